Source: an optimization exercise on an open RTL-to-GDS flow (aim: small area, a short achievable clock period and few clock cycles). Production flows keep margins and buffers that such runs may drop.
Function was checked by simulation only, so behaviour that the tests miss may differ from the original.
Runs are listed by start time; runs that overlapped did not see each other's results, and the first one shown may already differ from the original design.
Not every run is shown, and edits may drop behaviour that the tests do not exercise.

### design/flow/design.v
module CoeffTokenDecode (
  input  logic [15:0] Bits,
  input  logic  [4:0] nC,
  output logic  [4:0] TotalCoeff,
  output logic  [1:0] TrailingOnes,
  output logic  [4:0] Len
);
function automatic [11:0] ct0(input [15:0] b);
  casez (b)
    16'b1???????????????: ct0 = 12'd1;
    16'b01??????????????: ct0 = 12'd162;
    16'b001?????????????: ct0 = 12'd323;
    16'b00011???????????: ct0 = 12'd485;
    16'b000101??????????: ct0 = 12'd134;
    16'b000100??????????: ct0 = 12'd294;
    16'b000011??????????: ct0 = 12'd614;
    16'b0000101?????????: ct0 = 12'd455;
    16'b0000100?????????: ct0 = 12'd743;
    16'b00000111????????: ct0 = 12'd264;
    16'b00000110????????: ct0 = 12'd424;
    16'b00000101????????: ct0 = 12'd584;
    16'b00000100????????: ct0 = 12'd872;
    16'b000000111???????: ct0 = 12'd393;
    16'b000000110???????: ct0 = 12'd553;
    16'b000000101???????: ct0 = 12'd713;
    16'b000000100???????: ct0 = 12'd1001;
    16'b0000000111??????: ct0 = 12'd522;
    16'b0000000110??????: ct0 = 12'd682;
    16'b0000000101??????: ct0 = 12'd842;
    16'b0000000100??????: ct0 = 12'd1130;
    16'b00000000111?????: ct0 = 12'd651;
    16'b00000000110?????: ct0 = 12'd811;
    16'b00000000101?????: ct0 = 12'd971;
    16'b00000000100?????: ct0 = 12'd1259;
    16'b0000000001111???: ct0 = 12'd781;
    16'b0000000001011???: ct0 = 12'd909;
    16'b0000000001110???: ct0 = 12'd941;
    16'b0000000001000???: ct0 = 12'd1037;
    16'b0000000001010???: ct0 = 12'd1069;
    16'b0000000001101???: ct0 = 12'd1101;
    16'b0000000001001???: ct0 = 12'd1229;
    16'b0000000001100???: ct0 = 12'd1389;
    16'b00000000001111??: ct0 = 12'd1166;
    16'b00000000001110??: ct0 = 12'd1198;
    16'b00000000001011??: ct0 = 12'd1294;
    16'b00000000001010??: ct0 = 12'd1326;
    16'b00000000001101??: ct0 = 12'd1358;
    16'b00000000001001??: ct0 = 12'd1486;
    16'b00000000001100??: ct0 = 12'd1518;
    16'b00000000001000??: ct0 = 12'd1646;
    16'b000000000001111?: ct0 = 12'd1423;
    16'b000000000001110?: ct0 = 12'd1455;
    16'b000000000001011?: ct0 = 12'd1551;
    16'b000000000001010?: ct0 = 12'd1583;
    16'b000000000001101?: ct0 = 12'd1615;
    16'b000000000000001?: ct0 = 12'd1711;
    16'b000000000001001?: ct0 = 12'd1743;
    16'b000000000001100?: ct0 = 12'd1775;
    16'b000000000001000?: ct0 = 12'd1903;
    16'b0000000000001111: ct0 = 12'd1680;
    16'b0000000000001011: ct0 = 12'd1808;
    16'b0000000000001110: ct0 = 12'd1840;
    16'b0000000000001101: ct0 = 12'd1872;
    16'b0000000000000111: ct0 = 12'd1936;
    16'b0000000000001010: ct0 = 12'd1968;
    16'b0000000000001001: ct0 = 12'd2000;
    16'b0000000000001100: ct0 = 12'd2032;
    16'b0000000000000100: ct0 = 12'd2064;
    16'b0000000000000110: ct0 = 12'd2096;
    16'b0000000000000101: ct0 = 12'd2128;
    16'b0000000000001000: ct0 = 12'd2160;
    default: ct0 = {12{1'bx}};
  endcase
endfunction
function automatic [11:0] ct1(input [15:0] b);
  casez (b)
    16'b11??????????????: ct1 = 12'd2;
    16'b10??????????????: ct1 = 12'd162;
    16'b011?????????????: ct1 = 12'd323;
    16'b0101????????????: ct1 = 12'd484;
    16'b0100????????????: ct1 = 12'd612;
    16'b00111???????????: ct1 = 12'd293;
    16'b00110???????????: ct1 = 12'd741;
    16'b001011??????????: ct1 = 12'd134;
    16'b000111??????????: ct1 = 12'd262;
    16'b001010??????????: ct1 = 12'd422;
    16'b001001??????????: ct1 = 12'd454;
    16'b000110??????????: ct1 = 12'd550;
    16'b000101??????????: ct1 = 12'd582;
    16'b001000??????????: ct1 = 12'd870;
    16'b000100??????????: ct1 = 12'd998;
    16'b0000111?????????: ct1 = 12'd391;
    16'b0000110?????????: ct1 = 12'd679;
    16'b0000101?????????: ct1 = 12'd711;
    16'b0000100?????????: ct1 = 12'd1127;
    16'b00000111????????: ct1 = 12'd520;
    16'b00000100????????: ct1 = 12'd648;
    16'b00000110????????: ct1 = 12'd808;
    16'b00000101????????: ct1 = 12'd840;
    16'b000000111???????: ct1 = 12'd777;
    16'b000000110???????: ct1 = 12'd937;
    16'b000000101???????: ct1 = 12'd969;
    16'b000000100???????: ct1 = 12'd1257;
    16'b00000001111?????: ct1 = 12'd907;
    16'b00000001011?????: ct1 = 12'd1035;
    16'b00000001110?????: ct1 = 12'd1067;
    16'b00000001101?????: ct1 = 12'd1099;
    16'b00000001010?????: ct1 = 12'd1195;
    16'b00000001001?????: ct1 = 12'd1227;
    16'b00000001100?????: ct1 = 12'd1387;
    16'b00000001000?????: ct1 = 12'd1515;
    16'b000000001111????: ct1 = 12'd1164;
    16'b000000001011????: ct1 = 12'd1292;
    16'b000000001110????: ct1 = 12'd1324;
    16'b000000001101????: ct1 = 12'd1356;
    16'b000000001000????: ct1 = 12'd1420;
    16'b000000001010????: ct1 = 12'd1452;
    16'b000000001001????: ct1 = 12'd1484;
    16'b000000001100????: ct1 = 12'd1644;
    16'b0000000001111???: ct1 = 12'd1549;
    16'b0000000001110???: ct1 = 12'd1581;
    16'b0000000001101???: ct1 = 12'd1613;
    16'b0000000001011???: ct1 = 12'd1677;
    16'b0000000001010???: ct1 = 12'd1709;
    16'b0000000001001???: ct1 = 12'd1741;
    16'b0000000001100???: ct1 = 12'd1773;
    16'b0000000000111???: ct1 = 12'd1805;
    16'b0000000000110???: ct1 = 12'd1869;
    16'b0000000001000???: ct1 = 12'd1901;
    16'b0000000000001???: ct1 = 12'd2029;
    16'b00000000001011??: ct1 = 12'd1838;
    16'b00000000001001??: ct1 = 12'd1934;
    16'b00000000001000??: ct1 = 12'd1966;
    16'b00000000001010??: ct1 = 12'd1998;
    16'b00000000000111??: ct1 = 12'd2062;
    16'b00000000000110??: ct1 = 12'd2094;
    16'b00000000000101??: ct1 = 12'd2126;
    16'b00000000000100??: ct1 = 12'd2158;
    default: ct1 = {12{1'bx}};
  endcase
endfunction
function automatic [11:0] ct2(input [15:0] b);
  casez (b)
    16'b1111????????????: ct2 = 12'd4;
    16'b1110????????????: ct2 = 12'd164;
    16'b1101????????????: ct2 = 12'd324;
    16'b1100????????????: ct2 = 12'd484;
    16'b1011????????????: ct2 = 12'd612;
    16'b1010????????????: ct2 = 12'd740;
    16'b1001????????????: ct2 = 12'd868;
    16'b1000????????????: ct2 = 12'd996;
    16'b01111???????????: ct2 = 12'd293;
    16'b01100???????????: ct2 = 12'd421;
    16'b01110???????????: ct2 = 12'd453;
    16'b01010???????????: ct2 = 12'd549;
    16'b01011???????????: ct2 = 12'd581;
    16'b01000???????????: ct2 = 12'd677;
    16'b01001???????????: ct2 = 12'd709;
    16'b01101???????????: ct2 = 12'd1125;
    16'b001111??????????: ct2 = 12'd134;
    16'b001011??????????: ct2 = 12'd262;
    16'b001000??????????: ct2 = 12'd390;
    16'b001110??????????: ct2 = 12'd806;
    16'b001101??????????: ct2 = 12'd838;
    16'b001010??????????: ct2 = 12'd934;
    16'b001001??????????: ct2 = 12'd966;
    16'b001100??????????: ct2 = 12'd1254;
    16'b0001111?????????: ct2 = 12'd519;
    16'b0001011?????????: ct2 = 12'd647;
    16'b0001001?????????: ct2 = 12'd775;
    16'b0001000?????????: ct2 = 12'd903;
    16'b0001110?????????: ct2 = 12'd1063;
    16'b0001101?????????: ct2 = 12'd1095;
    16'b0001010?????????: ct2 = 12'd1223;
    16'b0001100?????????: ct2 = 12'd1383;
    16'b00001111????????: ct2 = 12'd1032;
    16'b00001011????????: ct2 = 12'd1160;
    16'b00001110????????: ct2 = 12'd1192;
    16'b00001010????????: ct2 = 12'd1320;
    16'b00001101????????: ct2 = 12'd1352;
    16'b00001001????????: ct2 = 12'd1480;
    16'b00001100????????: ct2 = 12'd1512;
    16'b00001000????????: ct2 = 12'd1640;
    16'b000001111???????: ct2 = 12'd1289;
    16'b000001011???????: ct2 = 12'd1417;
    16'b000001110???????: ct2 = 12'd1449;
    16'b000001000???????: ct2 = 12'd1545;
    16'b000001010???????: ct2 = 12'd1577;
    16'b000001101???????: ct2 = 12'd1609;
    16'b000000111???????: ct2 = 12'd1705;
    16'b000001001???????: ct2 = 12'd1737;
    16'b000001100???????: ct2 = 12'd1769;
    16'b0000001101??????: ct2 = 12'd1674;
    16'b0000001001??????: ct2 = 12'd1802;
    16'b0000001100??????: ct2 = 12'd1834;
    16'b0000001011??????: ct2 = 12'd1866;
    16'b0000001010??????: ct2 = 12'd1898;
    16'b0000000101??????: ct2 = 12'd1930;
    16'b0000001000??????: ct2 = 12'd1962;
    16'b0000000111??????: ct2 = 12'd1994;
    16'b0000000110??????: ct2 = 12'd2026;
    16'b0000000001??????: ct2 = 12'd2058;
    16'b0000000100??????: ct2 = 12'd2090;
    16'b0000000011??????: ct2 = 12'd2122;
    16'b0000000010??????: ct2 = 12'd2154;
    default: ct2 = {12{1'bx}};
  endcase
endfunction
function automatic [11:0] ct3(input [15:0] b);
  casez (b)
    16'b000011??????????: ct3 = 12'd6;
    16'b000000??????????: ct3 = 12'd134;
    16'b000001??????????: ct3 = 12'd166;
    16'b000100??????????: ct3 = 12'd262;
    16'b000101??????????: ct3 = 12'd294;
    16'b000110??????????: ct3 = 12'd326;
    16'b001000??????????: ct3 = 12'd390;
    16'b001001??????????: ct3 = 12'd422;
    16'b001010??????????: ct3 = 12'd454;
    16'b001011??????????: ct3 = 12'd486;
    16'b001100??????????: ct3 = 12'd518;
    16'b001101??????????: ct3 = 12'd550;
    16'b001110??????????: ct3 = 12'd582;
    16'b001111??????????: ct3 = 12'd614;
    16'b010000??????????: ct3 = 12'd646;
    16'b010001??????????: ct3 = 12'd678;
    16'b010010??????????: ct3 = 12'd710;
    16'b010011??????????: ct3 = 12'd742;
    16'b010100??????????: ct3 = 12'd774;
    16'b010101??????????: ct3 = 12'd806;
    16'b010110??????????: ct3 = 12'd838;
    16'b010111??????????: ct3 = 12'd870;
    16'b011000??????????: ct3 = 12'd902;
    16'b011001??????????: ct3 = 12'd934;
    16'b011010??????????: ct3 = 12'd966;
    16'b011011??????????: ct3 = 12'd998;
    16'b011100??????????: ct3 = 12'd1030;
    16'b011101??????????: ct3 = 12'd1062;
    16'b011110??????????: ct3 = 12'd1094;
    16'b011111??????????: ct3 = 12'd1126;
    16'b100000??????????: ct3 = 12'd1158;
    16'b100001??????????: ct3 = 12'd1190;
    16'b100010??????????: ct3 = 12'd1222;
    16'b100011??????????: ct3 = 12'd1254;
    16'b100100??????????: ct3 = 12'd1286;
    16'b100101??????????: ct3 = 12'd1318;
    16'b100110??????????: ct3 = 12'd1350;
    16'b100111??????????: ct3 = 12'd1382;
    16'b101000??????????: ct3 = 12'd1414;
    16'b101001??????????: ct3 = 12'd1446;
    16'b101010??????????: ct3 = 12'd1478;
    16'b101011??????????: ct3 = 12'd1510;
    16'b101100??????????: ct3 = 12'd1542;
    16'b101101??????????: ct3 = 12'd1574;
    16'b101110??????????: ct3 = 12'd1606;
    16'b101111??????????: ct3 = 12'd1638;
    16'b110000??????????: ct3 = 12'd1670;
    16'b110001??????????: ct3 = 12'd1702;
    16'b110010??????????: ct3 = 12'd1734;
    16'b110011??????????: ct3 = 12'd1766;
    16'b110100??????????: ct3 = 12'd1798;
    16'b110101??????????: ct3 = 12'd1830;
    16'b110110??????????: ct3 = 12'd1862;
    16'b110111??????????: ct3 = 12'd1894;
    16'b111000??????????: ct3 = 12'd1926;
    16'b111001??????????: ct3 = 12'd1958;
    16'b111010??????????: ct3 = 12'd1990;
    16'b111011??????????: ct3 = 12'd2022;
    16'b111100??????????: ct3 = 12'd2054;
    16'b111101??????????: ct3 = 12'd2086;
    16'b111110??????????: ct3 = 12'd2118;
    16'b111111??????????: ct3 = 12'd2150;
    default: ct3 = {12{1'bx}};
  endcase
endfunction
function automatic [11:0] ct4(input [15:0] b);
  casez (b)
    16'b1???????????????: ct4 = 12'd161;
    16'b01??????????????: ct4 = 12'd2;
    16'b001?????????????: ct4 = 12'd323;
    16'b000111??????????: ct4 = 12'd134;
    16'b000100??????????: ct4 = 12'd262;
    16'b000110??????????: ct4 = 12'd294;
    16'b000011??????????: ct4 = 12'd390;
    16'b000101??????????: ct4 = 12'd486;
    16'b000010??????????: ct4 = 12'd518;
    16'b0000011?????????: ct4 = 12'd423;
    16'b0000010?????????: ct4 = 12'd455;
    16'b0000000?????????: ct4 = 12'd615;
    16'b00000011????????: ct4 = 12'd552;
    16'b00000010????????: ct4 = 12'd584;
    default: ct4 = {12{1'bx}};
  endcase
endfunction
function automatic [11:0] ct5(input [15:0] b);
  casez (b)
    16'b1???????????????: ct5 = 12'd1;
    16'b01??????????????: ct5 = 12'd162;
    16'b001?????????????: ct5 = 12'd323;
    16'b00001???????????: ct5 = 12'd485;
    16'b000001??????????: ct5 = 12'd614;
    16'b0001111?????????: ct5 = 12'd135;
    16'b0001110?????????: ct5 = 12'd263;
    16'b0001101?????????: ct5 = 12'd295;
    16'b0001100?????????: ct5 = 12'd423;
    16'b0001011?????????: ct5 = 12'd455;
    16'b0001010?????????: ct5 = 12'd583;
    16'b0001001?????????: ct5 = 12'd743;
    16'b0001000?????????: ct5 = 12'd871;
    16'b000000111???????: ct5 = 12'd393;
    16'b000000110???????: ct5 = 12'd521;
    16'b000000101???????: ct5 = 12'd553;
    16'b000000100???????: ct5 = 12'd713;
    16'b0000000111??????: ct5 = 12'd650;
    16'b0000000110??????: ct5 = 12'd682;
    16'b0000000101??????: ct5 = 12'd842;
    16'b0000000100??????: ct5 = 12'd1002;
    16'b00000000111?????: ct5 = 12'd779;
    16'b00000000110?????: ct5 = 12'd811;
    16'b00000000101?????: ct5 = 12'd971;
    16'b00000000100?????: ct5 = 12'd1131;
    16'b000000000111????: ct5 = 12'd908;
    16'b000000000110????: ct5 = 12'd940;
    16'b000000000101????: ct5 = 12'd1068;
    16'b000000000100????: ct5 = 12'd1100;
    16'b0000000000111???: ct5 = 12'd1037;
    default: ct5 = {12{1'bx}};
  endcase
endfunction
always_comb begin
  if      (nC == 5'd30) {TotalCoeff, TrailingOnes, Len} = ct4(Bits);
  else if (nC == 5'd31) {TotalCoeff, TrailingOnes, Len} = ct5(Bits);
  else if (nC >= 5'd8)  {TotalCoeff, TrailingOnes, Len} = ct3(Bits);
  else if (nC >= 5'd4)  {TotalCoeff, TrailingOnes, Len} = ct2(Bits);
  else if (nC >= 5'd2)  {TotalCoeff, TrailingOnes, Len} = ct1(Bits);
  else                   {TotalCoeff, TrailingOnes, Len} = ct0(Bits);
end
endmodule
module TotalZeroTable_1 (
  input  logic [8:0] Bits,
  input  logic [3:0] TotalCoeff,
  input  logic       ChromaDC,
  output logic [3:0] TotalZeros,
  output logic [3:0] Len
);
function automatic [7:0] tz1(input [8:0] b);
  casez (b)
    9'b1????????: tz1 = 8'd1;
    9'b011??????: tz1 = 8'd19;
    9'b010??????: tz1 = 8'd35;
    9'b0011?????: tz1 = 8'd52;
    9'b0010?????: tz1 = 8'd68;
    9'b00011????: tz1 = 8'd85;
    9'b00010????: tz1 = 8'd101;
    9'b000011???: tz1 = 8'd118;
    9'b000010???: tz1 = 8'd134;
    9'b0000011??: tz1 = 8'd151;
    9'b0000010??: tz1 = 8'd167;
    9'b00000011?: tz1 = 8'd184;
    9'b00000010?: tz1 = 8'd200;
    9'b000000011: tz1 = 8'd217;
    9'b000000010: tz1 = 8'd233;
    9'b000000001: tz1 = 8'd249;
    default: tz1 = {8{1'bx}};
  endcase
endfunction
function automatic [7:0] tz2(input [8:0] b);
  casez (b)
    9'b111??????: tz2 = 8'd3;
    9'b110??????: tz2 = 8'd19;
    9'b101??????: tz2 = 8'd35;
    9'b100??????: tz2 = 8'd51;
    9'b011??????: tz2 = 8'd67;
    9'b0101?????: tz2 = 8'd84;
    9'b0100?????: tz2 = 8'd100;
    9'b0011?????: tz2 = 8'd116;
    9'b0010?????: tz2 = 8'd132;
    9'b00011????: tz2 = 8'd149;
    9'b00010????: tz2 = 8'd165;
    9'b000011???: tz2 = 8'd182;
    9'b000010???: tz2 = 8'd198;
    9'b000001???: tz2 = 8'd214;
    9'b000000???: tz2 = 8'd230;
    default: tz2 = {8{1'bx}};
  endcase
endfunction
function automatic [7:0] tz3(input [8:0] b);
  casez (b)
    9'b111??????: tz3 = 8'd19;
    9'b110??????: tz3 = 8'd35;
    9'b101??????: tz3 = 8'd51;
    9'b100??????: tz3 = 8'd99;
    9'b011??????: tz3 = 8'd115;
    9'b0101?????: tz3 = 8'd4;
    9'b0100?????: tz3 = 8'd68;
    9'b0011?????: tz3 = 8'd84;
    9'b0010?????: tz3 = 8'd132;
    9'b00011????: tz3 = 8'd149;
    9'b00010????: tz3 = 8'd165;
    9'b00001????: tz3 = 8'd197;
    9'b000001???: tz3 = 8'd182;
    9'b000000???: tz3 = 8'd214;
    default: tz3 = {8{1'bx}};
  endcase
endfunction
function automatic [7:0] tz4(input [8:0] b);
  casez (b)
    9'b111??????: tz4 = 8'd19;
    9'b110??????: tz4 = 8'd67;
    9'b101??????: tz4 = 8'd83;
    9'b100??????: tz4 = 8'd99;
    9'b011??????: tz4 = 8'd131;
    9'b0101?????: tz4 = 8'd36;
    9'b0100?????: tz4 = 8'd52;
    9'b0011?????: tz4 = 8'd116;
    9'b0010?????: tz4 = 8'd148;
    9'b00011????: tz4 = 8'd5;
    9'b00010????: tz4 = 8'd165;
    9'b00001????: tz4 = 8'd181;
    9'b00000????: tz4 = 8'd197;
    default: tz4 = {8{1'bx}};
  endcase
endfunction
function automatic [7:0] tz5(input [8:0] b);
  casez (b)
    9'b111??????: tz5 = 8'd51;
    9'b110??????: tz5 = 8'd67;
    9'b101??????: tz5 = 8'd83;
    9'b100??????: tz5 = 8'd99;
    9'b011??????: tz5 = 8'd115;
    9'b0101?????: tz5 = 8'd4;
    9'b0100?????: tz5 = 8'd20;
    9'b0011?????: tz5 = 8'd36;
    9'b0010?????: tz5 = 8'd132;
    9'b0001?????: tz5 = 8'd164;
    9'b00001????: tz5 = 8'd149;
    9'b00000????: tz5 = 8'd181;
    default: tz5 = {8{1'bx}};
  endcase
endfunction
function automatic [7:0] tz6(input [8:0] b);
  casez (b)
    9'b111??????: tz6 = 8'd35;
    9'b110??????: tz6 = 8'd51;
    9'b101??????: tz6 = 8'd67;
    9'b100??????: tz6 = 8'd83;
    9'b011??????: tz6 = 8'd99;
    9'b010??????: tz6 = 8'd115;
    9'b001??????: tz6 = 8'd147;
    9'b0001?????: tz6 = 8'd132;
    9'b00001????: tz6 = 8'd21;
    9'b000001???: tz6 = 8'd6;
    9'b000000???: tz6 = 8'd166;
    default: tz6 = {8{1'bx}};
  endcase
endfunction
function automatic [7:0] tz7(input [8:0] b);
  casez (b)
    9'b11???????: tz7 = 8'd82;
    9'b101??????: tz7 = 8'd35;
    9'b100??????: tz7 = 8'd51;
    9'b011??????: tz7 = 8'd67;
    9'b010??????: tz7 = 8'd99;
    9'b001??????: tz7 = 8'd131;
    9'b0001?????: tz7 = 8'd116;
    9'b00001????: tz7 = 8'd21;
    9'b000001???: tz7 = 8'd6;
    9'b000000???: tz7 = 8'd150;
    default: tz7 = {8{1'bx}};
  endcase
endfunction
function automatic [7:0] tz8(input [8:0] b);
  casez (b)
    9'b11???????: tz8 = 8'd66;
    9'b10???????: tz8 = 8'd82;
    9'b011??????: tz8 = 8'd51;
    9'b010??????: tz8 = 8'd99;
    9'b001??????: tz8 = 8'd115;
    9'b0001?????: tz8 = 8'd20;
    9'b00001????: tz8 = 8'd37;
    9'b000001???: tz8 = 8'd6;
    9'b000000???: tz8 = 8'd134;
    default: tz8 = {8{1'bx}};
  endcase
endfunction
function automatic [7:0] tz9(input [8:0] b);
  casez (b)
    9'b11???????: tz9 = 8'd50;
    9'b10???????: tz9 = 8'd66;
    9'b01???????: tz9 = 8'd98;
    9'b001??????: tz9 = 8'd83;
    9'b0001?????: tz9 = 8'd36;
    9'b00001????: tz9 = 8'd117;
    9'b000001???: tz9 = 8'd6;
    9'b000000???: tz9 = 8'd22;
    default: tz9 = {8{1'bx}};
  endcase
endfunction
function automatic [7:0] tz10(input [8:0] b);
  casez (b)
    9'b11???????: tz10 = 8'd50;
    9'b10???????: tz10 = 8'd66;
    9'b01???????: tz10 = 8'd82;
    9'b001??????: tz10 = 8'd35;
    9'b0001?????: tz10 = 8'd100;
    9'b00001????: tz10 = 8'd5;
    9'b00000????: tz10 = 8'd21;
    default: tz10 = {8{1'bx}};
  endcase
endfunction
function automatic [7:0] tz11(input [8:0] b);
  casez (b)
    9'b1????????: tz11 = 8'd65;
    9'b001??????: tz11 = 8'd35;
    9'b010??????: tz11 = 8'd51;
    9'b011??????: tz11 = 8'd83;
    9'b0000?????: tz11 = 8'd4;
    9'b0001?????: tz11 = 8'd20;
    default: tz11 = {8{1'bx}};
  endcase
endfunction
function automatic [7:0] tz12(input [8:0] b);
  casez (b)
    9'b1????????: tz12 = 8'd49;
    9'b01???????: tz12 = 8'd34;
    9'b001??????: tz12 = 8'd67;
    9'b0000?????: tz12 = 8'd4;
    9'b0001?????: tz12 = 8'd20;
    default: tz12 = {8{1'bx}};
  endcase
endfunction
function automatic [7:0] tz13(input [8:0] b);
  casez (b)
    9'b1????????: tz13 = 8'd33;
    9'b01???????: tz13 = 8'd50;
    9'b000??????: tz13 = 8'd3;
    9'b001??????: tz13 = 8'd19;
    default: tz13 = {8{1'bx}};
  endcase
endfunction
function automatic [7:0] tz14(input [8:0] b);
  casez (b)
    9'b1????????: tz14 = 8'd33;
    9'b00???????: tz14 = 8'd2;
    9'b01???????: tz14 = 8'd18;
    default: tz14 = {8{1'bx}};
  endcase
endfunction
function automatic [7:0] tz15(input [8:0] b);
  casez (b)
    9'b0????????: tz15 = 8'd1;
    9'b1????????: tz15 = 8'd17;
    default: tz15 = {8{1'bx}};
  endcase
endfunction
function automatic [7:0] tzdc1(input [2:0] b);
  casez (b)
    3'b1??: tzdc1 = 8'd1;
    3'b01?: tzdc1 = 8'd18;
    3'b001: tzdc1 = 8'd35;
    3'b000: tzdc1 = 8'd51;
    default: tzdc1 = {8{1'bx}};
  endcase
endfunction
function automatic [7:0] tzdc2(input [2:0] b);
  casez (b)
    3'b1??: tzdc2 = 8'd1;
    3'b01?: tzdc2 = 8'd18;
    3'b00?: tzdc2 = 8'd34;
    default: tzdc2 = {8{1'bx}};
  endcase
endfunction
function automatic [7:0] tzdc3(input [2:0] b);
  casez (b)
    3'b1??: tzdc3 = 8'd1;
    3'b0??: tzdc3 = 8'd17;
    default: tzdc3 = {8{1'bx}};
  endcase
endfunction
always_comb begin
  if (ChromaDC)
    case (TotalCoeff[1:0])
      2'd1: {TotalZeros, Len} = tzdc1(Bits[8:6]);
      2'd2: {TotalZeros, Len} = tzdc2(Bits[8:6]);
      2'd3: {TotalZeros, Len} = tzdc3(Bits[8:6]);
      default: {TotalZeros, Len} = 8'bx;
    endcase
  else
    case (TotalCoeff)
      4'd1: {TotalZeros, Len} = tz1(Bits);
      4'd2: {TotalZeros, Len} = tz2(Bits);
      4'd3: {TotalZeros, Len} = tz3(Bits);
      4'd4: {TotalZeros, Len} = tz4(Bits);
      4'd5: {TotalZeros, Len} = tz5(Bits);
      4'd6: {TotalZeros, Len} = tz6(Bits);
      4'd7: {TotalZeros, Len} = tz7(Bits);
      4'd8: {TotalZeros, Len} = tz8(Bits);
      4'd9: {TotalZeros, Len} = tz9(Bits);
      4'd10: {TotalZeros, Len} = tz10(Bits);
      4'd11: {TotalZeros, Len} = tz11(Bits);
      4'd12: {TotalZeros, Len} = tz12(Bits);
      4'd13: {TotalZeros, Len} = tz13(Bits);
      4'd14: {TotalZeros, Len} = tz14(Bits);
      4'd15: {TotalZeros, Len} = tz15(Bits);
      default: {TotalZeros, Len} = 8'bx;
    endcase
end
endmodule
module RunBeforeTable (
  input  logic [10:0] Bits,
  input  logic  [3:0] ZerosLeft,
  output logic  [3:0] RunBefore,
  output logic  [3:0] Len
);
function automatic [7:0] rb1(input [10:0] b);
  casez (b)
    11'b1??????????: rb1 = 8'd1;
    11'b0??????????: rb1 = 8'd17;
    default: rb1 = {8{1'bx}};
  endcase
endfunction
function automatic [7:0] rb2(input [10:0] b);
  casez (b)
    11'b1??????????: rb2 = 8'd1;
    11'b01?????????: rb2 = 8'd18;
    11'b00?????????: rb2 = 8'd34;
    default: rb2 = {8{1'bx}};
  endcase
endfunction
function automatic [7:0] rb3(input [10:0] b);
  casez (b)
    11'b11?????????: rb3 = 8'd2;
    11'b10?????????: rb3 = 8'd18;
    11'b01?????????: rb3 = 8'd34;
    11'b00?????????: rb3 = 8'd50;
    default: rb3 = {8{1'bx}};
  endcase
endfunction
function automatic [7:0] rb4(input [10:0] b);
  casez (b)
    11'b11?????????: rb4 = 8'd2;
    11'b10?????????: rb4 = 8'd18;
    11'b01?????????: rb4 = 8'd34;
    11'b001????????: rb4 = 8'd51;
    11'b000????????: rb4 = 8'd67;
    default: rb4 = {8{1'bx}};
  endcase
endfunction
function automatic [7:0] rb5(input [10:0] b);
  casez (b)
    11'b11?????????: rb5 = 8'd2;
    11'b10?????????: rb5 = 8'd18;
    11'b011????????: rb5 = 8'd35;
    11'b010????????: rb5 = 8'd51;
    11'b001????????: rb5 = 8'd67;
    11'b000????????: rb5 = 8'd83;
    default: rb5 = {8{1'bx}};
  endcase
endfunction
function automatic [7:0] rb6(input [10:0] b);
  casez (b)
    11'b11?????????: rb6 = 8'd2;
    11'b000????????: rb6 = 8'd19;
    11'b001????????: rb6 = 8'd35;
    11'b011????????: rb6 = 8'd51;
    11'b010????????: rb6 = 8'd67;
    11'b101????????: rb6 = 8'd83;
    11'b100????????: rb6 = 8'd99;
    default: rb6 = {8{1'bx}};
  endcase
endfunction
function automatic [7:0] rb7(input [10:0] b);
  casez (b)
    11'b111????????: rb7 = 8'd3;
    11'b110????????: rb7 = 8'd19;
    11'b101????????: rb7 = 8'd35;
    11'b100????????: rb7 = 8'd51;
    11'b011????????: rb7 = 8'd67;
    11'b010????????: rb7 = 8'd83;
    11'b001????????: rb7 = 8'd99;
    11'b0001???????: rb7 = 8'd116;
    11'b00001??????: rb7 = 8'd133;
    11'b000001?????: rb7 = 8'd150;
    11'b0000001????: rb7 = 8'd167;
    11'b00000001???: rb7 = 8'd184;
    11'b000000001??: rb7 = 8'd201;
    11'b0000000001?: rb7 = 8'd218;
    11'b00000000001: rb7 = 8'd235;
    default: rb7 = {8{1'bx}};
  endcase
endfunction
always_comb begin
  case (ZerosLeft)
    4'd1: {RunBefore, Len} = rb1(Bits);
    4'd2: {RunBefore, Len} = rb2(Bits);
    4'd3: {RunBefore, Len} = rb3(Bits);
    4'd4: {RunBefore, Len} = rb4(Bits);
    4'd5: {RunBefore, Len} = rb5(Bits);
    4'd6: {RunBefore, Len} = rb6(Bits);
    4'd0: {RunBefore, Len} = 8'bx;
    default: {RunBefore, Len} = rb7(Bits);
  endcase
end
endmodule
module CAVLC (
  input  logic        Clk,           
  input  logic        nReset,        
  input  logic        Enable,        
  input  logic  [4:0] nC,            
  input  logic [15:0] Bitstream,     
  output logic        RdReq,         
  output logic [12:0] LevelOut,      
  output logic        WrReq,         
  output logic        BlockDone,     
  output logic  [4:0] TotalCoeffOut  
);
localparam logic [2:0] S_F0 = 3'd0,   
                       S_F1 = 3'd1,   
                       S_CT = 3'd2,   
                       S_T1 = 3'd3,   
                       S_LV = 3'd4,   
                       S_TZ = 3'd5,   
                       S_RB = 3'd6,   
                       S_FW = 3'd7;   
logic  [2:0] State, NextState;
logic [15:0] W0, W1, W2;
logic        V2;
logic  [3:0] Ptr;
logic [31:0] Cat;
logic [15:0] Win;
logic  [4:0] NumShift;
logic  [4:0] PtrSum;
logic        Adv;
logic  [4:0] TotalCoeff;
logic  [1:0] TrailingOnes;
logic        ChromaDC;
logic  [4:0] LevelsLeft;
logic        First;
logic  [2:0] SuffixLength;
logic  [3:0] ZerosLeft;
logic  [3:0] RunsLeft;
logic  [1:0] T1Cnt;
logic  [1:0] T1Signs;
logic  [7:0] Level;
logic  [4:0] CtTotalCoeff;
logic  [1:0] CtTrailingOnes;
logic  [4:0] CtLen;
logic  [3:0] TzTotalZeros, TzLen;
logic  [3:0] RbRun, RbLen;
logic  [3:0] Prefix;
logic  [3:0] Suffix4;
logic  [7:0] LevelCode;
logic        Adjust;
logic  [6:0] Half;
logic  [7:0] LevelVal;
logic  [4:0] LvLen;
logic  [2:0] NextSuffixLength;
logic        MaxCoeff;
logic        BlockEnd;
logic        LvDecode;
logic  [1:0] T1CntNext;
assign LevelOut      = {{5{Level[7]}}, Level};
assign TotalCoeffOut = TotalCoeff;
assign Cat    = {W0, W1} << Ptr;
assign Win    = Cat[31:16];
assign PtrSum = {1'b0, Ptr} + NumShift;
assign Adv    = PtrSum[4];
CoeffTokenDecode uCoeffTokenDecode (
  .Bits        (Win),
  .nC          (nC),
  .TotalCoeff  (CtTotalCoeff),
  .TrailingOnes(CtTrailingOnes),
  .Len         (CtLen)
);
TotalZeroTable_1 uTotalZeroTable (
  .Bits        (Win[15:7]),
  .TotalCoeff  (TotalCoeff[3:0]),
  .ChromaDC    (ChromaDC),
  .TotalZeros  (TzTotalZeros),
  .Len         (TzLen)
);
RunBeforeTable uRunBeforeTable (
  .Bits        (Win[15:5]),
  .ZerosLeft   (ZerosLeft),
  .RunBefore   (RbRun),
  .Len         (RbLen)
);
always_comb begin
  casez (Win)
    16'b1???????????????: Prefix = 4'd0;
    16'b01??????????????: Prefix = 4'd1;
    16'b001?????????????: Prefix = 4'd2;
    16'b0001????????????: Prefix = 4'd3;
    16'b00001???????????: Prefix = 4'd4;
    16'b000001??????????: Prefix = 4'd5;
    16'b0000001?????????: Prefix = 4'd6;
    16'b00000001????????: Prefix = 4'd7;
    16'b000000001???????: Prefix = 4'd8;
    16'b0000000001??????: Prefix = 4'd9;
    16'b00000000001?????: Prefix = 4'd10;
    16'b000000000001????: Prefix = 4'd11;
    16'b0000000000001???: Prefix = 4'd12;
    16'b00000000000001??: Prefix = 4'd13;
    16'b000000000000001?: Prefix = 4'd14;
    default:              Prefix = 4'd15;
  endcase
end
logic [19:0] WinX;
assign WinX    = {Win, 4'b0} << Prefix;
assign Suffix4 = WinX[18:15];
always_comb begin
  case (SuffixLength)
    3'd0:    LevelCode = {4'd0, Prefix};
    3'd1:    LevelCode = {3'd0, Prefix, Suffix4[3]};
    3'd2:    LevelCode = {2'd0, Prefix, Suffix4[3:2]};
    3'd3:    LevelCode = {1'd0, Prefix, Suffix4[3:1]};
    default: LevelCode = {Prefix, Suffix4};
  endcase
end
assign Adjust   = First && (TrailingOnes != 2'd3);
assign Half     = LevelCode[7:1] + {6'd0, Adjust};
assign LevelVal = LevelCode[0] ? ~{1'b0, Half} : {1'b0, Half} + 8'd1;
assign LvLen    = {1'b0, Prefix} + {2'b0, SuffixLength} + 5'd1;
always_comb begin
  if (SuffixLength == 3'd0)
    NextSuffixLength = (Prefix >= (Adjust ? 4'd4 : 4'd6)) ? 3'd2 : 3'd1;
  else if (SuffixLength == 3'd1 && Adjust)
    NextSuffixLength = (Prefix >= 4'd2) ? 3'd2 : 3'd1;
  else if (Prefix >= 4'd3 && SuffixLength != 3'd4)
    NextSuffixLength = SuffixLength + 3'd1;
  else
    NextSuffixLength = SuffixLength;
end
assign MaxCoeff = ChromaDC ? (TotalCoeff == 5'd4) : (TotalCoeff == 5'd16);
assign LvDecode = (State == S_LV) && (T1Cnt == 2'd0);
always_comb begin
  NextState = State;
  NumShift  = 5'd0;
  BlockEnd  = 1'b0;
  case (State)
    S_CT: begin
      NumShift = CtLen;
      if (CtTotalCoeff == 5'd0)        BlockEnd  = 1'b1;
      else if (CtTrailingOnes != 2'd0) NextState = S_T1;
      else                             NextState = S_LV;
    end
    S_T1: begin
      NumShift = {3'd0, TrailingOnes};
      if (LevelsLeft == 5'd0) NextState = S_TZ;
      else                         NextState = S_LV;
    end
    S_LV: begin
      if (LvDecode) begin
        NumShift = LvLen;
        if (LevelsLeft == 5'd1) begin
          if (MaxCoeff) BlockEnd  = 1'b1;
          else          NextState = S_TZ;
        end
      end
    end
    S_TZ: begin
      NumShift = {1'b0, TzLen};
      if (TzTotalZeros == 4'd0 || TotalCoeff == 5'd1) BlockEnd  = 1'b1;
      else                                            NextState = S_RB;
    end
    S_RB: begin
      NumShift = {1'b0, RbLen};
      if (ZerosLeft == RbRun || RunsLeft == 4'd1) BlockEnd = 1'b1;
    end
    S_FW: BlockEnd = 1'b1;
    default: ;
  endcase
end
assign T1CntNext = (State == S_T1) ? TrailingOnes - 2'd1 :
                   (T1Cnt != 2'd0) ? T1Cnt - 2'd1 : 2'd0;
always_ff @(posedge Clk or negedge nReset)
  if (!nReset) begin
    State        <= S_F0;
    RdReq        <= 1'b0;
    WrReq        <= 1'b0;
    BlockDone    <= 1'b0;
    Ptr          <= '0;
    V2           <= 1'b0;
    T1Cnt        <= '0;
    TotalCoeff   <= '0;
    TrailingOnes <= '0;
    ChromaDC     <= 1'b0;
    LevelsLeft   <= '0;
    First        <= 1'b0;
    SuffixLength <= '0;
    ZerosLeft    <= '0;
    RunsLeft     <= '0;
    T1Signs      <= '0;
  end
  else if (!Enable) begin
    State     <= S_F0;
    RdReq     <= 1'b0;
    WrReq     <= 1'b0;
    BlockDone <= 1'b0;
    Ptr       <= '0;
    V2        <= 1'b0;
    T1Cnt     <= '0;
  end
  else begin
    WrReq     <= 1'b0;
    BlockDone <= 1'b0;
    case (State)
      S_F0: begin
        RdReq <= 1'b1;
        if (RdReq) State <= S_F1;
      end
      S_F1: begin
        State <= S_CT;
        V2    <= 1'b0;
      end
      default: begin
        Ptr   <= PtrSum[3:0];
        V2    <= !Adv;
        RdReq <= Adv;
        T1Cnt <= T1CntNext;
        if (BlockEnd) begin
          if (T1CntNext == 2'd0) begin
            State     <= S_CT;
            BlockDone <= 1'b1;
          end
          else State <= S_FW;
        end
        else State <= NextState;
        if (State == S_T1) WrReq <= 1'b1;
        else if (T1Cnt != 2'd0) WrReq <= 1'b1;
        else if (LvDecode) WrReq <= 1'b1;
        if (State == S_T1) T1Signs <= Win[14:13];
        else if (T1Cnt != 2'd0) T1Signs <= {T1Signs[0], 1'b0};
        if (State == S_CT) begin
          TotalCoeff   <= CtTotalCoeff;
          TrailingOnes <= CtTrailingOnes;
          ChromaDC     <= (nC == 5'd30);
          LevelsLeft   <= CtTotalCoeff - {3'd0, CtTrailingOnes};
          First        <= 1'b1;
          SuffixLength <= (CtTotalCoeff > 5'd10 && CtTrailingOnes != 2'd3) ? 3'd1 : 3'd0;
        end
        if (LvDecode) begin
          LevelsLeft   <= LevelsLeft - 5'd1;
          First        <= 1'b0;
          SuffixLength <= NextSuffixLength;
        end
        if (State == S_TZ) begin
          ZerosLeft <= TzTotalZeros;
          RunsLeft  <= TotalCoeff[3:0] - 4'd1;
        end
        if (State == S_RB) begin
          ZerosLeft <= ZerosLeft - RbRun;
          RunsLeft  <= RunsLeft - 4'd1;
        end
      end
    endcase
  end
always_ff @(posedge Clk) begin
  if (Enable) begin
    if (State == S_F0) W0 <= Bitstream;
    else if (State == S_F1) W1 <= Bitstream;
    else if (Adv) begin
      W0 <= W1;
      W1 <= V2 ? W2 : Bitstream;
    end
    if (!V2) W2 <= Bitstream;
  end
  if (State == S_T1)
    Level <= Win[15] ? 8'hFF : 8'h01;
  else if (T1Cnt != 2'd0)
    Level <= T1Signs[1] ? 8'hFF : 8'h01;
  else
    Level <= LevelVal;
end
endmodule
### design/flow/run.sh
#!/bin/bash
# synth_recipe.tcl (not shown) runs the flow's synth.tcl, then flattens the netlist and writes it again
# the make line also repeats each setting of config.mk as NAME=value (left out here)
make -C /OpenROAD-flow-scripts/flow DESIGN_CONFIG=/design/flow/config.mk WORK_HOME=/design/flow/orfs CLKGATE_MAP_FILE= SYNTH_SCRIPT=/design/flow/synth_recipe.tcl finish
### design/flow/config.mk
export PLATFORM = sky130hd
export DESIGN_NAME = CAVLC
export DESIGN_NICKNAME = CAVLC
export VERILOG_FILES = /design/flow/design.v
export SDC_FILE = /design/flow/constraint.sdc
export NUM_CORES = 4
export LEC_CHECK = 0
export CAP_MARGIN = 20
export CORE_MARGIN = 2
export CORE_UTILIZATION = 40
export SLEW_MARGIN = 20
### design/flow/constraint.sdc
create_clock -name core_clock -period 11.0 [get_ports {Clk}]
set_input_delay 2.2000 -clock core_clock [delete_from_list [all_inputs] [get_ports {Clk}]]
set_output_delay 2.2000 -clock core_clock [all_outputs]
set_load 0.01 [all_outputs]
==> run_summary.xml, run 1 <==
<?xml version="1.0" encoding="UTF-8"?>
<metrics>
  <group name="drt">
    <metric name="drt_iter0_drc" unit="">2500</metric>
    <metric name="detail_route.vias_per_cell" unit="">7.45</metric>
    <metric name="firstDrtPassIters" unit="">7</metric>
    <metric name="finalWirelength" unit="mm">75.5</metric>
    <metric name="routedWlPerCell" unit="µm">33.3</metric>
    <metric name="via_count" unit="">16900</metric>
    <metric name="final_antenna_net_count" unit="">0</metric>
    <metric name="remaining_drc_errors" unit="">0</metric>
  </group>
  <group name="yosys">
    <metric name="synth_seq_cells" unit="">96</metric>
    <metric name="post_synth_instance_area" unit="µm²">14100</metric>
    <metric name="syn-mean-instance-area" unit="µm²">7.65</metric>
    <metric name="synth-warning-count" unit="">4</metric>
    <metric name="synth_cells" unit="">1839</metric>
    <metric name="synthFlopType" unit="">sky130_fd_sc_hd__edfxtp_1</metric>
    <metric name="postSynth.asyncResetShare" unit="">0.417</metric>
    <metric name="yosys.cell_types.count" unit="">126</metric>
    <metric name="synth_enable_flop_cells" unit="">48</metric>
    <metric name="sequential_element_share_of_the_synthesized_area" unit="">0.185</metric>
    <metric name="syn_nets" unit="">1901</metric>
  </group>
  <group name="critical_path">
    <metric name="crit_path_end_kind" unit="">flip-flop</metric>
    <metric name="critPathSlowestCell" unit="">sky130_fd_sc_hd__dfrtp_2</metric>
    <metric name="critical_path.max_fanout" unit="">27</metric>
    <metric name="timing.critical_path.buf_inv" unit="">4</metric>
    <metric name="critical_path.most_common_cell" unit="">sky130_fd_sc_hd__inv_1</metric>
    <metric name="start_kind" unit="">flip-flop</metric>
    <metric name="cpLargestDelayFamily" unit="">compound AO/OA/AOI/OAI gates</metric>
    <metric name="critPathMaxStageDelay" unit="ns">0.63</metric>
    <metric name="cp.required" unit="ns">10.98</metric>
    <metric name="worst_path_class_setup" unit="">flip-flop to flip-flop</metric>
    <metric name="cp_data_arrival_time" unit="ns">8.52</metric>
  </group>
  <group name="cts">
    <metric name="hold_buf_count_cts" unit="">0</metric>
    <metric name="clk-insertion-delay-late" unit="ns">0.35</metric>
    <metric name="numCtsBuffers" unit="">9</metric>
    <metric name="post_cts_resize_count" unit="">0</metric>
    <metric name="clock_sink_count" unit="">96</metric>
    <metric name="cts.repair_timing.setup_buffer_count" unit="">0</metric>
    <metric name="max-clock-path-buffers" unit="">2</metric>
    <metric name="clk_pin_slew" unit="ns">0.07</metric>
    <metric name="cts.root.buffer_cell" unit="">sky130_fd_sc_hd__clkbuf_16</metric>
    <metric name="tritoncts" unit="">yes</metric>
    <metric name="htreeDepth" unit="">3</metric>
  </group>
  <group name="timing">
    <metric name="fmax" unit="MHz">117</metric>
    <metric name="maxSlewHeadroom" unit="">0.182</metric>
    <metric name="rsz_0062_raised_after_global_routing" unit="">false</metric>
    <metric name="timing.clock.skew" unit="ns">0.00851</metric>
    <metric name="setup_viol" unit="">0</metric>
    <metric name="worstMarginPinSlew" unit="ns">1.20</metric>
    <metric name="setup_tns" unit="ns">0</metric>
    <metric name="final_critical_period" unit="ns">8.53</metric>
    <metric name="maxSlewViolCount" unit="">0</metric>
    <metric name="fin_crit_sh" unit="">0.776</metric>
    <metric name="finalHoldViolCount" unit="">0</metric>
  </group>
  <group name="finish">
    <metric name="num-fill-cells" unit="">3634</metric>
    <metric name="layout.core_utilization" unit="">0.439</metric>
    <metric name="area_delta_synth_final" unit="%">7.86</metric>
    <metric name="layout-drive-gt1-share" unit="">0.140</metric>
    <metric name="insertedDiodeCount" unit="">0</metric>
    <metric name="design.final.nets" unit="">1869</metric>
  </group>
  <group name="run_status">
    <metric name="outcome" unit="">no timing/DRC/antenna violations</metric>
  </group>
  <group name="floorplanning">
    <metric name="die-height" unit="µm">192</metric>
    <metric name="dieArea" unit="µm²">36700</metric>
    <metric name="io-pin-count" unit="">45</metric>
    <metric name="site_row_count" unit="">68</metric>
    <metric name="chipWidth" unit="µm">192</metric>
    <metric name="placeableCoreArea" unit="µm²">34500</metric>
    <metric name="initial_core_utilization" unit="">0.407</metric>
  </group>
  <group name="grt">
    <metric name="grt_max_degree" unit="">47</metric>
    <metric name="first_global_vias" unit="">15900</metric>
    <metric name="global_route.overflow_total" unit="">0</metric>
    <metric name="initial_antenna_violation_count" unit="">1</metric>
    <metric name="gr-usage-all-layers" unit="">0.409</metric>
    <metric name="grt_first_pass_wirelength" unit="mm">110</metric>
  </group>
  <group name="placement">
    <metric name="dp_hpwl" unit="mm">55.2</metric>
    <metric name="globalplace.congestion" unit="">1.06</metric>
    <metric name="place.port_buffers" unit="">44</metric>
  </group>
  <group name="min_path">
    <metric name="timing.hold.worst.class" unit="">flip-flop to flip-flop</metric>
  </group>
  <group name="run">
    <metric name="cap_viol_max_count" unit="">0</metric>
  </group>
</metrics>
## tightest hold or removal path, delay by kind of cell, from the launching register on
kind	cells	cell delay, ns
AO/OA/AOI/OAI	2	0.15
flip-flops	1	0.34
## sequential cells by signal (all words and copies together) (netlist names), 5 cells and up
register and flops:
W0 16, W1 16, W2 16, Level 8, LevelsLeft 5, TotalCoeff 5
## Yosys cell counts (24+ instances only)
library cell	n	share of area
sky130_fd_sc_hd__a21oi_1	144	0.051
sky130_fd_sc_hd__a31oi_1	37	0.016
sky130_fd_sc_hd__clkbuf_1	95	0.025
sky130_fd_sc_hd__dfrtp_1	40	0.071
sky130_fd_sc_hd__edfxtp_1	48	0.10
sky130_fd_sc_hd__ha_1	34	0.030
sky130_fd_sc_hd__inv_1	32	0.0085
sky130_fd_sc_hd__mux2_2	69	0.055
sky130_fd_sc_hd__mux2i_1	42	0.030
sky130_fd_sc_hd__mux4_2	24	0.038
sky130_fd_sc_hd__nand2_1	195	0.052
sky130_fd_sc_hd__nand3_1	82	0.029
sky130_fd_sc_hd__nand4_1	29	0.013
sky130_fd_sc_hd__nor2_1	184	0.049
sky130_fd_sc_hd__nor3_1	76	0.027
sky130_fd_sc_hd__o21ai_0	132	0.047
sky130_fd_sc_hd__o22ai_1	26	0.012
## final cells by class
class / instances / area [µm²] / area share
multi-input combinational: 1558 / 10700 / 0.704
sequential: 96 / 2610 / 0.172
timing repair buffer: 103 / 878 / 0.0579
tap: 455 / 569 / 0.0375
clock buffer: 9 / 225 / 0.0148
inverter: 39 / 151 / 0.00998
clock inverter: 7 / 61.3 / 0.00404
## final timing paths
kind	slack [ns]	depth (start not counted)	start	end
worst max-delay path	2.47	27	Ptr[0]	W0[13]
worst min-delay path	0.52	2	T1Signs[0]	T1Signs[0]
worst max register to register	2.47	27	Ptr[0]	W0[13]
worst min register to register	0.52	2	T1Signs[0]	T1Signs[0]
max in group asynchronous	8.30	1	nReset	Ptr[2]
min in group asynchronous	2.01	1	nReset	LevelsLeft[2]
## cells by family after synthesis
family / synth area share
muxes: 0.139
xor gates and xnor gates: 0.0131
AOI/OAI and AO/OA: 0.325
adders and majority gates: 0.0359
buffers and inverters: 0.0607
DFF: 0.185
and+or+nand+nor: 0.242
## metal layers
metal	wire [µm]	vias to the layer above	track usage
li1	-	7112	-
met1	29200	8053	0.530
met2	31200	1357	0.603
met3	9200	369	0.106
met4	5950	2	0.261
met5	11	-	0
## stage by stage
stage | area, µm² | hold slack [ns] | setup WS [ns] | instances
floorplan | 14100 | 0.473 | 3.25 | 1839
finish | 15200 | 0.522 | 2.47 | 2267
global placement | 14900 | 0.500 | 2.98 | 2250
detailed placement | 14900 | 0.505 | 2.74 | 2250
global route | 15200 | 0.567 | 1.89 | 2267
CTS | 15100 | 0.523 | 2.71 | 2266
## cells in the final DEF, fill, tap and decap left out, types with 18 or more instances in the layout
cell	count
sky130_fd_sc_hd__nor3_1	74
sky130_fd_sc_hd__a2111oi_0	21
sky130_fd_sc_hd__dfrtp_1	37
sky130_fd_sc_hd__a221oi_1	18
sky130_fd_sc_hd__o31ai_1	20
sky130_fd_sc_hd__mux2_2	69
sky130_fd_sc_hd__inv_1	32
sky130_fd_sc_hd__nand4_1	29
sky130_fd_sc_hd__o211ai_1	23
sky130_fd_sc_hd__mux2i_1	38
sky130_fd_sc_hd__a211oi_1	23
sky130_fd_sc_hd__a21oi_1	144
sky130_fd_sc_hd__nand2_1	195
sky130_fd_sc_hd__o22ai_1	26
sky130_fd_sc_hd__nand3_1	82
sky130_fd_sc_hd__ha_1	34
sky130_fd_sc_hd__buf_4	58
sky130_fd_sc_hd__edfxtp_1	48
sky130_fd_sc_hd__nor4_1	19
sky130_fd_sc_hd__o21ai_0	130
sky130_fd_sc_hd__clkdlybuf4s50_1	43
sky130_fd_sc_hd__nor2_1	183
sky130_fd_sc_hd__mux4_2	24
sky130_fd_sc_hd__a31oi_1	37
Testbench counts, summed over its fixed seeds: cycles 27,245.
Power of run 1 is not shown: default switching activity piles up to over one toggle a cycle in this logic, so the estimate is an artifact.
--- run 2: outline of the changes from run 1 ---
design/flow/design.v: 975 -> 4142 lines; modules unchanged: 0
  CoeffTokenDecode: edited, 338 -> 579 lines, not shown
  TotalZeroTable_1: edited, 270 -> 2375 lines, shown in part
  RunBeforeTable: edited, 96 -> 911 lines, not shown
  CAVLC: edited, 271 -> 277 lines
==> module TotalZeroTable_1, changes in run 2, first 59 of 2566 lines <==
@@ -1,3 +1,4 @@
 module TotalZeroTable_1 (
-  input  logic [8:0] Bits,
+  input  logic [3:0] Lz,
+  input  logic [2:0] S,
   input  logic [3:0] TotalCoeff,
@@ -7,20 +8,76 @@
 );
-function automatic [7:0] tz1(input [8:0] b);
-  casez (b)
-    9'b1????????: tz1 = 8'd1;
-    9'b011??????: tz1 = 8'd19;
-    9'b010??????: tz1 = 8'd35;
-    9'b0011?????: tz1 = 8'd52;
-    9'b0010?????: tz1 = 8'd68;
-    9'b00011????: tz1 = 8'd85;
-    9'b00010????: tz1 = 8'd101;
-    9'b000011???: tz1 = 8'd118;
-    9'b000010???: tz1 = 8'd134;
-    9'b0000011??: tz1 = 8'd151;
-    9'b0000010??: tz1 = 8'd167;
-    9'b00000011?: tz1 = 8'd184;
-    9'b00000010?: tz1 = 8'd200;
-    9'b000000011: tz1 = 8'd217;
-    9'b000000010: tz1 = 8'd233;
-    9'b000000001: tz1 = 8'd249;
+function automatic [7:0] tz1(input [6:0] i);
+  case (i)
+    7'd0: tz1 = {4'd0, 4'd1};
+    7'd1: tz1 = {4'd0, 4'd1};
+    7'd2: tz1 = {4'd0, 4'd1};
+    7'd3: tz1 = {4'd0, 4'd1};
+    7'd4: tz1 = {4'd0, 4'd1};
+    7'd5: tz1 = {4'd0, 4'd1};
+    7'd6: tz1 = {4'd0, 4'd1};
+    7'd7: tz1 = {4'd0, 4'd1};
+    7'd8: tz1 = {4'd2, 4'd3};
+    7'd9: tz1 = {4'd2, 4'd3};
+    7'd10: tz1 = {4'd2, 4'd3};
+    7'd11: tz1 = {4'd2, 4'd3};
+    7'd12: tz1 = {4'd1, 4'd3};
+    7'd13: tz1 = {4'd1, 4'd3};
+    7'd14: tz1 = {4'd1, 4'd3};
+    7'd15: tz1 = {4'd1, 4'd3};
+    7'd16: tz1 = {4'd4, 4'd4};
+    7'd17: tz1 = {4'd4, 4'd4};
+    7'd18: tz1 = {4'd4, 4'd4};
+    7'd19: tz1 = {4'd4, 4'd4};
+    7'd20: tz1 = {4'd3, 4'd4};
+    7'd21: tz1 = {4'd3, 4'd4};
+    7'd22: tz1 = {4'd3, 4'd4};
+    7'd23: tz1 = {4'd3, 4'd4};
+    7'd24: tz1 = {4'd6, 4'd5};
+    7'd25: tz1 = {4'd6, 4'd5};
+    7'd26: tz1 = {4'd6, 4'd5};
+    7'd27: tz1 = {4'd6, 4'd5};
+    7'd28: tz1 = {4'd5, 4'd5};
+    7'd29: tz1 = {4'd5, 4'd5};
+    7'd30: tz1 = {4'd5, 4'd5};
==> module CAVLC, changes in run 2 <==
@@ -22,5 +22,5 @@
 logic [15:0] W0, W1, W2;
-logic        V2;
-logic  [3:0] Ptr;
-logic [31:0] Cat;
+logic  [4:0] Ptr;
+logic  [4:0] PtrBase;
+logic [47:0] Cat;
 logic [15:0] Win;
@@ -28,3 +28,2 @@
 logic  [4:0] PtrSum;
-logic        Adv;
 logic  [4:0] TotalCoeff;
@@ -47,2 +46,7 @@
 logic  [3:0] Suffix4;
+logic  [5:0] Suffix6;
+logic        CtFit;
+logic  [4:0] CtShift;
+logic  [2:0] CtSigns;
+logic        CtT1Write;
 logic  [7:0] LevelCode;
@@ -59,8 +63,11 @@
 assign TotalCoeffOut = TotalCoeff;
-assign Cat    = {W0, W1} << Ptr;
-assign Win    = Cat[31:16];
-assign PtrSum = {1'b0, Ptr} + NumShift;
-assign Adv    = PtrSum[4];
+assign Cat    = {W0, W1, W2} << Ptr;
+assign Win    = Cat[47:32];
+assign PtrBase = LvDecode ? {1'b0, Ptr[3:0]} + {2'b0, SuffixLength} + 5'd1 : {1'b0, Ptr[3:0]};
+assign PtrSum  = PtrBase + NumShift;
+assign RdReq   = Ptr[4];
 CoeffTokenDecode uCoeffTokenDecode (
-  .Bits        (Win),
+  .Lz          (Prefix),
+  .S6          (Suffix6),
+  .Win         (Win),
   .nC          (nC),
@@ -68,6 +75,10 @@
   .TrailingOnes(CtTrailingOnes),
-  .Len         (CtLen)
+  .Len         (CtLen),
+  .Fit         (CtFit),
+  .Shift       (CtShift),
+  .Signs       (CtSigns)
 );
 TotalZeroTable_1 uTotalZeroTable (
-  .Bits        (Win[15:7]),
+  .Lz          (Prefix),
+  .S           (Suffix6[5:3]),
   .TotalCoeff  (TotalCoeff[3:0]),
@@ -78,3 +89,4 @@
 RunBeforeTable uRunBeforeTable (
-  .Bits        (Win[15:5]),
+  .Lz          (Prefix),
+  .S           (Suffix6[5:3]),
   .ZerosLeft   (ZerosLeft),
@@ -103,5 +115,6 @@
 end
-logic [19:0] WinX;
-assign WinX    = {Win, 4'b0} << Prefix;
-assign Suffix4 = WinX[18:15];
+logic [21:0] WinX;
+assign WinX    = {Win, 6'b0} << Prefix;
+assign Suffix6 = WinX[20:15];
+assign Suffix4 = Suffix6[5:2];
 always_comb begin
@@ -137,6 +150,7 @@
     S_CT: begin
-      NumShift = CtLen;
-      if (CtTotalCoeff == 5'd0)        BlockEnd  = 1'b1;
-      else if (CtTrailingOnes != 2'd0) NextState = S_T1;
-      else                             NextState = S_LV;
+      NumShift = CtShift;
+      if (CtTotalCoeff == 5'd0)                 BlockEnd  = 1'b1;
+      else if (CtTrailingOnes != 2'd0 && !CtFit) NextState = S_T1;
+      else if (CtTotalCoeff == {3'd0, CtTrailingOnes}) NextState = S_TZ;
+      else                                      NextState = S_LV;
     end
@@ -149,3 +163,3 @@
       if (LvDecode) begin
-        NumShift = LvLen;
+        NumShift = {1'b0, Prefix};
         if (LevelsLeft == 5'd1) begin
@@ -169,3 +183,5 @@
 end
+assign CtT1Write = (State == S_CT) && (CtTrailingOnes != 2'd0) && CtFit;
 assign T1CntNext = (State == S_T1) ? TrailingOnes - 2'd1 :
+                   CtT1Write       ? CtTrailingOnes - 2'd1 :
                    (T1Cnt != 2'd0) ? T1Cnt - 2'd1 : 2'd0;
@@ -174,3 +190,2 @@
     State        <= S_F0;
-    RdReq        <= 1'b0;
     WrReq        <= 1'b0;
@@ -178,3 +193,2 @@
     Ptr          <= '0;
-    V2           <= 1'b0;
     T1Cnt        <= '0;
@@ -192,3 +206,2 @@
     State     <= S_F0;
-    RdReq     <= 1'b0;
     WrReq     <= 1'b0;
@@ -196,3 +209,2 @@
     Ptr       <= '0;
-    V2        <= 1'b0;
     T1Cnt     <= '0;
@@ -204,13 +216,8 @@
       S_F0: begin
-        RdReq <= 1'b1;
-        if (RdReq) State <= S_F1;
+        Ptr <= 5'd16;
+        if (Ptr[4]) State <= S_F1;
       end
-      S_F1: begin
-        State <= S_CT;
-        V2    <= 1'b0;
-      end
+      S_F1: State <= S_CT;
       default: begin
-        Ptr   <= PtrSum[3:0];
-        V2    <= !Adv;
-        RdReq <= Adv;
+        Ptr   <= PtrSum;
         T1Cnt <= T1CntNext;
@@ -224,3 +231,3 @@
         else State <= NextState;
-        if (State == S_T1) WrReq <= 1'b1;
+        if (State == S_T1 || CtT1Write) WrReq <= 1'b1;
         else if (T1Cnt != 2'd0) WrReq <= 1'b1;
@@ -228,2 +235,3 @@
         if (State == S_T1) T1Signs <= Win[14:13];
+        else if (State == S_CT) T1Signs <= CtSigns[1:0];
         else if (T1Cnt != 2'd0) T1Signs <= {T1Signs[0], 1'b0};
@@ -254,10 +262,6 @@
 always_ff @(posedge Clk) begin
-  if (Enable) begin
-    if (State == S_F0) W0 <= Bitstream;
-    else if (State == S_F1) W1 <= Bitstream;
-    else if (Adv) begin
-      W0 <= W1;
-      W1 <= V2 ? W2 : Bitstream;
-    end
-    if (!V2) W2 <= Bitstream;
+  if (Enable && Ptr[4]) begin
+    W0 <= W1;
+    W1 <= W2;
+    W2 <= Bitstream;
   end
@@ -265,2 +269,4 @@
     Level <= Win[15] ? 8'hFF : 8'h01;
+  else if (State == S_CT)
+    Level <= CtSigns[2] ? 8'hFF : 8'h01;
   else if (T1Cnt != 2'd0)
--- a/design/flow/config.mk
+++ b/design/flow/config.mk
@@ -7,2 +7,3 @@
 export LEC_CHECK = 0
+export ABC_AREA = 1
 export CAP_MARGIN = 20
@@ -10,2 +11,3 @@
 export CORE_UTILIZATION = 40
+export SETUP_SLACK_MARGIN = 5
 export SLEW_MARGIN = 20
==> run_summary.xml, run 2 <==
<?xml version="1.0" encoding="UTF-8"?>
<metrics>
  <group name="drt">
    <metric name="finalWirelength" unit="mm">75.8</metric>
    <metric name="remaining_drc_errors" unit="">0</metric>
    <metric name="final_antenna_net_count" unit="">0</metric>
    <metric name="detail_route.vias_per_cell" unit="">6.41</metric>
    <metric name="routedWlPerCell" unit="µm">25.9</metric>
    <metric name="firstDrtPassIters" unit="">9</metric>
    <metric name="via_count" unit="">18800</metric>
    <metric name="drt_iter0_drc" unit="">2731</metric>
  </group>
  <group name="grt">
    <metric name="grt-busiest-layer" unit="">met2</metric>
    <metric name="grt_use_met1" unit="">0.576</metric>
    <metric name="grt_first_pass_wirelength" unit="mm">111</metric>
    <metric name="globalRouteMet2Util" unit="">0.584</metric>
    <metric name="grt_max_degree" unit="">55</metric>
    <metric name="first_global_vias" unit="">17000</metric>
    <metric name="global_route.overflow_total" unit="">0</metric>
    <metric name="initial_antenna_violation_count" unit="">2</metric>
    <metric name="grtUsageMet3" unit="">0.0953</metric>
    <metric name="gr-usage-all-layers" unit="">0.410</metric>
  </group>
  <group name="critical_path">
    <metric name="cp_data_arrival_time" unit="ns">6.69</metric>
    <metric name="critical_path.most_common_cell" unit="">sky130_fd_sc_hd__nand2_1</metric>
    <metric name="cp.required" unit="ns">11.31</metric>
    <metric name="cpLargestDelayFamily" unit="">simple AND/OR/NAND/NOR gates</metric>
    <metric name="crit_path_end_kind" unit="">flip-flop</metric>
    <metric name="timing.critical_path.buf_inv" unit="">9</metric>
    <metric name="critical_path.reg2reg.startpoint" unit="">Ptr[0]</metric>
    <metric name="critPathLaunch" unit="">Ptr[0]</metric>
    <metric name="critPathMaxStageDelay" unit="ns">0.51</metric>
    <metric name="start_kind" unit="">flip-flop</metric>
    <metric name="critical_path.max_fanout" unit="">30</metric>
    <metric name="worst_path_class_setup" unit="">flip-flop to flip-flop</metric>
    <metric name="critPathSlowestCell" unit="">sky130_fd_sc_hd__dfrtp_2</metric>
  </group>
  <group name="yosys">
    <metric name="syn_nets" unit="">2470</metric>
    <metric name="synthFlopType" unit="">sky130_fd_sc_hd__edfxtp_1</metric>
    <metric name="synth_seq_cells" unit="">95</metric>
    <metric name="post_synth_most_frequent_cells" unit="">664 x sky130_fd_sc_hd__nand2_1, 389 x sky130_fd_sc_hd__nand3_1, 214 x sky130_fd_sc_hd__nor2_1, 192 x sky130_fd_sc_hd__inv_1, 140 x sky130_fd_sc_hd__o21ai_0</metric>
    <metric name="synth.area.top_cells" unit="">sky130_fd_sc_hd__nand2_1 18%, sky130_fd_sc_hd__nand3_1 14%, sky130_fd_sc_hd__edfxtp_1 10%</metric>
    <metric name="post_synth_instance_area" unit="µm²">13900</metric>
    <metric name="syn-mean-instance-area" unit="µm²">5.89</metric>
    <metric name="synthDominantAreaCellType" unit="">sky130_fd_sc_hd__nand2_1</metric>
    <metric name="yosys.cell_types.count" unit="">69</metric>
    <metric name="yosysTopAreaCellShare" unit="">0.179</metric>
    <metric name="synth_enable_flop_cells" unit="">48</metric>
    <metric name="yosysMostFrequentCell" unit="">sky130_fd_sc_hd__nand2_1</metric>
    <metric name="synth_cells" unit="">2365</metric>
    <metric name="synth-warning-count" unit="">4</metric>
    <metric name="sequential_element_share_of_the_synthesized_area" unit="">0.185</metric>
    <metric name="postSynth.asyncResetShare" unit="">0.411</metric>
  </group>
  <group name="finish">
    <metric name="top_regs" unit="">W0 (16), W1 (16), W2 (16)</metric>
    <metric name="num-fill-cells" unit="">3585</metric>
    <metric name="design.final.nets" unit="">2566</metric>
    <metric name="layout-drive-gt1-share" unit="">0.181</metric>
    <metric name="area_delta_synth_final" unit="%">25.3</metric>
    <metric name="most_common_cell_after_layout_fill_and_taps_aside" unit="">sky130_fd_sc_hd__nand2_1</metric>
    <metric name="layout_common_cells" unit="">620 x sky130_fd_sc_hd__nand2_1, 355 x sky130_fd_sc_hd__nand3_1, 186 x sky130_fd_sc_hd__nor2_1, 176 x sky130_fd_sc_hd__inv_1, 124 x sky130_fd_sc_hd__o21ai_0</metric>
  </group>
  <group name="cts">
    <metric name="cts.root.buffer_cell" unit="">sky130_fd_sc_hd__clkbuf_16</metric>
    <metric name="clk-insertion-delay-late" unit="ns">0.39</metric>
    <metric name="clock_sink_count" unit="">95</metric>
    <metric name="tritoncts" unit="">yes</metric>
    <metric name="htreeDepth" unit="">3</metric>
    <metric name="hold_buf_count_cts" unit="">0</metric>
    <metric name="numCtsBuffers" unit="">9</metric>
    <metric name="clk_pin_slew" unit="ns">0.08</metric>
    <metric name="max-clock-path-buffers" unit="">2</metric>
  </group>
  <group name="floorplanning">
    <metric name="die-height" unit="µm">191</metric>
    <metric name="chipWidth" unit="µm">191</metric>
    <metric name="io-pin-count" unit="">45</metric>
    <metric name="initial_core_utilization" unit="">0.405</metric>
    <metric name="dieArea" unit="µm²">36300</metric>
    <metric name="placeableCoreArea" unit="µm²">34400</metric>
    <metric name="site_row_count" unit="">68</metric>
  </group>
  <group name="timing">
    <metric name="final_critical_period" unit="ns">6.37</metric>
    <metric name="timing.clock.skew" unit="ns">0.00856</metric>
    <metric name="setup_tns" unit="ns">0</metric>
    <metric name="fin_crit_sh" unit="">0.579</metric>
    <metric name="setup_viol" unit="">0</metric>
    <metric name="worst_setup_slack_after_layout" unit="ns">4.63</metric>
    <metric name="rsz_0062_raised_after_global_routing" unit="">true</metric>
    <metric name="worstMarginPinSlew" unit="ns">1.00</metric>
    <metric name="finalHoldViolCount" unit="">0</metric>
    <metric name="fmax" unit="MHz">157</metric>
    <metric name="maxSlewViolCount" unit="">0</metric>
    <metric name="maxSlewHeadroom" unit="">0.332</metric>
  </group>
  <group name="run_status">
    <metric name="outcome" unit="">no timing/DRC/antenna violations</metric>
  </group>
  <group name="placement">
    <metric name="dp_hpwl" unit="mm">52.6</metric>
    <metric name="place_worst_setup_slack" unit="ns">1.52</metric>
    <metric name="globalplace.congestion" unit="">1.04</metric>
    <metric name="place.port_buffers" unit="">44</metric>
  </group>
  <group name="min_path">
    <metric name="timing.hold.worst.class" unit="">flip-flop to flip-flop</metric>
    <metric name="holdCritStartpoint" unit="">W2[0]</metric>
  </group>
  <group name="run">
    <metric name="cap_viol_max_count" unit="">0</metric>
  </group>
</metrics>
[run 2: cell count changes in the layout (fill, tap and decap cells not counted), sizes merged, moves of 75 or more]
cell,change
buf,+82
nand2,+496
mux2,-75
nand3,+313
inv,+182
[run 2: area by class of cell]
cell class | instances | area (µm²) | share of cell area
Antenna cell | 2 | 5.00 | 0.000287
Clock buffer | 9 | 225 | 0.0129
Clock inverter | 7 | 81.3 | 0.00466
Inverter | 229 | 977 | 0.0560
Multi-Input combinational cell | 1935 | 11000 | 0.633
Sequential cell | 95 | 2580 | 0.148
Tap cell | 455 | 569 | 0.0326
Timing Repair Buffer | 189 | 1950 | 0.112
Timing Repair inverter | 2 | 16.3 | 0.000933
[run 2: per-stage QoR]
stage / cells / util / hold WS, ns / area [µm²]
2_1_floorplan: 2365 / - / 0.400 / 13900
3_3_place_gp: 2771 / 0.421 / 0.401 / 14500
3_5_place_dp: 2772 / 0.422 / 0.405 / 14500
4_1_cts: 2886 / 0.487 / 0.423 / 16700
5_1_grt: 2922 / 0.507 / 0.450 / 17400
6_report: 2923 / 0.507 / 0.426 / 17400
[run 2: repair_timing]
| action | 4_1_cts | 5_1_grt |
|---|---|---|
| pin swaps | 53 | 38 |
| resized for setup | 251 | 106 |
| buffers inserted | 85 | 34 |
| endpoints found under the setup margin | 38 | 30 |
| gates cloned | 13 | 1 |
[run 2: worst paths after layout]
path | to | slack, ns | cells after the start
worst max-delay path | State[0] | 4.63 | 42
worst min-delay path | W1[0] | 0.43 | 0
worst max register to register | State[0] | 4.63 | 42
worst min register to register | W1[0] | 0.43 | 0
max in group asynchronous | Ptr[4] | 8.28 | 1
min in group asynchronous | RunsLeft[2] | 1.97 | 1
[run 2: logic make-up after synthesis]
kind of cell               Yosys count  share of synthesized area
and+or+nand+nor                   1401                      0.442
AOI/OAI and AO/OA                  433                      0.184
buffers and inverters              341                      0.105
DFF                                 95                      0.185
adders and majority gates           82                     0.0757
xor gates and xnor gates            13                    0.00818
[run 2: layer usage]
layer  vias to the layer above  wire [µm]
li1                       8255          -
met1                      8787      31300
met2                      1398      30700
met3                       306       9190
met4                         4       4450
met5                         -        106
Testbench counts for the RTL of run 2, summed over its fixed seeds: cycles 24,765.
Power of run 2 is left out for the same reason.
==> run 3: changes to the inputs <==
--- a/design/flow/design.v
+++ b/design/flow/design.v
@@ -2957,3 +2957,2 @@
   input  logic [2:0] S,
-  input  logic [3:0] ZerosLeft,
   output logic [3:0] RunBefore,
@@ -2961,800 +2960,2 @@
 );
-function automatic [7:0] rb1(input [6:0] i);
-  case (i)
-    7'd0: rb1 = {4'd0, 4'd1};
-    7'd1: rb1 = {4'd0, 4'd1};
-    7'd2: rb1 = {4'd0, 4'd1};
-    7'd3: rb1 = {4'd0, 4'd1};
-    7'd4: rb1 = {4'd0, 4'd1};
-    7'd5: rb1 = {4'd0, 4'd1};
-    7'd6: rb1 = {4'd0, 4'd1};
-    7'd7: rb1 = {4'd0, 4'd1};
-    7'd8: rb1 = {4'd1, 4'd1};
-    7'd9: rb1 = {4'd1, 4'd1};
-    7'd10: rb1 = {4'd1, 4'd1};
-    7'd11: rb1 = {4'd1, 4'd1};
-    7'd12: rb1 = {4'd1, 4'd1};
-    7'd13: rb1 = {4'd1, 4'd1};
-    7'd14: rb1 = {4'd1, 4'd1};
-    7'd15: rb1 = {4'd1, 4'd1};
-    7'd16: rb1 = {4'd1, 4'd1};
-    7'd17: rb1 = {4'd1, 4'd1};
-    7'd18: rb1 = {4'd1, 4'd1};
-    7'd19: rb1 = {4'd1, 4'd1};
-    7'd20: rb1 = {4'd1, 4'd1};
-    7'd21: rb1 = {4'd1, 4'd1};
-    7'd22: rb1 = {4'd1, 4'd1};
-    7'd23: rb1 = {4'd1, 4'd1};
-    7'd24: rb1 = {4'd1, 4'd1};
-    7'd25: rb1 = {4'd1, 4'd1};
-    7'd26: rb1 = {4'd1, 4'd1};
-    7'd27: rb1 = {4'd1, 4'd1};
-    7'd28: rb1 = {4'd1, 4'd1};
-    7'd29: rb1 = {4'd1, 4'd1};
-    7'd30: rb1 = {4'd1, 4'd1};
-    7'd31: rb1 = {4'd1, 4'd1};
-    7'd32: rb1 = {4'd1, 4'd1};
-    7'd33: rb1 = {4'd1, 4'd1};
-    7'd34: rb1 = {4'd1, 4'd1};
-    7'd35: rb1 = {4'd1, 4'd1};
-    7'd36: rb1 = {4'd1, 4'd1};
-    7'd37: rb1 = {4'd1, 4'd1};
-    7'd38: rb1 = {4'd1, 4'd1};
-    7'd39: rb1 = {4'd1, 4'd1};
-    7'd40: rb1 = {4'd1, 4'd1};
-    7'd41: rb1 = {4'd1, 4'd1};
-    7'd42: rb1 = {4'd1, 4'd1};
-    7'd43: rb1 = {4'd1, 4'd1};
-    7'd44: rb1 = {4'd1, 4'd1};
-    7'd45: rb1 = {4'd1, 4'd1};
-    7'd46: rb1 = {4'd1, 4'd1};
-    7'd47: rb1 = {4'd1, 4'd1};
-    7'd48: rb1 = {4'd1, 4'd1};
-    7'd49: rb1 = {4'd1, 4'd1};
-    7'd50: rb1 = {4'd1, 4'd1};
-    7'd51: rb1 = {4'd1, 4'd1};
-    7'd52: rb1 = {4'd1, 4'd1};
-    7'd53: rb1 = {4'd1, 4'd1};
-    7'd54: rb1 = {4'd1, 4'd1};
-    7'd55: rb1 = {4'd1, 4'd1};
-    7'd56: rb1 = {4'd1, 4'd1};
-    7'd57: rb1 = {4'd1, 4'd1};
-    7'd58: rb1 = {4'd1, 4'd1};
-    7'd59: rb1 = {4'd1, 4'd1};
-    7'd60: rb1 = {4'd1, 4'd1};
-    7'd61: rb1 = {4'd1, 4'd1};
-    7'd62: rb1 = {4'd1, 4'd1};
-    7'd63: rb1 = {4'd1, 4'd1};
-    7'd64: rb1 = {4'd1, 4'd1};
-    7'd65: rb1 = {4'd1, 4'd1};
-    7'd66: rb1 = {4'd1, 4'd1};
-    7'd67: rb1 = {4'd1, 4'd1};
-    7'd68: rb1 = {4'd1, 4'd1};
-    7'd69: rb1 = {4'd1, 4'd1};
-    7'd70: rb1 = {4'd1, 4'd1};
-    7'd71: rb1 = {4'd1, 4'd1};
-    7'd72: rb1 = {4'd1, 4'd1};
-    7'd73: rb1 = {4'd1, 4'd1};
-    7'd74: rb1 = {4'd1, 4'd1};
-    7'd75: rb1 = {4'd1, 4'd1};
-    7'd76: rb1 = {4'd1, 4'd1};
-    7'd77: rb1 = {4'd1, 4'd1};
-    7'd78: rb1 = {4'd1, 4'd1};
-    7'd79: rb1 = {4'd1, 4'd1};
-    7'd80: rb1 = {4'd1, 4'd1};
-    7'd81: rb1 = {4'd1, 4'd1};
-    7'd82: rb1 = {4'd1, 4'd1};
-    7'd83: rb1 = {4'd1, 4'd1};
-    7'd84: rb1 = {4'd1, 4'd1};
-    7'd85: rb1 = {4'd1, 4'd1};
-    7'd86: rb1 = {4'd1, 4'd1};
-    7'd87: rb1 = {4'd1, 4'd1};
-    7'd88: rb1 = {4'd1, 4'd1};
-    7'd89: rb1 = {4'd1, 4'd1};
-    7'd90: rb1 = {4'd1, 4'd1};
-    7'd91: rb1 = {4'd1, 4'd1};
-    7'd92: rb1 = {4'd1, 4'd1};
-    7'd93: rb1 = {4'd1, 4'd1};
-    7'd94: rb1 = {4'd1, 4'd1};
-    7'd95: rb1 = {4'd1, 4'd1};
-    7'd96: rb1 = {4'd1, 4'd1};
-    7'd97: rb1 = {4'd1, 4'd1};
-    7'd98: rb1 = {4'd1, 4'd1};
-    7'd99: rb1 = {4'd1, 4'd1};
-    7'd100: rb1 = {4'd1, 4'd1};
-    7'd101: rb1 = {4'd1, 4'd1};
-    7'd102: rb1 = {4'd1, 4'd1};
-    7'd103: rb1 = {4'd1, 4'd1};
-    7'd104: rb1 = {4'd1, 4'd1};
-    7'd105: rb1 = {4'd1, 4'd1};
-    7'd106: rb1 = {4'd1, 4'd1};
-    7'd107: rb1 = {4'd1, 4'd1};
-    7'd108: rb1 = {4'd1, 4'd1};
-    7'd109: rb1 = {4'd1, 4'd1};
-    7'd110: rb1 = {4'd1, 4'd1};
-    7'd111: rb1 = {4'd1, 4'd1};
-    7'd112: rb1 = {4'd1, 4'd1};
-    7'd113: rb1 = {4'd1, 4'd1};
-    7'd114: rb1 = {4'd1, 4'd1};
-    7'd115: rb1 = {4'd1, 4'd1};
-    7'd116: rb1 = {4'd1, 4'd1};
-    7'd117: rb1 = {4'd1, 4'd1};
-    7'd118: rb1 = {4'd1, 4'd1};
-    7'd119: rb1 = {4'd1, 4'd1};
-    7'd120: rb1 = {4'd1, 4'd1};
-    7'd121: rb1 = {4'd1, 4'd1};
-    7'd122: rb1 = {4'd1, 4'd1};
-    7'd123: rb1 = {4'd1, 4'd1};
-    7'd124: rb1 = {4'd1, 4'd1};
-    7'd125: rb1 = {4'd1, 4'd1};
-    7'd126: rb1 = {4'd1, 4'd1};
-    7'd127: rb1 = {4'd1, 4'd1};
-    default: rb1 = {8{1'bx}};
-  endcase
-endfunction
-function automatic [7:0] rb2(input [6:0] i);
-  case (i)
-    7'd0: rb2 = {4'd0, 4'd1};
-    7'd1: rb2 = {4'd0, 4'd1};
-    7'd2: rb2 = {4'd0, 4'd1};
-    7'd3: rb2 = {4'd0, 4'd1};
-    7'd4: rb2 = {4'd0, 4'd1};
-    7'd5: rb2 = {4'd0, 4'd1};
-    7'd6: rb2 = {4'd0, 4'd1};
-    7'd7: rb2 = {4'd0, 4'd1};
-    7'd8: rb2 = {4'd1, 4'd2};
-    7'd9: rb2 = {4'd1, 4'd2};
-    7'd10: rb2 = {4'd1, 4'd2};
-    7'd11: rb2 = {4'd1, 4'd2};
-    7'd12: rb2 = {4'd1, 4'd2};
-    7'd13: rb2 = {4'd1, 4'd2};
-    7'd14: rb2 = {4'd1, 4'd2};
-    7'd15: rb2 = {4'd1, 4'd2};
-    7'd16: rb2 = {4'd2, 4'd2};
-    7'd17: rb2 = {4'd2, 4'd2};
-    7'd18: rb2 = {4'd2, 4'd2};
-    7'd19: rb2 = {4'd2, 4'd2};
-    7'd20: rb2 = {4'd2, 4'd2};
-    7'd21: rb2 = {4'd2, 4'd2};
-    7'd22: rb2 = {4'd2, 4'd2};
-    7'd23: rb2 = {4'd2, 4'd2};
-    7'd24: rb2 = {4'd2, 4'd2};
-    7'd25: rb2 = {4'd2, 4'd2};
-    7'd26: rb2 = {4'd2, 4'd2};
-    7'd27: rb2 = {4'd2, 4'd2};
-    7'd28: rb2 = {4'd2, 4'd2};
-    7'd29: rb2 = {4'd2, 4'd2};
-    7'd30: rb2 = {4'd2, 4'd2};
-    7'd31: rb2 = {4'd2, 4'd2};
-    7'd32: rb2 = {4'd2, 4'd2};
-    7'd33: rb2 = {4'd2, 4'd2};
-    7'd34: rb2 = {4'd2, 4'd2};
-    7'd35: rb2 = {4'd2, 4'd2};
-    7'd36: rb2 = {4'd2, 4'd2};
-    7'd37: rb2 = {4'd2, 4'd2};
-    7'd38: rb2 = {4'd2, 4'd2};
-    7'd39: rb2 = {4'd2, 4'd2};
-    7'd40: rb2 = {4'd2, 4'd2};
-    7'd41: rb2 = {4'd2, 4'd2};
-    7'd42: rb2 = {4'd2, 4'd2};
-    7'd43: rb2 = {4'd2, 4'd2};
-    7'd44: rb2 = {4'd2, 4'd2};
-    7'd45: rb2 = {4'd2, 4'd2};
-    7'd46: rb2 = {4'd2, 4'd2};
-    7'd47: rb2 = {4'd2, 4'd2};
-    7'd48: rb2 = {4'd2, 4'd2};
-    7'd49: rb2 = {4'd2, 4'd2};
-    7'd50: rb2 = {4'd2, 4'd2};
-    7'd51: rb2 = {4'd2, 4'd2};
-    7'd52: rb2 = {4'd2, 4'd2};
-    7'd53: rb2 = {4'd2, 4'd2};
-    7'd54: rb2 = {4'd2, 4'd2};
-    7'd55: rb2 = {4'd2, 4'd2};
-    7'd56: rb2 = {4'd2, 4'd2};
-    7'd57: rb2 = {4'd2, 4'd2};
-    7'd58: rb2 = {4'd2, 4'd2};
-    7'd59: rb2 = {4'd2, 4'd2};
-    7'd60: rb2 = {4'd2, 4'd2};
-    7'd61: rb2 = {4'd2, 4'd2};
-    7'd62: rb2 = {4'd2, 4'd2};
-    7'd63: rb2 = {4'd2, 4'd2};
-    7'd64: rb2 = {4'd2, 4'd2};
-    7'd65: rb2 = {4'd2, 4'd2};
-    7'd66: rb2 = {4'd2, 4'd2};
-    7'd67: rb2 = {4'd2, 4'd2};
-    7'd68: rb2 = {4'd2, 4'd2};
-    7'd69: rb2 = {4'd2, 4'd2};
-    7'd70: rb2 = {4'd2, 4'd2};
-    7'd71: rb2 = {4'd2, 4'd2};
-    7'd72: rb2 = {4'd2, 4'd2};
-    7'd73: rb2 = {4'd2, 4'd2};
-    7'd74: rb2 = {4'd2, 4'd2};
-    7'd75: rb2 = {4'd2, 4'd2};
-    7'd76: rb2 = {4'd2, 4'd2};
-    7'd77: rb2 = {4'd2, 4'd2};
-    7'd78: rb2 = {4'd2, 4'd2};
-    7'd79: rb2 = {4'd2, 4'd2};
-    7'd80: rb2 = {4'd2, 4'd2};
-    7'd81: rb2 = {4'd2, 4'd2};
-    7'd82: rb2 = {4'd2, 4'd2};
-    7'd83: rb2 = {4'd2, 4'd2};
-    7'd84: rb2 = {4'd2, 4'd2};
-    7'd85: rb2 = {4'd2, 4'd2};
-    7'd86: rb2 = {4'd2, 4'd2};
-    7'd87: rb2 = {4'd2, 4'd2};
-    7'd88: rb2 = {4'd2, 4'd2};
-    7'd89: rb2 = {4'd2, 4'd2};
-    7'd90: rb2 = {4'd2, 4'd2};
-    7'd91: rb2 = {4'd2, 4'd2};
-    7'd92: rb2 = {4'd2, 4'd2};
-    7'd93: rb2 = {4'd2, 4'd2};
-    7'd94: rb2 = {4'd2, 4'd2};
-    7'd95: rb2 = {4'd2, 4'd2};
-    7'd96: rb2 = {4'd2, 4'd2};
-    7'd97: rb2 = {4'd2, 4'd2};
-    7'd98: rb2 = {4'd2, 4'd2};
-    7'd99: rb2 = {4'd2, 4'd2};
-    7'd100: rb2 = {4'd2, 4'd2};
-    7'd101: rb2 = {4'd2, 4'd2};
-    7'd102: rb2 = {4'd2, 4'd2};
-    7'd103: rb2 = {4'd2, 4'd2};
-    7'd104: rb2 = {4'd2, 4'd2};
-    7'd105: rb2 = {4'd2, 4'd2};
-    7'd106: rb2 = {4'd2, 4'd2};
-    7'd107: rb2 = {4'd2, 4'd2};
-    7'd108: rb2 = {4'd2, 4'd2};
-    7'd109: rb2 = {4'd2, 4'd2};
-    7'd110: rb2 = {4'd2, 4'd2};
-    7'd111: rb2 = {4'd2, 4'd2};
-    7'd112: rb2 = {4'd2, 4'd2};
-    7'd113: rb2 = {4'd2, 4'd2};
-    7'd114: rb2 = {4'd2, 4'd2};
-    7'd115: rb2 = {4'd2, 4'd2};
-    7'd116: rb2 = {4'd2, 4'd2};
-    7'd117: rb2 = {4'd2, 4'd2};
-    7'd118: rb2 = {4'd2, 4'd2};
-    7'd119: rb2 = {4'd2, 4'd2};
-    7'd120: rb2 = {4'd2, 4'd2};
-    7'd121: rb2 = {4'd2, 4'd2};
-    7'd122: rb2 = {4'd2, 4'd2};
-    7'd123: rb2 = {4'd2, 4'd2};
-    7'd124: rb2 = {4'd2, 4'd2};
-    7'd125: rb2 = {4'd2, 4'd2};
-    7'd126: rb2 = {4'd2, 4'd2};
-    7'd127: rb2 = {4'd2, 4'd2};
-    default: rb2 = {8{1'bx}};
-  endcase
-endfunction
-function automatic [7:0] rb3(input [6:0] i);
-  case (i)
-    7'd0: rb3 = {4'd1, 4'd2};
-    7'd1: rb3 = {4'd1, 4'd2};
-    7'd2: rb3 = {4'd1, 4'd2};
-    7'd3: rb3 = {4'd1, 4'd2};
-    7'd4: rb3 = {4'd0, 4'd2};
-    7'd5: rb3 = {4'd0, 4'd2};
-    7'd6: rb3 = {4'd0, 4'd2};
-    7'd7: rb3 = {4'd0, 4'd2};
-    7'd8: rb3 = {4'd2, 4'd2};
-    7'd9: rb3 = {4'd2, 4'd2};
-    7'd10: rb3 = {4'd2, 4'd2};
-    7'd11: rb3 = {4'd2, 4'd2};
-    7'd12: rb3 = {4'd2, 4'd2};
-    7'd13: rb3 = {4'd2, 4'd2};
-    7'd14: rb3 = {4'd2, 4'd2};
-    7'd15: rb3 = {4'd2, 4'd2};
-    7'd16: rb3 = {4'd3, 4'd2};
-    7'd17: rb3 = {4'd3, 4'd2};
-    7'd18: rb3 = {4'd3, 4'd2};
-    7'd19: rb3 = {4'd3, 4'd2};
-    7'd20: rb3 = {4'd3, 4'd2};
-    7'd21: rb3 = {4'd3, 4'd2};
-    7'd22: rb3 = {4'd3, 4'd2};
-    7'd23: rb3 = {4'd3, 4'd2};
-    7'd24: rb3 = {4'd3, 4'd2};
-    7'd25: rb3 = {4'd3, 4'd2};
-    7'd26: rb3 = {4'd3, 4'd2};
-    7'd27: rb3 = {4'd3, 4'd2};
-    7'd28: rb3 = {4'd3, 4'd2};
-    7'd29: rb3 = {4'd3, 4'd2};
-    7'd30: rb3 = {4'd3, 4'd2};
-    7'd31: rb3 = {4'd3, 4'd2};
-    7'd32: rb3 = {4'd3, 4'd2};
-    7'd33: rb3 = {4'd3, 4'd2};
-    7'd34: rb3 = {4'd3, 4'd2};
-    7'd35: rb3 = {4'd3, 4'd2};
-    7'd36: rb3 = {4'd3, 4'd2};
-    7'd37: rb3 = {4'd3, 4'd2};
-    7'd38: rb3 = {4'd3, 4'd2};
-    7'd39: rb3 = {4'd3, 4'd2};
-    7'd40: rb3 = {4'd3, 4'd2};
-    7'd41: rb3 = {4'd3, 4'd2};
-    7'd42: rb3 = {4'd3, 4'd2};
-    7'd43: rb3 = {4'd3, 4'd2};
-    7'd44: rb3 = {4'd3, 4'd2};
-    7'd45: rb3 = {4'd3, 4'd2};
-    7'd46: rb3 = {4'd3, 4'd2};
-    7'd47: rb3 = {4'd3, 4'd2};
-    7'd48: rb3 = {4'd3, 4'd2};
-    7'd49: rb3 = {4'd3, 4'd2};
-    7'd50: rb3 = {4'd3, 4'd2};
-    7'd51: rb3 = {4'd3, 4'd2};
-    7'd52: rb3 = {4'd3, 4'd2};
-    7'd53: rb3 = {4'd3, 4'd2};
-    7'd54: rb3 = {4'd3, 4'd2};
-    7'd55: rb3 = {4'd3, 4'd2};
-    7'd56: rb3 = {4'd3, 4'd2};
-    7'd57: rb3 = {4'd3, 4'd2};
-    7'd58: rb3 = {4'd3, 4'd2};
-    7'd59: rb3 = {4'd3, 4'd2};
-    7'd60: rb3 = {4'd3, 4'd2};
-    7'd61: rb3 = {4'd3, 4'd2};
-    7'd62: rb3 = {4'd3, 4'd2};
-    7'd63: rb3 = {4'd3, 4'd2};
-    7'd64: rb3 = {4'd3, 4'd2};
-    7'd65: rb3 = {4'd3, 4'd2};
-    7'd66: rb3 = {4'd3, 4'd2};
-    7'd67: rb3 = {4'd3, 4'd2};
-    7'd68: rb3 = {4'd3, 4'd2};
-    7'd69: rb3 = {4'd3, 4'd2};
-    7'd70: rb3 = {4'd3, 4'd2};
-    7'd71: rb3 = {4'd3, 4'd2};
-    7'd72: rb3 = {4'd3, 4'd2};
-    7'd73: rb3 = {4'd3, 4'd2};
-    7'd74: rb3 = {4'd3, 4'd2};
-    7'd75: rb3 = {4'd3, 4'd2};
-    7'd76: rb3 = {4'd3, 4'd2};
-    7'd77: rb3 = {4'd3, 4'd2};
-    7'd78: rb3 = {4'd3, 4'd2};
-    7'd79: rb3 = {4'd3, 4'd2};
-    7'd80: rb3 = {4'd3, 4'd2};
-    7'd81: rb3 = {4'd3, 4'd2};
-    7'd82: rb3 = {4'd3, 4'd2};
-    7'd83: rb3 = {4'd3, 4'd2};
-    7'd84: rb3 = {4'd3, 4'd2};
-    7'd85: rb3 = {4'd3, 4'd2};
-    7'd86: rb3 = {4'd3, 4'd2};
-    7'd87: rb3 = {4'd3, 4'd2};
-    7'd88: rb3 = {4'd3, 4'd2};
-    7'd89: rb3 = {4'd3, 4'd2};
-    7'd90: rb3 = {4'd3, 4'd2};
-    7'd91: rb3 = {4'd3, 4'd2};
-    7'd92: rb3 = {4'd3, 4'd2};
-    7'd93: rb3 = {4'd3, 4'd2};
-    7'd94: rb3 = {4'd3, 4'd2};
-    7'd95: rb3 = {4'd3, 4'd2};
-    7'd96: rb3 = {4'd3, 4'd2};
-    7'd97: rb3 = {4'd3, 4'd2};
-    7'd98: rb3 = {4'd3, 4'd2};
-    7'd99: rb3 = {4'd3, 4'd2};
-    7'd100: rb3 = {4'd3, 4'd2};
-    7'd101: rb3 = {4'd3, 4'd2};
-    7'd102: rb3 = {4'd3, 4'd2};
-    7'd103: rb3 = {4'd3, 4'd2};
-    7'd104: rb3 = {4'd3, 4'd2};
-    7'd105: rb3 = {4'd3, 4'd2};
-    7'd106: rb3 = {4'd3, 4'd2};
-    7'd107: rb3 = {4'd3, 4'd2};
-    7'd108: rb3 = {4'd3, 4'd2};
-    7'd109: rb3 = {4'd3, 4'd2};
-    7'd110: rb3 = {4'd3, 4'd2};
-    7'd111: rb3 = {4'd3, 4'd2};
-    7'd112: rb3 = {4'd3, 4'd2};
-    7'd113: rb3 = {4'd3, 4'd2};
-    7'd114: rb3 = {4'd3, 4'd2};
-    7'd115: rb3 = {4'd3, 4'd2};
-    7'd116: rb3 = {4'd3, 4'd2};
-    7'd117: rb3 = {4'd3, 4'd2};
-    7'd118: rb3 = {4'd3, 4'd2};
-    7'd119: rb3 = {4'd3, 4'd2};
-    7'd120: rb3 = {4'd3, 4'd2};
-    7'd121: rb3 = {4'd3, 4'd2};
-    7'd122: rb3 = {4'd3, 4'd2};
-    7'd123: rb3 = {4'd3, 4'd2};
-    7'd124: rb3 = {4'd3, 4'd2};
-    7'd125: rb3 = {4'd3, 4'd2};
-    7'd126: rb3 = {4'd3, 4'd2};
-    7'd127: rb3 = {4'd3, 4'd2};
-    default: rb3 = {8{1'bx}};
-  endcase
-endfunction
-function automatic [7:0] rb4(input [6:0] i);
-  case (i)
-    7'd0: rb4 = {4'd1, 4'd2};
-    7'd1: rb4 = {4'd1, 4'd2};
-    7'd2: rb4 = {4'd1, 4'd2};
-    7'd3: rb4 = {4'd1, 4'd2};
-    7'd4: rb4 = {4'd0, 4'd2};
-    7'd5: rb4 = {4'd0, 4'd2};
-    7'd6: rb4 = {4'd0, 4'd2};
-    7'd7: rb4 = {4'd0, 4'd2};
-    7'd8: rb4 = {4'd2, 4'd2};
-    7'd9: rb4 = {4'd2, 4'd2};
-    7'd10: rb4 = {4'd2, 4'd2};
-    7'd11: rb4 = {4'd2, 4'd2};
-    7'd12: rb4 = {4'd2, 4'd2};
-    7'd13: rb4 = {4'd2, 4'd2};
-    7'd14: rb4 = {4'd2, 4'd2};
-    7'd15: rb4 = {4'd2, 4'd2};
-    7'd16: rb4 = {4'd3, 4'd3};
-    7'd17: rb4 = {4'd3, 4'd3};
-    7'd18: rb4 = {4'd3, 4'd3};
-    7'd19: rb4 = {4'd3, 4'd3};
-    7'd20: rb4 = {4'd3, 4'd3};
-    7'd21: rb4 = {4'd3, 4'd3};
-    7'd22: rb4 = {4'd3, 4'd3};
-    7'd23: rb4 = {4'd3, 4'd3};
-    7'd24: rb4 = {4'd4, 4'd3};
-    7'd25: rb4 = {4'd4, 4'd3};
-    7'd26: rb4 = {4'd4, 4'd3};
-    7'd27: rb4 = {4'd4, 4'd3};
-    7'd28: rb4 = {4'd4, 4'd3};
-    7'd29: rb4 = {4'd4, 4'd3};
-    7'd30: rb4 = {4'd4, 4'd3};
-    7'd31: rb4 = {4'd4, 4'd3};
-    7'd32: rb4 = {4'd4, 4'd3};
-    7'd33: rb4 = {4'd4, 4'd3};
-    7'd34: rb4 = {4'd4, 4'd3};
-    7'd35: rb4 = {4'd4, 4'd3};
-    7'd36: rb4 = {4'd4, 4'd3};
-    7'd37: rb4 = {4'd4, 4'd3};
-    7'd38: rb4 = {4'd4, 4'd3};
-    7'd39: rb4 = {4'd4, 4'd3};
-    7'd40: rb4 = {4'd4, 4'd3};
-    7'd41: rb4 = {4'd4, 4'd3};
-    7'd42: rb4 = {4'd4, 4'd3};
-    7'd43: rb4 = {4'd4, 4'd3};
-    7'd44: rb4 = {4'd4, 4'd3};
-    7'd45: rb4 = {4'd4, 4'd3};
-    7'd46: rb4 = {4'd4, 4'd3};
-    7'd47: rb4 = {4'd4, 4'd3};
-    7'd48: rb4 = {4'd4, 4'd3};
-    7'd49: rb4 = {4'd4, 4'd3};
-    7'd50: rb4 = {4'd4, 4'd3};
-    7'd51: rb4 = {4'd4, 4'd3};
-    7'd52: rb4 = {4'd4, 4'd3};
-    7'd53: rb4 = {4'd4, 4'd3};
-    7'd54: rb4 = {4'd4, 4'd3};
-    7'd55: rb4 = {4'd4, 4'd3};
-    7'd56: rb4 = {4'd4, 4'd3};
-    7'd57: rb4 = {4'd4, 4'd3};
-    7'd58: rb4 = {4'd4, 4'd3};
-    7'd59: rb4 = {4'd4, 4'd3};
-    7'd60: rb4 = {4'd4, 4'd3};
-    7'd61: rb4 = {4'd4, 4'd3};
-    7'd62: rb4 = {4'd4, 4'd3};
-    7'd63: rb4 = {4'd4, 4'd3};
-    7'd64: rb4 = {4'd4, 4'd3};
-    7'd65: rb4 = {4'd4, 4'd3};
-    7'd66: rb4 = {4'd4, 4'd3};
-    7'd67: rb4 = {4'd4, 4'd3};
-    7'd68: rb4 = {4'd4, 4'd3};
-    7'd69: rb4 = {4'd4, 4'd3};
-    7'd70: rb4 = {4'd4, 4'd3};
-    7'd71: rb4 = {4'd4, 4'd3};
-    7'd72: rb4 = {4'd4, 4'd3};
-    7'd73: rb4 = {4'd4, 4'd3};
-    7'd74: rb4 = {4'd4, 4'd3};
-    7'd75: rb4 = {4'd4, 4'd3};
-    7'd76: rb4 = {4'd4, 4'd3};
-    7'd77: rb4 = {4'd4, 4'd3};
-    7'd78: rb4 = {4'd4, 4'd3};
-    7'd79: rb4 = {4'd4, 4'd3};
-    7'd80: rb4 = {4'd4, 4'd3};
-    7'd81: rb4 = {4'd4, 4'd3};
-    7'd82: rb4 = {4'd4, 4'd3};
-    7'd83: rb4 = {4'd4, 4'd3};
-    7'd84: rb4 = {4'd4, 4'd3};
-    7'd85: rb4 = {4'd4, 4'd3};
-    7'd86: rb4 = {4'd4, 4'd3};
-    7'd87: rb4 = {4'd4, 4'd3};
-    7'd88: rb4 = {4'd4, 4'd3};
-    7'd89: rb4 = {4'd4, 4'd3};
-    7'd90: rb4 = {4'd4, 4'd3};
-    7'd91: rb4 = {4'd4, 4'd3};
-    7'd92: rb4 = {4'd4, 4'd3};
-    7'd93: rb4 = {4'd4, 4'd3};
-    7'd94: rb4 = {4'd4, 4'd3};
-    7'd95: rb4 = {4'd4, 4'd3};
-    7'd96: rb4 = {4'd4, 4'd3};
-    7'd97: rb4 = {4'd4, 4'd3};
-    7'd98: rb4 = {4'd4, 4'd3};
-    7'd99: rb4 = {4'd4, 4'd3};
-    7'd100: rb4 = {4'd4, 4'd3};
-    7'd101: rb4 = {4'd4, 4'd3};
-    7'd102: rb4 = {4'd4, 4'd3};
-    7'd103: rb4 = {4'd4, 4'd3};
-    7'd104: rb4 = {4'd4, 4'd3};
-    7'd105: rb4 = {4'd4, 4'd3};
-    7'd106: rb4 = {4'd4, 4'd3};
-    7'd107: rb4 = {4'd4, 4'd3};
-    7'd108: rb4 = {4'd4, 4'd3};
-    7'd109: rb4 = {4'd4, 4'd3};
-    7'd110: rb4 = {4'd4, 4'd3};
-    7'd111: rb4 = {4'd4, 4'd3};
-    7'd112: rb4 = {4'd4, 4'd3};
-    7'd113: rb4 = {4'd4, 4'd3};
-    7'd114: rb4 = {4'd4, 4'd3};
-    7'd115: rb4 = {4'd4, 4'd3};
-    7'd116: rb4 = {4'd4, 4'd3};
-    7'd117: rb4 = {4'd4, 4'd3};
-    7'd118: rb4 = {4'd4, 4'd3};
-    7'd119: rb4 = {4'd4, 4'd3};
-    7'd120: rb4 = {4'd4, 4'd3};
-    7'd121: rb4 = {4'd4, 4'd3};
-    7'd122: rb4 = {4'd4, 4'd3};
-    7'd123: rb4 = {4'd4, 4'd3};
-    7'd124: rb4 = {4'd4, 4'd3};
-    7'd125: rb4 = {4'd4, 4'd3};
-    7'd126: rb4 = {4'd4, 4'd3};
-    7'd127: rb4 = {4'd4, 4'd3};
-    default: rb4 = {8{1'bx}};
-  endcase
-endfunction
-function automatic [7:0] rb5(input [6:0] i);
-  case (i)
-    7'd0: rb5 = {4'd1, 4'd2};
-    7'd1: rb5 = {4'd1, 4'd2};
-    7'd2: rb5 = {4'd1, 4'd2};
-    7'd3: rb5 = {4'd1, 4'd2};
-    7'd4: rb5 = {4'd0, 4'd2};
-    7'd5: rb5 = {4'd0, 4'd2};
-    7'd6: rb5 = {4'd0, 4'd2};
-    7'd7: rb5 = {4'd0, 4'd2};
-    7'd8: rb5 = {4'd3, 4'd3};
-    7'd9: rb5 = {4'd3, 4'd3};
-    7'd10: rb5 = {4'd3, 4'd3};
-    7'd11: rb5 = {4'd3, 4'd3};
-    7'd12: rb5 = {4'd2, 4'd3};
-    7'd13: rb5 = {4'd2, 4'd3};
-    7'd14: rb5 = {4'd2, 4'd3};
-    7'd15: rb5 = {4'd2, 4'd3};
-    7'd16: rb5 = {4'd4, 4'd3};
-    7'd17: rb5 = {4'd4, 4'd3};
-    7'd18: rb5 = {4'd4, 4'd3};
-    7'd19: rb5 = {4'd4, 4'd3};
-    7'd20: rb5 = {4'd4, 4'd3};
-    7'd21: rb5 = {4'd4, 4'd3};
-    7'd22: rb5 = {4'd4, 4'd3};
-    7'd23: rb5 = {4'd4, 4'd3};
-    7'd24: rb5 = {4'd5, 4'd3};
-    7'd25: rb5 = {4'd5, 4'd3};
-    7'd26: rb5 = {4'd5, 4'd3};
-    7'd27: rb5 = {4'd5, 4'd3};
-    7'd28: rb5 = {4'd5, 4'd3};
-    7'd29: rb5 = {4'd5, 4'd3};
-    7'd30: rb5 = {4'd5, 4'd3};
-    7'd31: rb5 = {4'd5, 4'd3};
-    7'd32: rb5 = {4'd5, 4'd3};
-    7'd33: rb5 = {4'd5, 4'd3};
-    7'd34: rb5 = {4'd5, 4'd3};
-    7'd35: rb5 = {4'd5, 4'd3};
-    7'd36: rb5 = {4'd5, 4'd3};
-    7'd37: rb5 = {4'd5, 4'd3};
-    7'd38: rb5 = {4'd5, 4'd3};
-    7'd39: rb5 = {4'd5, 4'd3};
-    7'd40: rb5 = {4'd5, 4'd3};
-    7'd41: rb5 = {4'd5, 4'd3};
-    7'd42: rb5 = {4'd5, 4'd3};
-    7'd43: rb5 = {4'd5, 4'd3};
-    7'd44: rb5 = {4'd5, 4'd3};
-    7'd45: rb5 = {4'd5, 4'd3};
-    7'd46: rb5 = {4'd5, 4'd3};
-    7'd47: rb5 = {4'd5, 4'd3};
-    7'd48: rb5 = {4'd5, 4'd3};
-    7'd49: rb5 = {4'd5, 4'd3};
-    7'd50: rb5 = {4'd5, 4'd3};
-    7'd51: rb5 = {4'd5, 4'd3};
-    7'd52: rb5 = {4'd5, 4'd3};
-    7'd53: rb5 = {4'd5, 4'd3};
-    7'd54: rb5 = {4'd5, 4'd3};
-    7'd55: rb5 = {4'd5, 4'd3};
-    7'd56: rb5 = {4'd5, 4'd3};
-    7'd57: rb5 = {4'd5, 4'd3};
-    7'd58: rb5 = {4'd5, 4'd3};
-    7'd59: rb5 = {4'd5, 4'd3};
-    7'd60: rb5 = {4'd5, 4'd3};
-    7'd61: rb5 = {4'd5, 4'd3};
-    7'd62: rb5 = {4'd5, 4'd3};
-    7'd63: rb5 = {4'd5, 4'd3};
-    7'd64: rb5 = {4'd5, 4'd3};
-    7'd65: rb5 = {4'd5, 4'd3};
-    7'd66: rb5 = {4'd5, 4'd3};
-    7'd67: rb5 = {4'd5, 4'd3};
-    7'd68: rb5 = {4'd5, 4'd3};
-    7'd69: rb5 = {4'd5, 4'd3};
-    7'd70: rb5 = {4'd5, 4'd3};
-    7'd71: rb5 = {4'd5, 4'd3};
-    7'd72: rb5 = {4'd5, 4'd3};
-    7'd73: rb5 = {4'd5, 4'd3};
-    7'd74: rb5 = {4'd5, 4'd3};
-    7'd75: rb5 = {4'd5, 4'd3};
-    7'd76: rb5 = {4'd5, 4'd3};
-    7'd77: rb5 = {4'd5, 4'd3};
-    7'd78: rb5 = {4'd5, 4'd3};
-    7'd79: rb5 = {4'd5, 4'd3};
-    7'd80: rb5 = {4'd5, 4'd3};
-    7'd81: rb5 = {4'd5, 4'd3};
-    7'd82: rb5 = {4'd5, 4'd3};
-    7'd83: rb5 = {4'd5, 4'd3};
-    7'd84: rb5 = {4'd5, 4'd3};
-    7'd85: rb5 = {4'd5, 4'd3};
-    7'd86: rb5 = {4'd5, 4'd3};
-    7'd87: rb5 = {4'd5, 4'd3};
-    7'd88: rb5 = {4'd5, 4'd3};
-    7'd89: rb5 = {4'd5, 4'd3};
-    7'd90: rb5 = {4'd5, 4'd3};
-    7'd91: rb5 = {4'd5, 4'd3};
-    7'd92: rb5 = {4'd5, 4'd3};
-    7'd93: rb5 = {4'd5, 4'd3};
-    7'd94: rb5 = {4'd5, 4'd3};
-    7'd95: rb5 = {4'd5, 4'd3};
-    7'd96: rb5 = {4'd5, 4'd3};
-    7'd97: rb5 = {4'd5, 4'd3};
-    7'd98: rb5 = {4'd5, 4'd3};
-    7'd99: rb5 = {4'd5, 4'd3};
-    7'd100: rb5 = {4'd5, 4'd3};
-    7'd101: rb5 = {4'd5, 4'd3};
-    7'd102: rb5 = {4'd5, 4'd3};
-    7'd103: rb5 = {4'd5, 4'd3};
-    7'd104: rb5 = {4'd5, 4'd3};
-    7'd105: rb5 = {4'd5, 4'd3};
-    7'd106: rb5 = {4'd5, 4'd3};
-    7'd107: rb5 = {4'd5, 4'd3};
-    7'd108: rb5 = {4'd5, 4'd3};
-    7'd109: rb5 = {4'd5, 4'd3};
-    7'd110: rb5 = {4'd5, 4'd3};
-    7'd111: rb5 = {4'd5, 4'd3};
-    7'd112: rb5 = {4'd5, 4'd3};
-    7'd113: rb5 = {4'd5, 4'd3};
-    7'd114: rb5 = {4'd5, 4'd3};
-    7'd115: rb5 = {4'd5, 4'd3};
-    7'd116: rb5 = {4'd5, 4'd3};
-    7'd117: rb5 = {4'd5, 4'd3};
-    7'd118: rb5 = {4'd5, 4'd3};
-    7'd119: rb5 = {4'd5, 4'd3};
-    7'd120: rb5 = {4'd5, 4'd3};
-    7'd121: rb5 = {4'd5, 4'd3};
-    7'd122: rb5 = {4'd5, 4'd3};
-    7'd123: rb5 = {4'd5, 4'd3};
-    7'd124: rb5 = {4'd5, 4'd3};
-    7'd125: rb5 = {4'd5, 4'd3};
-    7'd126: rb5 = {4'd5, 4'd3};
-    7'd127: rb5 = {4'd5, 4'd3};
-    default: rb5 = {8{1'bx}};
-  endcase
-endfunction
-function automatic [7:0] rb6(input [6:0] i);
-  case (i)
-    7'd0: rb6 = {4'd6, 4'd3};
-    7'd1: rb6 = {4'd6, 4'd3};
-    7'd2: rb6 = {4'd5, 4'd3};
-    7'd3: rb6 = {4'd5, 4'd3};
-    7'd4: rb6 = {4'd0, 4'd2};
-    7'd5: rb6 = {4'd0, 4'd2};
-    7'd6: rb6 = {4'd0, 4'd2};
-    7'd7: rb6 = {4'd0, 4'd2};
-    7'd8: rb6 = {4'd4, 4'd3};
-    7'd9: rb6 = {4'd4, 4'd3};
-    7'd10: rb6 = {4'd4, 4'd3};
-    7'd11: rb6 = {4'd4, 4'd3};
-    7'd12: rb6 = {4'd3, 4'd3};
-    7'd13: rb6 = {4'd3, 4'd3};
-    7'd14: rb6 = {4'd3, 4'd3};
-    7'd15: rb6 = {4'd3, 4'd3};
-    7'd16: rb6 = {4'd2, 4'd3};
-    7'd17: rb6 = {4'd2, 4'd3};
-    7'd18: rb6 = {4'd2, 4'd3};
-    7'd19: rb6 = {4'd2, 4'd3};
-    7'd20: rb6 = {4'd2, 4'd3};
-    7'd21: rb6 = {4'd2, 4'd3};
-    7'd22: rb6 = {4'd2, 4'd3};
-    7'd23: rb6 = {4'd2, 4'd3};
-    7'd24: rb6 = {4'd1, 4'd3};
-    7'd25: rb6 = {4'd1, 4'd3};
-    7'd26: rb6 = {4'd1, 4'd3};
-    7'd27: rb6 = {4'd1, 4'd3};
-    7'd28: rb6 = {4'd1, 4'd3};
-    7'd29: rb6 = {4'd1, 4'd3};
-    7'd30: rb6 = {4'd1, 4'd3};
-    7'd31: rb6 = {4'd1, 4'd3};
-    7'd32: rb6 = {4'd1, 4'd3};
-    7'd33: rb6 = {4'd1, 4'd3};
-    7'd34: rb6 = {4'd1, 4'd3};
-    7'd35: rb6 = {4'd1, 4'd3};
-    7'd36: rb6 = {4'd1, 4'd3};
-    7'd37: rb6 = {4'd1, 4'd3};
-    7'd38: rb6 = {4'd1, 4'd3};
-    7'd39: rb6 = {4'd1, 4'd3};
-    7'd40: rb6 = {4'd1, 4'd3};
-    7'd41: rb6 = {4'd1, 4'd3};
-    7'd42: rb6 = {4'd1, 4'd3};
-    7'd43: rb6 = {4'd1, 4'd3};
-    7'd44: rb6 = {4'd1, 4'd3};
-    7'd45: rb6 = {4'd1, 4'd3};
-    7'd46: rb6 = {4'd1, 4'd3};
-    7'd47: rb6 = {4'd1, 4'd3};
-    7'd48: rb6 = {4'd1, 4'd3};
-    7'd49: rb6 = {4'd1, 4'd3};
-    7'd50: rb6 = {4'd1, 4'd3};
-    7'd51: rb6 = {4'd1, 4'd3};
-    7'd52: rb6 = {4'd1, 4'd3};
-    7'd53: rb6 = {4'd1, 4'd3};
-    7'd54: rb6 = {4'd1, 4'd3};
-    7'd55: rb6 = {4'd1, 4'd3};
-    7'd56: rb6 = {4'd1, 4'd3};
-    7'd57: rb6 = {4'd1, 4'd3};
-    7'd58: rb6 = {4'd1, 4'd3};
-    7'd59: rb6 = {4'd1, 4'd3};
-    7'd60: rb6 = {4'd1, 4'd3};
-    7'd61: rb6 = {4'd1, 4'd3};
-    7'd62: rb6 = {4'd1, 4'd3};
-    7'd63: rb6 = {4'd1, 4'd3};
-    7'd64: rb6 = {4'd1, 4'd3};
-    7'd65: rb6 = {4'd1, 4'd3};
-    7'd66: rb6 = {4'd1, 4'd3};
-    7'd67: rb6 = {4'd1, 4'd3};
-    7'd68: rb6 = {4'd1, 4'd3};
-    7'd69: rb6 = {4'd1, 4'd3};
-    7'd70: rb6 = {4'd1, 4'd3};
-    7'd71: rb6 = {4'd1, 4'd3};
-    7'd72: rb6 = {4'd1, 4'd3};
-    7'd73: rb6 = {4'd1, 4'd3};
-    7'd74: rb6 = {4'd1, 4'd3};
-    7'd75: rb6 = {4'd1, 4'd3};
-    7'd76: rb6 = {4'd1, 4'd3};
-    7'd77: rb6 = {4'd1, 4'd3};
-    7'd78: rb6 = {4'd1, 4'd3};
-    7'd79: rb6 = {4'd1, 4'd3};
-    7'd80: rb6 = {4'd1, 4'd3};
-    7'd81: rb6 = {4'd1, 4'd3};
-    7'd82: rb6 = {4'd1, 4'd3};
-    7'd83: rb6 = {4'd1, 4'd3};
-    7'd84: rb6 = {4'd1, 4'd3};
-    7'd85: rb6 = {4'd1, 4'd3};
-    7'd86: rb6 = {4'd1, 4'd3};
-    7'd87: rb6 = {4'd1, 4'd3};
-    7'd88: rb6 = {4'd1, 4'd3};
-    7'd89: rb6 = {4'd1, 4'd3};
-    7'd90: rb6 = {4'd1, 4'd3};
-    7'd91: rb6 = {4'd1, 4'd3};
-    7'd92: rb6 = {4'd1, 4'd3};
-    7'd93: rb6 = {4'd1, 4'd3};
-    7'd94: rb6 = {4'd1, 4'd3};
-    7'd95: rb6 = {4'd1, 4'd3};
-    7'd96: rb6 = {4'd1, 4'd3};
-    7'd97: rb6 = {4'd1, 4'd3};
-    7'd98: rb6 = {4'd1, 4'd3};
-    7'd99: rb6 = {4'd1, 4'd3};
-    7'd100: rb6 = {4'd1, 4'd3};
-    7'd101: rb6 = {4'd1, 4'd3};
-    7'd102: rb6 = {4'd1, 4'd3};
-    7'd103: rb6 = {4'd1, 4'd3};
-    7'd104: rb6 = {4'd1, 4'd3};
-    7'd105: rb6 = {4'd1, 4'd3};
-    7'd106: rb6 = {4'd1, 4'd3};
-    7'd107: rb6 = {4'd1, 4'd3};
-    7'd108: rb6 = {4'd1, 4'd3};
-    7'd109: rb6 = {4'd1, 4'd3};
-    7'd110: rb6 = {4'd1, 4'd3};
-    7'd111: rb6 = {4'd1, 4'd3};
-    7'd112: rb6 = {4'd1, 4'd3};
-    7'd113: rb6 = {4'd1, 4'd3};
-    7'd114: rb6 = {4'd1, 4'd3};
-    7'd115: rb6 = {4'd1, 4'd3};
-    7'd116: rb6 = {4'd1, 4'd3};
-    7'd117: rb6 = {4'd1, 4'd3};
-    7'd118: rb6 = {4'd1, 4'd3};
-    7'd119: rb6 = {4'd1, 4'd3};
-    7'd120: rb6 = {4'd1, 4'd3};
-    7'd121: rb6 = {4'd1, 4'd3};
-    7'd122: rb6 = {4'd1, 4'd3};
-    7'd123: rb6 = {4'd1, 4'd3};
-    7'd124: rb6 = {4'd1, 4'd3};
-    7'd125: rb6 = {4'd1, 4'd3};
-    7'd126: rb6 = {4'd1, 4'd3};
-    7'd127: rb6 = {4'd1, 4'd3};
-    default: rb6 = {8{1'bx}};
-  endcase
-endfunction
 function automatic [7:0] rb7(input [6:0] i);
@@ -3852,12 +3053,40 @@
 endfunction
+assign {RunBefore, Len} = rb7({Lz, S});
+endmodule
+module RunBeforeShort (
+  input  logic [2:0] ZerosLeft,
+  input  logic [2:0] Bits,
+  output logic [2:0] RunBefore,
+  output logic [1:0] Len
+);
 always_comb begin
-  case (ZerosLeft)
-    4'd1: {RunBefore, Len} = rb1({Lz, S});
-    4'd2: {RunBefore, Len} = rb2({Lz, S});
-    4'd3: {RunBefore, Len} = rb3({Lz, S});
-    4'd4: {RunBefore, Len} = rb4({Lz, S});
-    4'd5: {RunBefore, Len} = rb5({Lz, S});
-    4'd6: {RunBefore, Len} = rb6({Lz, S});
-    4'd0: {RunBefore, Len} = 8'bx;
-    default: {RunBefore, Len} = rb7({Lz, S});
+  casez ({ZerosLeft, Bits})
+    6'b001_1??: {RunBefore, Len} = {3'd0, 2'd1};
+    6'b001_0??: {RunBefore, Len} = {3'd1, 2'd1};
+    6'b010_1??: {RunBefore, Len} = {3'd0, 2'd1};
+    6'b010_01?: {RunBefore, Len} = {3'd1, 2'd2};
+    6'b010_00?: {RunBefore, Len} = {3'd2, 2'd2};
+    6'b011_11?: {RunBefore, Len} = {3'd0, 2'd2};
+    6'b011_10?: {RunBefore, Len} = {3'd1, 2'd2};
+    6'b011_01?: {RunBefore, Len} = {3'd2, 2'd2};
+    6'b011_00?: {RunBefore, Len} = {3'd3, 2'd2};
+    6'b100_11?: {RunBefore, Len} = {3'd0, 2'd2};
+    6'b100_10?: {RunBefore, Len} = {3'd1, 2'd2};
+    6'b100_01?: {RunBefore, Len} = {3'd2, 2'd2};
+    6'b100_001: {RunBefore, Len} = {3'd3, 2'd3};
+    6'b100_000: {RunBefore, Len} = {3'd4, 2'd3};
+    6'b101_11?: {RunBefore, Len} = {3'd0, 2'd2};
+    6'b101_10?: {RunBefore, Len} = {3'd1, 2'd2};
+    6'b101_011: {RunBefore, Len} = {3'd2, 2'd3};
+    6'b101_010: {RunBefore, Len} = {3'd3, 2'd3};
+    6'b101_001: {RunBefore, Len} = {3'd4, 2'd3};
+    6'b101_000: {RunBefore, Len} = {3'd5, 2'd3};
+    6'b110_11?: {RunBefore, Len} = {3'd0, 2'd2};
+    6'b110_000: {RunBefore, Len} = {3'd1, 2'd3};
+    6'b110_001: {RunBefore, Len} = {3'd2, 2'd3};
+    6'b110_011: {RunBefore, Len} = {3'd3, 2'd3};
+    6'b110_010: {RunBefore, Len} = {3'd4, 2'd3};
+    6'b110_101: {RunBefore, Len} = {3'd5, 2'd3};
+    6'b110_100: {RunBefore, Len} = {3'd6, 2'd3};
+    default: {RunBefore, Len} = 5'bx;
   endcase
@@ -3889,3 +3118,2 @@
 logic  [4:0] PtrBase;
-logic [47:0] Cat;
 logic [15:0] Win;
@@ -3909,2 +3137,6 @@
 logic  [3:0] RbRun, RbLen;
+logic  [3:0] RbLongRun, RbLongLen;
+logic  [2:0] RbShortRun;
+logic  [1:0] RbShortLen;
+logic        RbShort;
 logic  [3:0] Prefix;
@@ -3928,4 +3160,11 @@
 assign TotalCoeffOut = TotalCoeff;
-assign Cat    = {W0, W1, W2} << Ptr;
-assign Win    = Cat[47:32];
+logic [30:0] Sh16;
+logic [22:0] Sh8;
+logic [18:0] Sh4;
+logic [16:0] Sh2;
+assign Sh16 = Ptr[4] ? {W1, W2[15:1]} : {W0, W1[15:1]};
+assign Sh8  = Ptr[3] ? Sh16[22:0] : Sh16[30:8];
+assign Sh4  = Ptr[2] ? Sh8[18:0]  : Sh8[22:4];
+assign Sh2  = Ptr[1] ? Sh4[16:0]  : Sh4[18:2];
+assign Win  = Ptr[0] ? Sh2[15:0]  : Sh2[16:1];
 assign PtrBase = LvDecode ? {1'b0, Ptr[3:0]} + {2'b0, SuffixLength} + 5'd1 : {1'b0, Ptr[3:0]};
@@ -3956,29 +3195,26 @@
   .S           (Suffix6[5:3]),
-  .ZerosLeft   (ZerosLeft),
-  .RunBefore   (RbRun),
-  .Len         (RbLen)
+  .RunBefore   (RbLongRun),
+  .Len         (RbLongLen)
 );
-always_comb begin
-  casez (Win)
-    16'b1???????????????: Prefix = 4'd0;
-    16'b01??????????????: Prefix = 4'd1;
-    16'b001?????????????: Prefix = 4'd2;
-    16'b0001????????????: Prefix = 4'd3;
-    16'b00001???????????: Prefix = 4'd4;
-    16'b000001??????????: Prefix = 4'd5;
-    16'b0000001?????????: Prefix = 4'd6;
-    16'b00000001????????: Prefix = 4'd7;
-    16'b000000001???????: Prefix = 4'd8;
-    16'b0000000001??????: Prefix = 4'd9;
-    16'b00000000001?????: Prefix = 4'd10;
-    16'b000000000001????: Prefix = 4'd11;
-    16'b0000000000001???: Prefix = 4'd12;
-    16'b00000000000001??: Prefix = 4'd13;
-    16'b000000000000001?: Prefix = 4'd14;
-    default:              Prefix = 4'd15;
-  endcase
-end
-logic [21:0] WinX;
-assign WinX    = {Win, 6'b0} << Prefix;
-assign Suffix6 = WinX[20:15];
+RunBeforeShort uRunBeforeShort (
+  .ZerosLeft   (ZerosLeft[2:0]),
+  .Bits        (Win[15:13]),
+  .RunBefore   (RbShortRun),
+  .Len         (RbShortLen)
+);
+assign RbShort = (ZerosLeft <= 4'd6);
+assign RbRun   = RbShort ? {1'b0, RbShortRun} : RbLongRun;
+assign RbLen   = RbShort ? {2'b0, RbShortLen} : RbLongLen;
+logic        Z8, Z4, Z2, Z1;
+logic [15:0] N8, N4, N2, N1;
+assign Z8      = ~|Win[15:8];
+assign N8      = Z8 ? {Win[7:0], 8'b0} : Win;
+assign Z4      = ~|N8[15:12];
+assign N4      = Z4 ? {N8[11:0], 4'b0} : N8;
+assign Z2      = ~|N4[15:14];
+assign N2      = Z2 ? {N4[13:0], 2'b0} : N4;
+assign Z1      = ~N2[15];
+assign N1      = Z1 ? {N2[14:0], 1'b0} : N2;
+assign Prefix  = {Z8, Z4, Z2, Z1};
+assign Suffix6 = N1[14:9];
 assign Suffix4 = Suffix6[5:2];
@@ -4059,11 +3295,2 @@
     T1Cnt        <= '0;
-    TotalCoeff   <= '0;
-    TrailingOnes <= '0;
-    ChromaDC     <= 1'b0;
-    LevelsLeft   <= '0;
-    First        <= 1'b0;
-    SuffixLength <= '0;
-    ZerosLeft    <= '0;
-    RunsLeft     <= '0;
-    T1Signs      <= '0;
   end
@@ -4099,26 +3326,2 @@
         else if (LvDecode) WrReq <= 1'b1;
-        if (State == S_T1) T1Signs <= Win[14:13];
-        else if (State == S_CT) T1Signs <= CtSigns[1:0];
-        else if (T1Cnt != 2'd0) T1Signs <= {T1Signs[0], 1'b0};
-        if (State == S_CT) begin
-          TotalCoeff   <= CtTotalCoeff;
-          TrailingOnes <= CtTrailingOnes;
-          ChromaDC     <= (nC == 5'd30);
-          LevelsLeft   <= CtTotalCoeff - {3'd0, CtTrailingOnes};
-          First        <= 1'b1;
-          SuffixLength <= (CtTotalCoeff > 5'd10 && CtTrailingOnes != 2'd3) ? 3'd1 : 3'd0;
-        end
-        if (LvDecode) begin
-          LevelsLeft   <= LevelsLeft - 5'd1;
-          First        <= 1'b0;
-          SuffixLength <= NextSuffixLength;
-        end
-        if (State == S_TZ) begin
-          ZerosLeft <= TzTotalZeros;
-          RunsLeft  <= TotalCoeff[3:0] - 4'd1;
-        end
-        if (State == S_RB) begin
-          ZerosLeft <= ZerosLeft - RbRun;
-          RunsLeft  <= RunsLeft - 4'd1;
-        end
       end
@@ -4127,2 +3330,26 @@
 always_ff @(posedge Clk) begin
+  if (State == S_T1) T1Signs <= Win[14:13];
+  else if (State == S_CT) T1Signs <= CtSigns[1:0];
+  else if (T1Cnt != 2'd0) T1Signs <= {T1Signs[0], 1'b0};
+  if (State == S_CT) begin
+    TotalCoeff   <= CtTotalCoeff;
+    TrailingOnes <= CtTrailingOnes;
+    ChromaDC     <= (nC == 5'd30);
+    LevelsLeft   <= CtTotalCoeff - {3'd0, CtTrailingOnes};
+    First        <= 1'b1;
+    SuffixLength <= (CtTotalCoeff > 5'd10 && CtTrailingOnes != 2'd3) ? 3'd1 : 3'd0;
+  end
+  if (LvDecode) begin
+    LevelsLeft   <= LevelsLeft - 5'd1;
+    First        <= 1'b0;
+    SuffixLength <= NextSuffixLength;
+  end
+  if (State == S_TZ) begin
+    ZerosLeft <= TzTotalZeros;
+    RunsLeft  <= TotalCoeff[3:0] - 4'd1;
+  end
+  if (State == S_RB) begin
+    ZerosLeft <= ZerosLeft - RbRun;
+    RunsLeft  <= RunsLeft - 4'd1;
+  end
   if (Enable && Ptr[4]) begin
==> run_summary.xml, run 3 <==
<?xml version="1.0" encoding="UTF-8"?>
<metrics>
  <group name="placement">
    <metric name="place.port_buffers" unit="">44</metric>
    <metric name="globalplace.congestion" unit="">1.07</metric>
    <metric name="dp_hpwl" unit="mm">47.6</metric>
  </group>
  <group name="yosys">
    <metric name="post_synth_most_frequent_cells" unit="">590 x sky130_fd_sc_hd__nand2_1, 242 x sky130_fd_sc_hd__nand3_1, 203 x sky130_fd_sc_hd__inv_1, 201 x sky130_fd_sc_hd__nor2_1, 128 x sky130_fd_sc_hd__o21ai_0</metric>
    <metric name="syn_nets" unit="">2133</metric>
    <metric name="post_synth_instance_area" unit="µm²">12400</metric>
    <metric name="yosysMostFrequentCell" unit="">sky130_fd_sc_hd__nand2_1</metric>
    <metric name="synth_seq_cells" unit="">95</metric>
    <metric name="postSynth.asyncResetShare" unit="">0.126</metric>
    <metric name="synth-warning-count" unit="">5</metric>
    <metric name="sequential_element_share_of_the_synthesized_area" unit="">0.217</metric>
    <metric name="yosys.cell_types.count" unit="">65</metric>
    <metric name="synth.area.top_cells" unit="">sky130_fd_sc_hd__edfxtp_1 18%, sky130_fd_sc_hd__nand2_1 18%, sky130_fd_sc_hd__nand3_1 9.7%</metric>
    <metric name="synth_enable_flop_cells" unit="">74</metric>
    <metric name="yosysTopAreaCellShare" unit="">0.179</metric>
    <metric name="synthDominantAreaCellType" unit="">sky130_fd_sc_hd__edfxtp_1</metric>
    <metric name="synth_cells" unit="">2041</metric>
    <metric name="synthFlopType" unit="">sky130_fd_sc_hd__edfxtp_1</metric>
    <metric name="syn-mean-instance-area" unit="µm²">6.10</metric>
  </group>
  <group name="timing">
    <metric name="maxSlewViolCount" unit="">0</metric>
    <metric name="finalHoldViolCount" unit="">0</metric>
    <metric name="setup_viol" unit="">0</metric>
    <metric name="worstMarginPinSlew" unit="ns">0.989</metric>
    <metric name="maxSlewHeadroom" unit="">0.340</metric>
    <metric name="setup_tns" unit="ns">0</metric>
    <metric name="final_critical_period" unit="ns">6.64</metric>
    <metric name="fmax" unit="MHz">151</metric>
    <metric name="fin_crit_sh" unit="">0.604</metric>
    <metric name="rsz_0062_raised_after_global_routing" unit="">true</metric>
    <metric name="timing.clock.skew" unit="ns">0.00843</metric>
  </group>
  <group name="critical_path">
    <metric name="cp.required" unit="ns">11.25</metric>
    <metric name="critPathSlowestCell" unit="">sky130_fd_sc_hd__dfrtp_4</metric>
    <metric name="worst_path_class_setup" unit="">flip-flop to flip-flop</metric>
    <metric name="critical_path.max_fanout" unit="">8</metric>
    <metric name="cpLargestDelayFamily" unit="">simple AND/OR/NAND/NOR gates</metric>
    <metric name="timing.critical_path.buf_inv" unit="">10</metric>
    <metric name="critPathMaxStageDelay" unit="ns">0.54</metric>
    <metric name="cp_data_arrival_time" unit="ns">6.89</metric>
    <metric name="start_kind" unit="">flip-flop</metric>
    <metric name="crit_path_end_kind" unit="">flip-flop</metric>
    <metric name="critical_path.most_common_cell" unit="">sky130_fd_sc_hd__o21ai_1</metric>
  </group>
  <group name="drt">
    <metric name="via_count" unit="">16200</metric>
    <metric name="routedWlPerCell" unit="µm">25.5</metric>
    <metric name="remaining_drc_errors" unit="">0</metric>
    <metric name="finalWirelength" unit="mm">66.1</metric>
    <metric name="drt_iter0_drc" unit="">2412</metric>
    <metric name="final_antenna_net_count" unit="">0</metric>
    <metric name="firstDrtPassIters" unit="">6</metric>
    <metric name="detail_route.vias_per_cell" unit="">6.25</metric>
  </group>
  <group name="finish">
    <metric name="area_delta_synth_final" unit="%">32.7</metric>
    <metric name="multi_input_area" unit="µm²">9950</metric>
    <metric name="layout_common_cells" unit="">527 x sky130_fd_sc_hd__nand2_1, 182 x sky130_fd_sc_hd__nor2_1, 181 x sky130_fd_sc_hd__nand3_1, 175 x sky130_fd_sc_hd__inv_1, 144 x sky130_fd_sc_hd__buf_4</metric>
    <metric name="design.final.nets" unit="">2287</metric>
    <metric name="top_regs" unit="">W0 (16), W1 (16), W2 (16)</metric>
    <metric name="final-seq-area" unit="µm²">2720</metric>
    <metric name="num-fill-cells" unit="">3065</metric>
    <metric name="most_common_cell_after_layout_fill_and_taps_aside" unit="">sky130_fd_sc_hd__nand2_1</metric>
    <metric name="insertedDiodeCount" unit="">0</metric>
    <metric name="layout-drive-gt1-share" unit="">0.248</metric>
  </group>
  <group name="floorplanning">
    <metric name="dieArea" unit="µm²">32500</metric>
    <metric name="placeableCoreArea" unit="µm²">30600</metric>
    <metric name="chipWidth" unit="µm">180</metric>
    <metric name="initial_core_utilization" unit="">0.407</metric>
    <metric name="site_row_count" unit="">64</metric>
    <metric name="io-pin-count" unit="">45</metric>
    <metric name="die-height" unit="µm">180</metric>
  </group>
  <group name="cts">
    <metric name="tritoncts" unit="">yes</metric>
    <metric name="hold_buf_count_cts" unit="">0</metric>
    <metric name="htreeDepth" unit="">3</metric>
    <metric name="clk-insertion-delay-late" unit="ns">0.36</metric>
    <metric name="numCtsBuffers" unit="">9</metric>
    <metric name="cts.root.buffer_cell" unit="">sky130_fd_sc_hd__clkbuf_16</metric>
    <metric name="clock_sink_count" unit="">95</metric>
    <metric name="max-clock-path-buffers" unit="">2</metric>
    <metric name="clk_pin_slew" unit="ns">0.07</metric>
  </group>
  <group name="grt">
    <metric name="initial_antenna_violation_count" unit="">1</metric>
    <metric name="grt_first_pass_wirelength" unit="mm">97.6</metric>
    <metric name="gr-usage-all-layers" unit="">0.394</metric>
    <metric name="grt_max_degree" unit="">49</metric>
    <metric name="global_route.overflow_total" unit="">0</metric>
    <metric name="first_global_vias" unit="">15200</metric>
  </group>
  <group name="run">
    <metric name="cap_viol_max_count" unit="">0</metric>
  </group>
  <group name="min_path">
    <metric name="timing.hold.worst.class" unit="">flip-flop to flip-flop</metric>
  </group>
  <group name="run_status">
    <metric name="outcome" unit="">no timing/DRC/antenna violations</metric>
  </group>
</metrics>
## run 3: cell count changes in the layout (fill, tap and decap cells not counted), moves of 19 or more
cell | previous run | this run
sky130_fd_sc_hd__buf_4 | 113 | 144
sky130_fd_sc_hd__dfrtp_1 | 36 | 7
sky130_fd_sc_hd__edfxtp_1 | 48 | 74
sky130_fd_sc_hd__ha_1 | 61 | 40
sky130_fd_sc_hd__nand2_1 | 620 | 527
sky130_fd_sc_hd__nand3_1 | 355 | 181
sky130_fd_sc_hd__nor2_4 | 29 | 10
sky130_fd_sc_hd__o21ai_0 | 124 | 100
## run 3: repair_timing
item	in CTS	in global routing
gates cloned	9	0
setup buffers	107	31
pin swaps	95	68
resized for setup	279	139
endpoints found under the setup margin	43	32
## run 3: metal layers
metal  up-vias  routed length [µm]  part of all wire  track usage
li1       7166                   -                 -            -
met3       286                8440              0.13        0.120
met2      1185               27300              0.41        0.580
met5         -                  96            0.0015            0
met1      7585               26500              0.40        0.530
met4         4                3880             0.059        0.173
## run 3: cell type report
class | count | area share
multi-input combinational | 1634 | 0.603
sequential | 95 | 0.165
timing repair buffer | 222 | 0.125
inverter | 227 | 0.0577
tap | 396 | 0.0300
clock buffer | 9 | 0.0136
timing repair inverter | 6 | 0.00349
clock inverter | 7 | 0.00280
## run 3: metrics by stage
stage	cell area, µm²	instances	util	worst slack, ns	hold WS (ns)
2_1_floorplan	12600	2041	-	5.00	0.400
3_3_place_gp	13300	2433	0.435	1.88	0.412
3_5_place_dp	13300	2433	0.435	1.67	0.416
4_1_cts	15700	2565	0.513	4.60	0.434
5_1_grt	16500	2596	0.540	4.06	0.455
6_report	16500	2596	0.540	4.36	0.428
## run 3: worst paths after layout
check	startpoint	endpoint	slack, ns	cells past startpoint
max in group asynchronous	nReset	Ptr[3]	8.39	1
min in group asynchronous	nReset	T1Cnt[1]	2.20	1
min	W2[0]	W1[0]	0.43	0
min reg2reg	W2[0]	W1[0]	0.43	0
max	Ptr[4]	Ptr[4]	4.36	50
max reg2reg	Ptr[4]	Ptr[4]	4.36	50
## run 3: cells by family after synthesis
group                    share of synthesized area
AO/OA/AOI/OAI                                0.188
XOR/XNOR                                    0.0113
adder cells (fa/ha/maj)                     0.0708
buffers and inverters                        0.107
flip-flops                                   0.217
multiplexers                               0.00161
AND/OR/NAND/NOR                              0.404
Testbench counts for the RTL of run 3, summed over its fixed seeds: cycles 24,765.
Power of run 3 is left out for the same reason.
## Run 4: large edit since run 3, in outline
design/flow/design.v: 3369 -> 3422 lines; modules unchanged: 2
  TotalZeroTable_1: edited, 2375 -> 2406 lines, shown in part
  RunBeforeShort: edited, 39 -> 60 lines
  CAVLC: edited, 275 -> 276 lines
==> module TotalZeroTable_1 as of run 4, first 74 of 2406 lines <==
module TotalZeroTable_1 (
  input  logic [3:0] Lz,
  input  logic [2:0] S,
  input  logic [3:0] TotalCoeff,
  input  logic       ChromaDC,
  output logic [3:0] TotalZeros,
  output logic [1:0] K,
  output logic       Flat,
  output logic [3:0] Len
);
function automatic [6:0] tz1(input [6:0] i);
  case (i)
    7'd0: tz1 = 7'd0;
    7'd1: tz1 = 7'd0;
    7'd2: tz1 = 7'd0;
    7'd3: tz1 = 7'd0;
    7'd4: tz1 = 7'd0;
    7'd5: tz1 = 7'd0;
    7'd6: tz1 = 7'd0;
    7'd7: tz1 = 7'd0;
    7'd8: tz1 = 7'd18;
    7'd9: tz1 = 7'd18;
    7'd10: tz1 = 7'd18;
    7'd11: tz1 = 7'd18;
    7'd12: tz1 = 7'd10;
    7'd13: tz1 = 7'd10;
    7'd14: tz1 = 7'd10;
    7'd15: tz1 = 7'd10;
    7'd16: tz1 = 7'd34;
    7'd17: tz1 = 7'd34;
    7'd18: tz1 = 7'd34;
    7'd19: tz1 = 7'd34;
    7'd20: tz1 = 7'd26;
    7'd21: tz1 = 7'd26;
    7'd22: tz1 = 7'd26;
    7'd23: tz1 = 7'd26;
    7'd24: tz1 = 7'd50;
    7'd25: tz1 = 7'd50;
    7'd26: tz1 = 7'd50;
    7'd27: tz1 = 7'd50;
    7'd28: tz1 = 7'd42;
    7'd29: tz1 = 7'd42;
    7'd30: tz1 = 7'd42;
    7'd31: tz1 = 7'd42;
    7'd32: tz1 = 7'd66;
    7'd33: tz1 = 7'd66;
    7'd34: tz1 = 7'd66;
    7'd35: tz1 = 7'd66;
    7'd36: tz1 = 7'd58;
    7'd37: tz1 = 7'd58;
    7'd38: tz1 = 7'd58;
    7'd39: tz1 = 7'd58;
    7'd40: tz1 = 7'd82;
    7'd41: tz1 = 7'd82;
    7'd42: tz1 = 7'd82;
    7'd43: tz1 = 7'd82;
    7'd44: tz1 = 7'd74;
    7'd45: tz1 = 7'd74;
    7'd46: tz1 = 7'd74;
    7'd47: tz1 = 7'd74;
    7'd48: tz1 = 7'd98;
    7'd49: tz1 = 7'd98;
    7'd50: tz1 = 7'd98;
    7'd51: tz1 = 7'd98;
    7'd52: tz1 = 7'd90;
    7'd53: tz1 = 7'd90;
    7'd54: tz1 = 7'd90;
    7'd55: tz1 = 7'd90;
    7'd56: tz1 = 7'd114;
    7'd57: tz1 = 7'd114;
    7'd58: tz1 = 7'd114;
    7'd59: tz1 = 7'd114;
    7'd60: tz1 = 7'd106;
    7'd61: tz1 = 7'd106;
==> module RunBeforeShort as of run 4 <==
module RunBeforeShort (
  input  logic [2:0] ZerosLeft,
  input  logic [2:0] Bits,
  output logic [2:0] RunBefore,
  output logic [1:0] Len
);
always_comb begin
  case ({ZerosLeft, Bits})
    6'd8: {RunBefore, Len} = {3'd1, 2'd1};
    6'd9: {RunBefore, Len} = {3'd1, 2'd1};
    6'd10: {RunBefore, Len} = {3'd1, 2'd1};
    6'd11: {RunBefore, Len} = {3'd1, 2'd1};
    6'd12: {RunBefore, Len} = {3'd0, 2'd1};
    6'd13: {RunBefore, Len} = {3'd0, 2'd1};
    6'd14: {RunBefore, Len} = {3'd0, 2'd1};
    6'd15: {RunBefore, Len} = {3'd0, 2'd1};
    6'd16: {RunBefore, Len} = {3'd2, 2'd2};
    6'd17: {RunBefore, Len} = {3'd2, 2'd2};
    6'd18: {RunBefore, Len} = {3'd1, 2'd2};
    6'd19: {RunBefore, Len} = {3'd1, 2'd2};
    6'd20: {RunBefore, Len} = {3'd0, 2'd1};
    6'd21: {RunBefore, Len} = {3'd0, 2'd1};
    6'd22: {RunBefore, Len} = {3'd0, 2'd1};
    6'd23: {RunBefore, Len} = {3'd0, 2'd1};
    6'd24: {RunBefore, Len} = {3'd3, 2'd2};
    6'd25: {RunBefore, Len} = {3'd3, 2'd2};
    6'd26: {RunBefore, Len} = {3'd2, 2'd2};
    6'd27: {RunBefore, Len} = {3'd2, 2'd2};
    6'd28: {RunBefore, Len} = {3'd1, 2'd2};
    6'd29: {RunBefore, Len} = {3'd1, 2'd2};
    6'd30: {RunBefore, Len} = {3'd0, 2'd2};
    6'd31: {RunBefore, Len} = {3'd0, 2'd2};
    6'd32: {RunBefore, Len} = {3'd4, 2'd3};
    6'd33: {RunBefore, Len} = {3'd3, 2'd3};
    6'd34: {RunBefore, Len} = {3'd2, 2'd2};
    6'd35: {RunBefore, Len} = {3'd2, 2'd2};
    6'd36: {RunBefore, Len} = {3'd1, 2'd2};
    6'd37: {RunBefore, Len} = {3'd1, 2'd2};
    6'd38: {RunBefore, Len} = {3'd0, 2'd2};
    6'd39: {RunBefore, Len} = {3'd0, 2'd2};
    6'd40: {RunBefore, Len} = {3'd5, 2'd3};
    6'd41: {RunBefore, Len} = {3'd4, 2'd3};
    6'd42: {RunBefore, Len} = {3'd3, 2'd3};
    6'd43: {RunBefore, Len} = {3'd2, 2'd3};
    6'd44: {RunBefore, Len} = {3'd1, 2'd2};
    6'd45: {RunBefore, Len} = {3'd1, 2'd2};
    6'd46: {RunBefore, Len} = {3'd0, 2'd2};
    6'd47: {RunBefore, Len} = {3'd0, 2'd2};
    6'd48: {RunBefore, Len} = {3'd1, 2'd3};
    6'd49: {RunBefore, Len} = {3'd2, 2'd3};
    6'd50: {RunBefore, Len} = {3'd4, 2'd3};
    6'd51: {RunBefore, Len} = {3'd3, 2'd3};
    6'd52: {RunBefore, Len} = {3'd6, 2'd3};
    6'd53: {RunBefore, Len} = {3'd5, 2'd3};
    6'd54: {RunBefore, Len} = {3'd0, 2'd2};
    6'd55: {RunBefore, Len} = {3'd0, 2'd2};
    default: {RunBefore, Len} = 5'bx;
  endcase
end
endmodule
==> module CAVLC, changes in run 4 <==
@@ -30,3 +30,3 @@
 logic        ChromaDC;
-logic  [4:0] LevelsLeft;
+logic  [4:0] LevelIdx;       
 logic        First;
@@ -56,3 +56,2 @@
 logic        Adjust;
-logic  [6:0] Half;
 logic  [7:0] LevelVal;
@@ -96,2 +95,4 @@
   .TotalZeros  (TzTotalZeros),
+  .K           (),
+  .Flat        (),
   .Len         (TzLen)
@@ -136,4 +137,4 @@
 assign Adjust   = First && (TrailingOnes != 2'd3);
-assign Half     = LevelCode[7:1] + {6'd0, Adjust};
-assign LevelVal = LevelCode[0] ? ~{1'b0, Half} : {1'b0, Half} + 8'd1;
+assign LevelVal = ({1'b0, LevelCode[7:1]} +
+                   {6'd0, Adjust & ~LevelCode[0], Adjust ^ ~LevelCode[0]}) ^ {8{LevelCode[0]}};
 assign LvLen    = {1'b0, Prefix} + {2'b0, SuffixLength} + 5'd1;
@@ -165,3 +166,3 @@
       NumShift = {3'd0, TrailingOnes};
-      if (LevelsLeft == 5'd0) NextState = S_TZ;
+      if (TotalCoeff == {3'd0, TrailingOnes}) NextState = S_TZ;
       else                         NextState = S_LV;
@@ -171,3 +172,3 @@
         NumShift = {1'b0, Prefix};
-        if (LevelsLeft == 5'd1) begin
+        if (LevelIdx + 5'd1 == TotalCoeff) begin
           if (MaxCoeff) BlockEnd  = 1'b1;
@@ -243,3 +244,3 @@
     ChromaDC     <= (nC == 5'd30);
-    LevelsLeft   <= CtTotalCoeff - {3'd0, CtTrailingOnes};
+    LevelIdx     <= {3'd0, CtTrailingOnes};
     First        <= 1'b1;
@@ -248,3 +249,3 @@
   if (LvDecode) begin
-    LevelsLeft   <= LevelsLeft - 5'd1;
+    LevelIdx     <= LevelIdx + 5'd1;
     First        <= 1'b0;
--- a/design/flow/config.mk
+++ b/design/flow/config.mk
@@ -11,2 +11,3 @@
 export CORE_UTILIZATION = 40
+export PLACE_DENSITY = 0.75
 export SETUP_SLACK_MARGIN = 5
==> run_summary.xml, run 4 <==
<?xml version="1.0" encoding="UTF-8"?>
<metrics>
  <group name="finish">
    <metric name="num-fill-cells" unit="">2857</metric>
    <metric name="final-seq-area" unit="µm²">2780</metric>
    <metric name="top_regs" unit="">W0 (16), W1 (16), W2 (16)</metric>
    <metric name="post_layout_nonfiller_instances" unit="">2526</metric>
    <metric name="layout-drive-gt1-share" unit="">0.261</metric>
    <metric name="area_delta_synth_final" unit="%">33.5</metric>
    <metric name="most_common_cell_after_layout_fill_and_taps_aside" unit="">sky130_fd_sc_hd__nand2_1</metric>
    <metric name="layout_common_cells" unit="">425 x sky130_fd_sc_hd__nand2_1, 181 x sky130_fd_sc_hd__nand3_1, 170 x sky130_fd_sc_hd__inv_1, 157 x sky130_fd_sc_hd__buf_4, 141 x sky130_fd_sc_hd__nor2_1</metric>
    <metric name="multi_input_area" unit="µm²">9770</metric>
    <metric name="design.final.nets" unit="">2221</metric>
  </group>
  <group name="min_path">
    <metric name="timing.hold.worst.class" unit="">flip-flop to flip-flop</metric>
  </group>
  <group name="drt">
    <metric name="firstDrtPassIters" unit="">10</metric>
    <metric name="final_antenna_net_count" unit="">0</metric>
    <metric name="routedWlPerCell" unit="µm">25.9</metric>
    <metric name="drt_iter0_drc" unit="">2619</metric>
    <metric name="finalWirelength" unit="mm">65.5</metric>
    <metric name="via_count" unit="">16600</metric>
    <metric name="remaining_drc_errors" unit="">0</metric>
    <metric name="detail_route.vias_per_cell" unit="">6.58</metric>
  </group>
  <group name="run">
    <metric name="cap_viol_max_count" unit="">0</metric>
  </group>
  <group name="timing">
    <metric name="rsz_0062_raised_after_global_routing" unit="">true</metric>
    <metric name="maxSlewViolCount" unit="">0</metric>
    <metric name="fmax" unit="MHz">149</metric>
    <metric name="finalHoldViolCount" unit="">0</metric>
    <metric name="setup_viol" unit="">0</metric>
    <metric name="setup_tns" unit="ns">0</metric>
    <metric name="final_critical_period" unit="ns">6.72</metric>
    <metric name="worstMarginPinSlew" unit="ns">1.06</metric>
    <metric name="timing.clock.skew" unit="ns">0.0120</metric>
    <metric name="maxSlewHeadroom" unit="">0.289</metric>
    <metric name="fin_crit_sh" unit="">0.611</metric>
  </group>
  <group name="grt">
    <metric name="grt_max_degree" unit="">50</metric>
    <metric name="gr-usage-all-layers" unit="">0.383</metric>
    <metric name="global_route.overflow_total" unit="">0</metric>
    <metric name="initial_antenna_violation_count" unit="">4</metric>
    <metric name="grt_first_pass_wirelength" unit="mm">95.2</metric>
    <metric name="first_global_vias" unit="">15300</metric>
  </group>
  <group name="floorplanning">
    <metric name="site_row_count" unit="">64</metric>
    <metric name="die-height" unit="µm">180</metric>
    <metric name="placeableCoreArea" unit="µm²">30600</metric>
    <metric name="dieArea" unit="µm²">32500</metric>
    <metric name="chipWidth" unit="µm">180</metric>
    <metric name="io-pin-count" unit="">45</metric>
    <metric name="initial_core_utilization" unit="">0.406</metric>
  </group>
  <group name="critical_path">
    <metric name="crit_path_end_kind" unit="">flip-flop</metric>
    <metric name="start_kind" unit="">flip-flop</metric>
    <metric name="critical_path.max_fanout" unit="">8</metric>
    <metric name="critical_path.most_common_cell" unit="">sky130_fd_sc_hd__nand2_1</metric>
    <metric name="critPathSlowestCell" unit="">sky130_fd_sc_hd__dfrtp_4</metric>
    <metric name="cpLargestDelayFamily" unit="">simple AND/OR/NAND/NOR gates</metric>
    <metric name="cp.required" unit="ns">11.26</metric>
    <metric name="worst_path_class_setup" unit="">flip-flop to flip-flop</metric>
    <metric name="timing.critical_path.buf_inv" unit="">6</metric>
    <metric name="critPathMaxStageDelay" unit="ns">0.60</metric>
    <metric name="cp_data_arrival_time" unit="ns">6.98</metric>
  </group>
  <group name="yosys">
    <metric name="synth-warning-count" unit="">5</metric>
    <metric name="yosys.cell_types.count" unit="">70</metric>
    <metric name="post_synth_most_frequent_cells" unit="">499 x sky130_fd_sc_hd__nand2_1, 233 x sky130_fd_sc_hd__nand3_1, 192 x sky130_fd_sc_hd__inv_1, 154 x sky130_fd_sc_hd__nor2_1, 153 x sky130_fd_sc_hd__o21ai_0</metric>
    <metric name="synthDominantAreaCellType" unit="">sky130_fd_sc_hd__edfxtp_1</metric>
    <metric name="postSynth.asyncResetShare" unit="">0.122</metric>
    <metric name="synth.area.top_cells" unit="">sky130_fd_sc_hd__edfxtp_1 18%, sky130_fd_sc_hd__nand2_1 15%, sky130_fd_sc_hd__nand3_1 9.4%</metric>
    <metric name="yosysMostFrequentCell" unit="">sky130_fd_sc_hd__nand2_1</metric>
    <metric name="syn-mean-instance-area" unit="µm²">6.37</metric>
    <metric name="post_synth_instance_area" unit="µm²">12400</metric>
    <metric name="syn_nets" unit="">2048</metric>
    <metric name="synth_cells" unit="">1951</metric>
    <metric name="sequential_element_share_of_the_synthesized_area" unit="">0.222</metric>
    <metric name="synth_enable_flop_cells" unit="">74</metric>
    <metric name="yosysTopAreaCellShare" unit="">0.179</metric>
    <metric name="synth_seq_cells" unit="">98</metric>
    <metric name="synthFlopType" unit="">sky130_fd_sc_hd__edfxtp_1</metric>
  </group>
  <group name="cts">
    <metric name="cts.root.buffer_cell" unit="">sky130_fd_sc_hd__clkbuf_16</metric>
    <metric name="tritoncts" unit="">yes</metric>
    <metric name="max-clock-path-buffers" unit="">2</metric>
    <metric name="clk_pin_slew" unit="ns">0.07</metric>
    <metric name="clk-insertion-delay-late" unit="ns">0.39</metric>
    <metric name="htreeDepth" unit="">3</metric>
    <metric name="clock_sink_count" unit="">98</metric>
    <metric name="numCtsBuffers" unit="">9</metric>
  </group>
  <group name="placement">
    <metric name="dp_hpwl" unit="mm">44.3</metric>
    <metric name="globalplace.congestion" unit="">1.19</metric>
    <metric name="dp.cells" unit="">2329</metric>
    <metric name="place.port_buffers" unit="">44</metric>
  </group>
  <group name="run_status">
    <metric name="outcome" unit="">no timing/DRC/antenna violations</metric>
  </group>
</metrics>
## run 4: changes by cell type after synthesis, sizes merged, moves of 7 or more
cell,change
inv,-14
nor2,-46
xor2,+8
o21ai,+30
a31oi,-7
nand2,-94
## run 4: kinds of logic (layout without fill, tap and decap cells)
kind of cell | after synthesis | after routing | share of synthesized area
AOI/OAI and AO/OA | 439 | 439 | 0.204
and+or+nand+nor | 1007 | 1013 | 0.368
xor gates and xnor gates | 29 | 29 | 0.0204
muxes | 2 | 2 | 0.00161
buffers and inverters | 303 | 475 | 0.107
adders and majority gates | 73 | 73 | 0.0766
DFF | 98 | 98 | 0.222
other | 0 | 1 | 0
## run 4: cell type report
cell class | instances | share of cell area
sequential | 98 | 0.168
timing repair inverter | 6 | 0.00340
antenna | 1 | 0.000151
tap | 396 | 0.0299
clock inverter | 7 | 0.00370
multi-input combinational | 1556 | 0.589
clock buffer | 9 | 0.0136
inverter | 211 | 0.0570
timing repair buffer | 242 | 0.135
## run 4: stage by stage
step | hold slack, ns | instance area [µm²] | setup WS [ns] | utilization
floorplan | 0.400 | 12800 | 4.95 | -
global placement | 0.406 | 13400 | 2.00 | 0.439
detailed placement | 0.408 | 13400 | 1.89 | 0.439
CTS | 0.444 | 15700 | 4.52 | 0.514
global route | 0.460 | 16600 | 3.99 | 0.542
finish | 0.438 | 16600 | 4.28 | 0.542
## run 4: routing by layer
metal | up-vias | share of wire | wire length (µm) | GRT usage
met2 | 1551 | 0.41 | 26600 | 0.550
met5 | - | 0.00041 | 27 | 0
met4 | 4 | 0.080 | 5260 | 0.235
met3 | 441 | 0.15 | 9750 | 0.136
li1 | 7001 | - | - | -
met1 | 7633 | 0.36 | 23900 | 0.489
## run 4: path summary, 6_finish.rpt
check / from / to / cells after the start / slack, ns
worst max-delay path: Ptr[4] / Ptr[4] / 39 / 4.28
worst min-delay path: W2[0] / W1[0] / 0 / 0.44
worst max register to register: Ptr[4] / Ptr[4] / 39 / 4.28
worst min register to register: W2[0] / W1[0] / 0 / 0.44
max in group asynchronous: nReset / Ptr[4] / 1 / 8.39
min in group asynchronous: nReset / State[0] / 1 / 2.17
## run 4: what timing repair did
item | 4_1_cts | 5_1_grt
hold buffers | 0 | 0
endpoints found under the setup margin | 42 | 29
setup buffers | 119 | 46
gates resized for setup | 216 | 127
pin swaps | 73 | 69
cloned | 15 | 0
Testbench counts for the RTL of run 4, summed over its fixed seeds: cycles 24,765.
Power of run 4 is left out for the same reason.
==> run 5: changes to the inputs <==
--- a/design/flow/design.v
+++ b/design/flow/design.v
@@ -14,124 +14,66 @@
 logic       Flat;
-function automatic [19:0] ct0(input [6:0] i);
-  case (i)
-    7'd0: ct0 = {5'd0, 2'd0, 2'd0, 1'b1, 5'd1, 5'd1};
-    7'd1: ct0 = {5'd0, 2'd0, 2'd0, 1'b1, 5'd1, 5'd1};
-    7'd2: ct0 = {5'd0, 2'd0, 2'd0, 1'b1, 5'd1, 5'd1};
-    7'd3: ct0 = {5'd0, 2'd0, 2'd0, 1'b1, 5'd1, 5'd1};
-    7'd4: ct0 = {5'd0, 2'd0, 2'd0, 1'b1, 5'd1, 5'd1};
-    7'd5: ct0 = {5'd0, 2'd0, 2'd0, 1'b1, 5'd1, 5'd1};
-    7'd6: ct0 = {5'd0, 2'd0, 2'd0, 1'b1, 5'd1, 5'd1};
-    7'd7: ct0 = {5'd0, 2'd0, 2'd0, 1'b1, 5'd1, 5'd1};
-    7'd8: ct0 = {5'd1, 2'd1, 2'd0, 1'b1, 5'd2, 5'd3};
-    7'd9: ct0 = {5'd1, 2'd1, 2'd0, 1'b1, 5'd2, 5'd3};
-    7'd10: ct0 = {5'd1, 2'd1, 2'd0, 1'b1, 5'd2, 5'd3};
-    7'd11: ct0 = {5'd1, 2'd1, 2'd0, 1'b1, 5'd2, 5'd3};
-    7'd12: ct0 = {5'd1, 2'd1, 2'd0, 1'b1, 5'd2, 5'd3};
-    7'd13: ct0 = {5'd1, 2'd1, 2'd0, 1'b1, 5'd2, 5'd3};
-    7'd14: ct0 = {5'd1, 2'd1, 2'd0, 1'b1, 5'd2, 5'd3};
-    7'd15: ct0 = {5'd1, 2'd1, 2'd0, 1'b1, 5'd2, 5'd3};
-    7'd16: ct0 = {5'd2, 2'd2, 2'd0, 1'b1, 5'd3, 5'd5};
-    7'd17: ct0 = {5'd2, 2'd2, 2'd0, 1'b1, 5'd3, 5'd5};
-    7'd18: ct0 = {5'd2, 2'd2, 2'd0, 1'b1, 5'd3, 5'd5};
-    7'd19: ct0 = {5'd2, 2'd2, 2'd0, 1'b1, 5'd3, 5'd5};
-    7'd20: ct0 = {5'd2, 2'd2, 2'd0, 1'b1, 5'd3, 5'd5};
-    7'd21: ct0 = {5'd2, 2'd2, 2'd0, 1'b1, 5'd3, 5'd5};
-    7'd22: ct0 = {5'd2, 2'd2, 2'd0, 1'b1, 5'd3, 5'd5};
-    7'd23: ct0 = {5'd2, 2'd2, 2'd0, 1'b1, 5'd3, 5'd5};
-    7'd24: ct0 = {5'd2, 2'd1, 2'd2, 1'b1, 5'd6, 5'd7};
-    7'd25: ct0 = {5'd2, 2'd1, 2'd2, 1'b1, 5'd6, 5'd7};
-    7'd26: ct0 = {5'd1, 2'd0, 2'd2, 1'b1, 5'd6, 5'd6};
-    7'd27: ct0 = {5'd1, 2'd0, 2'd2, 1'b1, 5'd6, 5'd6};
-    7'd28: ct0 = {5'd3, 2'd3, 2'd1, 1'b1, 5'd5, 5'd8};
-    7'd29: ct0 = {5'd3, 2'd3, 2'd1, 1'b1, 5'd5, 5'd8};
-    7'd30: ct0 = {5'd3, 2'd3, 2'd1, 1'b1, 5'd5, 5'd8};
-    7'd31: ct0 = {5'd3, 2'd3, 2'd1, 1'b1, 5'd5, 5'd8};
-    7'd32: ct0 = {5'd5, 2'd3, 2'd2, 1'b1, 5'd7, 5'd10};
-    7'd33: ct0 = {5'd5, 2'd3, 2'd2, 1'b1, 5'd7, 5'd10};
-    7'd34: ct0 = {5'd3, 2'd2, 2'd2, 1'b1, 5'd7, 5'd9};
-    7'd35: ct0 = {5'd3, 2'd2, 2'd2, 1'b1, 5'd7, 5'd9};
-    7'd36: ct0 = {5'd4, 2'd3, 2'd1, 1'b1, 5'd6, 5'd9};
-    7'd37: ct0 = {5'd4, 2'd3, 2'd1, 1'b1, 5'd6, 5'd9};
-    7'd38: ct0 = {5'd4, 2'd3, 2'd1, 1'b1, 5'd6, 5'd9};
-    7'd39: ct0 = {5'd4, 2'd3, 2'd1, 1'b1, 5'd6, 5'd9};
-    7'd40: ct0 = {5'd6, 2'd3, 2'd2, 1'b1, 5'd8, 5'd11};
-    7'd41: ct0 = {5'd6, 2'd3, 2'd2, 1'b1, 5'd8, 5'd11};
-    7'd42: ct0 = {5'd4, 2'd2, 2'd2, 1'b1, 5'd8, 5'd10};
-    7'd43: ct0 = {5'd4, 2'd2, 2'd2, 1'b1, 5'd8, 5'd10};
-    7'd44: ct0 = {5'd3, 2'd1, 2'd2, 1'b1, 5'd8, 5'd9};
-    7'd45: ct0 = {5'd3, 2'd1, 2'd2, 1'b1, 5'd8, 5'd9};
-    7'd46: ct0 = {5'd2, 2'd0, 2'd2, 1'b1, 5'd8, 5'd8};
-    7'd47: ct0 = {5'd2, 2'd0, 2'd2, 1'b1, 5'd8, 5'd8};
-    7'd48: ct0 = {5'd7, 2'd3, 2'd2, 1'b1, 5'd9, 5'd12};
-    7'd49: ct0 = {5'd7, 2'd3, 2'd2, 1'b1, 5'd9, 5'd12};
-    7'd50: ct0 = {5'd5, 2'd2, 2'd2, 1'b1, 5'd9, 5'd11};
-    7'd51: ct0 = {5'd5, 2'd2, 2'd2, 1'b1, 5'd9, 5'd11};
-    7'd52: ct0 = {5'd4, 2'd1, 2'd2, 1'b1, 5'd9, 5'd10};
-    7'd53: ct0 = {5'd4, 2'd1, 2'd2, 1'b1, 5'd9, 5'd10};
-    7'd54: ct0 = {5'd3, 2'd0, 2'd2, 1'b1, 5'd9, 5'd9};
-    7'd55: ct0 = {5'd3, 2'd0, 2'd2, 1'b1, 5'd9, 5'd9};
-    7'd56: ct0 = {5'd8, 2'd3, 2'd2, 1'b1, 5'd10, 5'd13};
-    7'd57: ct0 = {5'd8, 2'd3, 2'd2, 1'b1, 5'd10, 5'd13};
-    7'd58: ct0 = {5'd6, 2'd2, 2'd2, 1'b1, 5'd10, 5'd12};
-    7'd59: ct0 = {5'd6, 2'd2, 2'd2, 1'b1, 5'd10, 5'd12};
-    7'd60: ct0 = {5'd5, 2'd1, 2'd2, 1'b1, 5'd10, 5'd11};
-    7'd61: ct0 = {5'd5, 2'd1, 2'd2, 1'b1, 5'd10, 5'd11};
-    7'd62: ct0 = {5'd4, 2'd0, 2'd2, 1'b1, 5'd10, 5'd10};
-    7'd63: ct0 = {5'd4, 2'd0, 2'd2, 1'b1, 5'd10, 5'd10};
-    7'd64: ct0 = {5'd9, 2'd3, 2'd2, 1'b1, 5'd11, 5'd14};
-    7'd65: ct0 = {5'd9, 2'd3, 2'd2, 1'b1, 5'd11, 5'd14};
-    7'd66: ct0 = {5'd7, 2'd2, 2'd2, 1'b1, 5'd11, 5'd13};
-    7'd67: ct0 = {5'd7, 2'd2, 2'd2, 1'b1, 5'd11, 5'd13};
-    7'd68: ct0 = {5'd6, 2'd1, 2'd2, 1'b1, 5'd11, 5'd12};
-    7'd69: ct0 = {5'd6, 2'd1, 2'd2, 1'b1, 5'd11, 5'd12};
-    7'd70: ct0 = {5'd5, 2'd0, 2'd2, 1'b1, 5'd11, 5'd11};
-    7'd71: ct0 = {5'd5, 2'd0, 2'd2, 1'b1, 5'd11, 5'd11};
-    7'd72: ct0 = {5'd8, 2'd0, 2'd3, 1'b1, 5'd13, 5'd13};
-    7'd73: ct0 = {5'd9, 2'd2, 2'd3, 1'b1, 5'd13, 5'd15};
-    7'd74: ct0 = {5'd8, 2'd1, 2'd3, 1'b1, 5'd13, 5'd14};
-    7'd75: ct0 = {5'd7, 2'd0, 2'd3, 1'b1, 5'd13, 5'd13};
-    7'd76: ct0 = {5'd10, 2'd3, 2'd3, 1'b1, 5'd13, 5'd16};
-    7'd77: ct0 = {5'd8, 2'd2, 2'd3, 1'b1, 5'd13, 5'd15};
-    7'd78: ct0 = {5'd7, 2'd1, 2'd3, 1'b1, 5'd13, 5'd14};
-    7'd79: ct0 = {5'd6, 2'd0, 2'd3, 1'b1, 5'd13, 5'd13};
-    7'd80: ct0 = {5'd12, 2'd3, 2'd3, 1'b0, 5'd14, 5'd14};
-    7'd81: ct0 = {5'd11, 2'd2, 2'd3, 1'b1, 5'd14, 5'd16};
-    7'd82: ct0 = {5'd10, 2'd1, 2'd3, 1'b1, 5'd14, 5'd15};
-    7'd83: ct0 = {5'd10, 2'd0, 2'd3, 1'b1, 5'd14, 5'd14};
-    7'd84: ct0 = {5'd11, 2'd3, 2'd3, 1'b0, 5'd14, 5'd14};
-    7'd85: ct0 = {5'd10, 2'd2, 2'd3, 1'b1, 5'd14, 5'd16};
-    7'd86: ct0 = {5'd9, 2'd1, 2'd3, 1'b1, 5'd14, 5'd15};
-    7'd87: ct0 = {5'd9, 2'd0, 2'd3, 1'b1, 5'd14, 5'd14};
-    7'd88: ct0 = {5'd14, 2'd3, 2'd3, 1'b0, 5'd15, 5'd15};
-    7'd89: ct0 = {5'd13, 2'd2, 2'd3, 1'b0, 5'd15, 5'd15};
-    7'd90: ct0 = {5'd12, 2'd1, 2'd3, 1'b1, 5'd15, 5'd16};
-    7'd91: ct0 = {5'd12, 2'd0, 2'd3, 1'b1, 5'd15, 5'd15};
-    7'd92: ct0 = {5'd13, 2'd3, 2'd3, 1'b0, 5'd15, 5'd15};
-    7'd93: ct0 = {5'd12, 2'd2, 2'd3, 1'b0, 5'd15, 5'd15};
-    7'd94: ct0 = {5'd11, 2'd1, 2'd3, 1'b1, 5'd15, 5'd16};
-    7'd95: ct0 = {5'd11, 2'd0, 2'd3, 1'b1, 5'd15, 5'd15};
-    7'd96: ct0 = {5'd16, 2'd3, 2'd3, 1'b0, 5'd16, 5'd16};
-    7'd97: ct0 = {5'd15, 2'd2, 2'd3, 1'b0, 5'd16, 5'd16};
-    7'd98: ct0 = {5'd15, 2'd1, 2'd3, 1'b0, 5'd16, 5'd16};
-    7'd99: ct0 = {5'd14, 2'd0, 2'd3, 1'b1, 5'd16, 5'd16};
-    7'd100: ct0 = {5'd15, 2'd3, 2'd3, 1'b0, 5'd16, 5'd16};
-    7'd101: ct0 = {5'd14, 2'd2, 2'd3, 1'b0, 5'd16, 5'd16};
-    7'd102: ct0 = {5'd14, 2'd1, 2'd3, 1'b0, 5'd16, 5'd16};
-    7'd103: ct0 = {5'd13, 2'd0, 2'd3, 1'b1, 5'd16, 5'd16};
-    7'd104: ct0 = {5'd16, 2'd0, 2'd2, 1'b1, 5'd16, 5'd16};
-    7'd105: ct0 = {5'd16, 2'd0, 2'd2, 1'b1, 5'd16, 5'd16};
-    7'd106: ct0 = {5'd16, 2'd2, 2'd2, 1'b0, 5'd16, 5'd16};
-    7'd107: ct0 = {5'd16, 2'd2, 2'd2, 1'b0, 5'd16, 5'd16};
-    7'd108: ct0 = {5'd16, 2'd1, 2'd2, 1'b0, 5'd16, 5'd16};
-    7'd109: ct0 = {5'd16, 2'd1, 2'd2, 1'b0, 5'd16, 5'd16};
-    7'd110: ct0 = {5'd15, 2'd0, 2'd2, 1'b1, 5'd16, 5'd16};
-    7'd111: ct0 = {5'd15, 2'd0, 2'd2, 1'b1, 5'd16, 5'd16};
-    7'd112: ct0 = {5'd13, 2'd1, 2'd0, 1'b1, 5'd15, 5'd16};
-    7'd113: ct0 = {5'd13, 2'd1, 2'd0, 1'b1, 5'd15, 5'd16};
-    7'd114: ct0 = {5'd13, 2'd1, 2'd0, 1'b1, 5'd15, 5'd16};
-    7'd115: ct0 = {5'd13, 2'd1, 2'd0, 1'b1, 5'd15, 5'd16};
-    7'd116: ct0 = {5'd13, 2'd1, 2'd0, 1'b1, 5'd15, 5'd16};
-    7'd117: ct0 = {5'd13, 2'd1, 2'd0, 1'b1, 5'd15, 5'd16};
-    7'd118: ct0 = {5'd13, 2'd1, 2'd0, 1'b1, 5'd15, 5'd16};
-    7'd119: ct0 = {5'd13, 2'd1, 2'd0, 1'b1, 5'd15, 5'd16};
+function automatic [19:0] ct0(input [15:0] b);
+  casez (b)
+    16'b1???????????????: ct0 = {5'd0, 2'd0, 2'd0, 1'b1, 5'd1, 5'd1};
+    16'b01??????????????: ct0 = {5'd1, 2'd1, 2'd0, 1'b1, 5'd2, 5'd3};
+    16'b001?????????????: ct0 = {5'd2, 2'd2, 2'd0, 1'b1, 5'd3, 5'd5};
+    16'b00011???????????: ct0 = {5'd3, 2'd3, 2'd1, 1'b1, 5'd5, 5'd8};
+    16'b000101??????????: ct0 = {5'd1, 2'd0, 2'd2, 1'b1, 5'd6, 5'd6};
+    16'b000100??????????: ct0 = {5'd2, 2'd1, 2'd2, 1'b1, 5'd6, 5'd7};
+    16'b000011??????????: ct0 = {5'd4, 2'd3, 2'd1, 1'b1, 5'd6, 5'd9};
+    16'b0000101?????????: ct0 = {5'd3, 2'd2, 2'd2, 1'b1, 5'd7, 5'd9};
+    16'b0000100?????????: ct0 = {5'd5, 2'd3, 2'd2, 1'b1, 5'd7, 5'd10};
+    16'b00000111????????: ct0 = {5'd2, 2'd0, 2'd2, 1'b1, 5'd8, 5'd8};
+    16'b00000110????????: ct0 = {5'd3, 2'd1, 2'd2, 1'b1, 5'd8, 5'd9};
+    16'b00000101????????: ct0 = {5'd4, 2'd2, 2'd2, 1'b1, 5'd8, 5'd10};
+    16'b00000100????????: ct0 = {5'd6, 2'd3, 2'd2, 1'b1, 5'd8, 5'd11};
+    16'b000000111???????: ct0 = {5'd3, 2'd0, 2'd2, 1'b1, 5'd9, 5'd9};
+    16'b000000110???????: ct0 = {5'd4, 2'd1, 2'd2, 1'b1, 5'd9, 5'd10};
+    16'b000000101???????: ct0 = {5'd5, 2'd2, 2'd2, 1'b1, 5'd9, 5'd11};
+    16'b000000100???????: ct0 = {5'd7, 2'd3, 2'd2, 1'b1, 5'd9, 5'd12};
+    16'b0000000111??????: ct0 = {5'd4, 2'd0, 2'd2, 1'b1, 5'd10, 5'd10};
+    16'b0000000110??????: ct0 = {5'd5, 2'd1, 2'd2, 1'b1, 5'd10, 5'd11};
+    16'b0000000101??????: ct0 = {5'd6, 2'd2, 2'd2, 1'b1, 5'd10, 5'd12};
+    16'b0000000100??????: ct0 = {5'd8, 2'd3, 2'd2, 1'b1, 5'd10, 5'd13};
+    16'b00000000111?????: ct0 = {5'd5, 2'd0, 2'd2, 1'b1, 5'd11, 5'd11};
+    16'b00000000110?????: ct0 = {5'd6, 2'd1, 2'd2, 1'b1, 5'd11, 5'd12};
+    16'b00000000101?????: ct0 = {5'd7, 2'd2, 2'd2, 1'b1, 5'd11, 5'd13};
+    16'b00000000100?????: ct0 = {5'd9, 2'd3, 2'd2, 1'b1, 5'd11, 5'd14};
+    16'b0000000001111???: ct0 = {5'd6, 2'd0, 2'd3, 1'b1, 5'd13, 5'd13};
+    16'b0000000001011???: ct0 = {5'd7, 2'd0, 2'd3, 1'b1, 5'd13, 5'd13};
+    16'b0000000001110???: ct0 = {5'd7, 2'd1, 2'd3, 1'b1, 5'd13, 5'd14};
+    16'b0000000001000???: ct0 = {5'd8, 2'd0, 2'd3, 1'b1, 5'd13, 5'd13};
+    16'b0000000001010???: ct0 = {5'd8, 2'd1, 2'd3, 1'b1, 5'd13, 5'd14};
+    16'b0000000001101???: ct0 = {5'd8, 2'd2, 2'd3, 1'b1, 5'd13, 5'd15};
+    16'b0000000001001???: ct0 = {5'd9, 2'd2, 2'd3, 1'b1, 5'd13, 5'd15};
+    16'b0000000001100???: ct0 = {5'd10, 2'd3, 2'd3, 1'b1, 5'd13, 5'd16};
+    16'b00000000001111??: ct0 = {5'd9, 2'd0, 2'd3, 1'b1, 5'd14, 5'd14};
+    16'b00000000001110??: ct0 = {5'd9, 2'd1, 2'd3, 1'b1, 5'd14, 5'd15};
+    16'b00000000001011??: ct0 = {5'd10, 2'd0, 2'd3, 1'b1, 5'd14, 5'd14};
+    16'b00000000001010??: ct0 = {5'd10, 2'd1, 2'd3, 1'b1, 5'd14, 5'd15};
+    16'b00000000001101??: ct0 = {5'd10, 2'd2, 2'd3, 1'b1, 5'd14, 5'd16};
+    16'b00000000001001??: ct0 = {5'd11, 2'd2, 2'd3, 1'b1, 5'd14, 5'd16};
+    16'b00000000001100??: ct0 = {5'd11, 2'd3, 2'd3, 1'b0, 5'd14, 5'd14};
+    16'b00000000001000??: ct0 = {5'd12, 2'd3, 2'd3, 1'b0, 5'd14, 5'd14};
+    16'b000000000001111?: ct0 = {5'd11, 2'd0, 2'd3, 1'b1, 5'd15, 5'd15};
+    16'b000000000001110?: ct0 = {5'd11, 2'd1, 2'd3, 1'b1, 5'd15, 5'd16};
+    16'b000000000001011?: ct0 = {5'd12, 2'd0, 2'd3, 1'b1, 5'd15, 5'd15};
+    16'b000000000001010?: ct0 = {5'd12, 2'd1, 2'd3, 1'b1, 5'd15, 5'd16};
+    16'b000000000001101?: ct0 = {5'd12, 2'd2, 2'd3, 1'b0, 5'd15, 5'd15};
+    16'b000000000000001?: ct0 = {5'd13, 2'd1, 2'd0, 1'b1, 5'd15, 5'd16};
+    16'b000000000001001?: ct0 = {5'd13, 2'd2, 2'd3, 1'b0, 5'd15, 5'd15};
+    16'b000000000001100?: ct0 = {5'd13, 2'd3, 2'd3, 1'b0, 5'd15, 5'd15};
+    16'b000000000001000?: ct0 = {5'd14, 2'd3, 2'd3, 1'b0, 5'd15, 5'd15};
+    16'b0000000000001111: ct0 = {5'd13, 2'd0, 2'd3, 1'b1, 5'd16, 5'd16};
+    16'b0000000000001011: ct0 = {5'd14, 2'd0, 2'd3, 1'b1, 5'd16, 5'd16};
+    16'b0000000000001110: ct0 = {5'd14, 2'd1, 2'd3, 1'b0, 5'd16, 5'd16};
+    16'b0000000000001101: ct0 = {5'd14, 2'd2, 2'd3, 1'b0, 5'd16, 5'd16};
+    16'b0000000000000111: ct0 = {5'd15, 2'd0, 2'd2, 1'b1, 5'd16, 5'd16};
+    16'b0000000000001010: ct0 = {5'd15, 2'd1, 2'd3, 1'b0, 5'd16, 5'd16};
+    16'b0000000000001001: ct0 = {5'd15, 2'd2, 2'd3, 1'b0, 5'd16, 5'd16};
+    16'b0000000000001100: ct0 = {5'd15, 2'd3, 2'd3, 1'b0, 5'd16, 5'd16};
+    16'b0000000000000100: ct0 = {5'd16, 2'd0, 2'd2, 1'b1, 5'd16, 5'd16};
+    16'b0000000000000110: ct0 = {5'd16, 2'd1, 2'd2, 1'b0, 5'd16, 5'd16};
+    16'b0000000000000101: ct0 = {5'd16, 2'd2, 2'd2, 1'b0, 5'd16, 5'd16};
+    16'b0000000000001000: ct0 = {5'd16, 2'd3, 2'd3, 1'b0, 5'd16, 5'd16};
     default: ct0 = {20{1'bx}};
@@ -139,108 +81,66 @@
 endfunction
-function automatic [19:0] ct1(input [6:0] i);
-  case (i)
-    7'd0: ct1 = {5'd1, 2'd1, 2'd1, 1'b1, 5'd2, 5'd3};
-    7'd1: ct1 = {5'd1, 2'd1, 2'd1, 1'b1, 5'd2, 5'd3};
-    7'd2: ct1 = {5'd1, 2'd1, 2'd1, 1'b1, 5'd2, 5'd3};
-    7'd3: ct1 = {5'd1, 2'd1, 2'd1, 1'b1, 5'd2, 5'd3};
-    7'd4: ct1 = {5'd0, 2'd0, 2'd1, 1'b1, 5'd2, 5'd2};
-    7'd5: ct1 = {5'd0, 2'd0, 2'd1, 1'b1, 5'd2, 5'd2};
-    7'd6: ct1 = {5'd0, 2'd0, 2'd1, 1'b1, 5'd2, 5'd2};
-    7'd7: ct1 = {5'd0, 2'd0, 2'd1, 1'b1, 5'd2, 5'd2};
-    7'd8: ct1 = {5'd4, 2'd3, 2'd2, 1'b1, 5'd4, 5'd7};
-    7'd9: ct1 = {5'd4, 2'd3, 2'd2, 1'b1, 5'd4, 5'd7};
-    7'd10: ct1 = {5'd3, 2'd3, 2'd2, 1'b1, 5'd4, 5'd7};
-    7'd11: ct1 = {5'd3, 2'd3, 2'd2, 1'b1, 5'd4, 5'd7};
-    7'd12: ct1 = {5'd2, 2'd2, 2'd1, 1'b1, 5'd3, 5'd5};
-    7'd13: ct1 = {5'd2, 2'd2, 2'd1, 1'b1, 5'd3, 5'd5};
-    7'd14: ct1 = {5'd2, 2'd2, 2'd1, 1'b1, 5'd3, 5'd5};
-    7'd15: ct1 = {5'd2, 2'd2, 2'd1, 1'b1, 5'd3, 5'd5};
-    7'd16: ct1 = {5'd6, 2'd3, 2'd3, 1'b1, 5'd6, 5'd9};
-    7'd17: ct1 = {5'd3, 2'd2, 2'd3, 1'b1, 5'd6, 5'd8};
-    7'd18: ct1 = {5'd3, 2'd1, 2'd3, 1'b1, 5'd6, 5'd7};
-    7'd19: ct1 = {5'd1, 2'd0, 2'd3, 1'b1, 5'd6, 5'd6};
-    7'd20: ct1 = {5'd5, 2'd3, 2'd2, 1'b1, 5'd5, 5'd8};
-    7'd21: ct1 = {5'd5, 2'd3, 2'd2, 1'b1, 5'd5, 5'd8};
-    7'd22: ct1 = {5'd2, 2'd1, 2'd2, 1'b1, 5'd5, 5'd6};
-    7'd23: ct1 = {5'd2, 2'd1, 2'd2, 1'b1, 5'd5, 5'd6};
-    7'd24: ct1 = {5'd7, 2'd3, 2'd2, 1'b1, 5'd6, 5'd9};
-    7'd25: ct1 = {5'd7, 2'd3, 2'd2, 1'b1, 5'd6, 5'd9};
-    7'd26: ct1 = {5'd4, 2'd2, 2'd2, 1'b1, 5'd6, 5'd8};
-    7'd27: ct1 = {5'd4, 2'd2, 2'd2, 1'b1, 5'd6, 5'd8};
-    7'd28: ct1 = {5'd4, 2'd1, 2'd2, 1'b1, 5'd6, 5'd7};
-    7'd29: ct1 = {5'd4, 2'd1, 2'd2, 1'b1, 5'd6, 5'd7};
-    7'd30: ct1 = {5'd2, 2'd0, 2'd2, 1'b1, 5'd6, 5'd6};
-    7'd31: ct1 = {5'd2, 2'd0, 2'd2, 1'b1, 5'd6, 5'd6};
-    7'd32: ct1 = {5'd8, 2'd3, 2'd2, 1'b1, 5'd7, 5'd10};
-    7'd33: ct1 = {5'd8, 2'd3, 2'd2, 1'b1, 5'd7, 5'd10};
-    7'd34: ct1 = {5'd5, 2'd2, 2'd2, 1'b1, 5'd7, 5'd9};
-    7'd35: ct1 = {5'd5, 2'd2, 2'd2, 1'b1, 5'd7, 5'd9};
-    7'd36: ct1 = {5'd5, 2'd1, 2'd2, 1'b1, 5'd7, 5'd8};
-    7'd37: ct1 = {5'd5, 2'd1, 2'd2, 1'b1, 5'd7, 5'd8};
-    7'd38: ct1 = {5'd3, 2'd0, 2'd2, 1'b1, 5'd7, 5'd7};
-    7'd39: ct1 = {5'd3, 2'd0, 2'd2, 1'b1, 5'd7, 5'd7};
-    7'd40: ct1 = {5'd5, 2'd0, 2'd2, 1'b1, 5'd8, 5'd8};
-    7'd41: ct1 = {5'd5, 2'd0, 2'd2, 1'b1, 5'd8, 5'd8};
-    7'd42: ct1 = {5'd6, 2'd2, 2'd2, 1'b1, 5'd8, 5'd10};
-    7'd43: ct1 = {5'd6, 2'd2, 2'd2, 1'b1, 5'd8, 5'd10};
-    7'd44: ct1 = {5'd6, 2'd1, 2'd2, 1'b1, 5'd8, 5'd9};
-    7'd45: ct1 = {5'd6, 2'd1, 2'd2, 1'b1, 5'd8, 5'd9};
-    7'd46: ct1 = {5'd4, 2'd0, 2'd2, 1'b1, 5'd8, 5'd8};
-    7'd47: ct1 = {5'd4, 2'd0, 2'd2, 1'b1, 5'd8, 5'd8};
-    7'd48: ct1 = {5'd9, 2'd3, 2'd2, 1'b1, 5'd9, 5'd12};
-    7'd49: ct1 = {5'd9, 2'd3, 2'd2, 1'b1, 5'd9, 5'd12};
-    7'd50: ct1 = {5'd7, 2'd2, 2'd2, 1'b1, 5'd9, 5'd11};
-    7'd51: ct1 = {5'd7, 2'd2, 2'd2, 1'b1, 5'd9, 5'd11};
-    7'd52: ct1 = {5'd7, 2'd1, 2'd2, 1'b1, 5'd9, 5'd10};
-    7'd53: ct1 = {5'd7, 2'd1, 2'd2, 1'b1, 5'd9, 5'd10};
-    7'd54: ct1 = {5'd6, 2'd0, 2'd2, 1'b1, 5'd9, 5'd9};
-    7'd55: ct1 = {5'd6, 2'd0, 2'd2, 1'b1, 5'd9, 5'd9};
-    7'd56: ct1 = {5'd11, 2'd3, 2'd3, 1'b1, 5'd11, 5'd14};
-    7'd57: ct1 = {5'd9, 2'd2, 2'd3, 1'b1, 5'd11, 5'd13};
-    7'd58: ct1 = {5'd9, 2'd1, 2'd3, 1'b1, 5'd11, 5'd12};
-    7'd59: ct1 = {5'd8, 2'd0, 2'd3, 1'b1, 5'd11, 5'd11};
-    7'd60: ct1 = {5'd10, 2'd3, 2'd3, 1'b1, 5'd11, 5'd14};
-    7'd61: ct1 = {5'd8, 2'd2, 2'd3, 1'b1, 5'd11, 5'd13};
-    7'd62: ct1 = {5'd8, 2'd1, 2'd3, 1'b1, 5'd11, 5'd12};
-    7'd63: ct1 = {5'd7, 2'd0, 2'd3, 1'b1, 5'd11, 5'd11};
-    7'd64: ct1 = {5'd11, 2'd0, 2'd3, 1'b1, 5'd12, 5'd12};
-    7'd65: ct1 = {5'd11, 2'd2, 2'd3, 1'b1, 5'd12, 5'd14};
-    7'd66: ct1 = {5'd11, 2'd1, 2'd3, 1'b1, 5'd12, 5'd13};
-    7'd67: ct1 = {5'd10, 2'd0, 2'd3, 1'b1, 5'd12, 5'd12};
-    7'd68: ct1 = {5'd12, 2'd3, 2'd3, 1'b1, 5'd12, 5'd15};
-    7'd69: ct1 = {5'd10, 2'd2, 2'd3, 1'b1, 5'd12, 5'd14};
-    7'd70: ct1 = {5'd10, 2'd1, 2'd3, 1'b1, 5'd12, 5'd13};
-    7'd71: ct1 = {5'd9, 2'd0, 2'd3, 1'b1, 5'd12, 5'd12};
-    7'd72: ct1 = {5'd14, 2'd3, 2'd3, 1'b1, 5'd13, 5'd16};
-    7'd73: ct1 = {5'd13, 2'd2, 2'd3, 1'b1, 5'd13, 5'd15};
-    7'd74: ct1 = {5'd13, 2'd1, 2'd3, 1'b1, 5'd13, 5'd14};
-    7'd75: ct1 = {5'd13, 2'd0, 2'd3, 1'b1, 5'd13, 5'd13};
-    7'd76: ct1 = {5'd13, 2'd3, 2'd3, 1'b1, 5'd13, 5'd16};
-    7'd77: ct1 = {5'd12, 2'd2, 2'd3, 1'b1, 5'd13, 5'd15};
-    7'd78: ct1 = {5'd12, 2'd1, 2'd3, 1'b1, 5'd13, 5'd14};
-    7'd79: ct1 = {5'd12, 2'd0, 2'd3, 1'b1, 5'd13, 5'd13};
-    7'd80: ct1 = {5'd15, 2'd1, 2'd3, 1'b1, 5'd14, 5'd15};
-    7'd81: ct1 = {5'd15, 2'd0, 2'd3, 1'b1, 5'd14, 5'd14};
-    7'd82: ct1 = {5'd15, 2'd2, 2'd3, 1'b1, 5'd14, 5'd16};
-    7'd83: ct1 = {5'd14, 2'd1, 2'd3, 1'b1, 5'd14, 5'd15};
-    7'd84: ct1 = {5'd14, 2'd2, 2'd2, 1'b1, 5'd13, 5'd15};
-    7'd85: ct1 = {5'd14, 2'd2, 2'd2, 1'b1, 5'd13, 5'd15};
-    7'd86: ct1 = {5'd14, 2'd0, 2'd2, 1'b1, 5'd13, 5'd13};
-    7'd87: ct1 = {5'd14, 2'd0, 2'd2, 1'b1, 5'd13, 5'd13};
-    7'd88: ct1 = {5'd16, 2'd3, 2'd2, 1'b0, 5'd14, 5'd14};
-    7'd89: ct1 = {5'd16, 2'd3, 2'd2, 1'b0, 5'd14, 5'd14};
-    7'd90: ct1 = {5'd16, 2'd2, 2'd2, 1'b1, 5'd14, 5'd16};
-    7'd91: ct1 = {5'd16, 2'd2, 2'd2, 1'b1, 5'd14, 5'd16};
-    7'd92: ct1 = {5'd16, 2'd1, 2'd2, 1'b1, 5'd14, 5'd15};
-    7'd93: ct1 = {5'd16, 2'd1, 2'd2, 1'b1, 5'd14, 5'd15};
-    7'd94: ct1 = {5'd16, 2'd0, 2'd2, 1'b1, 5'd14, 5'd14};
-    7'd95: ct1 = {5'd16, 2'd0, 2'd2, 1'b1, 5'd14, 5'd14};
-    7'd96: ct1 = {5'd15, 2'd3, 2'd0, 1'b1, 5'd13, 5'd16};
-    7'd97: ct1 = {5'd15, 2'd3, 2'd0, 1'b1, 5'd13, 5'd16};
-    7'd98: ct1 = {5'd15, 2'd3, 2'd0, 1'b1, 5'd13, 5'd16};
-    7'd99: ct1 = {5'd15, 2'd3, 2'd0, 1'b1, 5'd13, 5'd16};
-    7'd100: ct1 = {5'd15, 2'd3, 2'd0, 1'b1, 5'd13, 5'd16};
-    7'd101: ct1 = {5'd15, 2'd3, 2'd0, 1'b1, 5'd13, 5'd16};
-    7'd102: ct1 = {5'd15, 2'd3, 2'd0, 1'b1, 5'd13, 5'd16};
-    7'd103: ct1 = {5'd15, 2'd3, 2'd0, 1'b1, 5'd13, 5'd16};
+function automatic [19:0] ct1(input [15:0] b);
+  casez (b)
+    16'b11??????????????: ct1 = {5'd0, 2'd0, 2'd1, 1'b1, 5'd2, 5'd2};
+    16'b10??????????????: ct1 = {5'd1, 2'd1, 2'd1, 1'b1, 5'd2, 5'd3};
+    16'b011?????????????: ct1 = {5'd2, 2'd2, 2'd1, 1'b1, 5'd3, 5'd5};
+    16'b0101????????????: ct1 = {5'd3, 2'd3, 2'd2, 1'b1, 5'd4, 5'd7};
+    16'b0100????????????: ct1 = {5'd4, 2'd3, 2'd2, 1'b1, 5'd4, 5'd7};
+    16'b00111???????????: ct1 = {5'd2, 2'd1, 2'd2, 1'b1, 5'd5, 5'd6};
+    16'b00110???????????: ct1 = {5'd5, 2'd3, 2'd2, 1'b1, 5'd5, 5'd8};
+    16'b001011??????????: ct1 = {5'd1, 2'd0, 2'd3, 1'b1, 5'd6, 5'd6};
+    16'b000111??????????: ct1 = {5'd2, 2'd0, 2'd2, 1'b1, 5'd6, 5'd6};
+    16'b001010??????????: ct1 = {5'd3, 2'd1, 2'd3, 1'b1, 5'd6, 5'd7};
+    16'b001001??????????: ct1 = {5'd3, 2'd2, 2'd3, 1'b1, 5'd6, 5'd8};
+    16'b000110??????????: ct1 = {5'd4, 2'd1, 2'd2, 1'b1, 5'd6, 5'd7};
+    16'b000101??????????: ct1 = {5'd4, 2'd2, 2'd2, 1'b1, 5'd6, 5'd8};
+    16'b001000??????????: ct1 = {5'd6, 2'd3, 2'd3, 1'b1, 5'd6, 5'd9};
+    16'b000100??????????: ct1 = {5'd7, 2'd3, 2'd2, 1'b1, 5'd6, 5'd9};
+    16'b0000111?????????: ct1 = {5'd3, 2'd0, 2'd2, 1'b1, 5'd7, 5'd7};
+    16'b0000110?????????: ct1 = {5'd5, 2'd1, 2'd2, 1'b1, 5'd7, 5'd8};
+    16'b0000101?????????: ct1 = {5'd5, 2'd2, 2'd2, 1'b1, 5'd7, 5'd9};
+    16'b0000100?????????: ct1 = {5'd8, 2'd3, 2'd2, 1'b1, 5'd7, 5'd10};
+    16'b00000111????????: ct1 = {5'd4, 2'd0, 2'd2, 1'b1, 5'd8, 5'd8};
+    16'b00000100????????: ct1 = {5'd5, 2'd0, 2'd2, 1'b1, 5'd8, 5'd8};
+    16'b00000110????????: ct1 = {5'd6, 2'd1, 2'd2, 1'b1, 5'd8, 5'd9};
+    16'b00000101????????: ct1 = {5'd6, 2'd2, 2'd2, 1'b1, 5'd8, 5'd10};
+    16'b000000111???????: ct1 = {5'd6, 2'd0, 2'd2, 1'b1, 5'd9, 5'd9};
+    16'b000000110???????: ct1 = {5'd7, 2'd1, 2'd2, 1'b1, 5'd9, 5'd10};
+    16'b000000101???????: ct1 = {5'd7, 2'd2, 2'd2, 1'b1, 5'd9, 5'd11};
+    16'b000000100???????: ct1 = {5'd9, 2'd3, 2'd2, 1'b1, 5'd9, 5'd12};
+    16'b00000001111?????: ct1 = {5'd7, 2'd0, 2'd3, 1'b1, 5'd11, 5'd11};
+    16'b00000001011?????: ct1 = {5'd8, 2'd0, 2'd3, 1'b1, 5'd11, 5'd11};
+    16'b00000001110?????: ct1 = {5'd8, 2'd1, 2'd3, 1'b1, 5'd11, 5'd12};
+    16'b00000001101?????: ct1 = {5'd8, 2'd2, 2'd3, 1'b1, 5'd11, 5'd13};
+    16'b00000001010?????: ct1 = {5'd9, 2'd1, 2'd3, 1'b1, 5'd11, 5'd12};
+    16'b00000001001?????: ct1 = {5'd9, 2'd2, 2'd3, 1'b1, 5'd11, 5'd13};
+    16'b00000001100?????: ct1 = {5'd10, 2'd3, 2'd3, 1'b1, 5'd11, 5'd14};
+    16'b00000001000?????: ct1 = {5'd11, 2'd3, 2'd3, 1'b1, 5'd11, 5'd14};
+    16'b000000001111????: ct1 = {5'd9, 2'd0, 2'd3, 1'b1, 5'd12, 5'd12};
+    16'b000000001011????: ct1 = {5'd10, 2'd0, 2'd3, 1'b1, 5'd12, 5'd12};
+    16'b000000001110????: ct1 = {5'd10, 2'd1, 2'd3, 1'b1, 5'd12, 5'd13};
+    16'b000000001101????: ct1 = {5'd10, 2'd2, 2'd3, 1'b1, 5'd12, 5'd14};
+    16'b000000001000????: ct1 = {5'd11, 2'd0, 2'd3, 1'b1, 5'd12, 5'd12};
+    16'b000000001010????: ct1 = {5'd11, 2'd1, 2'd3, 1'b1, 5'd12, 5'd13};
+    16'b000000001001????: ct1 = {5'd11, 2'd2, 2'd3, 1'b1, 5'd12, 5'd14};
+    16'b000000001100????: ct1 = {5'd12, 2'd3, 2'd3, 1'b1, 5'd12, 5'd15};
+    16'b0000000001111???: ct1 = {5'd12, 2'd0, 2'd3, 1'b1, 5'd13, 5'd13};
+    16'b0000000001110???: ct1 = {5'd12, 2'd1, 2'd3, 1'b1, 5'd13, 5'd14};
+    16'b0000000001101???: ct1 = {5'd12, 2'd2, 2'd3, 1'b1, 5'd13, 5'd15};
+    16'b0000000001011???: ct1 = {5'd13, 2'd0, 2'd3, 1'b1, 5'd13, 5'd13};
+    16'b0000000001010???: ct1 = {5'd13, 2'd1, 2'd3, 1'b1, 5'd13, 5'd14};
+    16'b0000000001001???: ct1 = {5'd13, 2'd2, 2'd3, 1'b1, 5'd13, 5'd15};
+    16'b0000000001100???: ct1 = {5'd13, 2'd3, 2'd3, 1'b1, 5'd13, 5'd16};
+    16'b0000000000111???: ct1 = {5'd14, 2'd0, 2'd2, 1'b1, 5'd13, 5'd13};
+    16'b0000000000110???: ct1 = {5'd14, 2'd2, 2'd2, 1'b1, 5'd13, 5'd15};
+    16'b0000000001000???: ct1 = {5'd14, 2'd3, 2'd3, 1'b1, 5'd13, 5'd16};
+    16'b0000000000001???: ct1 = {5'd15, 2'd3, 2'd0, 1'b1, 5'd13, 5'd16};
+    16'b00000000001011??: ct1 = {5'd14, 2'd1, 2'd3, 1'b1, 5'd14, 5'd15};
+    16'b00000000001001??: ct1 = {5'd15, 2'd0, 2'd3, 1'b1, 5'd14, 5'd14};
+    16'b00000000001000??: ct1 = {5'd15, 2'd1, 2'd3, 1'b1, 5'd14, 5'd15};
+    16'b00000000001010??: ct1 = {5'd15, 2'd2, 2'd3, 1'b1, 5'd14, 5'd16};
+    16'b00000000000111??: ct1 = {5'd16, 2'd0, 2'd2, 1'b1, 5'd14, 5'd14};
+    16'b00000000000110??: ct1 = {5'd16, 2'd1, 2'd2, 1'b1, 5'd14, 5'd15};
+    16'b00000000000101??: ct1 = {5'd16, 2'd2, 2'd2, 1'b1, 5'd14, 5'd16};
+    16'b00000000000100??: ct1 = {5'd16, 2'd3, 2'd2, 1'b0, 5'd14, 5'd14};
     default: ct1 = {20{1'bx}};
@@ -248,84 +148,66 @@
 endfunction
-function automatic [19:0] ct2(input [6:0] i);
-  case (i)
-    7'd0: ct2 = {5'd7, 2'd3, 2'd3, 1'b1, 5'd4, 5'd7};
-    7'd1: ct2 = {5'd6, 2'd3, 2'd3, 1'b1, 5'd4, 5'd7};
-    7'd2: ct2 = {5'd5, 2'd3, 2'd3, 1'b1, 5'd4, 5'd7};
-    7'd3: ct2 = {5'd4, 2'd3, 2'd3, 1'b1, 5'd4, 5'd7};
-    7'd4: ct2 = {5'd3, 2'd3, 2'd3, 1'b1, 5'd4, 5'd7};
-    7'd5: ct2 = {5'd2, 2'd2, 2'd3, 1'b1, 5'd4, 5'd6};
-    7'd6: ct2 = {5'd1, 2'd1, 2'd3, 1'b1, 5'd4, 5'd5};
-    7'd7: ct2 = {5'd0, 2'd0, 2'd3, 1'b1, 5'd4, 5'd4};
-    7'd8: ct2 = {5'd5, 2'd1, 2'd3, 1'b1, 5'd5, 5'd6};
-    7'd9: ct2 = {5'd5, 2'd2, 2'd3, 1'b1, 5'd5, 5'd7};
-    7'd10: ct2 = {5'd4, 2'd1, 2'd3, 1'b1, 5'd5, 5'd6};
-    7'd11: ct2 = {5'd4, 2'd2, 2'd3, 1'b1, 5'd5, 5'd7};
-    7'd12: ct2 = {5'd3, 2'd1, 2'd3, 1'b1, 5'd5, 5'd6};
-    7'd13: ct2 = {5'd8, 2'd3, 2'd3, 1'b1, 5'd5, 5'd8};
-    7'd14: ct2 = {5'd3, 2'd2, 2'd3, 1'b1, 5'd5, 5'd7};
-    7'd15: ct2 = {5'd2, 2'd1, 2'd3, 1'b1, 5'd5, 5'd6};
-    7'd16: ct2 = {5'd3, 2'd0, 2'd3, 1'b1, 5'd6, 5'd6};
-    7'd17: ct2 = {5'd7, 2'd2, 2'd3, 1'b1, 5'd6, 5'd8};
-    7'd18: ct2 = {5'd7, 2'd1, 2'd3, 1'b1, 5'd6, 5'd7};
-    7'd19: ct2 = {5'd2, 2'd0, 2'd3, 1'b1, 5'd6, 5'd6};
-    7'd20: ct2 = {5'd9, 2'd3, 2'd3, 1'b1, 5'd6, 5'd9};
-    7'd21: ct2 = {5'd6, 2'd2, 2'd3, 1'b1, 5'd6, 5'd8};
-    7'd22: ct2 = {5'd6, 2'd1, 2'd3, 1'b1, 5'd6, 5'd7};
-    7'd23: ct2 = {5'd1, 2'd0, 2'd3, 1'b1, 5'd6, 5'd6};
-    7'd24: ct2 = {5'd7, 2'd0, 2'd3, 1'b1, 5'd7, 5'd7};
-    7'd25: ct2 = {5'd6, 2'd0, 2'd3, 1'b1, 5'd7, 5'd7};
-    7'd26: ct2 = {5'd9, 2'd2, 2'd3, 1'b1, 5'd7, 5'd9};
-    7'd27: ct2 = {5'd5, 2'd0, 2'd3, 1'b1, 5'd7, 5'd7};
-    7'd28: ct2 = {5'd10, 2'd3, 2'd3, 1'b1, 5'd7, 5'd10};
-    7'd29: ct2 = {5'd8, 2'd2, 2'd3, 1'b1, 5'd7, 5'd9};
-    7'd30: ct2 = {5'd8, 2'd1, 2'd3, 1'b1, 5'd7, 5'd8};
-    7'd31: ct2 = {5'd4, 2'd0, 2'd3, 1'b1, 5'd7, 5'd7};
-    7'd32: ct2 = {5'd12, 2'd3, 2'd3, 1'b1, 5'd8, 5'd11};
-    7'd33: ct2 = {5'd11, 2'd2, 2'd3, 1'b1, 5'd8, 5'd10};
-    7'd34: ct2 = {5'd10, 2'd1, 2'd3, 1'b1, 5'd8, 5'd9};
-    7'd35: ct2 = {5'd9, 2'd0, 2'd3, 1'b1, 5'd8, 5'd8};
-    7'd36: ct2 = {5'd11, 2'd3, 2'd3, 1'b1, 5'd8, 5'd11};
-    7'd37: ct2 = {5'd10, 2'd2, 2'd3, 1'b1, 5'd8, 5'd10};
-    7'd38: ct2 = {5'd9, 2'd1, 2'd3, 1'b1, 5'd8, 5'd9};
-    7'd39: ct2 = {5'd8, 2'd0, 2'd3, 1'b1, 5'd8, 5'd8};
-    7'd40: ct2 = {5'd12, 2'd0, 2'd3, 1'b1, 5'd9, 5'd9};
-    7'd41: ct2 = {5'd13, 2'd2, 2'd3, 1'b1, 5'd9, 5'd11};
-    7'd42: ct2 = {5'd12, 2'd1, 2'd3, 1'b1, 5'd9, 5'd10};
-    7'd43: ct2 = {5'd11, 2'd0, 2'd3, 1'b1, 5'd9, 5'd9};
-    7'd44: ct2 = {5'd13, 2'd3, 2'd3, 1'b1, 5'd9, 5'd12};
-    7'd45: ct2 = {5'd12, 2'd2, 2'd3, 1'b1, 5'd9, 5'd11};
-    7'd46: ct2 = {5'd11, 2'd1, 2'd3, 1'b1, 5'd9, 5'd10};
-    7'd47: ct2 = {5'd10, 2'd0, 2'd3, 1'b1, 5'd9, 5'd9};
-    7'd48: ct2 = {5'd15, 2'd1, 2'd3, 1'b1, 5'd10, 5'd11};
-    7'd49: ct2 = {5'd14, 2'd0, 2'd3, 1'b1, 5'd10, 5'd10};
-    7'd50: ct2 = {5'd14, 2'd3, 2'd3, 1'b1, 5'd10, 5'd13};
-    7'd51: ct2 = {5'd14, 2'd2, 2'd3, 1'b1, 5'd10, 5'd12};
-    7'd52: ct2 = {5'd14, 2'd1, 2'd3, 1'b1, 5'd10, 5'd11};
-    7'd53: ct2 = {5'd13, 2'd0, 2'd3, 1'b1, 5'd10, 5'd10};
-    7'd54: ct2 = {5'd13, 2'd1, 2'd2, 1'b1, 5'd9, 5'd10};
-    7'd55: ct2 = {5'd13, 2'd1, 2'd2, 1'b1, 5'd9, 5'd10};
-    7'd56: ct2 = {5'd16, 2'd1, 2'd2, 1'b1, 5'd10, 5'd11};
-    7'd57: ct2 = {5'd16, 2'd1, 2'd2, 1'b1, 5'd10, 5'd11};
-    7'd58: ct2 = {5'd15, 2'd0, 2'd2, 1'b1, 5'd10, 5'd10};
-    7'd59: ct2 = {5'd15, 2'd0, 2'd2, 1'b1, 5'd10, 5'd10};
-    7'd60: ct2 = {5'd15, 2'd3, 2'd2, 1'b1, 5'd10, 5'd13};
-    7'd61: ct2 = {5'd15, 2'd3, 2'd2, 1'b1, 5'd10, 5'd13};
-    7'd62: ct2 = {5'd15, 2'd2, 2'd2, 1'b1, 5'd10, 5'd12};
-    7'd63: ct2 = {5'd15, 2'd2, 2'd2, 1'b1, 5'd10, 5'd12};
-    7'd64: ct2 = {5'd16, 2'd3, 2'd1, 1'b1, 5'd10, 5'd13};
-    7'd65: ct2 = {5'd16, 2'd3, 2'd1, 1'b1, 5'd10, 5'd13};
-    7'd66: ct2 = {5'd16, 2'd3, 2'd1, 1'b1, 5'd10, 5'd13};
-    7'd67: ct2 = {5'd16, 2'd3, 2'd1, 1'b1, 5'd10, 5'd13};
-    7'd68: ct2 = {5'd16, 2'd2, 2'd1, 1'b1, 5'd10, 5'd12};
-    7'd69: ct2 = {5'd16, 2'd2, 2'd1, 1'b1, 5'd10, 5'd12};
-    7'd70: ct2 = {5'd16, 2'd2, 2'd1, 1'b1, 5'd10, 5'd12};
-    7'd71: ct2 = {5'd16, 2'd2, 2'd1, 1'b1, 5'd10, 5'd12};
-    7'd72: ct2 = {5'd16, 2'd0, 2'd0, 1'b1, 5'd10, 5'd10};
-    7'd73: ct2 = {5'd16, 2'd0, 2'd0, 1'b1, 5'd10, 5'd10};
-    7'd74: ct2 = {5'd16, 2'd0, 2'd0, 1'b1, 5'd10, 5'd10};
-    7'd75: ct2 = {5'd16, 2'd0, 2'd0, 1'b1, 5'd10, 5'd10};
-    7'd76: ct2 = {5'd16, 2'd0, 2'd0, 1'b1, 5'd10, 5'd10};
-    7'd77: ct2 = {5'd16, 2'd0, 2'd0, 1'b1, 5'd10, 5'd10};
-    7'd78: ct2 = {5'd16, 2'd0, 2'd0, 1'b1, 5'd10, 5'd10};
-    7'd79: ct2 = {5'd16, 2'd0, 2'd0, 1'b1, 5'd10, 5'd10};
+function automatic [19:0] ct2(input [15:0] b);
+  casez (b)
+    16'b1111????????????: ct2 = {5'd0, 2'd0, 2'd3, 1'b1, 5'd4, 5'd4};
+    16'b1110????????????: ct2 = {5'd1, 2'd1, 2'd3, 1'b1, 5'd4, 5'd5};
+    16'b1101????????????: ct2 = {5'd2, 2'd2, 2'd3, 1'b1, 5'd4, 5'd6};
+    16'b1100????????????: ct2 = {5'd3, 2'd3, 2'd3, 1'b1, 5'd4, 5'd7};
+    16'b1011????????????: ct2 = {5'd4, 2'd3, 2'd3, 1'b1, 5'd4, 5'd7};
+    16'b1010????????????: ct2 = {5'd5, 2'd3, 2'd3, 1'b1, 5'd4, 5'd7};
+    16'b1001????????????: ct2 = {5'd6, 2'd3, 2'd3, 1'b1, 5'd4, 5'd7};
+    16'b1000????????????: ct2 = {5'd7, 2'd3, 2'd3, 1'b1, 5'd4, 5'd7};
+    16'b01111???????????: ct2 = {5'd2, 2'd1, 2'd3, 1'b1, 5'd5, 5'd6};
+    16'b01100???????????: ct2 = {5'd3, 2'd1, 2'd3, 1'b1, 5'd5, 5'd6};
+    16'b01110???????????: ct2 = {5'd3, 2'd2, 2'd3, 1'b1, 5'd5, 5'd7};
+    16'b01010???????????: ct2 = {5'd4, 2'd1, 2'd3, 1'b1, 5'd5, 5'd6};
+    16'b01011???????????: ct2 = {5'd4, 2'd2, 2'd3, 1'b1, 5'd5, 5'd7};
+    16'b01000???????????: ct2 = {5'd5, 2'd1, 2'd3, 1'b1, 5'd5, 5'd6};
+    16'b01001???????????: ct2 = {5'd5, 2'd2, 2'd3, 1'b1, 5'd5, 5'd7};
+    16'b01101???????????: ct2 = {5'd8, 2'd3, 2'd3, 1'b1, 5'd5, 5'd8};
+    16'b001111??????????: ct2 = {5'd1, 2'd0, 2'd3, 1'b1, 5'd6, 5'd6};
+    16'b001011??????????: ct2 = {5'd2, 2'd0, 2'd3, 1'b1, 5'd6, 5'd6};
+    16'b001000??????????: ct2 = {5'd3, 2'd0, 2'd3, 1'b1, 5'd6, 5'd6};
+    16'b001110??????????: ct2 = {5'd6, 2'd1, 2'd3, 1'b1, 5'd6, 5'd7};
+    16'b001101??????????: ct2 = {5'd6, 2'd2, 2'd3, 1'b1, 5'd6, 5'd8};
+    16'b001010??????????: ct2 = {5'd7, 2'd1, 2'd3, 1'b1, 5'd6, 5'd7};
+    16'b001001??????????: ct2 = {5'd7, 2'd2, 2'd3, 1'b1, 5'd6, 5'd8};
+    16'b001100??????????: ct2 = {5'd9, 2'd3, 2'd3, 1'b1, 5'd6, 5'd9};
+    16'b0001111?????????: ct2 = {5'd4, 2'd0, 2'd3, 1'b1, 5'd7, 5'd7};
+    16'b0001011?????????: ct2 = {5'd5, 2'd0, 2'd3, 1'b1, 5'd7, 5'd7};
+    16'b0001001?????????: ct2 = {5'd6, 2'd0, 2'd3, 1'b1, 5'd7, 5'd7};
+    16'b0001000?????????: ct2 = {5'd7, 2'd0, 2'd3, 1'b1, 5'd7, 5'd7};
+    16'b0001110?????????: ct2 = {5'd8, 2'd1, 2'd3, 1'b1, 5'd7, 5'd8};
+    16'b0001101?????????: ct2 = {5'd8, 2'd2, 2'd3, 1'b1, 5'd7, 5'd9};
+    16'b0001010?????????: ct2 = {5'd9, 2'd2, 2'd3, 1'b1, 5'd7, 5'd9};
+    16'b0001100?????????: ct2 = {5'd10, 2'd3, 2'd3, 1'b1, 5'd7, 5'd10};
+    16'b00001111????????: ct2 = {5'd8, 2'd0, 2'd3, 1'b1, 5'd8, 5'd8};
+    16'b00001011????????: ct2 = {5'd9, 2'd0, 2'd3, 1'b1, 5'd8, 5'd8};
+    16'b00001110????????: ct2 = {5'd9, 2'd1, 2'd3, 1'b1, 5'd8, 5'd9};
+    16'b00001010????????: ct2 = {5'd10, 2'd1, 2'd3, 1'b1, 5'd8, 5'd9};
+    16'b00001101????????: ct2 = {5'd10, 2'd2, 2'd3, 1'b1, 5'd8, 5'd10};
+    16'b00001001????????: ct2 = {5'd11, 2'd2, 2'd3, 1'b1, 5'd8, 5'd10};
+    16'b00001100????????: ct2 = {5'd11, 2'd3, 2'd3, 1'b1, 5'd8, 5'd11};
+    16'b00001000????????: ct2 = {5'd12, 2'd3, 2'd3, 1'b1, 5'd8, 5'd11};
+    16'b000001111???????: ct2 = {5'd10, 2'd0, 2'd3, 1'b1, 5'd9, 5'd9};
+    16'b000001011???????: ct2 = {5'd11, 2'd0, 2'd3, 1'b1, 5'd9, 5'd9};
+    16'b000001110???????: ct2 = {5'd11, 2'd1, 2'd3, 1'b1, 5'd9, 5'd10};
+    16'b000001000???????: ct2 = {5'd12, 2'd0, 2'd3, 1'b1, 5'd9, 5'd9};
+    16'b000001010???????: ct2 = {5'd12, 2'd1, 2'd3, 1'b1, 5'd9, 5'd10};
+    16'b000001101???????: ct2 = {5'd12, 2'd2, 2'd3, 1'b1, 5'd9, 5'd11};
+    16'b000000111???????: ct2 = {5'd13, 2'd1, 2'd2, 1'b1, 5'd9, 5'd10};
+    16'b000001001???????: ct2 = {5'd13, 2'd2, 2'd3, 1'b1, 5'd9, 5'd11};
+    16'b000001100???????: ct2 = {5'd13, 2'd3, 2'd3, 1'b1, 5'd9, 5'd12};
+    16'b0000001101??????: ct2 = {5'd13, 2'd0, 2'd3, 1'b1, 5'd10, 5'd10};
+    16'b0000001001??????: ct2 = {5'd14, 2'd0, 2'd3, 1'b1, 5'd10, 5'd10};
+    16'b0000001100??????: ct2 = {5'd14, 2'd1, 2'd3, 1'b1, 5'd10, 5'd11};
+    16'b0000001011??????: ct2 = {5'd14, 2'd2, 2'd3, 1'b1, 5'd10, 5'd12};
+    16'b0000001010??????: ct2 = {5'd14, 2'd3, 2'd3, 1'b1, 5'd10, 5'd13};
+    16'b0000000101??????: ct2 = {5'd15, 2'd0, 2'd2, 1'b1, 5'd10, 5'd10};
+    16'b0000001000??????: ct2 = {5'd15, 2'd1, 2'd3, 1'b1, 5'd10, 5'd11};
+    16'b0000000111??????: ct2 = {5'd15, 2'd2, 2'd2, 1'b1, 5'd10, 5'd12};
+    16'b0000000110??????: ct2 = {5'd15, 2'd3, 2'd2, 1'b1, 5'd10, 5'd13};
+    16'b0000000001??????: ct2 = {5'd16, 2'd0, 2'd0, 1'b1, 5'd10, 5'd10};
+    16'b0000000100??????: ct2 = {5'd16, 2'd1, 2'd2, 1'b1, 5'd10, 5'd11};
+    16'b0000000011??????: ct2 = {5'd16, 2'd2, 2'd1, 1'b1, 5'd10, 5'd12};
+    16'b0000000010??????: ct2 = {5'd16, 2'd3, 2'd1, 1'b1, 5'd10, 5'd13};
     default: ct2 = {20{1'bx}};
@@ -333,132 +215,18 @@
 endfunction
-function automatic [19:0] ct4(input [6:0] i);
-  case (i)
-    7'd0: ct4 = {5'd1, 2'd1, 2'd0, 1'b1, 5'd1, 5'd2};
-    7'd1: ct4 = {5'd1, 2'd1, 2'd0, 1'b1, 5'd1, 5'd2};
-    7'd2: ct4 = {5'd1, 2'd1, 2'd0, 1'b1, 5'd1, 5'd2};
-    7'd3: ct4 = {5'd1, 2'd1, 2'd0, 1'b1, 5'd1, 5'd2};
-    7'd4: ct4 = {5'd1, 2'd1, 2'd0, 1'b1, 5'd1, 5'd2};
-    7'd5: ct4 = {5'd1, 2'd1, 2'd0, 1'b1, 5'd1, 5'd2};
-    7'd6: ct4 = {5'd1, 2'd1, 2'd0, 1'b1, 5'd1, 5'd2};
-    7'd7: ct4 = {5'd1, 2'd1, 2'd0, 1'b1, 5'd1, 5'd2};
-    7'd8: ct4 = {5'd0, 2'd0, 2'd0, 1'b1, 5'd2, 5'd2};
-    7'd9: ct4 = {5'd0, 2'd0, 2'd0, 1'b1, 5'd2, 5'd2};
-    7'd10: ct4 = {5'd0, 2'd0, 2'd0, 1'b1, 5'd2, 5'd2};
-    7'd11: ct4 = {5'd0, 2'd0, 2'd0, 1'b1, 5'd2, 5'd2};
-    7'd12: ct4 = {5'd0, 2'd0, 2'd0, 1'b1, 5'd2, 5'd2};
-    7'd13: ct4 = {5'd0, 2'd0, 2'd0, 1'b1, 5'd2, 5'd2};
-    7'd14: ct4 = {5'd0, 2'd0, 2'd0, 1'b1, 5'd2, 5'd2};
-    7'd15: ct4 = {5'd0, 2'd0, 2'd0, 1'b1, 5'd2, 5'd2};
-    7'd16: ct4 = {5'd2, 2'd2, 2'd0, 1'b1, 5'd3, 5'd5};
-    7'd17: ct4 = {5'd2, 2'd2, 2'd0, 1'b1, 5'd3, 5'd5};
-    7'd18: ct4 = {5'd2, 2'd2, 2'd0, 1'b1, 5'd3, 5'd5};
-    7'd19: ct4 = {5'd2, 2'd2, 2'd0, 1'b1, 5'd3, 5'd5};
-    7'd20: ct4 = {5'd2, 2'd2, 2'd0, 1'b1, 5'd3, 5'd5};
-    7'd21: ct4 = {5'd2, 2'd2, 2'd0, 1'b1, 5'd3, 5'd5};
-    7'd22: ct4 = {5'd2, 2'd2, 2'd0, 1'b1, 5'd3, 5'd5};
-    7'd23: ct4 = {5'd2, 2'd2, 2'd0, 1'b1, 5'd3, 5'd5};
-    7'd24: ct4 = {5'd2, 2'd0, 2'd2, 1'b1, 5'd6, 5'd6};
-    7'd25: ct4 = {5'd2, 2'd0, 2'd2, 1'b1, 5'd6, 5'd6};
-    7'd26: ct4 = {5'd3, 2'd3, 2'd2, 1'b1, 5'd6, 5'd9};
-    7'd27: ct4 = {5'd3, 2'd3, 2'd2, 1'b1, 5'd6, 5'd9};
-    7'd28: ct4 = {5'd2, 2'd1, 2'd2, 1'b1, 5'd6, 5'd7};
-    7'd29: ct4 = {5'd2, 2'd1, 2'd2, 1'b1, 5'd6, 5'd7};
-    7'd30: ct4 = {5'd1, 2'd0, 2'd2, 1'b1, 5'd6, 5'd6};
-    7'd31: ct4 = {5'd1, 2'd0, 2'd2, 1'b1, 5'd6, 5'd6};
-    7'd32: ct4 = {5'd4, 2'd0, 2'd1, 1'b1, 5'd6, 5'd6};
-    7'd33: ct4 = {5'd4, 2'd0, 2'd1, 1'b1, 5'd6, 5'd6};
-    7'd34: ct4 = {5'd4, 2'd0, 2'd1, 1'b1, 5'd6, 5'd6};
-    7'd35: ct4 = {5'd4, 2'd0, 2'd1, 1'b1, 5'd6, 5'd6};
-    7'd36: ct4 = {5'd3, 2'd0, 2'd1, 1'b1, 5'd6, 5'd6};
-    7'd37: ct4 = {5'd3, 2'd0, 2'd1, 1'b1, 5'd6, 5'd6};
-    7'd38: ct4 = {5'd3, 2'd0, 2'd1, 1'b1, 5'd6, 5'd6};
-    7'd39: ct4 = {5'd3, 2'd0, 2'd1, 1'b1, 5'd6, 5'd6};
-    7'd40: ct4 = {5'd3, 2'd2, 2'd1, 1'b1, 5'd7, 5'd9};
-    7'd41: ct4 = {5'd3, 2'd2, 2'd1, 1'b1, 5'd7, 5'd9};
-    7'd42: ct4 = {5'd3, 2'd2, 2'd1, 1'b1, 5'd7, 5'd9};
-    7'd43: ct4 = {5'd3, 2'd2, 2'd1, 1'b1, 5'd7, 5'd9};
-    7'd44: ct4 = {5'd3, 2'd1, 2'd1, 1'b1, 5'd7, 5'd8};
-    7'd45: ct4 = {5'd3, 2'd1, 2'd1, 1'b1, 5'd7, 5'd8};
-    7'd46: ct4 = {5'd3, 2'd1, 2'd1, 1'b1, 5'd7, 5'd8};
-    7'd47: ct4 = {5'd3, 2'd1, 2'd1, 1'b1, 5'd7, 5'd8};
-    7'd48: ct4 = {5'd4, 2'd2, 2'd1, 1'b1, 5'd8, 5'd10};
-    7'd49: ct4 = {5'd4, 2'd2, 2'd1, 1'b1, 5'd8, 5'd10};
-    7'd50: ct4 = {5'd4, 2'd2, 2'd1, 1'b1, 5'd8, 5'd10};
-    7'd51: ct4 = {5'd4, 2'd2, 2'd1, 1'b1, 5'd8, 5'd10};
-    7'd52: ct4 = {5'd4, 2'd1, 2'd1, 1'b1, 5'd8, 5'd9};
-    7'd53: ct4 = {5'd4, 2'd1, 2'd1, 1'b1, 5'd8, 5'd9};
-    7'd54: ct4 = {5'd4, 2'd1, 2'd1, 1'b1, 5'd8, 5'd9};
-    7'd55: ct4 = {5'd4, 2'd1, 2'd1, 1'b1, 5'd8, 5'd9};
-    7'd56: ct4 = {5'd4, 2'd3, 2'd0, 1'b1, 5'd7, 5'd10};
-    7'd57: ct4 = {5'd4, 2'd3, 2'd0, 1'b1, 5'd7, 5'd10};
-    7'd58: ct4 = {5'd4, 2'd3, 2'd0, 1'b1, 5'd7, 5'd10};
-    7'd59: ct4 = {5'd4, 2'd3, 2'd0, 1'b1, 5'd7, 5'd10};
-    7'd60: ct4 = {5'd4, 2'd3, 2'd0, 1'b1, 5'd7, 5'd10};
-    7'd61: ct4 = {5'd4, 2'd3, 2'd0, 1'b1, 5'd7, 5'd10};
-    7'd62: ct4 = {5'd4, 2'd3, 2'd0, 1'b1, 5'd7, 5'd10};
-    7'd63: ct4 = {5'd4, 2'd3, 2'd0, 1'b1, 5'd7, 5'd10};
-    7'd64: ct4 = {5'd4, 2'd3, 2'd0, 1'b1, 5'd7, 5'd10};
-    7'd65: ct4 = {5'd4, 2'd3, 2'd0, 1'b1, 5'd7, 5'd10};
-    7'd66: ct4 = {5'd4, 2'd3, 2'd0, 1'b1, 5'd7, 5'd10};
-    7'd67: ct4 = {5'd4, 2'd3, 2'd0, 1'b1, 5'd7, 5'd10};
-    7'd68: ct4 = {5'd4, 2'd3, 2'd0, 1'b1, 5'd7, 5'd10};
-    7'd69: ct4 = {5'd4, 2'd3, 2'd0, 1'b1, 5'd7, 5'd10};
-    7'd70: ct4 = {5'd4, 2'd3, 2'd0, 1'b1, 5'd7, 5'd10};
-    7'd71: ct4 = {5'd4, 2'd3, 2'd0, 1'b1, 5'd7, 5'd10};
-    7'd72: ct4 = {5'd4, 2'd3, 2'd0, 1'b1, 5'd7, 5'd10};
-    7'd73: ct4 = {5'd4, 2'd3, 2'd0, 1'b1, 5'd7, 5'd10};
-    7'd74: ct4 = {5'd4, 2'd3, 2'd0, 1'b1, 5'd7, 5'd10};
-    7'd75: ct4 = {5'd4, 2'd3, 2'd0, 1'b1, 5'd7, 5'd10};
-    7'd76: ct4 = {5'd4, 2'd3, 2'd0, 1'b1, 5'd7, 5'd10};
-    7'd77: ct4 = {5'd4, 2'd3, 2'd0, 1'b1, 5'd7, 5'd10};
-    7'd78: ct4 = {5'd4, 2'd3, 2'd0, 1'b1, 5'd7, 5'd10};
-    7'd79: ct4 = {5'd4, 2'd3, 2'd0, 1'b1, 5'd7, 5'd10};
-    7'd80: ct4 = {5'd4, 2'd3, 2'd0, 1'b1, 5'd7, 5'd10};
-    7'd81: ct4 = {5'd4, 2'd3, 2'd0, 1'b1, 5'd7, 5'd10};
-    7'd82: ct4 = {5'd4, 2'd3, 2'd0, 1'b1, 5'd7, 5'd10};
-    7'd83: ct4 = {5'd4, 2'd3, 2'd0, 1'b1, 5'd7, 5'd10};
-    7'd84: ct4 = {5'd4, 2'd3, 2'd0, 1'b1, 5'd7, 5'd10};
-    7'd85: ct4 = {5'd4, 2'd3, 2'd0, 1'b1, 5'd7, 5'd10};
-    7'd86: ct4 = {5'd4, 2'd3, 2'd0, 1'b1, 5'd7, 5'd10};
-    7'd87: ct4 = {5'd4, 2'd3, 2'd0, 1'b1, 5'd7, 5'd10};
-    7'd88: ct4 = {5'd4, 2'd3, 2'd0, 1'b1, 5'd7, 5'd10};
-    7'd89: ct4 = {5'd4, 2'd3, 2'd0, 1'b1, 5'd7, 5'd10};
-    7'd90: ct4 = {5'd4, 2'd3, 2'd0, 1'b1, 5'd7, 5'd10};
-    7'd91: ct4 = {5'd4, 2'd3, 2'd0, 1'b1, 5'd7, 5'd10};
-    7'd92: ct4 = {5'd4, 2'd3, 2'd0, 1'b1, 5'd7, 5'd10};
-    7'd93: ct4 = {5'd4, 2'd3, 2'd0, 1'b1, 5'd7, 5'd10};
-    7'd94: ct4 = {5'd4, 2'd3, 2'd0, 1'b1, 5'd7, 5'd10};
-    7'd95: ct4 = {5'd4, 2'd3, 2'd0, 1'b1, 5'd7, 5'd10};
-    7'd96: ct4 = {5'd4, 2'd3, 2'd0, 1'b1, 5'd7, 5'd10};
-    7'd97: ct4 = {5'd4, 2'd3, 2'd0, 1'b1, 5'd7, 5'd10};
-    7'd98: ct4 = {5'd4, 2'd3, 2'd0, 1'b1, 5'd7, 5'd10};
-    7'd99: ct4 = {5'd4, 2'd3, 2'd0, 1'b1, 5'd7, 5'd10};
-    7'd100: ct4 = {5'd4, 2'd3, 2'd0, 1'b1, 5'd7, 5'd10};
-    7'd101: ct4 = {5'd4, 2'd3, 2'd0, 1'b1, 5'd7, 5'd10};
-    7'd102: ct4 = {5'd4, 2'd3, 2'd0, 1'b1, 5'd7, 5'd10};
-    7'd103: ct4 = {5'd4, 2'd3, 2'd0, 1'b1, 5'd7, 5'd10};
-    7'd104: ct4 = {5'd4, 2'd3, 2'd0, 1'b1, 5'd7, 5'd10};
-    7'd105: ct4 = {5'd4, 2'd3, 2'd0, 1'b1, 5'd7, 5'd10};
-    7'd106: ct4 = {5'd4, 2'd3, 2'd0, 1'b1, 5'd7, 5'd10};
-    7'd107: ct4 = {5'd4, 2'd3, 2'd0, 1'b1, 5'd7, 5'd10};
-    7'd108: ct4 = {5'd4, 2'd3, 2'd0, 1'b1, 5'd7, 5'd10};
-    7'd109: ct4 = {5'd4, 2'd3, 2'd0, 1'b1, 5'd7, 5'd10};
-    7'd110: ct4 = {5'd4, 2'd3, 2'd0, 1'b1, 5'd7, 5'd10};
-    7'd111: ct4 = {5'd4, 2'd3, 2'd0, 1'b1, 5'd7, 5'd10};
-    7'd112: ct4 = {5'd4, 2'd3, 2'd0, 1'b1, 5'd7, 5'd10};
-    7'd113: ct4 = {5'd4, 2'd3, 2'd0, 1'b1, 5'd7, 5'd10};
-    7'd114: ct4 = {5'd4, 2'd3, 2'd0, 1'b1, 5'd7, 5'd10};
-    7'd115: ct4 = {5'd4, 2'd3, 2'd0, 1'b1, 5'd7, 5'd10};
-    7'd116: ct4 = {5'd4, 2'd3, 2'd0, 1'b1, 5'd7, 5'd10};
-    7'd117: ct4 = {5'd4, 2'd3, 2'd0, 1'b1, 5'd7, 5'd10};
-    7'd118: ct4 = {5'd4, 2'd3, 2'd0, 1'b1, 5'd7, 5'd10};
-    7'd119: ct4 = {5'd4, 2'd3, 2'd0, 1'b1, 5'd7, 5'd10};
-    7'd120: ct4 = {5'd4, 2'd3, 2'd0, 1'b1, 5'd7, 5'd10};
-    7'd121: ct4 = {5'd4, 2'd3, 2'd0, 1'b1, 5'd7, 5'd10};
-    7'd122: ct4 = {5'd4, 2'd3, 2'd0, 1'b1, 5'd7, 5'd10};
-    7'd123: ct4 = {5'd4, 2'd3, 2'd0, 1'b1, 5'd7, 5'd10};
-    7'd124: ct4 = {5'd4, 2'd3, 2'd0, 1'b1, 5'd7, 5'd10};
-    7'd125: ct4 = {5'd4, 2'd3, 2'd0, 1'b1, 5'd7, 5'd10};
-    7'd126: ct4 = {5'd4, 2'd3, 2'd0, 1'b1, 5'd7, 5'd10};
-    7'd127: ct4 = {5'd4, 2'd3, 2'd0, 1'b1, 5'd7, 5'd10};
+function automatic [19:0] ct4(input [15:0] b);
+  casez (b)
+    16'b1???????????????: ct4 = {5'd1, 2'd1, 2'd0, 1'b1, 5'd1, 5'd2};
+    16'b01??????????????: ct4 = {5'd0, 2'd0, 2'd0, 1'b1, 5'd2, 5'd2};
+    16'b001?????????????: ct4 = {5'd2, 2'd2, 2'd0, 1'b1, 5'd3, 5'd5};
+    16'b000111??????????: ct4 = {5'd1, 2'd0, 2'd2, 1'b1, 5'd6, 5'd6};
+    16'b000100??????????: ct4 = {5'd2, 2'd0, 2'd2, 1'b1, 5'd6, 5'd6};
+    16'b000110??????????: ct4 = {5'd2, 2'd1, 2'd2, 1'b1, 5'd6, 5'd7};
+    16'b000011??????????: ct4 = {5'd3, 2'd0, 2'd1, 1'b1, 5'd6, 5'd6};
+    16'b000101??????????: ct4 = {5'd3, 2'd3, 2'd2, 1'b1, 5'd6, 5'd9};
+    16'b000010??????????: ct4 = {5'd4, 2'd0, 2'd1, 1'b1, 5'd6, 5'd6};
+    16'b0000011?????????: ct4 = {5'd3, 2'd1, 2'd1, 1'b1, 5'd7, 5'd8};
+    16'b0000010?????????: ct4 = {5'd3, 2'd2, 2'd1, 1'b1, 5'd7, 5'd9};
+    16'b0000000?????????: ct4 = {5'd4, 2'd3, 2'd0, 1'b1, 5'd7, 5'd10};
+    16'b00000011????????: ct4 = {5'd4, 2'd1, 2'd1, 1'b1, 5'd8, 5'd9};
+    16'b00000010????????: ct4 = {5'd4, 2'd2, 2'd1, 1'b1, 5'd8, 5'd10};
     default: ct4 = {20{1'bx}};
@@ -466,86 +234,34 @@
 endfunction
-function automatic [19:0] ct5(input [6:0] i);
-  case (i)
-    7'd0: ct5 = {5'd0, 2'd0, 2'd0, 1'b1, 5'd1, 5'd1};
-    7'd1: ct5 = {5'd0, 2'd0, 2'd0, 1'b1, 5'd1, 5'd1};
-    7'd2: ct5 = {5'd0, 2'd0, 2'd0, 1'b1, 5'd1, 5'd1};
-    7'd3: ct5 = {5'd0, 2'd0, 2'd0, 1'b1, 5'd1, 5'd1};
-    7'd4: ct5 = {5'd0, 2'd0, 2'd0, 1'b1, 5'd1, 5'd1};
-    7'd5: ct5 = {5'd0, 2'd0, 2'd0, 1'b1, 5'd1, 5'd1};
-    7'd6: ct5 = {5'd0, 2'd0, 2'd0, 1'b1, 5'd1, 5'd1};
-    7'd7: ct5 = {5'd0, 2'd0, 2'd0, 1'b1, 5'd1, 5'd1};
-    7'd8: ct5 = {5'd1, 2'd1, 2'd0, 1'b1, 5'd2, 5'd3};
-    7'd9: ct5 = {5'd1, 2'd1, 2'd0, 1'b1, 5'd2, 5'd3};
-    7'd10: ct5 = {5'd1, 2'd1, 2'd0, 1'b1, 5'd2, 5'd3};
-    7'd11: ct5 = {5'd1, 2'd1, 2'd0, 1'b1, 5'd2, 5'd3};
-    7'd12: ct5 = {5'd1, 2'd1, 2'd0, 1'b1, 5'd2, 5'd3};
-    7'd13: ct5 = {5'd1, 2'd1, 2'd0, 1'b1, 5'd2, 5'd3};
-    7'd14: ct5 = {5'd1, 2'd1, 2'd0, 1'b1, 5'd2, 5'd3};
-    7'd15: ct5 = {5'd1, 2'd1, 2'd0, 1'b1, 5'd2, 5'd3};
-    7'd16: ct5 = {5'd2, 2'd2, 2'd0, 1'b1, 5'd3, 5'd5};
-    7'd17: ct5 = {5'd2, 2'd2, 2'd0, 1'b1, 5'd3, 5'd5};
-    7'd18: ct5 = {5'd2, 2'd2, 2'd0, 1'b1, 5'd3, 5'd5};
-    7'd19: ct5 = {5'd2, 2'd2, 2'd0, 1'b1, 5'd3, 5'd5};
-    7'd20: ct5 = {5'd2, 2'd2, 2'd0, 1'b1, 5'd3, 5'd5};
-    7'd21: ct5 = {5'd2, 2'd2, 2'd0, 1'b1, 5'd3, 5'd5};
-    7'd22: ct5 = {5'd2, 2'd2, 2'd0, 1'b1, 5'd3, 5'd5};
-    7'd23: ct5 = {5'd2, 2'd2, 2'd0, 1'b1, 5'd3, 5'd5};
-    7'd24: ct5 = {5'd6, 2'd3, 2'd3, 1'b1, 5'd7, 5'd10};
-    7'd25: ct5 = {5'd5, 2'd3, 2'd3, 1'b1, 5'd7, 5'd10};
-    7'd26: ct5 = {5'd4, 2'd2, 2'd3, 1'b1, 5'd7, 5'd9};
-    7'd27: ct5 = {5'd3, 2'd2, 2'd3, 1'b1, 5'd7, 5'd9};
-    7'd28: ct5 = {5'd3, 2'd1, 2'd3, 1'b1, 5'd7, 5'd8};
-    7'd29: ct5 = {5'd2, 2'd1, 2'd3, 1'b1, 5'd7, 5'd8};
-    7'd30: ct5 = {5'd2, 2'd0, 2'd3, 1'b1, 5'd7, 5'd7};
-    7'd31: ct5 = {5'd1, 2'd0, 2'd3, 1'b1, 5'd7, 5'd7};
-    7'd32: ct5 = {5'd3, 2'd3, 2'd0, 1'b1, 5'd5, 5'd8};
-    7'd33: ct5 = {5'd3, 2'd3, 2'd0, 1'b1, 5'd5, 5'd8};
-    7'd34: ct5 = {5'd3, 2'd3, 2'd0, 1'b1, 5'd5, 5'd8};
-    7'd35: ct5 = {5'd3, 2'd3, 2'd0, 1'b1, 5'd5, 5'd8};
-    7'd36: ct5 = {5'd3, 2'd3, 2'd0, 1'b1, 5'd5, 5'd8};
-    7'd37: ct5 = {5'd3, 2'd3, 2'd0, 1'b1, 5'd5, 5'd8};
-    7'd38: ct5 = {5'd3, 2'd3, 2'd0, 1'b1, 5'd5, 5'd8};
-    7'd39: ct5 = {5'd3, 2'd3, 2'd0, 1'b1, 5'd5, 5'd8};
-    7'd40: ct5 = {5'd4, 2'd3, 2'd0, 1'b1, 5'd6, 5'd9};
-    7'd41: ct5 = {5'd4, 2'd3, 2'd0, 1'b1, 5'd6, 5'd9};
-    7'd42: ct5 = {5'd4, 2'd3, 2'd0, 1'b1, 5'd6, 5'd9};
-    7'd43: ct5 = {5'd4, 2'd3, 2'd0, 1'b1, 5'd6, 5'd9};
-    7'd44: ct5 = {5'd4, 2'd3, 2'd0, 1'b1, 5'd6, 5'd9};
-    7'd45: ct5 = {5'd4, 2'd3, 2'd0, 1'b1, 5'd6, 5'd9};
-    7'd46: ct5 = {5'd4, 2'd3, 2'd0, 1'b1, 5'd6, 5'd9};
-    7'd47: ct5 = {5'd4, 2'd3, 2'd0, 1'b1, 5'd6, 5'd9};
-    7'd48: ct5 = {5'd5, 2'd2, 2'd2, 1'b1, 5'd9, 5'd11};
-    7'd49: ct5 = {5'd5, 2'd2, 2'd2, 1'b1, 5'd9, 5'd11};
-    7'd50: ct5 = {5'd4, 2'd1, 2'd2, 1'b1, 5'd9, 5'd10};
-    7'd51: ct5 = {5'd4, 2'd1, 2'd2, 1'b1, 5'd9, 5'd10};
-    7'd52: ct5 = {5'd4, 2'd0, 2'd2, 1'b1, 5'd9, 5'd9};
-    7'd53: ct5 = {5'd4, 2'd0, 2'd2, 1'b1, 5'd9, 5'd9};
-    7'd54: ct5 = {5'd3, 2'd0, 2'd2, 1'b1, 5'd9, 5'd9};
-    7'd55: ct5 = {5'd3, 2'd0, 2'd2, 1'b1, 5'd9, 5'd9};
-    7'd56: ct5 = {5'd7, 2'd3, 2'd2, 1'b1, 5'd10, 5'd13};
-    7'd57: ct5 = {5'd7, 2'd3, 2'd2, 1'b1, 5'd10, 5'd13};
-    7'd58: ct5 = {5'd6, 2'd2, 2'd2, 1'b1, 5'd10, 5'd12};
-    7'd59: ct5 = {5'd6, 2'd2, 2'd2, 1'b1, 5'd10, 5'd12};
-    7'd60: ct5 = {5'd5, 2'd1, 2'd2, 1'b1, 5'd10, 5'd11};
-    7'd61: ct5 = {5'd5, 2'd1, 2'd2, 1'b1, 5'd10, 5'd11};
-    7'd62: ct5 = {5'd5, 2'd0, 2'd2, 1'b1, 5'd10, 5'd10};
-    7'd63: ct5 = {5'd5, 2'd0, 2'd2, 1'b1, 5'd10, 5'd10};
-    7'd64: ct5 = {5'd8, 2'd3, 2'd2, 1'b1, 5'd11, 5'd14};
-    7'd65: ct5 = {5'd8, 2'd3, 2'd2, 1'b1, 5'd11, 5'd14};
-    7'd66: ct5 = {5'd7, 2'd2, 2'd2, 1'b1, 5'd11, 5'd13};
-    7'd67: ct5 = {5'd7, 2'd2, 2'd2, 1'b1, 5'd11, 5'd13};
-    7'd68: ct5 = {5'd6, 2'd1, 2'd2, 1'b1, 5'd11, 5'd12};
-    7'd69: ct5 = {5'd6, 2'd1, 2'd2, 1'b1, 5'd11, 5'd12};
-    7'd70: ct5 = {5'd6, 2'd0, 2'd2, 1'b1, 5'd11, 5'd11};
-    7'd71: ct5 = {5'd6, 2'd0, 2'd2, 1'b1, 5'd11, 5'd11};
-    7'd72: ct5 = {5'd8, 2'd2, 2'd2, 1'b1, 5'd12, 5'd14};
-    7'd73: ct5 = {5'd8, 2'd2, 2'd2, 1'b1, 5'd12, 5'd14};
-    7'd74: ct5 = {5'd8, 2'd1, 2'd2, 1'b1, 5'd12, 5'd13};
-    7'd75: ct5 = {5'd8, 2'd1, 2'd2, 1'b1, 5'd12, 5'd13};
-    7'd76: ct5 = {5'd7, 2'd1, 2'd2, 1'b1, 5'd12, 5'd13};
-    7'd77: ct5 = {5'd7, 2'd1, 2'd2, 1'b1, 5'd12, 5'd13};
-    7'd78: ct5 = {5'd7, 2'd0, 2'd2, 1'b1, 5'd12, 5'd12};
-    7'd79: ct5 = {5'd7, 2'd0, 2'd2, 1'b1, 5'd12, 5'd12};
-    7'd86: ct5 = {5'd8, 2'd0, 2'd2, 1'b1, 5'd13, 5'd13};
-    7'd87: ct5 = {5'd8, 2'd0, 2'd2, 1'b1, 5'd13, 5'd13};
+function automatic [19:0] ct5(input [15:0] b);
+  casez (b)
+    16'b1???????????????: ct5 = {5'd0, 2'd0, 2'd0, 1'b1, 5'd1, 5'd1};
+    16'b01??????????????: ct5 = {5'd1, 2'd1, 2'd0, 1'b1, 5'd2, 5'd3};
+    16'b001?????????????: ct5 = {5'd2, 2'd2, 2'd0, 1'b1, 5'd3, 5'd5};
+    16'b00001???????????: ct5 = {5'd3, 2'd3, 2'd0, 1'b1, 5'd5, 5'd8};
+    16'b000001??????????: ct5 = {5'd4, 2'd3, 2'd0, 1'b1, 5'd6, 5'd9};
+    16'b0001111?????????: ct5 = {5'd1, 2'd0, 2'd3, 1'b1, 5'd7, 5'd7};
+    16'b0001110?????????: ct5 = {5'd2, 2'd0, 2'd3, 1'b1, 5'd7, 5'd7};
+    16'b0001101?????????: ct5 = {5'd2, 2'd1, 2'd3, 1'b1, 5'd7, 5'd8};
+    16'b0001100?????????: ct5 = {5'd3, 2'd1, 2'd3, 1'b1, 5'd7, 5'd8};
+    16'b0001011?????????: ct5 = {5'd3, 2'd2, 2'd3, 1'b1, 5'd7, 5'd9};
+    16'b0001010?????????: ct5 = {5'd4, 2'd2, 2'd3, 1'b1, 5'd7, 5'd9};
+    16'b0001001?????????: ct5 = {5'd5, 2'd3, 2'd3, 1'b1, 5'd7, 5'd10};
+    16'b0001000?????????: ct5 = {5'd6, 2'd3, 2'd3, 1'b1, 5'd7, 5'd10};
+    16'b000000111???????: ct5 = {5'd3, 2'd0, 2'd2, 1'b1, 5'd9, 5'd9};
+    16'b000000110???????: ct5 = {5'd4, 2'd0, 2'd2, 1'b1, 5'd9, 5'd9};
+    16'b000000101???????: ct5 = {5'd4, 2'd1, 2'd2, 1'b1, 5'd9, 5'd10};
+    16'b000000100???????: ct5 = {5'd5, 2'd2, 2'd2, 1'b1, 5'd9, 5'd11};
+    16'b0000000111??????: ct5 = {5'd5, 2'd0, 2'd2, 1'b1, 5'd10, 5'd10};
+    16'b0000000110??????: ct5 = {5'd5, 2'd1, 2'd2, 1'b1, 5'd10, 5'd11};
+    16'b0000000101??????: ct5 = {5'd6, 2'd2, 2'd2, 1'b1, 5'd10, 5'd12};
+    16'b0000000100??????: ct5 = {5'd7, 2'd3, 2'd2, 1'b1, 5'd10, 5'd13};
+    16'b00000000111?????: ct5 = {5'd6, 2'd0, 2'd2, 1'b1, 5'd11, 5'd11};
+    16'b00000000110?????: ct5 = {5'd6, 2'd1, 2'd2, 1'b1, 5'd11, 5'd12};
+    16'b00000000101?????: ct5 = {5'd7, 2'd2, 2'd2, 1'b1, 5'd11, 5'd13};
+    16'b00000000100?????: ct5 = {5'd8, 2'd3, 2'd2, 1'b1, 5'd11, 5'd14};
+    16'b000000000111????: ct5 = {5'd7, 2'd0, 2'd2, 1'b1, 5'd12, 5'd12};
+    16'b000000000110????: ct5 = {5'd7, 2'd1, 2'd2, 1'b1, 5'd12, 5'd13};
+    16'b000000000101????: ct5 = {5'd8, 2'd1, 2'd2, 1'b1, 5'd12, 5'd13};
+    16'b000000000100????: ct5 = {5'd8, 2'd2, 2'd2, 1'b1, 5'd12, 5'd14};
+    16'b0000000000111???: ct5 = {5'd8, 2'd0, 2'd2, 1'b1, 5'd13, 5'd13};
     default: ct5 = {20{1'bx}};
@@ -555,4 +271,4 @@
   Flat = 1'b0;
-  if (nC == 5'd30)      {TotalCoeff, TrailingOnes, K, Fit, Len, Shift} = ct4({Lz, S6[5:3]});
-  else if (nC == 5'd31) {TotalCoeff, TrailingOnes, K, Fit, Len, Shift} = ct5({Lz, S6[5:3]});
+  if (nC == 5'd30)      {TotalCoeff, TrailingOnes, K, Fit, Len, Shift} = ct4(Win);
+  else if (nC == 5'd31) {TotalCoeff, TrailingOnes, K, Fit, Len, Shift} = ct5(Win);
   else if (nC >= 5'd8) begin
@@ -566,5 +282,5 @@
   end
-  else if (nC >= 5'd4)  {TotalCoeff, TrailingOnes, K, Fit, Len, Shift} = ct2({Lz, S6[5:3]});
-  else if (nC >= 5'd2)  {TotalCoeff, TrailingOnes, K, Fit, Len, Shift} = ct1({Lz, S6[5:3]});
-  else                  {TotalCoeff, TrailingOnes, K, Fit, Len, Shift} = ct0({Lz, S6[5:3]});
+  else if (nC >= 5'd4)  {TotalCoeff, TrailingOnes, K, Fit, Len, Shift} = ct2(Win);
+  else if (nC >= 5'd2)  {TotalCoeff, TrailingOnes, K, Fit, Len, Shift} = ct1(Win);
+  else                  {TotalCoeff, TrailingOnes, K, Fit, Len, Shift} = ct0(Win);
   if (Flat)                     Signs = Win[9:7];
--- a/design/flow/config.mk
+++ b/design/flow/config.mk
@@ -11,3 +11,2 @@
 export CORE_UTILIZATION = 40
-export PLACE_DENSITY = 0.75
 export SETUP_SLACK_MARGIN = 5
==> run_summary.xml, run 5 <==
<?xml version="1.0" encoding="UTF-8"?>
<metrics>
  <group name="timing">
    <metric name="rsz_0062_raised_after_global_routing" unit="">true</metric>
    <metric name="worstMarginPinSlew" unit="ns">0.969</metric>
    <metric name="timing.clock.skew" unit="ns">0.0121</metric>
    <metric name="setup_viol" unit="">0</metric>
    <metric name="fin_crit_sh" unit="">0.543</metric>
    <metric name="finalHoldViolCount" unit="">0</metric>
    <metric name="maxSlewHeadroom" unit="">0.354</metric>
    <metric name="final_critical_period" unit="ns">5.97</metric>
    <metric name="maxSlewViolCount" unit="">0</metric>
    <metric name="setup_tns" unit="ns">0</metric>
    <metric name="fmax" unit="MHz">168</metric>
  </group>
  <group name="yosys">
    <metric name="sequential_element_share_of_the_synthesized_area" unit="">0.195</metric>
    <metric name="post_synth_instance_area" unit="µm²">14100</metric>
    <metric name="post_synth_and_or_nand_nor_area_fraction" unit="">0.484</metric>
    <metric name="synthFlopType" unit="">sky130_fd_sc_hd__edfxtp_1</metric>
    <metric name="yosys.area_share.xor_xnor" unit="">0.0173</metric>
    <metric name="syn_nets" unit="">2430</metric>
    <metric name="synth_fa_ha_area_frac" unit="">0.0486</metric>
    <metric name="postSynth.asyncResetShare" unit="">0.122</metric>
    <metric name="synthDominantAreaCellType" unit="">sky130_fd_sc_hd__edfxtp_1</metric>
    <metric name="muxShareOfSynthArea" unit="">0.000708</metric>
    <metric name="synth_seq_cells" unit="">98</metric>
    <metric name="post_synth_most_frequent_cells" unit="">560 x sky130_fd_sc_hd__nand2_1, 313 x sky130_fd_sc_hd__nor2_1, 282 x sky130_fd_sc_hd__inv_1, 255 x sky130_fd_sc_hd__nand3_1, 127 x sky130_fd_sc_hd__nand4_1</metric>
    <metric name="synth.area.top_cells" unit="">sky130_fd_sc_hd__edfxtp_1 16%, sky130_fd_sc_hd__nand2_1 15%, sky130_fd_sc_hd__nand3_1 9.0%</metric>
    <metric name="synth-warning-count" unit="">5</metric>
    <metric name="area_fraction_in_compound_gates_after_synthesis" unit="">0.136</metric>
    <metric name="yosysTopAreaCellShare" unit="">0.157</metric>
    <metric name="yosys.cell_types.count" unit="">70</metric>
    <metric name="synth_enable_flop_cells" unit="">74</metric>
    <metric name="syn-mean-instance-area" unit="µm²">6.01</metric>
    <metric name="synth_cells" unit="">2354</metric>
    <metric name="yosysMostFrequentCell" unit="">sky130_fd_sc_hd__nand2_1</metric>
    <metric name="synth_top_family_by_area" unit="">simple AND/OR/NAND/NOR gates</metric>
  </group>
  <group name="drt">
    <metric name="remaining_drc_errors" unit="">0</metric>
    <metric name="detail_route.vias_per_cell" unit="">6.40</metric>
    <metric name="drt_iter0_drc" unit="">2753</metric>
    <metric name="final_antenna_net_count" unit="">0</metric>
    <metric name="routedWlPerCell" unit="µm">25.4</metric>
    <metric name="via_count" unit="">18600</metric>
    <metric name="firstDrtPassIters" unit="">8</metric>
    <metric name="finalWirelength" unit="mm">74.0</metric>
  </group>
  <group name="critical_path">
    <metric name="critPathSlowestCell" unit="">sky130_fd_sc_hd__dfrtp_4</metric>
    <metric name="cpLargestDelayFamily" unit="">simple AND/OR/NAND/NOR gates</metric>
    <metric name="worst_path_class_setup" unit="">flip-flop to flip-flop</metric>
    <metric name="timing.critical_path.buf_inv" unit="">5</metric>
    <metric name="critical_path_depth" unit="">37</metric>
    <metric name="start_kind" unit="">flip-flop</metric>
    <metric name="critPathMaxStageDelay" unit="ns">0.62</metric>
    <metric name="timing.reg2reg.setup_slack" unit="ns">5.03</metric>
    <metric name="crit_path_end_kind" unit="">flip-flop</metric>
    <metric name="cp_data_arrival_time" unit="ns">6.21</metric>
    <metric name="cp.required" unit="ns">11.24</metric>
    <metric name="worst-r2r-cell-count" unit="">37</metric>
    <metric name="critical_path.reg2reg.startpoint" unit="">Ptr[4]</metric>
    <metric name="critical_path.reg2reg.endpoint" unit="">Ptr[4]</metric>
    <metric name="critical_path.most_common_cell" unit="">sky130_fd_sc_hd__nand2_1</metric>
    <metric name="critical_path.max_fanout" unit="">21</metric>
  </group>
  <group name="grt">
    <metric name="initial_antenna_violation_count" unit="">0</metric>
    <metric name="global_route.overflow_total" unit="">0</metric>
    <metric name="gr-usage-all-layers" unit="">0.391</metric>
    <metric name="first_global_vias" unit="">16900</metric>
    <metric name="grt_max_degree" unit="">49</metric>
    <metric name="grt_first_pass_wirelength" unit="mm">107</metric>
  </group>
  <group name="floorplanning">
    <metric name="io-pin-count" unit="">45</metric>
    <metric name="dieArea" unit="µm²">36900</metric>
    <metric name="placeableCoreArea" unit="µm²">34700</metric>
    <metric name="chipWidth" unit="µm">192</metric>
    <metric name="initial_core_utilization" unit="">0.408</metric>
    <metric name="site_row_count" unit="">68</metric>
    <metric name="die-height" unit="µm">192</metric>
  </group>
  <group name="run">
    <metric name="cap_viol_max_count" unit="">0</metric>
  </group>
  <group name="cts">
    <metric name="hold_buf_count_cts" unit="">0</metric>
    <metric name="cts.root.buffer_cell" unit="">sky130_fd_sc_hd__clkbuf_16</metric>
    <metric name="tritoncts" unit="">yes</metric>
    <metric name="clock_sink_count" unit="">98</metric>
    <metric name="clk-insertion-delay-late" unit="ns">0.36</metric>
    <metric name="clk_pin_slew" unit="ns">0.07</metric>
    <metric name="numCtsBuffers" unit="">9</metric>
    <metric name="max-clock-path-buffers" unit="">2</metric>
    <metric name="htreeDepth" unit="">3</metric>
  </group>
  <group name="min_path">
    <metric name="holdPathEnd" unit="">W1[0]</metric>
    <metric name="holdCritStartpoint" unit="">W2[0]</metric>
    <metric name="hold_path_depth" unit="">0</metric>
    <metric name="timing.hold.worst.class" unit="">flip-flop to flip-flop</metric>
  </group>
  <group name="placement">
    <metric name="globalplace.congestion" unit="">1.09</metric>
    <metric name="dp_hpwl" unit="mm">56.8</metric>
    <metric name="place.port_buffers" unit="">44</metric>
  </group>
  <group name="finish">
    <metric name="area_delta_synth_final" unit="%">19.3</metric>
    <metric name="top_regs" unit="">W0 (16), W1 (16), W2 (16)</metric>
    <metric name="layout_common_cells" unit="">534 x sky130_fd_sc_hd__nand2_1, 289 x sky130_fd_sc_hd__nor2_1, 270 x sky130_fd_sc_hd__inv_1, 234 x sky130_fd_sc_hd__nand3_1, 127 x sky130_fd_sc_hd__nand4_1</metric>
    <metric name="num-fill-cells" unit="">3661</metric>
    <metric name="most_common_cell_after_layout_fill_and_taps_aside" unit="">sky130_fd_sc_hd__nand2_1</metric>
    <metric name="design.final.nets" unit="">2526</metric>
    <metric name="layout-drive-gt1-share" unit="">0.156</metric>
  </group>
  <group name="run_status">
    <metric name="outcome" unit="">no timing/DRC/antenna violations</metric>
  </group>
</metrics>
[run 5: cell count changes in the layout (fill, tap and decap cells not counted), moves of 21 or more]
cell                      change
sky130_fd_sc_hd__nand2_1    +109
sky130_fd_sc_hd__nor4_1      +27
sky130_fd_sc_hd__nand3_1     +53
sky130_fd_sc_hd__nor2_1     +148
sky130_fd_sc_hd__nor3_1      +41
sky130_fd_sc_hd__a21oi_1     -33
sky130_fd_sc_hd__nand2_2     -32
sky130_fd_sc_hd__inv_1      +100
sky130_fd_sc_hd__buf_4       -69
sky130_fd_sc_hd__nand3_2     -21
sky130_fd_sc_hd__nand4_1    +110
[run 5: per-stage QoR]
| stage | setup WS, ns | hold WS (ns) | cells | util | instance area [µm²] |
|---|---|---|---|---|---|
| final | 5.03 | 0.431 | 2911 | 0.486 | 16900 |
| after global routing | 4.92 | 0.458 | 2910 | 0.486 | 16900 |
| after CTS | 4.95 | 0.433 | 2855 | 0.455 | 15800 |
| after detailed placement | 3.03 | 0.415 | 2790 | 0.425 | 14800 |
| after global placement | 3.16 | 0.414 | 2790 | 0.425 | 14800 |
| after floorplan | 5.30 | 0.400 | 2354 | - | 14100 |
[run 5: metal layers]
layer	vias to the layer above	routed length, µm	share of wire	track usage
met2	1435	32300	0.44	0.631
met1	8621	27800	0.38	0.492
met3	362	8010	0.11	0.0612
met4	0	5900	0.080	0.233
met5	-	0	0	0
li1	8200	-	-	-
[run 5: what timing repair did]
action	CTS	global route
setup endpoints to repair	37	15
resized for setup	79	137
pin swaps	15	43
setup buffers	45	48
gates cloned	4	7
endpoints found under the hold margin	0	0
[run 5: area by class of cell]
cell class	instances	area [µm²]	share of cell area
repair inverters	4	32.5	0.00193
diodes	1	2.50	0.000148
repair buffers	151	1450	0.0857
inverters	315	1260	0.0744
flip-flops and latches	98	2780	0.164
multi-input cells	1871	10500	0.621
clock inverters	7	95.1	0.00563
clock buffers	9	225	0.0133
well taps	455	569	0.0337
[run 5: worst max-delay path by stage]
| stage | to | startpoint | slack (ns) |
|---|---|---|---|
| 6_report | Ptr[4] | Ptr[4] | 5.03 |
| 5_1_grt | Ptr[3] | Ptr[4] | 4.92 |
| 3_5_place_dp | Ptr[4] | Ptr[4] | 3.03 |
| 4_1_cts | Ptr[4] | Ptr[4] | 4.95 |
| 2_1_floorplan | Ptr[4] | Ptr[4] | 5.30 |
| 3_3_place_gp | Ptr[4] | nC[3] | 3.16 |
[run 5: worst register-to-register path, delay by kind of cell, from the launching register on]
family	cells	cell delay (ns)
xor gates and xnor gates	1	0.15
AOI/OAI and AO/OA	8	1.10
adders and majority gates	3	0.76
DFF	1	0.62
and+or+nand+nor	20	2.52
buffers and inverters	5	0.74
[run 5: logic make-up after synthesis]
| kind of cell | Yosys count |
|---|---|
| simple gates | 1461 |
| mux | 1 |
| compound gates | 325 |
| xor+xnor | 28 |
| flops | 98 |
| fa+ha+maj | 52 |
| buf+inv | 389 |
Testbench counts for the RTL of run 5, summed over its fixed seeds: cycles 24,765.
Power of run 5 is left out for the same reason.
==> run 6: changes to the inputs <==
--- a/design/flow/design.v
+++ b/design/flow/design.v
@@ -2916,3 +2916,2 @@
 logic        CtT1Write;
-logic  [7:0] LevelCode;
 logic        Adjust;
@@ -2989,14 +2988,38 @@
 assign Suffix4 = Suffix6[5:2];
+assign Adjust   = First && (TrailingOnes != 2'd3);
+logic [4:0] PrefixP1, PrefixP2;
+logic [7:0] LvPos, LvNeg;
+logic       LvSign;
+assign PrefixP1 = {1'b0, Prefix} + 5'd1;
+assign PrefixP2 = {1'b0, Prefix} + 5'd2;
 always_comb begin
   case (SuffixLength)
-    3'd0:    LevelCode = {4'd0, Prefix};
-    3'd1:    LevelCode = {3'd0, Prefix, Suffix4[3]};
-    3'd2:    LevelCode = {2'd0, Prefix, Suffix4[3:2]};
-    3'd3:    LevelCode = {1'd0, Prefix, Suffix4[3:1]};
-    default: LevelCode = {Prefix, Suffix4};
+    3'd0: begin
+      LvSign = Prefix[0];
+      LvPos  = {5'd0, Prefix[3:1]} + (Adjust ? 8'd2 : 8'd1);
+      LvNeg  = ~({5'd0, Prefix[3:1]} + {7'd0, Adjust});
+    end
+    3'd1: begin
+      LvSign = Suffix6[5];
+      LvPos  = {3'd0, Adjust ? PrefixP2 : PrefixP1};
+      LvNeg  = ~{3'd0, Adjust ? PrefixP1 : {1'b0, Prefix}};
+    end
+    3'd2: begin
+      LvSign = Suffix6[4];
+      LvPos  = Suffix6[5] ? {2'd0, PrefixP1, 1'b0} : {3'd0, Prefix, 1'b1};
+      LvNeg  = ~{3'd0, Prefix, Suffix6[5]};
+    end
+    3'd3: begin
+      LvSign = Suffix6[3];
+      LvPos  = (Suffix6[5:4] == 2'b11) ? {1'd0, PrefixP1, 2'b0} : {2'd0, Prefix, Suffix6[5:4] + 2'd1};
+      LvNeg  = ~{2'd0, Prefix, Suffix6[5:4]};
+    end
+    default: begin
+      LvSign = Suffix6[2];
+      LvPos  = (Suffix6[5:3] == 3'b111) ? {PrefixP1, 3'b0} : {1'd0, Prefix, Suffix6[5:3] + 3'd1};
+      LvNeg  = ~{1'd0, Prefix, Suffix6[5:3]};
+    end
   endcase
 end
-assign Adjust   = First && (TrailingOnes != 2'd3);
-assign LevelVal = ({1'b0, LevelCode[7:1]} +
-                   {6'd0, Adjust & ~LevelCode[0], Adjust ^ ~LevelCode[0]}) ^ {8{LevelCode[0]}};
+assign LevelVal = LvSign ? LvNeg : LvPos;
 assign LvLen    = {1'b0, Prefix} + {2'b0, SuffixLength} + 5'd1;
==> run_summary.xml, run 6 <==
<?xml version="1.0" encoding="UTF-8"?>
<metrics>
  <group name="grt">
    <metric name="grt_first_pass_wirelength" unit="mm">112</metric>
    <metric name="grt_max_degree" unit="">49</metric>
    <metric name="grt-busiest-layer" unit="">met2</metric>
    <metric name="globalRouteMet2Util" unit="">0.612</metric>
    <metric name="initial_antenna_violation_count" unit="">1</metric>
    <metric name="grt_use_met1" unit="">0.547</metric>
    <metric name="global_route.overflow_total" unit="">0</metric>
    <metric name="grtUsageMet3" unit="">0.0800</metric>
    <metric name="gr-usage-all-layers" unit="">0.412</metric>
    <metric name="first_global_vias" unit="">17300</metric>
  </group>
  <group name="critical_path">
    <metric name="critPathSlowestCell" unit="">sky130_fd_sc_hd__nor4_1</metric>
    <metric name="cp.required" unit="ns">11.26</metric>
    <metric name="cp_data_arrival_time" unit="ns">6.25</metric>
    <metric name="worst_path_class_setup" unit="">flip-flop to flip-flop</metric>
    <metric name="start_kind" unit="">flip-flop</metric>
    <metric name="timing.reg2reg.setup_slack" unit="ns">5.02</metric>
    <metric name="crit_path_end_kind" unit="">flip-flop</metric>
    <metric name="critical_path.max_fanout" unit="">16</metric>
    <metric name="critical_path.reg2reg.startpoint" unit="">Ptr[4]</metric>
    <metric name="worst-r2r-cell-count" unit="">33</metric>
    <metric name="critPathMaxStageDelay" unit="ns">0.66</metric>
    <metric name="critical_path.reg2reg.endpoint" unit="">Ptr[4]</metric>
  </group>
  <group name="finish">
    <metric name="top_regs" unit="">W0 (16), W1 (16), W2 (16)</metric>
    <metric name="layout_common_cells" unit="">544 x sky130_fd_sc_hd__nand2_1, 312 x sky130_fd_sc_hd__nor2_1, 268 x sky130_fd_sc_hd__inv_1, 239 x sky130_fd_sc_hd__nand3_1, 121 x sky130_fd_sc_hd__o21ai_0</metric>
    <metric name="area_delta_synth_final" unit="%">22.2</metric>
    <metric name="multi_input_area" unit="µm²">10800</metric>
    <metric name="design.final.nets" unit="">2610</metric>
    <metric name="final-seq-area" unit="µm²">2780</metric>
    <metric name="layout-drive-gt1-share" unit="">0.158</metric>
    <metric name="insertedDiodeCount" unit="">0</metric>
    <metric name="most_common_cell_after_layout_fill_and_taps_aside" unit="">sky130_fd_sc_hd__nand2_1</metric>
    <metric name="num-fill-cells" unit="">3757</metric>
  </group>
  <group name="timing">
    <metric name="fin_crit_sh" unit="">0.544</metric>
    <metric name="maxSlewViolCount" unit="">0</metric>
    <metric name="timing.clock.skew" unit="ns">0.0131</metric>
    <metric name="setup_viol" unit="">0</metric>
    <metric name="maxSlewHeadroom" unit="">0.312</metric>
    <metric name="final_critical_period" unit="ns">5.98</metric>
    <metric name="rsz_0062_raised_after_global_routing" unit="">true</metric>
    <metric name="worstMarginPinSlew" unit="ns">1.02</metric>
    <metric name="worst_setup_slack_after_layout" unit="ns">5.02</metric>
    <metric name="finalHoldViolCount" unit="">0</metric>
    <metric name="setup_tns" unit="ns">0</metric>
    <metric name="fmax" unit="MHz">167</metric>
  </group>
  <group name="cts">
    <metric name="clk_pin_slew" unit="ns">0.08</metric>
    <metric name="clock_sink_count" unit="">98</metric>
    <metric name="max-clock-path-buffers" unit="">2</metric>
    <metric name="tritoncts" unit="">yes</metric>
    <metric name="htreeDepth" unit="">3</metric>
    <metric name="clk-insertion-delay-late" unit="ns">0.38</metric>
    <metric name="numCtsBuffers" unit="">9</metric>
    <metric name="cts.root.buffer_cell" unit="">sky130_fd_sc_hd__clkbuf_16</metric>
  </group>
  <group name="yosys">
    <metric name="sequential_element_share_of_the_synthesized_area" unit="">0.194</metric>
    <metric name="post_synth_instance_area" unit="µm²">14200</metric>
    <metric name="postSynth.asyncResetShare" unit="">0.122</metric>
    <metric name="syn_nets" unit="">2492</metric>
    <metric name="synth_enable_flop_cells" unit="">74</metric>
    <metric name="yosys.cell_types.count" unit="">68</metric>
    <metric name="synthFlopType" unit="">sky130_fd_sc_hd__edfxtp_1</metric>
    <metric name="yosysMostFrequentCell" unit="">sky130_fd_sc_hd__nand2_1</metric>
    <metric name="synth-warning-count" unit="">5</metric>
    <metric name="yosysTopAreaCellShare" unit="">0.156</metric>
    <metric name="synthDominantAreaCellType" unit="">sky130_fd_sc_hd__edfxtp_1</metric>
    <metric name="synth_seq_cells" unit="">98</metric>
    <metric name="syn-mean-instance-area" unit="µm²">5.90</metric>
    <metric name="synth_cells" unit="">2410</metric>
    <metric name="post_synth_most_frequent_cells" unit="">573 x sky130_fd_sc_hd__nand2_1, 343 x sky130_fd_sc_hd__nor2_1, 293 x sky130_fd_sc_hd__inv_1, 270 x sky130_fd_sc_hd__nand3_1, 134 x sky130_fd_sc_hd__o21ai_0</metric>
    <metric name="synth.area.top_cells" unit="">sky130_fd_sc_hd__edfxtp_1 16%, sky130_fd_sc_hd__nand2_1 15%, sky130_fd_sc_hd__nand3_1 9.5%</metric>
  </group>
  <group name="placement">
    <metric name="place.port_buffers" unit="">44</metric>
    <metric name="place_worst_setup_slack" unit="ns">2.81</metric>
    <metric name="globalplace.congestion" unit="">1.06</metric>
    <metric name="dp_hpwl" unit="mm">59.3</metric>
  </group>
  <group name="min_path">
    <metric name="holdPathEnd" unit="">W1[0]</metric>
    <metric name="hold_path_depth" unit="">0</metric>
    <metric name="holdCritStartpoint" unit="">W2[0]</metric>
    <metric name="timing.hold.worst.class" unit="">flip-flop to flip-flop</metric>
  </group>
  <group name="drt">
    <metric name="finalWirelength" unit="mm">77.8</metric>
    <metric name="final_antenna_net_count" unit="">0</metric>
    <metric name="routedWlPerCell" unit="µm">26.0</metric>
    <metric name="firstDrtPassIters" unit="">8</metric>
    <metric name="remaining_drc_errors" unit="">0</metric>
    <metric name="via_count" unit="">19000</metric>
    <metric name="detail_route.vias_per_cell" unit="">6.36</metric>
    <metric name="drt_iter0_drc" unit="">2758</metric>
  </group>
  <group name="floorplanning">
    <metric name="chipWidth" unit="µm">193</metric>
    <metric name="placeableCoreArea" unit="µm²">35300</metric>
    <metric name="io-pin-count" unit="">45</metric>
    <metric name="initial_core_utilization" unit="">0.403</metric>
    <metric name="dieArea" unit="µm²">37100</metric>
    <metric name="die-height" unit="µm">193</metric>
    <metric name="site_row_count" unit="">69</metric>
  </group>
  <group name="run_status">
    <metric name="outcome" unit="">no timing/DRC/antenna violations</metric>
  </group>
  <group name="run">
    <metric name="cap_viol_max_count" unit="">0</metric>
  </group>
</metrics>
run 6: changes by cell type in the layout (fill, tap and decap cells not counted), sizes merged, moves of 7 or more:
| cell | change |
|---|---|
| buf | +29 |
| xor2 | -8 |
| o31ai | +8 |
| a31oi | +7 |
| nor2 | +17 |
| clkinvlp | +8 |
| o2111ai | +10 |
| nand4 | -22 |
| inv | -11 |
| o311ai | +7 |
run 6: cell type report:
type                       instances  area share
sequential                        98       0.160
inverter                         316      0.0744
clock inverter                     7     0.00539
tap                              461      0.0332
timing repair buffer             178      0.0942
multi-input combinational       1923       0.619
clock buffer                       9      0.0129
timing repair inverter             2    0.000791
run 6: kinds of logic after synthesis:
family,Yosys count,share of synthesized area
buffers and inverters,393,0.114
adder cells (fa/ha/maj),58,0.0536
XOR/XNOR,19,0.0117
AND/OR/NAND/NOR,1459,0.459
multiplexers,2,0.00141
AO/OA/AOI/OAI,381,0.166
flip-flops,98,0.194
run 6: repair_timing:
item,CTS,global route
gates resized for setup,140,143
setup endpoints to repair,31,24
pin swaps,37,55
buffers inserted,56,56
cloned,6,3
hold buffers,0,0
run 6: per-stage QoR:
step | instance area (µm²) | std cells | util | hold slack [ns]
floorplan | 14200 | 2410 | - | 0.400
global placement | 15000 | 2857 | 0.424 | 0.412
detailed placement | 15000 | 2857 | 0.424 | 0.420
CTS | 16400 | 2935 | 0.464 | 0.438
global route | 17400 | 2994 | 0.493 | 0.437
finish | 17400 | 2994 | 0.493 | 0.432
run 6: worst max-delay path: cells and delay by family, from the launching register on:
kind	cells	cell delay (ns)
AO/OA/AOI/OAI	6	0.99
XOR/XNOR	1	0.10
adder cells (fa/ha/maj)	2	0.40
buffers and inverters	8	1.13
flip-flops	1	0.45
AND/OR/NAND/NOR	16	2.74
run 6: routing by layer:
metal  share of wire  vias up
li1                -     8474
met1            0.39     8800
met2            0.41     1398
met3            0.11      375
met4           0.082        2
met5         0.00012        -
run 6: how the worst max path moves through the flow:
stage	startpoint	to	depth (start not counted)
5_1_grt	Ptr[4]	Ptr[4]	33
6_report	Ptr[4]	Ptr[4]	33
2_1_floorplan	Ptr[4]	Ptr[4]	36
3_3_place_gp	nC[4]	Ptr[4]	27
3_5_place_dp	nC[4]	Ptr[4]	27
4_1_cts	Ptr[4]	Ptr[3]	39
Testbench counts for the RTL of run 6, summed over its fixed seeds: cycles 24,765.
Power of run 6 is left out for the same reason.
==> run 7: changes to the inputs <==
--- a/design/flow/design.v
+++ b/design/flow/design.v
@@ -2909,2 +2909,5 @@
 logic        RbShort;
+logic  [2:0] Zl1, Rb2Run, Rb2Bits;
+logic  [1:0] Rb2Len;
+logic        RbTwo;
 logic  [3:0] Prefix;
@@ -2916,2 +2919,3 @@
 logic        CtT1Write;
+logic  [7:0] LevelCode;
 logic        Adjust;
@@ -2975,2 +2979,17 @@
 assign RbLen   = RbShort ? {2'b0, RbShortLen} : RbLongLen;
+assign Zl1 = ZerosLeft[2:0] - RbShortRun;
+always_comb begin
+  case (RbShortLen)
+    2'd1:    Rb2Bits = Win[14:12];
+    2'd2:    Rb2Bits = Win[13:11];
+    default: Rb2Bits = Win[12:10];
+  endcase
+end
+RunBeforeShort uRunBeforeShort2 (
+  .ZerosLeft   (Zl1),
+  .Bits        (Rb2Bits),
+  .RunBefore   (Rb2Run),
+  .Len         (Rb2Len)
+);
+assign RbTwo = RbShort && (Zl1 != 3'd0) && (RunsLeft >= 4'd2);
 logic        Z8, Z4, Z2, Z1;
@@ -2988,38 +3007,14 @@
 assign Suffix4 = Suffix6[5:2];
-assign Adjust   = First && (TrailingOnes != 2'd3);
-logic [4:0] PrefixP1, PrefixP2;
-logic [7:0] LvPos, LvNeg;
-logic       LvSign;
-assign PrefixP1 = {1'b0, Prefix} + 5'd1;
-assign PrefixP2 = {1'b0, Prefix} + 5'd2;
 always_comb begin
   case (SuffixLength)
-    3'd0: begin
-      LvSign = Prefix[0];
-      LvPos  = {5'd0, Prefix[3:1]} + (Adjust ? 8'd2 : 8'd1);
-      LvNeg  = ~({5'd0, Prefix[3:1]} + {7'd0, Adjust});
-    end
-    3'd1: begin
-      LvSign = Suffix6[5];
-      LvPos  = {3'd0, Adjust ? PrefixP2 : PrefixP1};
-      LvNeg  = ~{3'd0, Adjust ? PrefixP1 : {1'b0, Prefix}};
-    end
-    3'd2: begin
-      LvSign = Suffix6[4];
-      LvPos  = Suffix6[5] ? {2'd0, PrefixP1, 1'b0} : {3'd0, Prefix, 1'b1};
-      LvNeg  = ~{3'd0, Prefix, Suffix6[5]};
-    end
-    3'd3: begin
-      LvSign = Suffix6[3];
-      LvPos  = (Suffix6[5:4] == 2'b11) ? {1'd0, PrefixP1, 2'b0} : {2'd0, Prefix, Suffix6[5:4] + 2'd1};
-      LvNeg  = ~{2'd0, Prefix, Suffix6[5:4]};
-    end
-    default: begin
-      LvSign = Suffix6[2];
-      LvPos  = (Suffix6[5:3] == 3'b111) ? {PrefixP1, 3'b0} : {1'd0, Prefix, Suffix6[5:3] + 3'd1};
-      LvNeg  = ~{1'd0, Prefix, Suffix6[5:3]};
-    end
+    3'd0:    LevelCode = {4'd0, Prefix};
+    3'd1:    LevelCode = {3'd0, Prefix, Suffix4[3]};
+    3'd2:    LevelCode = {2'd0, Prefix, Suffix4[3:2]};
+    3'd3:    LevelCode = {1'd0, Prefix, Suffix4[3:1]};
+    default: LevelCode = {Prefix, Suffix4};
   endcase
 end
-assign LevelVal = LvSign ? LvNeg : LvPos;
+assign Adjust   = First && (TrailingOnes != 2'd3);
+assign LevelVal = ({1'b0, LevelCode[7:1]} +
+                   {6'd0, Adjust & ~LevelCode[0], Adjust ^ ~LevelCode[0]}) ^ {8{LevelCode[0]}};
 assign LvLen    = {1'b0, Prefix} + {2'b0, SuffixLength} + 5'd1;
@@ -3069,4 +3064,10 @@
     S_RB: begin
-      NumShift = {1'b0, RbLen};
-      if (ZerosLeft == RbRun || RunsLeft == 4'd1) BlockEnd = 1'b1;
+      if (RbTwo) begin
+        NumShift = {3'd0, RbShortLen} + {3'd0, Rb2Len};
+        if (Zl1 == Rb2Run || RunsLeft == 4'd2) BlockEnd = 1'b1;
+      end
+      else begin
+        NumShift = {1'b0, RbLen};
+        if (ZerosLeft == RbRun || RunsLeft == 4'd1) BlockEnd = 1'b1;
+      end
     end
@@ -3143,4 +3144,10 @@
   if (State == S_RB) begin
-    ZerosLeft <= ZerosLeft - RbRun;
-    RunsLeft  <= RunsLeft - 4'd1;
+    if (RbTwo) begin
+      ZerosLeft <= {1'b0, Zl1 - Rb2Run};
+      RunsLeft  <= RunsLeft - 4'd2;
+    end
+    else begin
+      ZerosLeft <= ZerosLeft - RbRun;
+      RunsLeft  <= RunsLeft - 4'd1;
+    end
   end
==> run_summary.xml, run 7 <==
<?xml version="1.0" encoding="UTF-8"?>
<metrics>
  <group name="critical_path">
    <metric name="worst-r2r-cell-count" unit="">31</metric>
    <metric name="crit_path_end_kind" unit="">flip-flop</metric>
    <metric name="critical_path.reg2reg.startpoint" unit="">Ptr[4]</metric>
    <metric name="cp_data_arrival_time" unit="ns">6.35</metric>
    <metric name="worst_path_class_setup" unit="">flip-flop to flip-flop</metric>
    <metric name="critPathMaxStageDelay" unit="ns">0.59</metric>
    <metric name="critical_path.max_fanout" unit="">12</metric>
    <metric name="timing.reg2reg.setup_slack" unit="ns">4.91</metric>
    <metric name="cp.required" unit="ns">11.26</metric>
    <metric name="critPathSlowestCell" unit="">sky130_fd_sc_hd__fa_2</metric>
    <metric name="critical_path.reg2reg.endpoint" unit="">Ptr[4]</metric>
    <metric name="critPathLaunch" unit="">Ptr[4]</metric>
    <metric name="start_kind" unit="">flip-flop</metric>
  </group>
  <group name="grt">
    <metric name="gr-usage-all-layers" unit="">0.388</metric>
    <metric name="first_global_vias" unit="">17500</metric>
    <metric name="grt_first_pass_wirelength" unit="mm">110</metric>
    <metric name="grt_max_degree" unit="">49</metric>
    <metric name="global_route.overflow_total" unit="">0</metric>
    <metric name="initial_antenna_violation_count" unit="">1</metric>
  </group>
  <group name="placement">
    <metric name="dp.cells" unit="">2849</metric>
    <metric name="place_worst_setup_slack" unit="ns">2.49</metric>
    <metric name="globalplace.congestion" unit="">1.08</metric>
    <metric name="placement.cell_area" unit="µm²">15000</metric>
    <metric name="place.port_buffers" unit="">44</metric>
    <metric name="dp_hpwl" unit="mm">58.4</metric>
  </group>
  <group name="timing">
    <metric name="maxSlewHeadroom" unit="">0.324</metric>
    <metric name="setup_viol" unit="">0</metric>
    <metric name="finalHoldViolCount" unit="">0</metric>
    <metric name="worst_setup_slack_after_layout" unit="ns">4.91</metric>
    <metric name="fin_crit_sh" unit="">0.554</metric>
    <metric name="setup_tns" unit="ns">0</metric>
    <metric name="final_critical_period" unit="ns">6.09</metric>
    <metric name="fmax" unit="MHz">164</metric>
    <metric name="timing.clock.skew" unit="ns">0.0184</metric>
    <metric name="maxSlewViolCount" unit="">0</metric>
    <metric name="rsz_0062_raised_after_global_routing" unit="">true</metric>
    <metric name="worstMarginPinSlew" unit="ns">1.00</metric>
  </group>
  <group name="finish">
    <metric name="area_delta_synth_final" unit="%">22.4</metric>
    <metric name="layout_common_cells" unit="">567 x sky130_fd_sc_hd__nand2_1, 273 x sky130_fd_sc_hd__nor2_1, 267 x sky130_fd_sc_hd__inv_1, 236 x sky130_fd_sc_hd__nand3_1, 138 x sky130_fd_sc_hd__o21ai_0</metric>
    <metric name="layout-drive-gt1-share" unit="">0.166</metric>
    <metric name="finalInstanceArea" unit="µm²">17600</metric>
    <metric name="num-fill-cells" unit="">3757</metric>
    <metric name="top_regs" unit="">W0 (16), W1 (16), W2 (16)</metric>
    <metric name="design.final.nets" unit="">2629</metric>
    <metric name="post_layout_nonfiller_instances" unit="">3006</metric>
    <metric name="final-seq-area" unit="µm²">2780</metric>
    <metric name="most_common_cell_after_layout_fill_and_taps_aside" unit="">sky130_fd_sc_hd__nand2_1</metric>
    <metric name="multi_input_area" unit="µm²">11000</metric>
  </group>
  <group name="drt">
    <metric name="finalWirelength" unit="mm">76.2</metric>
    <metric name="routedWlPerCell" unit="µm">25.3</metric>
    <metric name="firstDrtPassIters" unit="">8</metric>
    <metric name="remaining_drc_errors" unit="">0</metric>
    <metric name="drt_iter0_drc" unit="">2736</metric>
    <metric name="final_antenna_net_count" unit="">0</metric>
    <metric name="via_count" unit="">19000</metric>
    <metric name="detail_route.vias_per_cell" unit="">6.33</metric>
  </group>
  <group name="min_path">
    <metric name="timing.hold.worst.class" unit="">flip-flop to flip-flop</metric>
    <metric name="holdCritStartpoint" unit="">W2[0]</metric>
    <metric name="hold_path_depth" unit="">0</metric>
    <metric name="holdPathEnd" unit="">W1[0]</metric>
  </group>
  <group name="cts">
    <metric name="tritoncts" unit="">yes</metric>
    <metric name="clock_sink_count" unit="">98</metric>
    <metric name="htreeDepth" unit="">3</metric>
    <metric name="max-clock-path-buffers" unit="">2</metric>
    <metric name="cts.root.buffer_cell" unit="">sky130_fd_sc_hd__clkbuf_16</metric>
    <metric name="clk_pin_slew" unit="ns">0.07</metric>
    <metric name="hold_buf_count_cts" unit="">0</metric>
    <metric name="clk-insertion-delay-late" unit="ns">0.38</metric>
    <metric name="numCtsBuffers" unit="">9</metric>
  </group>
  <group name="run">
    <metric name="cap_viol_max_count" unit="">0</metric>
  </group>
  <group name="yosys">
    <metric name="post_synth_and_or_nand_nor_area_fraction" unit="">0.454</metric>
    <metric name="yosysMostFrequentCell" unit="">sky130_fd_sc_hd__nand2_1</metric>
    <metric name="synthFlopType" unit="">sky130_fd_sc_hd__edfxtp_1</metric>
    <metric name="synth_cells" unit="">2405</metric>
    <metric name="yosysTopAreaCellShare" unit="">0.158</metric>
    <metric name="area_fraction_in_compound_gates_after_synthesis" unit="">0.159</metric>
    <metric name="synth_top_family_by_area" unit="">simple AND/OR/NAND/NOR gates</metric>
    <metric name="yosys.cell_types.count" unit="">66</metric>
    <metric name="synth_enable_flop_cells" unit="">74</metric>
    <metric name="yosys.area_share.xor_xnor" unit="">0.0189</metric>
    <metric name="post_synth_instance_area" unit="µm²">14400</metric>
    <metric name="postSynth.asyncResetShare" unit="">0.122</metric>
    <metric name="post_synth_most_frequent_cells" unit="">603 x sky130_fd_sc_hd__nand2_1, 291 x sky130_fd_sc_hd__nor2_1, 287 x sky130_fd_sc_hd__inv_1, 263 x sky130_fd_sc_hd__nand3_1, 157 x sky130_fd_sc_hd__o21ai_0</metric>
    <metric name="synth-warning-count" unit="">5</metric>
    <metric name="synthDominantAreaCellType" unit="">sky130_fd_sc_hd__nand2_1</metric>
    <metric name="syn-mean-instance-area" unit="µm²">5.97</metric>
    <metric name="syn_nets" unit="">2495</metric>
    <metric name="sequential_element_share_of_the_synthesized_area" unit="">0.192</metric>
    <metric name="synth_fa_ha_area_frac" unit="">0.0617</metric>
    <metric name="muxShareOfSynthArea" unit="">0</metric>
    <metric name="synth_seq_cells" unit="">98</metric>
    <metric name="synth.area.top_cells" unit="">sky130_fd_sc_hd__nand2_1 16%, sky130_fd_sc_hd__edfxtp_1 15%, sky130_fd_sc_hd__nand3_1 9.2%</metric>
  </group>
  <group name="floorplanning">
    <metric name="chipWidth" unit="µm">194</metric>
    <metric name="site_row_count" unit="">69</metric>
    <metric name="dieArea" unit="µm²">37500</metric>
    <metric name="initial_core_utilization" unit="">0.405</metric>
    <metric name="io-pin-count" unit="">45</metric>
    <metric name="die-height" unit="µm">194</metric>
    <metric name="placeableCoreArea" unit="µm²">35500</metric>
  </group>
  <group name="run_status">
    <metric name="outcome" unit="">no timing/DRC/antenna violations</metric>
  </group>
</metrics>
## run 7: cell count changes in the layout (fill, tap and decap cells not counted), sizes merged, moves of 10 or more
cell,change
xor2,+10
buf,+14
nand2,+35
a21oi,+10
nor2,-51
o21ai,+22
## run 7: worst max path at each step
stage / slack [ns] / to
floorplan: 5.17 / Ptr[3]
global placement: 2.41 / Ptr[4]
detailed placement: 2.49 / Ptr[4]
CTS: 5.01 / Ptr[4]
global route: 4.68 / Ptr[4]
finish: 4.91 / Ptr[4]
## run 7: metrics by stage
stage / hold WS [ns] / utilization
after floorplan: 0.400 / -
after global placement: 0.401 / 0.423
after detailed placement: 0.427 / 0.423
after CTS: 0.445 / 0.459
after global routing: 0.463 / 0.496
final: 0.444 / 0.496
## run 7: cell type report
type	instances	share of cell area
Antenna cell	1	0.000142
Clock buffer	10	0.0130
Clock inverter	6	0.00420
Inverter	310	0.0726
Multi-Input combinational cell	1925	0.624
Sequential cell	98	0.158
Tap cell	461	0.0328
Timing Repair Buffer	192	0.0938
Timing Repair inverter	3	0.00185
## run 7: cell families (layout without fill, tap and decap cells)
group / Yosys count / in the layout
compound gates: 383 / 383
xor+xnor: 31 / 31
fa+ha+maj: 66 / 66
buf+inv: 384 / 521
flops: 98 / 98
other cells: 0 / 1
simple gates: 1443 / 1445
## run 7: worst max-delay path, delay by kind of cell (launching register included)
kind | cells | cell delay (ns)
buffers and inverters | 6 | 0.70
AND/OR/NAND/NOR | 6 | 0.56
adder cells (fa/ha/maj) | 6 | 1.87
flip-flops | 1 | 0.54
XOR/XNOR | 1 | 0.18
AO/OA/AOI/OAI | 12 | 2.10
## run 7: repair_timing
item                       4_1_cts  5_1_grt
resized for setup              131      164
buffers inserted                58       76
pin swaps                       32       68
setup endpoints to repair       46       19
gates cloned                     2        4
## run 7: metal layers
| metal | vias to the layer above | GRT usage | wire length (µm) |
|---|---|---|---|
| li1 | 8455 | - | - |
| met1 | 8986 | 0.482 | 29100 |
| met2 | 1265 | 0.607 | 33800 |
| met3 | 328 | 0.0671 | 7100 |
| met4 | 0 | 0.277 | 6160 |
| met5 | - | 0 | 0 |
Testbench counts for the RTL of run 7, summed over its fixed seeds: cycles 23,168.
Power of run 7 is left out for the same reason.
==> run 8: changes to the inputs <==
--- a/design/flow/design.v
+++ b/design/flow/design.v
@@ -2900,2 +2900,4 @@
 logic  [7:0] Level;
+logic  [7:0] Q0;
+logic        QFull, QPush;
 logic  [4:0] CtTotalCoeff;
@@ -3031,3 +3033,3 @@
 assign MaxCoeff = ChromaDC ? (TotalCoeff == 5'd4) : (TotalCoeff == 5'd16);
-assign LvDecode = (State == S_LV) && (T1Cnt == 2'd0);
+assign LvDecode = (State == S_LV) && (T1Cnt == 2'd0 || !QFull);
 always_comb begin
@@ -3081,2 +3083,3 @@
                    (T1Cnt != 2'd0) ? T1Cnt - 2'd1 : 2'd0;
+assign QPush = LvDecode && (T1Cnt != 2'd0 || QFull);
 always_ff @(posedge Clk or negedge nReset)
@@ -3088,2 +3091,3 @@
     T1Cnt        <= '0;
+    QFull        <= 1'b0;
   end
@@ -3095,2 +3099,3 @@
     T1Cnt     <= '0;
+    QFull     <= 1'b0;
   end
@@ -3108,4 +3113,5 @@
         T1Cnt <= T1CntNext;
+        QFull <= (T1Cnt != 2'd0) ? (QFull | LvDecode) : (QFull & LvDecode);
         if (BlockEnd) begin
-          if (T1CntNext == 2'd0) begin
+          if (T1CntNext == 2'd0 && !((T1Cnt != 2'd0) ? (QFull | LvDecode) : (QFull & LvDecode))) begin
             State     <= S_CT;
@@ -3117,3 +3123,3 @@
         if (State == S_T1 || CtT1Write) WrReq <= 1'b1;
-        else if (T1Cnt != 2'd0) WrReq <= 1'b1;
+        else if (T1Cnt != 2'd0 || QFull) WrReq <= 1'b1;
         else if (LvDecode) WrReq <= 1'b1;
@@ -3164,4 +3170,7 @@
     Level <= T1Signs[1] ? 8'hFF : 8'h01;
+  else if (QFull)
+    Level <= Q0;
   else
     Level <= LevelVal;
+  if (QPush) Q0 <= LevelVal;
 end
==> run_summary.xml, run 8 <==
<?xml version="1.0" encoding="UTF-8"?>
<metrics>
  <group name="yosys">
    <metric name="yosysMostFrequentCell" unit="">sky130_fd_sc_hd__nand2_1</metric>
    <metric name="synth_enable_flop_cells" unit="">82</metric>
    <metric name="sequential_element_share_of_the_synthesized_area" unit="">0.202</metric>
    <metric name="synth-warning-count" unit="">5</metric>
    <metric name="postSynth.asyncResetShare" unit="">0.121</metric>
    <metric name="syn-mean-instance-area" unit="µm²">5.93</metric>
    <metric name="synthDominantAreaCellType" unit="">sky130_fd_sc_hd__edfxtp_1</metric>
    <metric name="syn_nets" unit="">2611</metric>
    <metric name="synth_seq_cells" unit="">107</metric>
    <metric name="yosysTopAreaCellShare" unit="">0.165</metric>
    <metric name="synth.area.top_cells" unit="">sky130_fd_sc_hd__edfxtp_1 16%, sky130_fd_sc_hd__nand2_1 16%, sky130_fd_sc_hd__nand3_1 9.0%</metric>
    <metric name="post_synth_most_frequent_cells" unit="">621 x sky130_fd_sc_hd__nand2_1, 349 x sky130_fd_sc_hd__nor2_1, 311 x sky130_fd_sc_hd__inv_1, 269 x sky130_fd_sc_hd__nand3_1, 161 x sky130_fd_sc_hd__o21ai_0</metric>
    <metric name="synthFlopType" unit="">sky130_fd_sc_hd__edfxtp_1</metric>
    <metric name="synth_cells" unit="">2521</metric>
    <metric name="yosys.cell_types.count" unit="">65</metric>
    <metric name="post_synth_instance_area" unit="µm²">15000</metric>
  </group>
  <group name="finish">
    <metric name="area_delta_synth_final" unit="%">26.3</metric>
    <metric name="insertedDiodeCount" unit="">0</metric>
    <metric name="top_regs" unit="">W0 (16), W1 (16), W2 (16)</metric>
    <metric name="final-seq-area" unit="µm²">3040</metric>
    <metric name="layout-drive-gt1-share" unit="">0.193</metric>
    <metric name="design.final.nets" unit="">2788</metric>
    <metric name="layout_common_cells" unit="">568 x sky130_fd_sc_hd__nand2_1, 300 x sky130_fd_sc_hd__nor2_1, 284 x sky130_fd_sc_hd__inv_1, 229 x sky130_fd_sc_hd__nand3_1, 167 x sky130_fd_sc_hd__buf_4</metric>
    <metric name="num-fill-cells" unit="">3759</metric>
    <metric name="multi_input_area" unit="µm²">11400</metric>
    <metric name="post_layout_nonfiller_instances" unit="">3171</metric>
    <metric name="most_common_cell_after_layout_fill_and_taps_aside" unit="">sky130_fd_sc_hd__nand2_1</metric>
    <metric name="layout.core_utilization" unit="">0.515</metric>
  </group>
  <group name="min_path">
    <metric name="holdPathEnd" unit="">W1[0]</metric>
    <metric name="timing.hold.worst.class" unit="">flip-flop to flip-flop</metric>
    <metric name="hold_path_depth" unit="">0</metric>
    <metric name="holdCritStartpoint" unit="">W2[0]</metric>
  </group>
  <group name="run_status">
    <metric name="outcome" unit="">no timing/DRC/antenna violations</metric>
  </group>
  <group name="drt">
    <metric name="remaining_drc_errors" unit="">0</metric>
    <metric name="final_antenna_net_count" unit="">0</metric>
    <metric name="firstDrtPassIters" unit="">9</metric>
    <metric name="finalWirelength" unit="mm">82.7</metric>
    <metric name="routedWlPerCell" unit="µm">26.1</metric>
    <metric name="drt_iter0_drc" unit="">3063</metric>
    <metric name="via_count" unit="">20300</metric>
    <metric name="detail_route.vias_per_cell" unit="">6.41</metric>
  </group>
  <group name="timing">
    <metric name="maxSlewViolCount" unit="">0</metric>
    <metric name="finalHoldViolCount" unit="">0</metric>
    <metric name="rsz_0062_raised_after_global_routing" unit="">true</metric>
    <metric name="final_critical_period" unit="ns">6.02</metric>
    <metric name="worstMarginPinSlew" unit="ns">1.02</metric>
    <metric name="timing.clock.skew" unit="ns">0.0229</metric>
    <metric name="setup_tns" unit="ns">0</metric>
    <metric name="fin_crit_sh" unit="">0.548</metric>
    <metric name="setup_viol" unit="">0</metric>
    <metric name="worst_setup_slack_after_layout" unit="ns">4.98</metric>
    <metric name="fmax" unit="MHz">166</metric>
    <metric name="maxSlewHeadroom" unit="">0.322</metric>
  </group>
  <group name="critical_path">
    <metric name="critPathSlowestCell" unit="">sky130_fd_sc_hd__dfrtp_2</metric>
    <metric name="start_kind" unit="">flip-flop</metric>
    <metric name="critical_path.reg2reg.endpoint" unit="">Ptr[4]</metric>
    <metric name="critical_path.reg2reg.startpoint" unit="">Ptr[4]</metric>
    <metric name="critical_path.max_fanout" unit="">7</metric>
    <metric name="worst_path_class_setup" unit="">flip-flop to flip-flop</metric>
    <metric name="cp.required" unit="ns">11.27</metric>
    <metric name="crit_path_end_kind" unit="">flip-flop</metric>
    <metric name="critical_path.most_common_cell" unit="">sky130_fd_sc_hd__nand2_1</metric>
    <metric name="timing.reg2reg.setup_slack" unit="ns">4.98</metric>
    <metric name="cp_data_arrival_time" unit="ns">6.30</metric>
    <metric name="critPathMaxStageDelay" unit="ns">0.47</metric>
    <metric name="worst-r2r-cell-count" unit="">35</metric>
  </group>
  <group name="cts">
    <metric name="hold_buf_count_cts" unit="">0</metric>
    <metric name="htreeDepth" unit="">3</metric>
    <metric name="cts.root.buffer_cell" unit="">sky130_fd_sc_hd__clkbuf_16</metric>
    <metric name="max-clock-path-buffers" unit="">2</metric>
    <metric name="tritoncts" unit="">yes</metric>
    <metric name="clock_sink_count" unit="">107</metric>
    <metric name="clk-insertion-delay-late" unit="ns">0.40</metric>
    <metric name="numCtsBuffers" unit="">9</metric>
    <metric name="clk_pin_slew" unit="ns">0.09</metric>
  </group>
  <group name="floorplanning">
    <metric name="initial_core_utilization" unit="">0.408</metric>
    <metric name="placeableCoreArea" unit="µm²">36700</metric>
    <metric name="chipWidth" unit="µm">197</metric>
    <metric name="dieArea" unit="µm²">39000</metric>
    <metric name="die-height" unit="µm">197</metric>
    <metric name="io-pin-count" unit="">45</metric>
    <metric name="site_row_count" unit="">70</metric>
  </group>
  <group name="run">
    <metric name="cap_viol_max_count" unit="">0</metric>
  </group>
  <group name="grt">
    <metric name="first_global_vias" unit="">18300</metric>
    <metric name="grt_max_degree" unit="">49</metric>
    <metric name="global_route.overflow_total" unit="">0</metric>
    <metric name="initial_antenna_violation_count" unit="">0</metric>
    <metric name="grt_first_pass_wirelength" unit="mm">117</metric>
    <metric name="gr-usage-all-layers" unit="">0.403</metric>
  </group>
  <group name="placement">
    <metric name="dp.cells" unit="">2967</metric>
    <metric name="place.port_buffers" unit="">44</metric>
    <metric name="place_worst_setup_slack" unit="ns">3.20</metric>
    <metric name="globalplace.congestion" unit="">1.13</metric>
    <metric name="dp_hpwl" unit="mm">60.9</metric>
  </group>
</metrics>
run 8: how the worst max path moves through the flow:
stage | startpoint | to | slack [ns] | depth (start not counted)
2_1_floorplan | Ptr[4] | Ptr[4] | 5.09 | 37
3_3_place_gp | nC[4] | Ptr[4] | 3.15 | 23
3_5_place_dp | nC[4] | Ptr[4] | 3.20 | 23
4_1_cts | Ptr[4] | Ptr[4] | 4.97 | 38
5_1_grt | Ptr[4] | Ptr[4] | 4.79 | 40
6_report | Ptr[4] | Ptr[4] | 4.98 | 35
run 8: metal layers:
metal / vias up / track usage / wire, µm
met3: 408 / 0.0763 / 8630
met1: 9514 / 0.505 / 31100
li1: 8907 / - / -
met5: - / 0 / 0
met4: 0 / 0.249 / 6580
met2: 1509 / 0.642 / 36400
run 8: worst max-delay path, delay by kind of cell (launching register included):
kind	cells	cell delay (ns)
AOI/OAI and AO/OA	7	1.03
adders and majority gates	3	0.73
buffers and inverters	8	1.33
DFF	1	0.47
and+or+nand+nor	17	2.32
run 8: layout make-up:
class	instances	share of cell area
multi-input cells	2008	0.604
flip-flops and latches	107	0.161
repair buffers	238	0.114
inverters	329	0.0716
well taps	468	0.0310
clock buffers	9	0.0119
clock inverters	7	0.00483
repair inverters	5	0.00238
run 8: logic make-up (layout without fill, tap and decap cells):
kind of cell / count (synthesis) / count (layout) / synth area share
XOR/XNOR: 28 / 28 / 0.0164
AND/OR/NAND/NOR: 1521 / 1525 / 0.455
adder cells (fa/ha/maj): 66 / 66 / 0.0592
AO/OA/AOI/OAI: 389 / 389 / 0.153
flip-flops: 107 / 107 / 0.202
buffers and inverters: 410 / 588 / 0.114
run 8: stage by stage:
step	hold WS, ns	cell area (µm²)
global placement	0.402	15600
global route	0.448	18900
floorplan	0.400	15000
detailed placement	0.410	15600
CTS	0.430	16800
finish	0.429	18900
run 8: repair_timing:
item	CTS	global route
buffers inserted	46	129
resized for setup	103	284
setup endpoints to repair	43	26
pin swaps	20	98
endpoints found under the hold margin	0	0
gates cloned	7	6
Testbench counts for the RTL of run 8, summed over its fixed seeds: cycles 22,308.
Power of run 8 is left out for the same reason.

what the ideal ports hide:
Ports are ideal in the flow. The routed layouts listed here were re-timed in OpenROAD.
Step 1 assumes that a clkbuf_16 drives the clock port and a buf_2 every other input.
Step 2 also shifts input and output timing later by t, the mid clock arrival at the registers, as if the neighbouring blocks saw the same clock.
Three values: ideal ports, drivers, drivers and shift; two values: the first two.
run | t (ns) | setup slack, ns | worst setup path after step 2 | latest minus earliest clock arrival (ns)
run 1 | 0.377 | 2.467 / 2.467 / 2.467 | register to register | 0.009 / 0.009
run 2 | 0.435 | 4.627 / 4.627 / 4.246 | input to register | 0.009 / 0.009
run 3 | 0.405 | 4.356 / 4.356 / 4.158 | input to register | 0.008 / 0.008
run 4 | 0.433 | 4.276 / 4.276 / 4.270 | input to register | 0.012 / 0.012
run 5 | 0.399 | 5.031 / 5.031 / 4.689 | input to register | 0.012 / 0.012
run 6 | 0.420 | 5.018 / 5.018 / 4.710 | input to register | 0.013 / 0.013
run 7 | 0.424 | 4.906 / 4.906 / 4.569 | input to register | 0.019 / 0.018
run 8 | 0.442 | 4.976 / 4.976 / 4.762 | input to register | 0.023 / 0.023
After both steps setup and hold are still met in every run listed. For run 2, which loses most, drivers alone change the setup slack by 0.000 ns; drivers and shift together by -0.381 ns.
